This is an optimization exercise on Yosys and OpenROAD, whose aim is small area and a short achievable clock period, not a production implementation. RTL that was checked went through simulation tests only; none was proved equivalent to the original. The runs stand in the order in which they began. Some may have run side by side, so a run need not build on the results above it, and the first need not be the original design. Not every run is shown, and edits may drop behaviour that the tests do not exercise. Only the layout flow was run in runs 2 and 8; the RTL was not checked for function there.

===== flow/design.v =====
module top_riscv_core 
#(
  parameter ADDR_WIDTH = 8,
  parameter ADDR_NUM = 256
) 
(
    input clk,
    input rst_n,
    input boot_up,
    output valid,
    output [ADDR_WIDTH-1:0] imem_addr,
    input  [32-1 :0] imem_rdata,
    output [ADDR_WIDTH-1:0] dmem_addr,
    output dmem_re,
    output dmem_we,
    output [3:0] dmem_wmask,
    output [32-1 :0] dmem_wdata,
    input  [32-1 :0] dmem_rdata,
    output rf_we,
    output [5-1 :0] rf_waddr,
    output [32-1 :0] rf_wdata
);
    wire [3-1: 0] rs1_ID_fwd;
    wire [3-1: 0] rs2_ID_fwd;
    wire [2-1: 0] rs2_EX_fwd;
    wire [32-1: 0] pc;
    wire [32-1: 0] pc_ID;
    wire [32-1: 0] pc_ID_org;
    wire [32-1 :0] pc_EX;
    wire [32-1: 0] pc_EX_org;
    wire [32-1 :0] pc_M;
    wire [32-1 :0] pc_RB;
    wire [32-1: 0] instr_IF;
    wire [32-1: 0] instr_ID;
    wire [32-1:0] instr_EX;
    wire [32-1:0] instr_M;
    wire [32-1:0] instr_RB;
    wire [32-1: 0] pc_branch_M;
    wire [32-1 :0] alu_result_EX;
    wire [32-1: 0] alu_result_M;
    wire [32-1 :0] alu_result_RB;
    wire [32-1: 0] rd_wdata_RB;
    wire branch_valid;
    wire branch_equal;
    wire jalr_ID;
    wire jalr_EX;
    wire jalr_M;
    wire [32-1: 0] mem_rdata_M;
    wire [32-1: 0] mem_rdata_RB;
    wire [ADDR_WIDTH-1:0] icache_addr;
    wire alu_src_EX;
    wire alu_src_ID;
    wire [4-1: 0] alu_ctrl_ID;
    wire [4-1: 0] alu_ctrl_EX;
    wire [2-1: 0] PMAItoReg_ID;
    wire [2-1: 0] PMAItoReg_EX;
    wire [2-1: 0] PMAItoReg_M;
    wire [2-1: 0] PMAItoReg_RB;
    wire [32-1: 0] imm_ID;
    wire [32-1: 0] imm_EX;
    wire [32-1: 0] imm_M;
    wire [32-1: 0] imm_RB;
    wire [32-1: 0] rs1_rdata_ID;
    wire [32-1: 0] rs1_rdata_EX;
    wire [32-1: 0] rs2_rdata_ID;
    wire [32-1: 0] rs2_rdata_EX;
    wire [32-1: 0] rs2_rdata_M;
    wire [5-1: 0] rd_waddr_ID;
    wire [5-1: 0] rd_waddr_EX;
    wire [5-1: 0] rd_waddr_M;
    wire [5-1: 0] rd_waddr_RB;
    wire rd_wen_ID;
    wire rd_wen_EX;
    wire rd_wen_M;
    wire rd_wen_RB;
    wire branch_ID;
    wire branch_EX;
    wire branch_M;
    wire [32-1 :0] opr1; 
    wire [32-1 :0] opr2;
    wire [3-1: 0] funct3_M;
    wire zero_EX;
    wire zero_M;
    wire mem_write_ID;
    wire mem_write_EX;
    wire mem_write_M;
    wire jal_ID;
    wire jal_EX;
    wire jal_M;
    wire [5-1: 0] rs1_raddr_ID;
    wire [5-1: 0] rs1_raddr_EX;
    wire [5-1: 0] rs1_raddr_M;
    wire [5-1: 0] rs1_raddr_RB;
    wire [5-1: 0] rs2_raddr_ID;
    wire [5-1: 0] rs2_raddr_EX;
    wire [5-1: 0] rs2_raddr_M;
    wire [5-1: 0] rs2_raddr_RB;
    wire [32-1:0] instr_ID_mux;
    wire keep_pc;
    wire keep_instr;
    wire nop_sel;
    wire pc_running;
    wire [31:0] pc_branch_ID;
    wire beq_ID;
    wire bne_ID;
    wire auipc_EX;
    wire [32-1: 0] rs1_rdata_ID_muxed;
    wire [32-1: 0] rs2_rdata_ID_muxed;
    wire [32-1: 0] rs2_rdata_EX_muxed;
    assign rs1_rdata_ID_muxed = (rs1_ID_fwd == 0)? rs1_rdata_ID:
        (rs1_ID_fwd == 1)? alu_result_EX:
        (rs1_ID_fwd == 2)? alu_result_M: 
        (rs1_ID_fwd == 4)? rd_wdata_RB: 
        (rs1_ID_fwd == 5)? pc_M: mem_rdata_M;
    assign rs2_rdata_ID_muxed = (rs2_ID_fwd == 0)? rs2_rdata_ID:
        (rs2_ID_fwd == 1)? alu_result_EX:
        (rs2_ID_fwd == 2)? alu_result_M:
        (rs2_ID_fwd == 4)? rd_wdata_RB: 
        (rs2_ID_fwd == 5)? pc_M: mem_rdata_M;
    assign rs2_rdata_EX_muxed = (rs2_EX_fwd == 0)? rs2_rdata_EX:
        (rs2_EX_fwd == 1)? alu_result_M: mem_rdata_M;
    assign rd_wdata_RB = (PMAItoReg_RB == 2'd3)? pc_RB:
        (PMAItoReg_RB == 2'd2)? mem_rdata_RB:
        (PMAItoReg_RB == 2'd1)? alu_result_RB: imm_RB;
    assign opr1 = (auipc_EX) ? pc_EX_org : rs1_rdata_EX;
    assign opr2 = (alu_src_EX)? rs2_rdata_EX: imm_EX;
    assign beq_ID = (instr_ID_mux[14:12] == 3'b000) && (rs1_rdata_ID_muxed == rs2_rdata_ID_muxed);
    assign bne_ID = (instr_ID_mux[14:12] == 3'b001) && ~(rs1_rdata_ID_muxed == rs2_rdata_ID_muxed);
    assign branch_valid = ((beq_ID || bne_ID) && branch_ID) || jal_ID;
    assign pc_branch_ID = (jal_ID || (branch_ID && ~nop_sel) ) ? pc_ID_org + $signed(imm_ID) : pc_ID_org + $signed(imm_ID) - 4;
    reg [4-1: 0] counter;
    assign valid = (counter == 12);
    always @(posedge clk) begin
        if (~rst_n) counter <= 0;
        else if (boot_up == 0 && instr_IF == 0) counter <= counter + 1;
        else counter <= 0;
    end
    PC PC_U0 (
        .clk(clk),
        .rst_n(rst_n),
        .pc_branch_M(pc_branch_ID),  
        .alu_result_M(alu_result_M),
        .boot_up(boot_up),
        .keep_PC(keep_pc),
        .branch_valid(branch_valid),
        .jalr_M(jalr_M),
        .pc(pc),
        .pc_running(pc_running)
    );
    assign imem_addr = pc[ADDR_WIDTH + 1: 2];
    assign instr_IF = imem_rdata;
    IF_ID IF_ID_U0 (
        .clk(clk),
        .rst_n(rst_n),
        .pc_running(pc_running),
        .pc(pc),
        .instr_IF(instr_IF),
        .keep_instr(keep_instr),
        .jalr_ID(jalr_ID),
        .jalr_EX(jalr_EX),
        .jalr_M(jalr_M),
        .PC_ID(pc_ID),
        .PC_ID_org(pc_ID_org),
        .instr_ID(instr_ID),
        .rs1_raddr(rs1_raddr_ID),
        .rs2_raddr(rs2_raddr_ID),
        .rd_waddr_ID(rd_waddr_ID),
        .branch_valid(branch_valid)
    );
    control_unit control_unit_U0 (
        .instr_ID(instr_ID_mux), .ALU_src(alu_src_ID), .ALU_ctrl(alu_ctrl_ID),
        .branch(branch_ID), .MemWrite(mem_write_ID), .jal(jal_ID),
        .jalr(jalr_ID), .PMAItoReg(PMAItoReg_ID), .rd_wen(rd_wen_ID)
    );
    imm_gen imm_gen_U0 (
        .instr(instr_ID_mux), .imm(imm_ID)
    );
    regfile regfile_U0 (
        .clk(clk), .srst_n(rst_n), .raddr1(rs1_raddr_ID), .raddr2(rs2_raddr_ID),
        .wen(rd_wen_RB), .waddr(rd_waddr_RB), .wdata(rd_wdata_RB),
        .rdata1(rs1_rdata_ID), .rdata2(rs2_rdata_ID)
    );
    ID_EX ID_EX_U0 (
        .clk(clk), 
        .rst_n(rst_n),
        .PC_ID(pc_ID),
        .PC_ID_org(pc_ID_org),
        .imm_ID(imm_ID),
        .rs1_rdata_ID(rs1_rdata_ID_muxed),
        .rs2_rdata_ID(rs2_rdata_ID_muxed),
        .rd_waddr_ID(rd_waddr_ID),
        .ALU_src_ID(alu_src_ID),
        .ALU_ctrl_ID(alu_ctrl_ID),
        .branch_ID(branch_ID),
        .MemWrite_ID(mem_write_ID),
        .jal_ID(jal_ID),
        .jalr_ID(jalr_ID),
        .PMAItoReg_ID(PMAItoReg_ID),
        .rd_wen_ID(rd_wen_ID),
        .PC_EX(pc_EX),
        .PC_EX_org(pc_EX_org),
        .imm_EX(imm_EX),
        .rs1_rdata_EX(rs1_rdata_EX),
        .rs2_rdata_EX(rs2_rdata_EX),
        .rd_waddr_EX(rd_waddr_EX),
        .ALU_src_EX(alu_src_EX),
        .ALU_ctrl_EX(alu_ctrl_EX),
        .branch_EX(branch_EX),
        .MemWrite_EX(mem_write_EX),
        .jal_EX(jal_EX),
        .jalr_EX(jalr_EX),
        .PMAItoReg_EX(PMAItoReg_EX),
        .rd_wen_EX(rd_wen_EX),
        .rs1_raddr_ID(rs1_raddr_ID), .rs2_raddr_ID(rs2_raddr_ID),
        .rs1_raddr_EX(rs1_raddr_EX), .rs2_raddr_EX(rs2_raddr_EX),
        .instr_ID(instr_ID_mux), .instr_EX(instr_EX),
        .auipc_EX(auipc_EX)
    );
    ALU ALU_U0 (
        .opr1(opr1), .opr2(opr2), 
        .alu_ctrl(alu_ctrl_EX), .zero(zero_EX), 
        .alu_out(alu_result_EX)
    );
    EX_M EX_M_U0(
        .clk(clk),
        .rst_n(rst_n),
        .PC_EX(pc_EX),
        .imm_EX(imm_EX),
        .rs2_rdata_EX(rs2_rdata_EX_muxed),
        .rd_waddr_EX(rd_waddr_EX),
        .ALU_ctrl_EX(alu_ctrl_EX),
        .zero_EX(zero_EX),
        .alu_result_EX(alu_result_EX),
        .branch_EX(branch_EX),
        .MemWrite_EX(mem_write_EX),
        .jal_EX(jal_EX),
        .jalr_EX(jalr_EX),
        .PMAItoReg_EX(PMAItoReg_EX),
        .rd_wen_EX(rd_wen_EX),
        .PC_M(pc_M),
        .PC_branch_M(pc_branch_M),
        .imm_M(imm_M),
        .rs2_rdata_M(rs2_rdata_M),
        .rd_waddr_M(rd_waddr_M),
        .funct3_M(funct3_M),
        .alu_result_M(alu_result_M),
        .branch_M(branch_M),
        .MemWrite_M(mem_write_M),
        .jal_M(jal_M),
        .jalr_M(jalr_M),
        .PMAItoReg_M(PMAItoReg_M),
        .rd_wen_M(rd_wen_M),
        .rs1_raddr_EX(rs1_raddr_EX),
        .rs2_raddr_EX(rs2_raddr_EX),
        .rs1_raddr_M(rs1_raddr_M),
        .rs2_raddr_M(rs2_raddr_M),
        .instr_EX(instr_EX),
        .instr_M(instr_M)
    );
    Dcache Dcache_U0(
        .clk(clk),
        .rst_n(rst_n),
        .MemWrite(mem_write_M), 
        .alu_result_M(alu_result_M), 
        .rs2_rdata_M(rs2_rdata_M),
        .funct3(funct3_M),
        .mem_rdata(mem_rdata_M),
        .dmem_rdata(dmem_rdata),
        .dmem_addr(dmem_addr),
        .dmem_we(dmem_we),
        .dmem_wmask(dmem_wmask),
        .dmem_wdata(dmem_wdata)
    );
    assign dmem_re = (instr_M[6:0] == 7'b0000011);
    assign rf_we = rd_wen_RB;
    assign rf_waddr = rd_waddr_RB;
    assign rf_wdata = rd_wdata_RB;
    M_RB M_RB_U0(
        .clk(clk),
        .rst_n(rst_n),
        .PMAItoReg_M(PMAItoReg_M),
        .rd_wen_M(rd_wen_M),
        .imm_M(imm_M),
        .mem_rdata_M(mem_rdata_M),
        .alu_result_M(alu_result_M),
        .PC_M(pc_M),
        .rd_waddr_M(rd_waddr_M),
        .PMAItoReg_RB(PMAItoReg_RB),
        .rd_wen_RB(rd_wen_RB),
        .imm_RB(imm_RB),
        .mem_rdata_RB(mem_rdata_RB),
        .alu_result_RB(alu_result_RB),
        .PC_RB(pc_RB),
        .rd_waddr_RB(rd_waddr_RB),
        .rs1_raddr_RB(rs1_raddr_RB),
        .rs2_raddr_RB(rs2_raddr_RB),
        .rs1_raddr_M(rs1_raddr_M),
        .rs2_raddr_M(rs2_raddr_M),
        .instr_M(instr_M),
        .instr_RB(instr_RB)
    );
    stall_unit stall_unit_U0(
        .instr_ID(instr_ID),
        .instr_EX(instr_EX),
        .instr_M(instr_M),
        .keep_PC(keep_pc),
        .keep_instr(keep_instr),
        .nop_sel(nop_sel)
    );
    nop_mux nop_mux_U0(
        .instr_ID(instr_ID),
        .nop_sel(nop_sel),
        .instr_ID_mux(instr_ID_mux)
    );
    forward_unit forward_unit(
        .instr_IF(instr_IF),
        .instr_ID(instr_ID_mux),
        .instr_EX(instr_EX),
        .instr_M(instr_M),
        .instr_RB(instr_RB),
        .rs1_raddr_ID(rs1_raddr_ID),
        .rs2_raddr_ID(rs2_raddr_ID),
        .rs1_raddr_EX(rs1_raddr_EX),
        .rs2_raddr_EX(rs2_raddr_EX),
        .rd_waddr_EX(rd_waddr_EX),
        .rs1_raddr_M(rs1_raddr_M),
        .rs2_raddr_M(rs2_raddr_M),
        .rd_waddr_M(rd_waddr_M),
        .rs1_raddr_RB(rs1_raddr_RB),
        .rs2_raddr_RB(rs2_raddr_RB),
        .rd_waddr_RB(rd_waddr_RB),
        .rs1_ID_fwd(rs1_ID_fwd),
        .rs2_ID_fwd(rs2_ID_fwd),
        .rs2_EX_fwd(rs2_EX_fwd)
    );
endmodule
module PC(
    input clk,
    input rst_n,
    input [31:0] pc_branch_M,  
    input [31:0] alu_result_M,
    input boot_up,
    input branch_valid,
    input jalr_M,
    input keep_PC,
    output reg [31:0] pc,
    output pc_running
);
localparam  PC_IDLE = 2'b00,
            PC_LOAD = 2'b01,
            PC_RUN  = 2'b10;
wire [32-1: 0] pc_IF;
reg [1:0] state, state_n;
reg [31:0] pc_temp;
assign pc_running = (state == PC_RUN);
assign pc_IF = pc + 4;
always@(posedge clk)
    if(!rst_n)
        state <= PC_IDLE;
    else
        state <= state_n;
always@*
    case(state)
        PC_IDLE: state_n = boot_up ? PC_LOAD : PC_IDLE;
        PC_LOAD: state_n = ~boot_up ? PC_RUN : PC_LOAD;
        default   : state_n = PC_RUN;
    endcase
always@(posedge clk) begin
    if(~rst_n || (state != PC_RUN))
        pc <= 0;
    else
        pc <= pc_temp;
end
always@* begin
    case(1'b1)
        branch_valid: pc_temp = pc_branch_M;  
        jalr_M: pc_temp = alu_result_M;
        keep_PC: pc_temp = pc;
        default: pc_temp = pc_IF;
    endcase
end
endmodule
module IF_ID(
    input clk,
    input rst_n,
    input pc_running,
    input [31:0] pc,
    input [31:0] instr_IF,
    input branch_valid,
    input keep_instr,
    input jalr_ID,
    input jalr_EX,
    input jalr_M,
    output reg [31:0] PC_ID,
    output reg [31:0] PC_ID_org,
    output reg [31:0] instr_ID,
    output [4:0] rs1_raddr,
    output [4:0] rs2_raddr,
    output [4:0] rd_waddr_ID
);
wire [31:0] instr_ID_n;    
wire [31:0] PC_IF;
assign PC_IF = pc + 4;
assign rs1_raddr = instr_ID[19:15];
assign rs2_raddr = instr_ID[24:20];
assign rd_waddr_ID = instr_ID[11:7];
always@(posedge clk) begin
    if(~(rst_n & pc_running))begin
        PC_ID <= 0;
        instr_ID <= 0;
        PC_ID_org <= 0;
    end
    else begin
        PC_ID <= PC_IF;
        instr_ID <= instr_ID_n;
        PC_ID_org <= pc;
    end
end
reg keep_instr_n;
assign instr_ID_n = ((branch_valid) || jalr_EX || jalr_ID || jalr_M)? 0: (keep_instr) ? instr_ID : instr_IF;
always @(posedge clk) begin
    keep_instr_n <= keep_instr;
end
endmodule
module control_unit(
    input [31:0] instr_ID,
    output reg ALU_src,  
    output reg [3:0] ALU_ctrl,
    output reg branch,
    output reg MemWrite,
    output reg jal,
    output reg jalr,
    output reg [1:0] PMAItoReg,  
    output reg rd_wen
);
wire [6:0] opcode;
wire [2:0] funct3;
wire [6:0] funct7;
assign opcode = instr_ID[6:0];
assign funct3 = instr_ID[14:12];
assign funct7 = instr_ID[31:25];
reg state, state_n;
wire r_type;
wire i_type;
wire i_type_load;
wire i_type_jalr;
wire s_type;
wire b_type;
wire u_type_lui;
wire u_type_auipc;
wire j_type;
assign r_type		= (opcode == 7'b0110011);
assign i_type		= (opcode == 7'b0010011);
assign i_type_load	= (opcode == 7'b0000011);
assign i_type_jalr	= (opcode == 7'b1100111);
assign s_type		= (opcode == 7'b0100011);
assign b_type		= (opcode == 7'b1100011);
assign u_type_lui	= (opcode == 7'b0110111);
assign u_type_auipc	= (opcode == 7'b0010111);
assign j_type		= (opcode == 7'b1101111);
always@* begin
    case(1'b1) 
        i_type_jalr: begin
            jal = 0;
            jalr = 1;
        end
        j_type: begin
            jal = 1;
            jalr = 0;
        end
        default: begin
            jal = 0;
            jalr = 0;
        end
    endcase
end
always@* begin
    case(1'b1) 
        r_type: begin 
            ALU_src = 1'b1;
            ALU_ctrl[2:0] = funct3;
            ALU_ctrl[3] = funct7[5];
            branch = 1'b0;
            MemWrite = 1'b0;
            PMAItoReg = 2'b01;
            rd_wen = 1'b1;
        end
        i_type: begin 
            ALU_src = 1'b0;
            ALU_ctrl[2:0] = funct3;
            ALU_ctrl[3] = (funct3 == 3'h1 | funct3 == 3'h5 | funct3 == 3'h5)? funct7[5]:
                          0;
            branch = 1'b0;
            MemWrite = 1'b0;
            PMAItoReg = 2'b01;
            rd_wen = 1'b1;
        end
        i_type_load: begin 
            ALU_src = 1'b0;
            ALU_ctrl[2:0] = 3'h0;
            ALU_ctrl[3] = 0;
            branch = 1'b0;
            MemWrite = 1'b0;
            PMAItoReg = 2'b10;
            rd_wen = 1'b1;
        end
        i_type_jalr: begin 
            ALU_src = 1'b0;
            ALU_ctrl[2:0] = funct3;
            ALU_ctrl[3] = 0;
            branch = 1'b0;
            MemWrite = 1'b0;
            PMAItoReg = 2'b11;
            rd_wen = 1'b1;
        end
        s_type: begin 
            ALU_src = 1'b0;
            ALU_ctrl[2:0] = 3'h0;
            ALU_ctrl[3] = 0;
            branch = 1'b0;
            MemWrite = 1'b1;
            PMAItoReg = 2'b00;
            rd_wen = 1'b0;
        end
        b_type: begin 
            ALU_src = 1'b1;
            ALU_ctrl[2:0] = 3'h0;
            ALU_ctrl[3] = 1;
            branch = 1'b1;
            MemWrite = 1'b0;
            PMAItoReg = 2'b00;
            rd_wen = 1'b0;
        end
        u_type_lui: begin  
            ALU_src = 1'b1;
            ALU_ctrl[2:0] = funct3;
            ALU_ctrl[3] = funct7;
            branch = 1'b0;
            MemWrite = 1'b0;
            PMAItoReg = 2'b00;
            rd_wen = 1'b1;
        end
        u_type_auipc: begin 
            ALU_src = 1'b0;
            ALU_ctrl[2:0] = 3'h0;
            ALU_ctrl[3] = 0;
            branch = 1'b0;
            MemWrite = 1'b0;
            PMAItoReg = 2'b01;
            rd_wen = 1'b1;
        end
        j_type: begin 
            ALU_src = 1'b1;
            ALU_ctrl[2:0] = 3'h0;
            ALU_ctrl[3] = 0;
            branch = 1'b0;
            MemWrite = 1'b0;
            PMAItoReg = 2'b11;
            rd_wen = 1'b1;
        end
        default: begin 
            ALU_src = 1'b0;
            ALU_ctrl[2:0] = funct3;
            ALU_ctrl[3] = funct7;
            branch = 1'b0;
            MemWrite = 1'b0;
            PMAItoReg = 2'b00;
            rd_wen = 1'b0;
        end
    endcase
end
endmodule
module imm_gen
(
    input [31:0] instr,
    output reg [31:0] imm
);
wire [6:0] opcode;
wire [31:0] i, s, b, j, u;
assign opcode = instr[6:0];
assign i = {{20{instr[31]}}, instr[31:20]};
assign s = {{20{instr[31]}}, instr[31:25], instr[11:7]};
assign b = {{20{instr[31]}}, instr[7], instr[30:25], instr[11:8], 1'b0};
assign j = {{12{instr[31]}}, instr[19:12], instr[20], instr[30:21], 1'b0};
assign u = {instr[31:12], 12'd0};
always @(*) begin
    case(opcode)
        7'b0110011:        imm = 0;
        7'b0010011: imm = i;
        7'b0000011:   imm = i;
        7'b0100011:        imm = s;
        7'b1100011:        imm = b;
        7'b1101111:        imm = j;
        7'b1100111:   imm = i;
        7'b0110111:    imm = u;
        7'b0010111:  imm = u;
        default:        imm = 0;
    endcase
end
endmodule
module regfile(
	input clk,
	input srst_n,
	input [4:0] raddr1,
	input [4:0] raddr2,
	input wen,
	input [4:0]  waddr,
	input [31:0] wdata,
	output [31:0] rdata1,
	output [31:0] rdata2
);
reg [31:0] gpr   [31:0];
reg [31:0] gpr_n [31:0];
integer i;
assign rdata1 = gpr[raddr1];
assign rdata2 = gpr[raddr2];
always @(posedge clk) begin
    if (~srst_n) begin
        for(i = 0; i < 32; i = i + 1) begin
		    gpr[i] <= 0;
	    end
    end
    else begin
		gpr [0] <= 0;
	    for(i = 1; i < 32; i = i + 1) begin
	    	gpr[i] <= gpr_n[i];
	    end
    end
end
always @(*) begin
	for(i = 0; i < 32; i = i + 1) begin
		gpr_n[i] = (wen && (i == waddr)) ? wdata : gpr[i];
	end
end
endmodule
module ID_EX(
    input clk,
    input rst_n,
    input [31:0] instr_ID,
    output reg [31:0] instr_EX,
    input [31:0] PC_ID,
    input [31:0] PC_ID_org,
    input [31:0] imm_ID,
    input [31:0] rs1_rdata_ID,
    input [31:0] rs2_rdata_ID,
    input [4:0] rd_waddr_ID,
    input ALU_src_ID,
    input [3:0] ALU_ctrl_ID,
    input branch_ID,
    input MemWrite_ID,
    input jal_ID,
    input jalr_ID,
    input [1:0] PMAItoReg_ID,
    input rd_wen_ID,
    input [5-1: 0] rs1_raddr_ID,
    input [5-1: 0] rs2_raddr_ID,
    output reg auipc_EX,
    output reg [5-1: 0] rs1_raddr_EX,
    output reg [5-1: 0] rs2_raddr_EX,
    output reg [31:0] PC_EX,
    output reg [31:0] PC_EX_org,
    output reg [31:0] imm_EX,
    output reg [31:0] rs1_rdata_EX,
    output reg [31:0] rs2_rdata_EX,
    output reg [4:0] rd_waddr_EX,
    output reg ALU_src_EX,
    output reg [3:0] ALU_ctrl_EX,
    output reg branch_EX,
    output reg MemWrite_EX,
    output reg jal_EX,
    output reg jalr_EX,
    output reg [1:0] PMAItoReg_EX,
    output reg rd_wen_EX
);
wire auipc_ID;
assign auipc_ID = (instr_ID[6:0] == 7'b0010111);
always@(posedge clk) begin
    if(!rst_n) begin
        rd_wen_EX <= 0;
        MemWrite_EX <= 0;
    end
    else begin
        rd_wen_EX <= rd_wen_ID;
        MemWrite_EX <= MemWrite_ID;
    end
end
always@(posedge clk) begin
    PC_EX <= PC_ID;
    PC_EX_org <= PC_ID_org;
    imm_EX <= imm_ID;
    rs1_rdata_EX <= rs1_rdata_ID;
    rs2_rdata_EX <= rs2_rdata_ID;
    rd_waddr_EX <= rd_waddr_ID;
    ALU_src_EX <= ALU_src_ID;
    ALU_ctrl_EX <= ALU_ctrl_ID;
    branch_EX <= branch_ID;
    jal_EX <= jal_ID;
    jalr_EX <= jalr_ID;
    PMAItoReg_EX <= PMAItoReg_ID;
    rs1_raddr_EX <= rs1_raddr_ID;
    rs2_raddr_EX <= rs2_raddr_ID;
    instr_EX <= instr_ID;
    auipc_EX <= auipc_ID;
end
endmodule
module ALU
(
    input [31:0] opr1,
    input [31:0] opr2,
    input [3:0]  alu_ctrl,
    output zero,
    output reg [31:0] alu_out
);
assign zero = (alu_out == 0) ? 1'b1 : 1'b0;
always @(*) begin
    case(1'b1)
        (alu_ctrl == {1'b0, 3'h0}):  alu_out = $signed(opr1) + $signed(opr2);
        (alu_ctrl == {1'b1, 3'h0}):  alu_out = $signed(opr1) - $signed(opr2);
        (alu_ctrl == {1'b0, 3'h4}):  alu_out = opr1 ^ opr2;
        (alu_ctrl == {1'b0, 3'h6}):   alu_out = opr1 | opr2;
        (alu_ctrl == {1'b0, 3'h7}):  alu_out = opr1 & opr2;
        (alu_ctrl == {1'b0, 3'h1}):  alu_out = opr1 << opr2[4:0];
        (alu_ctrl == {1'b0, 3'h5}):  alu_out = opr1 >> opr2;
        (alu_ctrl == {1'b1, 3'h5}):  alu_out = $signed(opr1) >>> opr2;
        (alu_ctrl == {1'b0, 3'h2}):  alu_out = ($signed(opr1) < $signed(opr2)) ? 1 : 0;
        (alu_ctrl == {1'b0, 3'h3}): alu_out = (opr1 < opr2) ? 1 : 0;
        default:                            alu_out = 0;
    endcase
end
endmodule
module EX_M(
    input clk,
    input rst_n,
    input [31:0] PC_EX,
    input [31:0] imm_EX,
    input [31:0] rs2_rdata_EX,
    input [4:0] rd_waddr_EX,
    input [3:0] ALU_ctrl_EX,
    input zero_EX,
    input [31:0] alu_result_EX,
    input branch_EX,
    input MemWrite_EX,
    input jal_EX,
    input jalr_EX,
    input [1:0] PMAItoReg_EX,
    input rd_wen_EX,
    input [5-1: 0] rs1_raddr_EX,
    input [5-1: 0] rs2_raddr_EX,
    input [32-1:0] instr_EX,
    output reg [32-1:0] instr_M,
    output reg [5-1: 0] rs1_raddr_M,
    output reg [5-1: 0] rs2_raddr_M,
    output reg [31:0] PC_M,
    output reg [31:0] PC_branch_M,
    output reg [31:0] imm_M,
    output reg [31:0] rs2_rdata_M,
    output reg [4:0] rd_waddr_M,
    output reg [2:0] funct3_M,
    output reg [31:0] alu_result_M,
    output reg branch_M,
    output reg MemWrite_M,
    output reg jal_M,
    output reg jalr_M,
    output reg [1:0] PMAItoReg_M,
    output reg rd_wen_M
);
wire [2:0] funct3_EX;    
wire [31:0] pc_branch_EX;
assign funct3_EX = instr_EX[14:12];
assign pc_branch_EX = PC_EX + (imm_EX << 2);
always@(posedge clk) begin
    if(!rst_n) begin
        rd_wen_M <= 0;
        MemWrite_M <= 0;
    end
    else begin
        rd_wen_M <= rd_wen_EX;
        MemWrite_M <= MemWrite_EX;
    end
end
always@(posedge clk) begin
    PC_M <= PC_EX;
    PC_branch_M <= pc_branch_EX;
    imm_M <= imm_EX;
    rs2_rdata_M <= rs2_rdata_EX;
    rd_waddr_M <= rd_waddr_EX;
    funct3_M <= funct3_EX;
    alu_result_M <= alu_result_EX;
    branch_M <= branch_EX;
    jal_M <= jal_EX;
    jalr_M <= jalr_EX;
    PMAItoReg_M <= PMAItoReg_EX;
    rs1_raddr_M <= rs1_raddr_EX;
    rs2_raddr_M <= rs2_raddr_EX;
    instr_M <= instr_EX;
end
endmodule
module Dcache 
#(
  parameter ADDR_WIDTH = 8,
  parameter ADDR_NUM = 256
) 
(
    input clk,
    input rst_n,
    input MemWrite,
    input [32-1: 0] alu_result_M,
    input [32-1: 0] rs2_rdata_M,
    input [2:0] funct3,
    output reg [32-1: 0] mem_rdata,
    input  [32-1: 0] dmem_rdata,
    output [ADDR_WIDTH-1: 0] dmem_addr,
    output dmem_we,
    output [3:0] dmem_wmask,
    output [32-1: 0] dmem_wdata
);
wire [ADDR_WIDTH-1: 0] addr;
wire ext;
wire mask_b;
wire mask_h;
assign ext = (funct3 == 0)? dmem_rdata[7]:
             (funct3 == 1)? dmem_rdata[15]:
             1'b0;
assign mask_b = (funct3 == 0)? 1'b1:
                (funct3 == 1)? 1'b0:
                1'b0;
assign mask_h = (funct3 == 0)? 1'b1:
                (funct3 == 1)? 1'b1:
                1'b0;
assign addr = alu_result_M [ADDR_WIDTH + 1: 2];
always @(*) begin
    mem_rdata = 
    (dmem_rdata & {{16{~(mask_b | mask_h)}}, {8{~mask_b}}, {8{1'b1}}}) |
    ({32{ext}} & {{16{(mask_b | mask_h)}}, {8{mask_b}}, {8{1'b0}}});
end
assign dmem_addr  = addr;
assign dmem_we    = MemWrite;
assign dmem_wmask = (funct3 == 0) ? 4'b0001 :
                    (funct3 == 1) ? 4'b0011 : 4'b1111;
assign dmem_wdata = rs2_rdata_M;
endmodule
module M_RB(
    input clk,
    input rst_n,
    input [1:0] PMAItoReg_M,
    input rd_wen_M,
    input [31:0] imm_M,
    input [31:0] mem_rdata_M,
    input [31:0] alu_result_M,
    input [31:0] PC_M,
    input [4:0] rd_waddr_M,
    input [5-1: 0] rs1_raddr_M,
    input [5-1: 0] rs2_raddr_M,
    input [31:0] instr_M,
    output reg [31:0] instr_RB,
    output reg [5-1: 0] rs1_raddr_RB,
    output reg [5-1: 0] rs2_raddr_RB,
    output reg [1:0] PMAItoReg_RB,
    output reg rd_wen_RB,
    output reg [31:0] imm_RB,
    output reg [31:0] mem_rdata_RB,
    output reg [31:0] alu_result_RB,
    output reg [31:0] PC_RB,
    output reg [4:0] rd_waddr_RB
);
always@(posedge clk) begin
    if(!rst_n) begin
        rd_wen_RB <= 0;
    end
    else begin
        rd_wen_RB <= rd_wen_M;
    end
end
always@(posedge clk) begin
    PMAItoReg_RB <= PMAItoReg_M;
    imm_RB <= imm_M;
    mem_rdata_RB <= mem_rdata_M;
    alu_result_RB <= alu_result_M;
    PC_RB <= PC_M;
    rd_waddr_RB <= rd_waddr_M;
    rs1_raddr_RB <= rs1_raddr_M;
    rs2_raddr_RB <= rs2_raddr_M;
    instr_RB <= instr_M;
end
endmodule
module stall_unit
(
    input [31:0] instr_ID,
    input [31:0] instr_EX,
    input [31:0] instr_M,
    output reg keep_PC,
    output reg keep_instr,
    output reg nop_sel
);
wire [6:0] opcode_ID;
wire [6:0] opcode_EX;
wire [6:0] opcode_M;
wire [4:0] rd_ID;
wire [4:0] rd_EX;
wire [4:0] rd_M;
wire [4:0] rs1_ID;
wire [4:0] rs1_EX;
wire [4:0] rs1_M;
wire [4:0] rs2_ID;
wire [4:0] rs2_EX;
wire [4:0] rs2_M;
assign opcode_ID = instr_ID[6:0];
assign opcode_EX = instr_EX[6:0];
assign opcode_M  = instr_M[6:0];
assign rd_ID = instr_ID[11:7];
assign rd_EX = instr_EX[11:7];
assign rd_M  = instr_M[11:7];
assign rs1_ID = instr_ID[19:15];
assign rs1_EX = instr_EX[19:15];
assign rs1_M  = instr_M[19:15];
assign rs2_ID = instr_ID[24:20];
assign rs2_EX = instr_EX[24:20];
assign rs2_M  = instr_M[24:20];
always @(*) begin
    case(1'b1)
        (opcode_EX == 7'b0000011 && opcode_ID == 7'b0110011): begin
            case(1'b1)
                (rd_EX == rs1_ID): {keep_PC, keep_instr, nop_sel} = 3'b111;
                (rd_EX == rs2_ID): {keep_PC, keep_instr, nop_sel} = 3'b111;
                default:           {keep_PC, keep_instr, nop_sel} = 3'b000;
            endcase
        end
        (opcode_EX == 7'b0000011 && opcode_ID == 7'b0010011): begin
            case(1'b1)
                (rd_EX == rs1_ID): {keep_PC, keep_instr, nop_sel} = 3'b111;
                default:           {keep_PC, keep_instr, nop_sel} = 3'b000;
            endcase
        end
        (opcode_EX == 7'b0000011 && opcode_ID == 7'b0100011): begin
            case(1'b1)
                (rd_EX == rs1_ID): {keep_PC, keep_instr, nop_sel} = 3'b111;
                default:           {keep_PC, keep_instr, nop_sel} = 3'b000;
            endcase
        end
        (opcode_EX == 7'b0000011 && opcode_ID == 7'b1100011): begin
            case(1'b1)
                (rd_EX == rs1_ID): {keep_PC, keep_instr, nop_sel} = 3'b111;
                (rd_EX == rs2_ID): {keep_PC, keep_instr, nop_sel} = 3'b111;
                default:           {keep_PC, keep_instr, nop_sel} = 3'b000;
            endcase
        end
        (opcode_M == 7'b0000011 && opcode_ID == 7'b1100011): begin
            case(1'b1)
                (rd_M == rs1_ID): {keep_PC, keep_instr, nop_sel} = 3'b111;
                (rd_M == rs2_ID): {keep_PC, keep_instr, nop_sel} = 3'b111;
                default:          {keep_PC, keep_instr, nop_sel} = 3'b000;
            endcase
        end
        (opcode_EX == 7'b1100011 && ~(opcode_ID == 7'b1101111) ): begin
            {keep_PC, keep_instr, nop_sel} = 3'b111;
        end
        default: {keep_PC, keep_instr, nop_sel} = 3'b000;
    endcase
end
endmodule
module nop_mux
(
    input [31:0] instr_ID,
    input nop_sel,
    output [31:0] instr_ID_mux
);
assign instr_ID_mux = (nop_sel) ? 32'd0 : instr_ID;
endmodule
module forward_unit (
        input [32-1: 0] instr_IF,
        input [32-1: 0] instr_ID,
        input [32-1:0] instr_EX,
        input [32-1:0] instr_M,
        input [32-1:0] instr_RB,
        input [5-1: 0] rs1_raddr_ID,
        input [5-1: 0] rs2_raddr_ID,
        input [5-1: 0] rs1_raddr_EX,
        input [5-1: 0] rs2_raddr_EX,
        input [5-1: 0] rd_waddr_EX,
        input [5-1: 0] rs1_raddr_M,
        input [5-1: 0] rs2_raddr_M,
        input [5-1: 0] rd_waddr_M,
        input [5-1: 0] rs1_raddr_RB,
        input [5-1: 0] rs2_raddr_RB,
        input [5-1: 0] rd_waddr_RB,
        output [3-1: 0] rs1_ID_fwd, 
        output [3-1: 0] rs2_ID_fwd, 
        output [2-1: 0] rs2_EX_fwd 
);
    wire [6:0] op_IF;
    wire [6:0] op_ID;
    wire [6:0] op_EX;
    wire [6:0] op_M;
    wire [6:0] op_RB;
    assign op_IF = instr_IF[6:0];
    assign op_ID = instr_ID[6:0];
    assign op_EX = instr_EX[6:0];
    assign op_M = instr_M[6:0];
    assign op_RB = instr_RB[6:0];
    assign rs1_ID_fwd = (((op_EX==7'b0110011 || op_EX==7'b0010011) && (op_ID==7'b0110011 || op_ID==7'b0000011 || op_ID==7'b0010011 || op_ID==7'b0100011 || op_ID==7'b1100011) && rd_waddr_EX == rs1_raddr_ID && ~(rs1_raddr_ID == 0))==1)? 1:
        (((op_M==7'b1101111) && (op_ID==7'b1100011) && rd_waddr_M == rs1_raddr_ID && ~(rs1_raddr_ID == 0))==1)? 5:
        (((op_M==7'b0110011 || op_M==7'b0010011) && (op_ID==7'b1100011 || op_ID==7'b0100011) && rd_waddr_M == rs1_raddr_ID)==1 && ~(rs1_raddr_ID == 0))? 2:
        (((op_M==7'b0110011 || op_M==7'b0010011) && (op_ID==7'b0110011 || op_ID==7'b0010011) && rd_waddr_M == rs1_raddr_ID)==1 && ~(rs1_raddr_ID == 0))? 2:
        ((op_M==7'b0000011 && (op_ID==7'b0110011 || op_ID==7'b0000011 || op_ID==7'b0010011 || op_ID==7'b0100011 || op_ID==7'b1100111) && rd_waddr_M == rs1_raddr_ID && ~(rs1_raddr_ID == 0))==1)? 3: 
        ((((op_RB==7'b0000011 || op_RB==7'b0110011 || op_RB==7'b0010011 || op_RB == 7'b1101111) && (op_ID==7'b1100011 || op_ID==7'b0100011)) && rd_waddr_RB == rs1_raddr_ID && ~(rs1_raddr_ID == 0))==1) ? 4:
        ((op_RB==7'b0010011 && op_ID==7'b0010011 && rd_waddr_RB == rs1_raddr_ID && ~(rs1_raddr_ID == 0))==1)? 4: 0;
    assign rs2_ID_fwd = ((op_EX==7'b0110011 && (op_ID==7'b0110011 || op_ID==7'b1100011) && rd_waddr_EX == rs2_raddr_ID && ~(rs2_raddr_ID == 0))==1)? 1:
        (((op_M==7'b1101111) && (op_ID==7'b1100011) && rd_waddr_M == rs2_raddr_ID && ~(rs2_raddr_ID == 0))==1)? 5:
        ((((op_RB == 7'b1101111) && (op_ID==7'b0100011)) && rd_waddr_RB == rs2_raddr_ID && ~(rs2_raddr_ID == 0))==1) ? 4:
        ((op_M==7'b0110011 && op_ID==7'b1100011 && rd_waddr_M == rs2_raddr_ID && ~(rs2_raddr_ID == 0))==1)? 2:
        (((op_M==7'b0110011) && (op_ID==7'b0110011) && rd_waddr_M == rs2_raddr_ID)==1 && ~(rs2_raddr_ID == 0))? 2:
        ((op_M==7'b0000011 && (op_ID==7'b0110011 || op_ID==7'b0100011) && rd_waddr_M == rs2_raddr_ID && ~(rs2_raddr_ID == 0))==1)? 3: 
        (((op_RB==7'b0000011 && op_ID==7'b1100011) && rd_waddr_RB == rs2_raddr_ID && ~(rs2_raddr_ID == 0))==1) ? 4: 0;
    assign rs2_EX_fwd = (((op_M==7'b0110011 || op_M==7'b0010011 ) && op_EX==7'b0100011 && rd_waddr_M == rs2_raddr_EX && ~(rs2_raddr_EX == 0))==1)? 1:
        ((op_M==7'b0000011 && op_EX==7'b0100011 && rd_waddr_M == rs2_raddr_EX && ~(rs2_raddr_EX == 0))==1)? 2: 0;
endmodule

===== flow/run.sh =====
#!/bin/bash
# synth_recipe.tcl (not shown) runs the flow's synth.tcl, then flattens the netlist and writes it again
# the make line also repeats each setting of config.mk as NAME=value (left out here)
make -C /OpenROAD-flow-scripts/flow DESIGN_CONFIG=/design/flow/config.mk WORK_HOME=/design/flow/orfs CLKGATE_MAP_FILE= SYNTH_SCRIPT=/design/flow/synth_recipe.tcl finish

===== flow/config.mk =====
export PLATFORM = sky130hd
export DESIGN_NAME = top_riscv_core
export DESIGN_NICKNAME = top_riscv_core
export VERILOG_FILES = /design/flow/design.v
export SDC_FILE = /design/flow/constraint.sdc
export NUM_CORES = 8
export LEC_CHECK = 0
export CAP_MARGIN = 20
export CORE_MARGIN = 2
export CORE_UTILIZATION = 30
export SLEW_MARGIN = 20

===== flow/constraint.sdc =====
create_clock -name core_clock -period 11.0 [get_ports {clk}]
set_input_delay 2.2000 -clock core_clock [delete_from_list [all_inputs] [get_ports {clk}]]
set_output_delay 2.2000 -clock core_clock [all_outputs]
set_load 0.01 [all_outputs]

==> results.toml, run 1 <==
[flow_run]
maxCapViolCount = 0

[sta]
slew_headroom = 0.126
fmax_mhz = 109
drv_slew = 0
worst_pin_slew_ns = 1.30
hold_viol_final = 0
timing.final.crit_share = 0.835
fin_setup_tns_ns = 0
fin_skew_ns = 0.101
setup_violations = 0
rsz0062_at_grt = "false"
post-route-min-period_ns = 9.19

[cells_and_area]
layout_commonest_cell = "nand2_1"
syn_to_final_growth_pct = 14.3
regArea_sq_mm = 0.0323
multi_input_area_sq_mm = 0.0496
fin_cells = 14443
final_nets = 10734
fillers = 29436
largest_reg_flops = 992
drive_above_1_share = 0.0897
regMostFlops = "regfile_U0.gpr"
final_cell_mix = "2688 x nand2_1, 1606 x dfxtp_1, 1004 x a21boi_0, 838 x a22oi_1, 375 x nor2_1"

[global_routing]
grt_usage = 0.355
grt_start_max_net_pins = 223
antenna_found_initial = 56
grt_pass1_vias = 84682
grt_pass1_wl_microns = 717000
grt_overflow = 0

[setup_path]
path_max_fanout = 42
rrSetupSlack_ns = 1.81
crit_top_cell = "a21oi_1"
reg2reg_to = "IF_ID_U0.instr_ID[0]"
cp_cell_sequence = "mux2i_4 > buf_4 > ha_1 > nor2_1 > o311ai_0 > a31oi_1 > a211oi_2 > o21ai_0 > a31oi_1 > o21bai_1 > a21oi_1 > mux2i_1 > o32ai_1 > a21oi_1 > xor2_1 > nor4_1 > nand2_1 > mux2_4 > or2_2 > nand3_1 > buf_4 > a21oi_1"
critPathLaunchType = "flip-flop"
max_stage_delay_ns = 0.97
crit_buf_inv = 2
crit_path_start = "ID_EX_U0.ALU_src_EX"
crit_type = "reg -> reg"
timing.rr.start = "ID_EX_U0.ALU_src_EX"
worst_setup_path_end_kind = "flip-flop"
crit_arrival_ns = 9.90
crit_required_ns = 11.71
crit_family = "compound AO/OA/AOI/OAI gates"
reg2reg_depth = 22
timing.critical_path.slowest_stage_cell = "dfxtp_2"

[synthesis]
ys_types = 122
synth_ff_type = "dfxtp_1"
synthMuxAreaShare = 0.0421
synth_top_area_frac = 0.379
seq_area_frac_synth = 0.379
mappedNetlistArea_sq_mm = 0.0853
synth_seq_cells = 1614
synth_fa_ha_area_frac = 0.0201
synth_cells = 10765
synth_top_family_by_area = "compound AO/OA/AOI/OAI gates"
yosys_warnings = 14
synth.avg_cell_area_sq_um = 7.92
synthXorXnorAreaFrac = 0.0168
synth_enable_flop_cells = 0
yosys.area.top_type = "dfxtp_1"
yosys-top-cells-area = "dfxtp_1 38%, nand2_1 12%, a21boi_0 8.8%"
async_flop_share = 0
synth_compound_area_frac = 0.278
synth-simple-area-share = 0.214

[clocking]
numCtsBuffers = 183
cts_hold_buf = 0
clk_pin_slew_ns = 0.07
root_buffer = "clkbuf_16"
h-tree-depth = 4
cts.sinks = 1614
clk_path_buf_depth = 4
clkLatencyLatePin_ns = 0.93
post_cts_buffers = 0
cts_resized = 0
cts_tree = "built"

[drt]
drtPass1Iterations = 15
ant_nets = 0
wl_per_cell_microns = 37.2
vias = 95102
wirelength_microns = 537000
drc = 0
drt-vias-per-instance = 6.58
drt-initial-drc-count = 20840

[floorplanning]
die_w_microns = 537
die_h_microns = 537
ios = 160
placementRows = 195
start_util = 0.302
floorplan.die_area_sq_mm = 0.289
core-area_sq_mm = 0.283

[place]
gp_congestion = 1.08
post-place-cells = 14088
dp_hpwl_microns = 340000
numPortBuffers = 158

[worst_hold_path]
hold_start = "EX_M_U0.imm_M[8]"
hold_end = "M_RB_U0.imm_RB[8]"
whs_path_depth = 0
hp-class = "reg -> reg"

[status]
status = "timing/DRC/antenna clean"
==> synthesized netlist by cell type (all sizes together) (51+ instances only) <==
cell	instances
o31ai	51
a21oi	321
mux2i	217
nand3	206
a21boi	1007
and3	99
a211oi	66
clkbuf	670
buf	226
nor2	459
and2	80
a221oi	58
nor3	181
xor2	82
a22oi	838
a31oi	54
o211ai	56
xnor2	82
nor4	84
dfxtp	1614
nand4	116
o22ai	64
nand2b	53
a21o	84
ha	132
nand2	2714
inv	161
o21ai	299
==> metrics by stage <==
step	setup slack (ns)	util	hold slack, ns	instance area, sq um
after floorplan	3.96	-	0.310	85300
after global placement	2.40	0.323	0.310	91200
after detailed placement	2.33	0.323	0.312	91200
after CTS	2.25	0.344	0.289	97300
after global routing	1.63	0.345	0.298	97400
final	1.81	0.345	0.291	97500
==> worst reg2reg max path, cell delays in order (launching register included) <==
cell	delay [ns]
dfxtp_2	0.97
mux2i_4	0.61
buf_4	0.46
ha_1	0.25
nor2_1	0.07
o311ai_0	0.70
a31oi_1	0.43
a211oi_2	0.69
o21ai_0	0.36
a31oi_1	0.47
o21bai_1	0.11
a21oi_1	0.19
mux2i_1	0.09
o32ai_1	0.79
a21oi_1	0.22
xor2_1	0.22
nor4_1	0.28
nand2_1	0.27
mux2_4	0.46
or2_2	0.74
nand3_1	0.25
buf_4	0.34
a21oi_1	0.09
==> cell families after synthesis <==
family / Yosys count
flip-flops: 1614
buffers and inverters: 1060
AND/OR/NAND/NOR: 4215
multiplexers: 298
other: 1
XOR/XNOR: 164
AO/OA/AOI/OAI: 3278
adder cells (fa/ha/maj): 135
==> worst max-delay path by stage <==
stage | endpoint | slack, ns | depth (start not counted)
finish | IF_ID_U0.instr_ID[0] | 1.81 | 22
detailed placement | IF_ID_U0.instr_ID[0] | 2.33 | 22
global route | IF_ID_U0.instr_ID[3] | 1.63 | 22
floorplan | PC_U0.pc[28] | 3.96 | 35
global placement | IF_ID_U0.instr_ID[26] | 2.40 | 22
CTS | IF_ID_U0.instr_ID[0] | 2.25 | 22
==> metal layers <==
layer / GRT usage / wire length (microns) / part of all wire
met1: 0.447 / 195000 / 0.36
met2: 0.472 / 202000 / 0.38
met3: 0.158 / 89200 / 0.17
met4: 0.260 / 51000 / 0.095
met5: 0.00247 / 287 / 0.00053
==> area by class of cell <==
class,instances,area share
tap,3743,0.0480
timing repair buffer,478,0.0413
antenna,36,0.000924
clock buffer,249,0.0538
sequential,1614,0.332
inverter,164,0.00634
clock inverter,68,0.00875
multi-input combinational,8091,0.509
Power of run 1 is not shown: the default activity estimate is doubtful for this run.
==> inputs of run 2 (changes only) <==
==> flow/design.v (replaced) <==
module top_riscv_core
#(
  parameter ADDR_WIDTH = 8,
  parameter ADDR_NUM = 256
)
(
    input clk,
    input rst_n,
    input boot_up,
    output valid,
    output [ADDR_WIDTH-1:0] imem_addr,
    input  [32-1 :0] imem_rdata,
    output [ADDR_WIDTH-1:0] dmem_addr,
    output dmem_re,
    output dmem_we,
    output [3:0] dmem_wmask,
    output [32-1 :0] dmem_wdata,
    input  [32-1 :0] dmem_rdata,
    output rf_we,
    output [5-1 :0] rf_waddr,
    output [32-1 :0] rf_wdata
);
    localparam OP_R     = 7'b0110011;
    localparam OP_I     = 7'b0010011;
    localparam OP_L     = 7'b0000011;
    localparam OP_S     = 7'b0100011;
    localparam OP_B     = 7'b1100011;
    localparam OP_J     = 7'b1101111;
    localparam OP_JR    = 7'b1100111;
    localparam OP_LUI   = 7'b0110111;
    localparam OP_AUIPC = 7'b0010111;
    reg        loaded, running;
    reg [31:0] pc;
    reg [3:0]  cnt;
    reg        valid_r;
    reg [31:0] ir;
    reg        iv;
    reg [31:0] pcid;
    reg [31:0] op1_ex, op2_ex, x_ex;
    reg        big_ex;
    reg        a_add, a_sub, a_xor, a_or, a_and, a_sll, a_srl, a_sra, a_slt, a_sltu;
    reg        exR, exI, exL, exS, exB, exJ, exJR, exX, wen_ex;
    reg [4:0]  rd_ex, rs2_ex;
    reg        nb_ex, w_ex;
    reg [31:0] res_m, aux_m;
    reg        mR, mI, mL, mS, mJ, mJR, wen_m;
    reg [4:0]  rd_m;
    reg        nb_m, w_m;
    reg [31:0] res_rb;
    reg        rbL, rbR, rbI, rbJ, wen_rb;
    reg [4:0]  rd_rb;
    reg [31:0] gpr [1:31];
    always @(posedge clk) begin
        running <= rst_n & (running | (loaded & ~boot_up));
        loaded  <= rst_n & ~running & boot_up;
    end
    wire [3:0] cnt_n = (~rst_n) ? 4'd0 : (~boot_up && imem_rdata == 32'd0) ? cnt + 4'd1 : 4'd0;
    always @(posedge clk) begin
        cnt     <= cnt_n;
        valid_r <= (cnt_n == 4'd12);
    end
    assign valid = valid_r;
    assign imem_addr = pc[ADDR_WIDTH+1:2];
    wire [6:0] op = ir[6:0];
    wire [2:0] f3 = ir[14:12];
    wire [4:0] rs1 = ir[19:15];
    wire [4:0] rs2 = ir[24:20];
    wire [4:0] rd  = ir[11:7];
    wire rawR   = iv & (op == OP_R);
    wire rawI   = iv & (op == OP_I);
    wire rawL   = iv & (op == OP_L);
    wire rawS   = iv & (op == OP_S);
    wire rawB   = iv & (op == OP_B);
    wire rawJ   = iv & (op == OP_J);
    wire rawJR  = iv & (op == OP_JR);
    wire rawLUI = iv & (op == OP_LUI);
    wire rawAU  = iv & (op == OP_AUIPC);
    wire e1 = (rd_ex == rs1);
    wire e2 = (rd_ex == rs2);
    wire m1 = (rd_m == rs1);
    wire m2 = (rd_m == rs2);
    wire r1 = (rd_rb == rs1);
    wire r2 = (rd_rb == rs2);
    wire nz1 = |rs1;
    wire nz2 = |rs2;
    wire stall = exL ? (((rawR | rawB) & (e1 | e2)) | ((rawI | rawS) & e1)) :
                 (mL & rawB) ? (m1 | m2) :
                 (exB & ~rawJ);
    wire idB  = rawB & ~stall;
    wire idJ  = rawJ & ~stall;
    wire idJR = rawJR & ~stall;
    wire f1E = (exR | exI) & (rawR | rawL | rawI | rawS | rawB) & e1 & nz1;
    wire f1M = ((mJ & rawB) | ((mR | mI) & (rawB | rawS | rawR | rawI)) |
                (mL & (rawR | rawL | rawI | rawS | rawJR))) & m1 & nz1;
    wire f1R = (((rbL | rbR | rbI | rbJ) & (rawB | rawS)) | (rbI & rawI)) & r1 & nz1;
    wire f2E  = exR & (rawR | rawB) & e2 & nz2;
    wire f2Ra = rbJ & rawS & r2 & nz2;
    wire f2M0 = ((mJ & rawB) | (mR & (rawB | rawR)) | (mL & (rawR | rawS))) & m2 & nz2;
    wire f2Rb = rbL & rawB & r2 & nz2;
    wire f2M  = f2M0 & ~f2Ra;
    wire f2R  = f2Ra | (f2Rb & ~f2M0);
    wire [31:0] rdata1 = (rs1 == 5'd0) ? 32'd0 : gpr[rs1];
    wire [31:0] rdata2 = (rs2 == 5'd0) ? 32'd0 : gpr[rs2];
    wire [31:0] alu_out;
    wire [31:0] mem_data;
    wire [31:0] c1 = f1E ? alu_out : f1M ? res_m : f1R ? res_rb : rdata1;
    wire [31:0] c2 = f2E ? alu_out : f2M ? res_m : f2R ? res_rb : rdata2;
    wire [31:0] v1 = (f1M & ~f1E & mL) ? mem_data : c1;
    wire [31:0] v2 = (f2M & ~f2E & mL) ? mem_data : c2;
    wire eq = (c1 == c2);
    wire taken = (idB & ((f3 == 3'd0 & eq) | (f3 == 3'd1 & ~eq))) | idJ;
    wire [31:0] immI = {{20{ir[31]}}, ir[31:20]};
    wire [31:0] immS = {{20{ir[31]}}, ir[31:25], ir[11:7]};
    wire [31:0] immB = {{20{ir[31]}}, ir[7], ir[30:25], ir[11:8], 1'b0};
    wire [31:0] immJ = {{12{ir[31]}}, ir[19:12], ir[20], ir[30:21], 1'b0};
    wire [31:0] immU = {ir[31:12], 12'd0};
    wire [31:0] immT = ir[2] ? (ir[3] ? immJ : immU) : immB;
    wire [31:0] target = pcid + immT;
    wire [31:0] link = pcid + 32'd4;
    wire [3:0] ctrl = rawR ? {ir[30], f3} :
                      rawI ? {((f3 == 3'd1) | (f3 == 3'd5)) & ir[30], f3} :
                      rawJR ? {1'b0, f3} : 4'b0000;
    wire c_sub  = (ctrl == 4'b1000) | (ctrl == 4'b0010) | (ctrl == 4'b0011);
    wire [31:0] b_val = rawR ? v2 : (rawS ? immS : immI);
    always @(posedge clk) begin
        op1_ex <= v1;
        op2_ex <= c_sub ? ~b_val : b_val;
        big_ex <= |b_val[31:5];
        x_ex   <= rawS ? v2 : rawLUI ? immU : rawAU ? target : link;
        a_add  <= (ctrl == 4'b0000) | (ctrl == 4'b1000);
        a_sub  <= c_sub;
        a_xor  <= (ctrl == 4'b0100);
        a_or   <= (ctrl == 4'b0110);
        a_and  <= (ctrl == 4'b0111);
        a_sll  <= (ctrl == 4'b0001);
        a_srl  <= (ctrl == 4'b0101);
        a_sra  <= (ctrl == 4'b1101);
        a_slt  <= (ctrl == 4'b0010);
        a_sltu <= (ctrl == 4'b0011);
        exR    <= rawR & ~stall;
        exI    <= rawI & ~stall;
        exL    <= rawL & ~stall;
        exS    <= rawS & ~stall;
        exB    <= rawB & ~stall;
        exJ    <= rawJ & ~stall;
        exJR   <= rawJR & ~stall;
        exX    <= (rawJ | rawLUI | rawAU) & ~stall;
        wen_ex <= (rawR | rawI | rawL | rawJR | rawLUI | rawAU | rawJ) & ~stall;
        rd_ex  <= rd;
        rs2_ex <= rs2;
        nb_ex  <= (f3 != 3'd0);
        w_ex   <= (f3[2:1] != 2'd0);
    end
    wire [32:0] sum = {1'b0, op1_ex} + {1'b0, op2_ex} + {32'd0, a_sub};
    wire b31 = ~op2_ex[31];    
    wire lt_s = (op1_ex[31] ^ b31) ? op1_ex[31] : sum[31];
    wire lt_u = ~sum[32];
    wire [31:0] sh_l = op1_ex << op2_ex[4:0];
    wire [31:0] sh_r = $signed({a_sra & op1_ex[31], op1_ex}) >>> op2_ex[4:0];
    wire [31:0] sh_rb = big_ex ? {32{a_sra & op1_ex[31]}} : sh_r;
    assign alu_out = ({32{a_add}} & sum[31:0]) |
                     ({32{a_xor}} & (op1_ex ^ op2_ex)) |
                     ({32{a_or}}  & (op1_ex | op2_ex)) |
                     ({32{a_and}} & (op1_ex & op2_ex)) |
                     ({32{a_sll}} & sh_l) |
                     ({32{a_srl | a_sra}} & sh_rb) |
                     {31'd0, (a_slt & lt_s) | (a_sltu & lt_u)};
    wire sf = (mR | mI | mL) & exS & (rd_m == rs2_ex) & (rs2_ex != 5'd0);
    wire [31:0] mval = mL ? mem_data : res_m;
    always @(posedge clk) begin
        res_m <= exX ? x_ex : alu_out;
        aux_m <= sf ? mval : x_ex;
        mR    <= exR;
        mI    <= exI;
        mL    <= exL;
        mS    <= exS;
        mJ    <= exJ;
        mJR   <= exJR;
        wen_m <= wen_ex;
        rd_m  <= rd_ex;
        nb_m  <= nb_ex;
        w_m   <= w_ex;
    end
    wire byte_m = ~nb_m;
    wire half_m = nb_m & ~w_m;
    wire sx = byte_m ? dmem_rdata[7] : dmem_rdata[15];
    assign mem_data = {w_m ? dmem_rdata[31:16] : {16{sx}},
                       byte_m ? {8{dmem_rdata[7]}} : dmem_rdata[15:8],
                       dmem_rdata[7:0]};
    assign dmem_addr  = res_m[ADDR_WIDTH+1:2];
    assign dmem_re    = mL;
    assign dmem_we    = mS;
    assign dmem_wmask = {w_m, w_m, nb_m, 1'b1};
    assign dmem_wdata = aux_m;
    always @(posedge clk) begin
        res_rb <= mL ? mem_data : mJR ? aux_m : res_m;
        rbL    <= mL;
        rbR    <= mR;
        rbI    <= mI;
        rbJ    <= mJ;
        wen_rb <= wen_m;
        rd_rb  <= rd_m;
    end
    assign rf_we    = wen_rb;
    assign rf_waddr = rd_rb;
    assign rf_wdata = res_rb;
    wire [31:0] wd = rst_n ? res_rb : 32'd0;
    integer i;
    always @(posedge clk) begin
        for (i = 1; i < 32; i = i + 1)
            if (~rst_n | (wen_rb & (rd_rb == i))) gpr[i] <= wd;
    end
    wire flush = taken | idJR | exJR | mJR;
    wire [31:0] pc_n = taken ? target : mJR ? res_m : stall ? pc : pc + 32'd4;
    always @(posedge clk) begin
        pc   <= (rst_n & running) ? pc_n : 32'd0;
        ir   <= stall ? ir : imem_rdata;
        iv   <= rst_n & running & ~flush & (~stall | iv);
        pcid <= pc;
    end
endmodule
==> run 2 against run 1 <==
  * Still clean
  * Global-route usage is 4.1 points lower
  * Design area fell by 17%
  * Final cell count fell by 32%
  * Sequential share of layout area rose by 13 points
  * Via count down 30%
  * Largest cell class is now sequential cells
==> results.toml, run 2 <==
[setup_path]
path_max_fanout = 52
crit_required_ns = 11.70
critPathLaunchType = "flip-flop"
reg2reg_depth = 26
crit_type = "reg -> reg"
worst_setup_path_end_kind = "flip-flop"
crit_arrival_ns = 9.17

[synthesis]
mappedNetlistArea_sq_mm = 0.0704
synth_common_cells = "1024 x edfxtp_1, 547 x a22oi_1, 469 x nand2_1"
synth_ff_type = "edfxtp_1"
yosys.area.top_type = "edfxtp_1"
synth_top_area_frac = 0.437
ys_types = 104
async_flop_share = 0
synth.most_common_cell = "edfxtp_1"
yosys-top-cells-area = "edfxtp_1 44%, dfxtp_1 9.1%, a22oi_1 5.8%"
seq_area_frac_synth = 0.528
synth.avg_cell_area_sq_um = 10.7
yosys_warnings = 34
synth_enable_flop_cells = 1024
synth_cells = 6564
synth_seq_cells = 1344

[drt]
wirelength_microns = 390000
drt-initial-drc-count = 12903
drtPass1Iterations = 10
drc = 0
drt-vias-per-instance = 6.73
vias = 66397
ant_nets = 0
wl_per_cell_microns = 39.5

[clocking]
clk_pin_slew_ns = 0.06
h-tree-depth = 4
cts.sinks = 1344
clk_path_buf_depth = 3
post_cts_buffers = 0
cts_tree = "built"
numCtsBuffers = 148
clkLatencyLatePin_ns = 0.85
cts_hold_buf = 0
cts_resized = 0
root_buffer = "clkbuf_16"

[sta]
setup_ws_ns = 2.53
fin_skew_ns = 0.0643
drv_slew = 0
timing.final.crit_share = 0.770
worst_pin_slew_ns = 1.32
slew_headroom = 0.120
setup_violations = 0
fmax_mhz = 118
hold_viol_final = 0
rsz0062_at_grt = "false"
fin_setup_tns_ns = 0
hold_ws_ns = 0.327
post-route-min-period_ns = 8.47

[floorplanning]
die_h_microns = 488
ios = 160
floorplan.die_area_sq_mm = 0.238
placementRows = 177
start_util = 0.302
die_w_microns = 488
core-area_sq_mm = 0.233

[cells_and_area]
layout_commonest_cell = "edfxtp_1"
final_nets = 6750
fillers = 23197
syn_to_final_growth_pct = 15.4
largest_reg_flops = 992
fin_cells = 9862
regMostFlops = "gpr"
drive_above_1_share = 0.115
final_cell_mix = "1024 x edfxtp_1, 547 x a22oi_1, 469 x nand2_1, 421 x and3_1, 323 x a21oi_1"

[global_routing]
grt_start_max_net_pins = 77
grt_pass1_wl_microns = 522000
grt_overflow = 0
grt_usage = 0.314
grt_pass1_vias = 61350
antenna_found_initial = 37

[worst_hold_path]
whs_path_depth = 0
hp-class = "reg -> reg"

[status]
status = "timing/DRC/antenna clean"

[place]
numPortBuffers = 158
pre_cts_slack_ns = 2.57
post-place-cells = 9562
dp_hpwl_microns = 247000
gp_congestion = 1.01

[flow_run]
maxCapViolCount = 0
[run 2: cell count changes after synthesis, moves of 46 or more]
cell and change:
nand2_1 -2244, dfxtp_1 -1294, edfxtp_1 +1024, a21boi_0 -1000
clkbuf_1 -347, and3_1 +322, a22oi_1 -291, a2111oi_0 +90
nor2_1 -82, nor3_1 -68, buf_1 -60, xnor2_1 +49
a21o_1 -46
[run 2: path summary, 6_finish.rpt]
path	start	to	slack, ns
hold reg to reg	wen_m	wen_rb	0.33
setup / recovery	op2_ex[2]	pc[9]	2.53
hold / removal	wen_m	wen_rb	0.33
setup reg to reg	op2_ex[2]	pc[9]	2.53
[run 2: layout make-up]
| type | instances | area, sq um | area share |
|---|---|---|---|
| Antenna cell | 33 | 82.6 | 0.00102 |
| Clock buffer | 201 | 4130 | 0.0508 |
| Clock inverter | 65 | 706 | 0.00869 |
| Inverter | 144 | 541 | 0.00666 |
| Multi-Input combinational cell | 4550 | 31300 | 0.386 |
| Sequential cell | 1344 | 37200 | 0.458 |
| Tap cell | 3132 | 3920 | 0.0483 |
| Timing Repair Buffer | 393 | 3340 | 0.0412 |
[run 2: cell families after synthesis]
family	share of synthesized area
xor gates and xnor gates	0.0238
DFF	0.528
adders and majority gates	0.0186
muxes	0.0492
other	0.0000533
and+or+nand+nor	0.155
AOI/OAI and AO/OA	0.184
buffers and inverters	0.0409
[run 2: stage by stage]
step | util | cell area, sq um
final | 0.349 | 81200
after global placement | 0.327 | 76200
after floorplan | - | 70400
after CTS | 0.348 | 81100
after detailed placement | 0.327 | 76200
after global routing | 0.348 | 81100
[run 2: layer usage]
metal / global-route usage / vias up / routed length, microns
met2: 0.445 / 6842 / 157000
met4: 0.236 / 31 / 37800
met3: 0.134 / 1894 / 62100
met5: 0 / - / 336
met1: 0.377 / 32057 / 133000
li1: - / 25573 / -
[run 2: worst max-delay path: stages (launching register included)]
cell	delay [ns]
dfxtp_4	0.34
buf_4	0.55
ha_1	0.42
o211ai_1	0.14
o211a_1	0.31
nor4_1	0.45
o21ai_0	0.33
o31a_1	0.41
o21ai_0	0.24
o41ai_1	0.14
o21bai_1	0.15
a21oi_1	0.11
fa_1	0.50
o22ai_1	0.07
nor3_1	0.26
o311ai_1	0.32
mux2_2	0.38
xnor2_1	0.15
a2111oi_2	0.25
nand4bb_1	0.21
nor4_1	0.69
nand4b_1	0.21
nor3_2	0.23
mux2i_2	0.21
nor2_8	0.61
mux2_2	0.42
a211oi_1	0.21
Power of run 2 is not shown: the default activity estimate is doubtful for this run.
==> inputs of run 3 (changes only) <==
--- a/flow/design.v
+++ b/flow/design.v
@@ -38,4 +38,5 @@
     reg [31:0] pcid;
+    reg [31:0] rd1_q, rd2_q;    
     reg [31:0] op1_ex, op2_ex, x_ex;
-    reg        big_ex;
+    reg [4:0]  shl_ex, shr_ex;  
     reg        a_add, a_sub, a_xor, a_or, a_and, a_sll, a_srl, a_sra, a_slt, a_sltu;
@@ -91,22 +92,47 @@
     wire idJR = rawJR & ~stall;
-    wire f1E = (exR | exI) & (rawR | rawL | rawI | rawS | rawB) & e1 & nz1;
-    wire f1M = ((mJ & rawB) | ((mR | mI) & (rawB | rawS | rawR | rawI)) |
-                (mL & (rawR | rawL | rawI | rawS | rawJR))) & m1 & nz1;
-    wire f1R = (((rbL | rbR | rbI | rbJ) & (rawB | rawS)) | (rbI & rawI)) & r1 & nz1;
-    wire f2E  = exR & (rawR | rawB) & e2 & nz2;
-    wire f2Ra = rbJ & rawS & r2 & nz2;
-    wire f2M0 = ((mJ & rawB) | (mR & (rawB | rawR)) | (mL & (rawR | rawS))) & m2 & nz2;
-    wire f2Rb = rbL & rawB & r2 & nz2;
-    wire f2M  = f2M0 & ~f2Ra;
-    wire f2R  = f2Ra | (f2Rb & ~f2M0);
-    wire [31:0] rdata1 = (rs1 == 5'd0) ? 32'd0 : gpr[rs1];
-    wire [31:0] rdata2 = (rs2 == 5'd0) ? 32'd0 : gpr[rs2];
-    wire [31:0] alu_out;
+    reg f1E, f1M, u1, f1ML, f2E, f2M, u2, f2ML;
+    reg s_all, s_add, s_na, s_12;
+    wire [31:0] alu_out, alu_na, alu_lg, sh;
+    wire        alu_lt;
     wire [31:0] mem_data;
-    wire [31:0] c1 = f1E ? alu_out : f1M ? res_m : f1R ? res_rb : rdata1;
-    wire [31:0] c2 = f2E ? alu_out : f2M ? res_m : f2R ? res_rb : rdata2;
-    wire [31:0] v1 = (f1M & ~f1E & mL) ? mem_data : c1;
-    wire [31:0] v2 = (f2M & ~f2E & mL) ? mem_data : c2;
-    wire eq = (c1 == c2);
-    wire taken = (idB & ((f3 == 3'd0 & eq) | (f3 == 3'd1 & ~eq))) | idJ;
+    wire [31:0] e1v = f1M ? res_m : res_rb;
+    wire [31:0] e2v = f2M ? res_m : res_rb;
+    wire [31:0] c1n = u1 ? e1v : rd1_q;
+    wire [31:0] c2n = u2 ? e2v : rd2_q;
+    wire [31:0] v1m = f1ML ? mem_data : c1n;
+    wire [31:0] v1 = f1E ? alu_out : v1m;
+    wire [31:0] v2s = f2ML ? mem_data : c2n;      
+    wire [31:0] oth = f1E ? c2n : c1n;
+    wire [31:0] eqb_add;
+    eq_sum u_eqs (.x(op1_ex ^ op2_ex), .n(op1_ex & op2_ex), .o(op1_ex | op2_ex),
+                  .k(oth), .cin(a_sub), .e(eqb_add));
+    wire [31:0] eqp1, eqp0, eqb;
+    genvar ge;
+    generate
+        for (ge = 0; ge < 32; ge = ge + 1) begin : g_eqb
+            eq_pre u_pre (.s_all(s_all), .s_add(s_add), .s_na(s_na), .s_12(s_12),
+                          .ea(eqb_add[ge]), .lg(alu_lg[ge]), .k(oth[ge]),
+                          .c1(c1n[ge]), .c2(c2n[ge]), .p1(eqp1[ge]), .p0(eqp0[ge]));
+            if (ge > 0) begin : g_m
+                mux2_m u_mx (.s(sh[ge]), .a(eqp1[ge]), .b(eqp0[ge]), .y(eqb[ge]));
+            end
+        end
+    endgenerate
+    wire ne0;
+    muxn2_m u_mx0 (.s(sh[0] | alu_lt), .a(eqp1[0]), .b(eqp0[0]), .y(ne0));
+    assign eqb[0] = ~ne0;
+    wire [7:0] eqn;
+    nand3_m u_eqn0 (.a(eqb[3:1]), .y(eqn[0]));
+    generate
+        for (ge = 1; ge < 8; ge = ge + 1) begin : g_eqn
+            nand4_m u_eqn (.a(eqb[4*ge+3:4*ge]), .y(eqn[ge]));
+        end
+    endgenerate
+    wire [3:0] eqq;
+    nor3_m u_eqq0 (.a({ne0, eqn[1:0]}), .y(eqq[0]));
+    nor2_m u_eqq1 (.a(eqn[3:2]), .y(eqq[1]));
+    nor2_m u_eqq2 (.a(eqn[5:4]), .y(eqq[2]));
+    nor2_m u_eqq3 (.a(eqn[7:6]), .y(eqq[3]));
+    wire tEq = idJ | (idB & (f3 == 3'd0));
+    wire tNe = idJ | (idB & (f3 == 3'd1));
     wire [31:0] immI = {{20{ir[31]}}, ir[31:20]};
@@ -117,3 +143,5 @@
     wire [31:0] immT = ir[2] ? (ir[3] ? immJ : immU) : immB;
-    wire [31:0] target = pcid + immT;
+    wire [32:0] target_s;
+    ks_add u_tgt (.a(pcid), .b(immT), .cin(1'b0), .s(target_s));
+    wire [31:0] target = target_s[31:0];
     wire [31:0] link = pcid + 32'd4;
@@ -123,9 +151,15 @@
     wire c_sub  = (ctrl == 4'b1000) | (ctrl == 4'b0010) | (ctrl == 4'b0011);
-    wire [31:0] b_val = rawR ? v2 : (rawS ? immS : immI);
+    wire c_add  = (ctrl == 4'b0000) | (ctrl == 4'b1000);
+    wire [31:0] imm_b = rawS ? immS : immI;
+    wire [31:0] b_r  = (f2ML ? mem_data : c2n);
+    wire [31:0] b_nx = (rawR ? b_r : imm_b);
+    wire [31:0] b_x  = (rawR & f2E) ? alu_out : b_nx;
+    wire [4:0]  sh_n = b_x[4:0];
     always @(posedge clk) begin
         op1_ex <= v1;
-        op2_ex <= c_sub ? ~b_val : b_val;
-        big_ex <= |b_val[31:5];
-        x_ex   <= rawS ? v2 : rawLUI ? immU : rawAU ? target : link;
-        a_add  <= (ctrl == 4'b0000) | (ctrl == 4'b1000);
+        op2_ex <= b_x ^ {32{c_sub}};
+        shl_ex <= sh_n;
+        shr_ex <= sh_n;
+        x_ex   <= rawS ? v2s : rawLUI ? immU : rawAU ? target : link;
+        a_add  <= c_add;
         a_sub  <= c_sub;
@@ -153,16 +187,12 @@
     end
-    wire [32:0] sum = {1'b0, op1_ex} + {1'b0, op2_ex} + {32'd0, a_sub};
-    wire b31 = ~op2_ex[31];    
-    wire lt_s = (op1_ex[31] ^ b31) ? op1_ex[31] : sum[31];
-    wire lt_u = ~sum[32];
-    wire [31:0] sh_l = op1_ex << op2_ex[4:0];
-    wire [31:0] sh_r = $signed({a_sra & op1_ex[31], op1_ex}) >>> op2_ex[4:0];
-    wire [31:0] sh_rb = big_ex ? {32{a_sra & op1_ex[31]}} : sh_r;
-    assign alu_out = ({32{a_add}} & sum[31:0]) |
-                     ({32{a_xor}} & (op1_ex ^ op2_ex)) |
-                     ({32{a_or}}  & (op1_ex | op2_ex)) |
-                     ({32{a_and}} & (op1_ex & op2_ex)) |
-                     ({32{a_sll}} & sh_l) |
-                     ({32{a_srl | a_sra}} & sh_rb) |
-                     {31'd0, (a_slt & lt_s) | (a_sltu & lt_u)};
+    wire [32:0] sum;
+    ks_add u_add (.a(op1_ex), .b(op2_ex), .cin(a_sub), .s(sum));
+    assign alu_lt = (a_slt & (op1_ex[31] ^ op2_ex[31] ^ sum[32])) | (a_sltu & ~sum[32]);
+    shifter u_sh (.a(op1_ex), .sl(shl_ex), .sr(shr_ex), .hi(op2_ex[31:5]), .sll(a_sll),
+                  .srl(a_srl), .sra(a_sra), .y(sh));
+    assign alu_lg = ({32{a_xor}} & (op1_ex ^ op2_ex)) |
+                         ({32{a_or}}  & (op1_ex | op2_ex)) |
+                         ({32{a_and}} & (op1_ex & op2_ex));
+    assign alu_na = alu_lg | sh;
+    assign alu_out = a_add ? sum[31:0] : {alu_na[31:1], alu_na[0] | alu_lt};
     wire sf = (mR | mI | mL) & exS & (rd_m == rs2_ex) & (rs2_ex != 5'd0);
@@ -184,3 +214,2 @@
     wire byte_m = ~nb_m;
-    wire half_m = nb_m & ~w_m;
     wire sx = byte_m ? dmem_rdata[7] : dmem_rdata[15];
@@ -206,3 +235,5 @@
     assign rf_wdata = res_rb;
-    wire [31:0] wd = rst_n ? res_rb : 32'd0;
+    reg rst_q;
+    always @(posedge clk) rst_q <= rst_n;
+    wire [31:0] wd = rst_q ? res_rb : 32'd0;
     integer i;
@@ -210,12 +241,226 @@
         for (i = 1; i < 32; i = i + 1)
-            if (~rst_n | (wen_rb & (rd_rb == i))) gpr[i] <= wd;
+            if (~rst_q | (wen_rb & (rd_rb == i))) gpr[i] <= wd;
     end
-    wire flush = taken | idJR | exJR | mJR;
-    wire [31:0] pc_n = taken ? target : mJR ? res_m : stall ? pc : pc + 32'd4;
+    wire [31:0] ir_n = stall ? ir : imem_rdata;
+    wire [31:1] fs1, fs2;
+    wire [31:0] frd1, frd2;
+    genvar gi, gb;
+    generate
+        for (gi = 1; gi < 32; gi = gi + 1) begin : g_dec
+            assign fs1[gi] = (imem_rdata[19:15] == gi);
+            assign fs2[gi] = (imem_rdata[24:20] == gi);
+        end
+        for (gb = 0; gb < 32; gb = gb + 1) begin : g_col
+            wire [31:1] col;
+            for (gi = 1; gi < 32; gi = gi + 1) begin : g_bit
+                assign col[gi] = gpr[gi][gb];
+            end
+            rf_rd u_rd1 (.s(fs1), .d(col), .o(frd1[gb]));
+            rf_rd u_rd2 (.s(fs2), .d(col), .o(frd2[gb]));
+        end
+    endgenerate
+    wire [4:0] rs1N = ir_n[19:15];
+    wire [4:0] rs2N = ir_n[24:20];
+    wire nz1N = |rs1N;
+    wire nz2N = |rs2N;
+    wire wb1 = wen_rb & (stall ? ((rd_rb == ir[19:15]) & nz1) :
+                                 ((rd_rb == imem_rdata[19:15]) & (|imem_rdata[19:15])));
+    wire wb2 = wen_rb & (stall ? ((rd_rb == ir[24:20]) & nz2) :
+                                 ((rd_rb == imem_rdata[24:20]) & (|imem_rdata[24:20])));
+    wire [6:0] opN = ir_n[6:0];
+    wire nR  = (opN == OP_R);
+    wire nI  = (opN == OP_I);
+    wire nL  = (opN == OP_L);
+    wire nS  = (opN == OP_S);
+    wire nB  = (opN == OP_B);
+    wire nJR = (opN == OP_JR);
+    wire xR  = rawR & ~stall;
+    wire xI  = rawI & ~stall;
+    wire e1N = (rd == rs1N);
+    wire e2N = (rd == rs2N);
+    wire m1N = (rd_ex == rs1N);
+    wire m2N = (rd_ex == rs2N);
+    wire r1N = (rd_m == rs1N);
+    wire r2N = (rd_m == rs2N);
+    wire g1E  = (xR | xI) & (nR | nL | nI | nS | nB) & e1N & nz1N;
+    wire g1M  = ((exJ & nB) | ((exR | exI) & (nB | nS | nR | nI)) |
+                 (exL & (nR | nL | nI | nS | nJR))) & m1N & nz1N;
+    wire g1R  = (((mL | mR | mI | mJ) & (nB | nS)) | (mI & nI)) & r1N & nz1N;
+    wire g2E  = xR & (nR | nB) & e2N & nz2N;
+    wire g2Ra = mJ & nS & r2N & nz2N;
+    wire g2M0 = ((exJ & nB) | (exR & (nB | nR)) | (exL & (nR | nS))) & m2N & nz2N;
+    wire g2Rb = mL & nB & r2N & nz2N;
+    wire g2M  = g2M0 & ~g2Ra;
+    wire g2R  = g2Ra | (g2Rb & ~g2M0);
     always @(posedge clk) begin
-        pc   <= (rst_n & running) ? pc_n : 32'd0;
-        ir   <= stall ? ir : imem_rdata;
-        iv   <= rst_n & running & ~flush & (~stall | iv);
-        pcid <= pc;
+        f1E   <= g1E;
+        f1M   <= g1M;
+        u1    <= g1M | g1R;
+        f1ML  <= g1M & exL & ~g1E;
+        f2E   <= g2E;
+        f2M   <= g2M;
+        u2    <= g2M | g2R;
+        f2ML  <= g2M & exL & ~g2E;
+        s_all <= g1E & g2E;
+        s_add <= (g1E ^ g2E) & c_add;
+        s_na  <= (g1E ^ g2E) & ~c_add;
+        s_12  <= ~(g1E | g2E);
     end
+    wire go = running;    
+    wire [31:0] pc_rest = mJR ? res_m : stall ? pc : pc + 32'd4;
+    wire [31:0] pc_eq = ~go ? 32'd0 : tEq ? target : pc_rest;
+    wire [31:0] pc_ne = ~go ? 32'd0 : tNe ? target : pc_rest;
+    wire iv_keep = go & ~(idJR | exJR | mJR) & (~stall | iv);
+    wire iv_eq = iv_keep & ~tEq;
+    wire iv_ne = iv_keep & ~tNe;
+    wire [32:0] pcv_n;
+    generate
+        for (ge = 0; ge < 4; ge = ge + 1) begin : g_pcsel
+            if (ge < 3) begin : g_q
+                pc_sel #(.W(8)) u_sel (.q(eqq),
+                    .a(pc_eq[8*ge+7:8*ge]), .b(pc_ne[8*ge+7:8*ge]), .y(pcv_n[8*ge+7:8*ge]));
+            end else begin : g_l
+                pc_sel #(.W(9)) u_sel (.q(eqq),
+                    .a({iv_eq, pc_eq[31:24]}), .b({iv_ne, pc_ne[31:24]}), .y(pcv_n[32:24]));
+            end
+        end
+    endgenerate
+    always @(posedge clk) begin
+        pc    <= pcv_n[31:0];
+        iv    <= pcv_n[32];
+        ir    <= ir_n;
+        pcid  <= pc;
+        rd1_q <= wb1 ? res_rb : stall ? rd1_q : frd1;
+        rd2_q <= wb2 ? res_rb : stall ? rd2_q : frd2;
+    end
+endmodule
+module rf_rd (
+    input  [31:1] s,
+    input  [31:1] d,
+    output        o
+);
+    assign o = |(s & d);
+endmodule
+module eq_sum (
+    input  [31:0] x,
+    input  [31:0] n,
+    input  [31:0] o,
+    input  [31:0] k,
+    input         cin,
+    output [31:0] e
+);
+    wire [31:0] g = (n | (o & ~k));
+    assign e = ~(x ^ k ^ {g[30:0], cin});
+endmodule
+module ks_add (
+    input  [31:0] a,
+    input  [31:0] b,
+    input         cin,
+    output [32:0] s
+);
+    wire [32:0] G [0:5];
+    wire [32:0] P [0:5];
+    assign G[0] = {a & b, cin};
+    assign P[0] = {a ^ b, 1'b0};
+    genvar l, i;
+    generate
+        for (l = 0; l < 5; l = l + 1) begin : g_lv
+            for (i = 0; i < 33; i = i + 1) begin : g_b
+                if (i >= (1 << l)) begin : g_op
+                    assign G[l+1][i] = G[l][i] | (P[l][i] & G[l][i-(1<<l)]);
+                    assign P[l+1][i] = P[l][i] & P[l][i-(1<<l)];
+                end else begin : g_pass
+                    assign G[l+1][i] = G[l][i];
+                    assign P[l+1][i] = P[l][i];
+                end
+            end
+        end
+    endgenerate
+    assign s = {G[5][32] | (P[5][32] & cin), (a ^ b) ^ G[5][31:0]};
+endmodule
+module shifter (
+    input  [31:0] a,
+    input  [4:0]  sl,
+    input  [4:0]  sr,
+    input  [26:0] hi,
+    input         sll,
+    input         srl,
+    input         sra,
+    output [31:0] y
+);
+    wire fill = sra & a[31];
+    wire big = |hi;
+    wire [31:0] l = a << sl;
+    wire [31:0] r = $signed({fill, a}) >>> sr;
+    wire use_r = (srl | sra) & ~big;
+    wire use_f = (srl | sra) & big & fill;
+    assign y = ({32{sll}} & l) | ({32{use_r}} & r) | {32{use_f}};
+endmodule
+module eq_pre (
+    input  s_all,
+    input  s_add,
+    input  s_na,
+    input  s_12,
+    input  ea,
+    input  lg,
+    input  k,
+    input  c1,
+    input  c2,
+    output p1,
+    output p0
+);
+    wire early = s_all | (s_add & ea) | (s_12 & ~(c1 ^ c2));
+    assign p1 = early | (s_na & k);
+    assign p0 = early | (s_na & ~(lg ^ k));
+endmodule
+module mux2_m (
+    input  s,
+    input  a,
+    input  b,
+    output y
+);
+    assign y = s ? a : b;
+endmodule
+module muxn2_m (
+    input  s,
+    input  a,
+    input  b,
+    output y
+);
+    assign y = ~(s ? a : b);
+endmodule
+module nor2_m (
+    input  [1:0] a,
+    output       y
+);
+    assign y = ~|a;
+endmodule
+module nor3_m (
+    input  [2:0] a,
+    output       y
+);
+    assign y = ~|a;
+endmodule
+module nand3_m (
+    input  [2:0] a,
+    output       y
+);
+    assign y = ~&a;
+endmodule
+module nand4_m (
+    input  [3:0] a,
+    output       y
+);
+    assign y = ~&a;
+endmodule
+module pc_sel #(
+    parameter W = 8
+) (
+    input  [3:0]   q,
+    input  [W-1:0] a,
+    input  [W-1:0] b,
+    output [W-1:0] y
+);
+    wire ne = ~&q;
+    assign y = ne ? b : a;
 endmodule
==> flow/flow/run.sh (new file) <==
#!/bin/bash
set -euo pipefail
export SETUP_SLACK_MARGIN=7.0
export CTS_ARGS="-sink_clustering_enable -repair_clock_nets -buf_list sky130_fd_sc_hd__clkbuf_8 -root_buf sky130_fd_sc_hd__clkbuf_16 -dont_use_dummy_load"
bash standard.sh > orfs_make.log 2>&1
==> flow/standard.sh (new file) <==
#!/bin/bash
# synth_recipe.tcl (not shown) runs the flow's synth.tcl, then flattens the netlist and writes it again
# the make line also repeats each setting of config.mk as NAME=value (left out here)
make -C /OpenROAD-flow-scripts/flow DESIGN_CONFIG=/design/flow/config.mk WORK_HOME=/design/flow/orfs CLKGATE_MAP_FILE= SYNTH_SCRIPT=/design/flow/synth_recipe.tcl "${@:-finish}"
--- a/flow/config.mk
+++ b/flow/config.mk
@@ -9,3 +9,5 @@
 export CORE_MARGIN = 2
-export CORE_UTILIZATION = 30
+export CORE_UTILIZATION = 60
 export SLEW_MARGIN = 20
+export SYNTH_HIERARCHICAL = 1
+export SYNTH_MINIMUM_KEEP_SIZE = 0
removed: flow/run.sh
==> run 3 against run 2 <==
  * Core utilization up 34 points
  * Wire length down 20%
  * Clock skew up 0.10 ns
  * Final cell count down 11%
  * Design area up 6.6%
  * Count of clock-buffer cells in the layout up 26
  * Flip-flop and latch count up 77
  * Critical endpoint is now x_ex[23]
  * Largest cell class unchanged
  * Highest routed layer unchanged
==> results.toml, run 3 <==
[status]
status = "timing/DRC/antenna clean"

[cells_and_area]
final_cell_mix = "1071 x edfxtp_1, 777 x a22oi_1, 479 x nand2_1, 307 x inv_1, 268 x o21ai_0"
largest_reg_flops = 992
regMostFlops = "gpr"
layout_commonest_cell = "edfxtp_1"
syn_to_final_growth_pct = 14.0
regArea_sq_mm = 0.0394
drive_above_1_share = 0.189
multi_input_area_sq_mm = 0.0359
fillers = 9263
final_nets = 7325

[setup_path]
crit_top_cell = "a21oi_2"
path_max_fanout = 11
critPathLaunchType = "flip-flop"
cp_cell_sequence = "and2_4 > nand2_1 > o21ai_0 > ha_2 > a21oi_2 > a2bb2oi_1 > a21oi_1 > a21oi_2 > o221ai_1 > a21oi_2 > xnor2_1 > mux2i_1 > nand2_1 > o211ai_1 > o21ai_0"
crit_path_start = "ir[2]"
crit_arrival_ns = 4.72
crit_buf_inv = 0
worst_setup_path_end_kind = "flip-flop"
timing.rr.start = "ir[2]"
crit_required_ns = 11.57
crit_type = "reg -> reg"
max_stage_delay_ns = 0.44
timing.critical_path.slowest_stage_cell = "dfxtp_4"
crit_family = "compound AO/OA/AOI/OAI gates"

[sta]
setup_violations = 0
fin_skew_ns = 0.164
post-route-min-period_ns = 4.15
drv_slew = 0
timing.final.crit_share = 0.378
fmax_mhz = 241
slew_headroom = 0.154
hold_viol_final = 0
worst_pin_slew_ns = 1.26
rsz0062_at_grt = "true"
fin_setup_tns_ns = 0

[clocking]
clk_path_buf_depth = 3
cts.sinks = 1421
clk_pin_slew_ns = 0.06
clkLatencyLatePin_ns = 0.84
root_buffer = "clkbuf_16"
numCtsBuffers = 227
cts_tree = "built"
h-tree-depth = 4

[global_routing]
antenna_found_initial = 16
grt_pass1_vias = 62234
grt_start_max_net_pins = 93
grt_overflow = 0
grt_usage = 0.465
grt_pass1_wl_microns = 435000

[drt]
drc = 0
drt-vias-per-instance = 7.53
drt-initial-drc-count = 11034
vias = 66163
wirelength_microns = 312000
wl_per_cell_microns = 35.6
drtPass1Iterations = 9
ant_nets = 0

[place]
gp_congestion = 1.05
dp_hpwl_microns = 197000
numPortBuffers = 158

[floorplanning]
placementRows = 130
die_h_microns = 360
core-area_sq_mm = 0.126
ios = 160
floorplan.die_area_sq_mm = 0.129
die_w_microns = 360
start_util = 0.605

[synthesis]
yosys_warnings = 9
mappedNetlistArea_sq_mm = 0.0759
synth_cells = 6750
synth.avg_cell_area_sq_um = 11.3

[worst_hold_path]
hold_start = "wen_m"
hp-class = "reg -> reg"

[flow_run]
maxCapViolCount = 0
==> run 3: cell types whose count changed in the layout (fill, tap and decap cells not counted), moves of 71 or more <==
| cell | change |
|---|---|
| clkbuf_8 | +219 |
| a2111oi_0 | -118 |
| inv_1 | +170 |
| clkbuf_16 | -148 |
| nor2_1 | -89 |
| a22oi_1 | +230 |
| and3_1 | -391 |
| xor2_1 | +71 |
==> run 3: worst register-to-register path, cell delays in order, from the launching register on <==
cell,delay [ns]
dfxtp_4,0.44
and2_4,0.27
nand2_1,0.07
o21ai_0,0.22
ha_2,0.43
a21oi_2,0.19
a2bb2oi_1,0.25
a21oi_1,0.16
a21oi_2,0.29
o221ai_1,0.34
a21oi_2,0.29
xnor2_1,0.13
mux2i_1,0.15
nand2_1,0.07
o211ai_1,0.39
o21ai_0,0.27
==> run 3: per-layer routing <==
metal / GRT usage / part of all wire / vias up
met1: 0.573 / 0.34 / 31888
met5: 0 / 0.00061 / -
li1: - / - / 27113
met2: 0.693 / 0.43 / 5734
met4: 0.304 / 0.081 / 16
met3: 0.163 / 0.15 / 1412
==> run 3: path summary, 6_finish.rpt <==
check                           endpoint  slack (ns)  cells past startpoint
worst min register to register    wen_rb        0.32                      0
worst max register to register  x_ex[23]        6.85                     15
worst max-delay path            x_ex[23]        6.85                     15
worst min-delay path              wen_rb        0.32                      0
==> run 3: layout make-up <==
class,instances,area share
tap,1650,0.0238
sequential,1421,0.455
clock buffer,227,0.0362
multi-input combinational,4689,0.414
timing repair buffer,468,0.0558
inverter,315,0.0140
timing repair inverter,1,0.0000578
antenna,10,0.000289
==> run 3: stage by stage <==
stage	std cells	setup WS [ns]	instance area [sq um]	utilization	hold WS, ns
6_report	8781	6.85	86600	0.690	0.325
5_1_grt	8772	6.84	86600	0.689	0.329
4_1_cts	8717	6.92	85500	0.681	0.324
3_5_place_dp	8391	5.16	80400	0.640	0.312
3_3_place_gp	8391	5.21	80400	0.640	0.310
2_1_floorplan	6753	6.79	76700	-	0.310
==> run 3: what timing repair did <==
| item | in CTS | in global routing |
|---|---|---|
| hold endpoints to repair | 0 | 0 |
| resized for setup | 378 | 123 |
| gates cloned | 9 | 5 |
| setup buffers | 90 | 47 |
| hold buffers | 0 | 0 |
| setup endpoints to repair | 291 | 138 |
| pin swaps | 57 | 64 |
Power of run 3 is not shown: the default activity estimate is doubtful for this run.
==> inputs of run 4 (changes only) <==
--- a/flow/design.v
+++ b/flow/design.v
@@ -40,3 +40,4 @@
     reg [31:0] op1_ex, op2_ex, x_ex;
-    reg [4:0]  shl_ex, shr_ex;  
+    reg [3:0]  sha_ex, shb_ex;  
+    reg [1:0]  shc_ex;          
     reg        a_add, a_sub, a_xor, a_or, a_and, a_sll, a_srl, a_sra, a_slt, a_sltu;
@@ -109,2 +110,3 @@
     wire [31:0] eqp1, eqp0, eqb;
+    wire [31:0] eqp1z, eqp0z;    
     genvar ge;
@@ -113,6 +115,7 @@
             eq_pre u_pre (.s_all(s_all), .s_add(s_add), .s_na(s_na), .s_12(s_12),
-                          .ea(eqb_add[ge]), .lg(alu_lg[ge]), .k(oth[ge]),
-                          .c1(c1n[ge]), .c2(c2n[ge]), .p1(eqp1[ge]), .p0(eqp0[ge]));
+                          .ea(eqb_add[ge]), .lg(alu_lg[ge]), .k(oth_s[ge]),
+                          .c1(c1n[ge]), .c2(c2n[ge]), .use_r(sh_use_r), .use_f(sh_use_f),
+                          .p1(eqp1[ge]), .p0(eqp0[ge]), .p1z(eqp1z[ge]), .p0z(eqp0z[ge]));
             if (ge > 0) begin : g_m
-                mux2_m u_mx (.s(sh[ge]), .a(eqp1[ge]), .b(eqp0[ge]), .y(eqb[ge]));
+                mux2_m u_mx (.s(shr[ge]), .a(eqp1[ge]), .b(eqp0[ge]), .y(eqb[ge]));
             end
@@ -121,3 +124,3 @@
     wire ne0;
-    muxn2_m u_mx0 (.s(sh[0] | alu_lt), .a(eqp1[0]), .b(eqp0[0]), .y(ne0));
+    muxn2_m u_mx0 (.s(alu_lt | (shr[0] & sh_use_r) | sh_use_f), .a(eqp1z[0]), .b(eqp0z[0]), .y(ne0));
     assign eqb[0] = ~ne0;
@@ -143,5 +146,4 @@
     wire [31:0] immT = ir[2] ? (ir[3] ? immJ : immU) : immB;
-    wire [32:0] target_s;
-    ks_add u_tgt (.a(pcid), .b(immT), .cin(1'b0), .s(target_s));
-    wire [31:0] target = target_s[31:0];
+    wire [31:0] target;
+    bk_add u_tgt (.a(pcid), .b(immT), .s(target));
     wire [31:0] link = pcid + 32'd4;
@@ -160,4 +162,5 @@
         op2_ex <= b_x ^ {32{c_sub}};
-        shl_ex <= sh_n;
-        shr_ex <= sh_n;
+        sha_ex <= {sh_n[1:0] == 2'd3, sh_n[1:0] == 2'd2, sh_n[1:0] == 2'd1, sh_n[1:0] == 2'd0};
+        shb_ex <= {sh_n[3:2] == 2'd3, sh_n[3:2] == 2'd2, sh_n[3:2] == 2'd1, sh_n[3:2] == 2'd0};
+        shc_ex <= {sh_n[4], ~sh_n[4]};
         x_ex   <= rawS ? v2s : rawLUI ? immU : rawAU ? target : link;
@@ -190,4 +193,20 @@
     assign alu_lt = (a_slt & (op1_ex[31] ^ op2_ex[31] ^ sum[32])) | (a_sltu & ~sum[32]);
-    shifter u_sh (.a(op1_ex), .sl(shl_ex), .sr(shr_ex), .hi(op2_ex[31:5]), .sll(a_sll),
-                  .srl(a_srl), .sra(a_sra), .y(sh));
+    wire [31:0] shr;
+    wire sh_fill = a_sra & op1_ex[31];
+    shifter u_sh (.a(op1_ex), .sll(a_sll), .fill(sh_fill), .da(sha_ex), .db(shb_ex),
+                  .dc(shc_ex), .y(shr));
+    wire sh_big = |op2_ex[31:5];    
+    wire sh_use_r = a_sll | ((a_srl | a_sra) & ~sh_big);
+    wire sh_use_f = (a_srl | a_sra) & sh_big & sh_fill;
+    wire [31:0] shr_rev, oth_rev;
+    genvar gr;
+    generate
+        for (gr = 0; gr < 32; gr = gr + 1) begin : g_rev
+            assign shr_rev[gr] = shr[31-gr];
+            assign oth_rev[gr] = oth[31-gr];
+        end
+    endgenerate
+    assign sh = ({32{sh_use_r & a_sll}} & shr_rev) | ({32{sh_use_r & ~a_sll}} & shr) |
+                {32{sh_use_f}};
+    wire [31:0] oth_s = a_sll ? oth_rev : oth;
     assign alu_lg = ({32{a_xor}} & (op1_ex ^ op2_ex)) |
@@ -265,6 +284,8 @@
     wire nz2N = |rs2N;
-    wire wb1 = wen_rb & (stall ? ((rd_rb == ir[19:15]) & nz1) :
-                                 ((rd_rb == imem_rdata[19:15]) & (|imem_rdata[19:15])));
-    wire wb2 = wen_rb & (stall ? ((rd_rb == ir[24:20]) & nz2) :
-                                 ((rd_rb == imem_rdata[24:20]) & (|imem_rdata[24:20])));
+    wire wv = wen_rb & (rd_rb != 5'd0);
+    wire wbf1, wbf2;
+    eq5_m u_wbf1 (.a(rd_rb), .b(imem_rdata[19:15]), .y(wbf1));
+    eq5_m u_wbf2 (.a(rd_rb), .b(imem_rdata[24:20]), .y(wbf2));
+    wire wb1 = wv & (stall ? (rd_rb == ir[19:15]) : wbf1);
+    wire wb2 = wv & (stall ? (rd_rb == ir[24:20]) : wbf2);
     wire [6:0] opN = ir_n[6:0];
@@ -382,17 +403,37 @@
     input  [31:0] a,
-    input  [4:0]  sl,
-    input  [4:0]  sr,
-    input  [26:0] hi,
     input         sll,
-    input         srl,
-    input         sra,
+    input         fill,
+    input  [3:0]  da,
+    input  [3:0]  db,
+    input  [1:0]  dc,
     output [31:0] y
 );
-    wire fill = sra & a[31];
-    wire big = |hi;
-    wire [31:0] l = a << sl;
-    wire [31:0] r = $signed({fill, a}) >>> sr;
-    wire use_r = (srl | sra) & ~big;
-    wire use_f = (srl | sra) & big & fill;
-    assign y = ({32{sll}} & l) | ({32{use_r}} & r) | {32{use_f}};
+    wire [31:0] a_rev;
+    genvar i;
+    generate
+        for (i = 0; i < 32; i = i + 1) begin : g_rev
+            assign a_rev[i] = a[31-i];
+        end
+    endgenerate
+    wire [31:0] ai = sll ? a_rev : a;
+    wire [34:0] x0 = {{3{fill}}, ai};
+    wire [31:0] t1;
+    generate
+        for (i = 0; i < 32; i = i + 1) begin : g_a
+            assign t1[i] = (da[0] & x0[i]) | (da[1] & x0[i+1]) | (da[2] & x0[i+2]) | (da[3] & x0[i+3]);
+        end
+    endgenerate
+    wire [43:0] x1 = {{12{fill}}, t1};
+    wire [31:0] t2;
+    generate
+        for (i = 0; i < 32; i = i + 1) begin : g_b
+            assign t2[i] = (db[0] & x1[i]) | (db[1] & x1[i+4]) | (db[2] & x1[i+8]) | (db[3] & x1[i+12]);
+        end
+    endgenerate
+    wire [47:0] x2 = {{16{fill}}, t2};
+    generate
+        for (i = 0; i < 32; i = i + 1) begin : g_c
+            assign y[i] = (dc[0] & x2[i]) | (dc[1] & x2[i+16]);
+        end
+    endgenerate
 endmodule
@@ -408,8 +449,14 @@
     input  c2,
+    input  use_r,
+    input  use_f,
     output p1,
-    output p0
+    output p0,
+    output p1z,
+    output p0z
 );
     wire early = s_all | (s_add & ea) | (s_12 & ~(c1 ^ c2));
-    assign p1 = early | (s_na & k);
-    assign p0 = early | (s_na & ~(lg ^ k));
+    assign p1z = early | (s_na & k);
+    assign p0z = early | (s_na & ~(lg ^ k));
+    assign p1 = (use_r | use_f) ? p1z : p0z;
+    assign p0 = use_f ? p1z : p0z;
 endmodule
@@ -466 +513,82 @@
 endmodule
+module bk_add (
+    input  [31:0] a,
+    input  [31:0] b,
+    output [31:0] s
+);
+    wire [31:0] p = a ^ b;
+    wire [31:0] g0 = a & b;
+    wire [31:0] G1, P1, G2, P2, G3, P3, G4, P4, G5, P5;
+    genvar i;
+    generate
+        for (i = 0; i < 32; i = i + 1) begin : u1
+            if (i % 2 == 1) begin : o
+                assign G1[i] = g0[i] | (p[i] & g0[i-1]);
+                assign P1[i] = p[i] & p[i-1];
+            end else begin : e
+                assign G1[i] = g0[i]; assign P1[i] = p[i];
+            end
+        end
+        for (i = 0; i < 32; i = i + 1) begin : u2
+            if (i % 4 == 3) begin : o
+                assign G2[i] = G1[i] | (P1[i] & G1[i-2]);
+                assign P2[i] = P1[i] & P1[i-2];
+            end else begin : e
+                assign G2[i] = G1[i]; assign P2[i] = P1[i];
+            end
+        end
+        for (i = 0; i < 32; i = i + 1) begin : u3
+            if (i % 8 == 7) begin : o
+                assign G3[i] = G2[i] | (P2[i] & G2[i-4]);
+                assign P3[i] = P2[i] & P2[i-4];
+            end else begin : e
+                assign G3[i] = G2[i]; assign P3[i] = P2[i];
+            end
+        end
+        for (i = 0; i < 32; i = i + 1) begin : u4
+            if (i % 16 == 15) begin : o
+                assign G4[i] = G3[i] | (P3[i] & G3[i-8]);
+                assign P4[i] = P3[i] & P3[i-8];
+            end else begin : e
+                assign G4[i] = G3[i]; assign P4[i] = P3[i];
+            end
+        end
+        for (i = 0; i < 32; i = i + 1) begin : u5
+            if (i == 31) begin : o
+                assign G5[i] = G4[i] | (P4[i] & G4[i-16]);
+                assign P5[i] = P4[i] & P4[i-16];
+            end else begin : e
+                assign G5[i] = G4[i]; assign P5[i] = P4[i];
+            end
+        end
+    endgenerate
+    wire [31:0] C;
+    generate
+        for (i = 0; i < 32; i = i + 1) begin : d
+            if (i == 0 || i == 1 || i == 3 || i == 7 || i == 15 || i == 31) begin : k
+                assign C[i] = G5[i];
+            end else begin : c
+                localparam integer LOW = (i % 16 == 15) ? 16 : (i % 8 == 7) ? 8 : (i % 4 == 3) ? 4 : (i % 2 == 1) ? 2 : 1;
+                if (LOW == 1) begin : l1
+                    assign C[i] = g0[i] | (p[i] & C[i-1]);
+                end else if (LOW == 2) begin : l2
+                    assign C[i] = G1[i] | (P1[i] & C[i-2]);
+                end else if (LOW == 4) begin : l4
+                    assign C[i] = G2[i] | (P2[i] & C[i-4]);
+                end else if (LOW == 8) begin : l8
+                    assign C[i] = G3[i] | (P3[i] & C[i-8]);
+                end else begin : l16
+                    assign C[i] = G4[i] | (P4[i] & C[i-16]);
+                end
+            end
+        end
+    endgenerate
+    assign s = p ^ {C[30:0], 1'b0};
+endmodule
+module eq5_m (
+    input  [4:0] a,
+    input  [4:0] b,
+    output       y
+);
+    assign y = (a == b);
+endmodule
==> flow/flow/run.sh (replaced) <==
#!/bin/bash
set -euo pipefail
export SETUP_SLACK_MARGIN=7.0
export CTS_ARGS="-sink_clustering_enable -repair_clock_nets -buf_list sky130_fd_sc_hd__clkbuf_8 -root_buf sky130_fd_sc_hd__clkbuf_16 -dont_use_dummy_load"
export BUFFER_PORTS_ARGS="-buffer_cell sky130_fd_sc_hd__buf_4"
bash standard.sh > orfs_make.log 2>&1
==> run 4 against run 3 <==
  * Wire length increased by 2.7%
  * Design area is 2.3% lower
  * Final cell count shrank 0.83%
  * Count of clock-buffer cells in the layout rose by 1
  * Sequential share of layout area up 1.0 points
  * Worst hold slack worse by 0.084 ns
  * Critical endpoint is now rd2_q[5]
==> results.toml, run 4 <==
[status]
status = "timing/DRC/antenna clean"

[global_routing]
grt_overflow = 0
antenna_found_initial = 17
grt_pass1_wl_microns = 445000
grt_pass1_vias = 62638
grt_start_max_net_pins = 65
grt_usage = 0.491

[setup_path]
timing.critical_path.slowest_stage_cell = "nor2_4"
critPathLaunchType = "primary input"
crit_buf_inv = 3
path_max_fanout = 20
cp_cell_sequence = "buf_4 > inv_4 > or3_4 > nor2_4 > buf_4 > a22oi_1 > nand4_1 > or4_1 > mux2_4"
max_stage_delay_ns = 0.57
crit_top_cell = "buf_4"
crit_type = "in -> reg"
crit_family = "simple AND/OR/NAND/NOR gates"
crit_arrival_ns = 4.75
crit_required_ns = 11.66
worst_setup_path_end_kind = "flip-flop"

[sta]
fmax_mhz = 245
setup_violations = 0
fin_skew_ns = 0.139
slew_headroom = 0.224
post-route-min-period_ns = 4.09
drv_slew = 0
hold_viol_final = 0
timing.final.crit_share = 0.372
worst_pin_slew_ns = 1.16
rsz0062_at_grt = "true"
fin_setup_tns_ns = 0

[floorplanning]
start_util = 0.605
ios = 160
floorplan.die_area_sq_mm = 0.128
die_h_microns = 357
core-area_sq_mm = 0.124
die_w_microns = 357
placementRows = 129

[cells_and_area]
final_cell_mix = "1071 x edfxtp_1, 844 x a22oi_1, 439 x nand2_1, 379 x o21ai_0, 329 x buf_4"
drive_above_1_share = 0.194
largest_reg_flops = 992
syn_to_final_growth_pct = 13.0
regArea_sq_mm = 0.0394
fillers = 9215
layout_commonest_cell = "edfxtp_1"
final_nets = 7276
regMostFlops = "gpr"
multi_input_area_sq_mm = 0.0352

[clocking]
root_buffer = "clkbuf_16"
clkLatencyLatePin_ns = 0.87
h-tree-depth = 4
cts_tree = "built"
cts.sinks = 1426
clk_path_buf_depth = 3
clk_pin_slew_ns = 0.07
numCtsBuffers = 228

[drt]
drt-initial-drc-count = 11248
ant_nets = 0
highest_layer = "met5"
wirelength_microns = 321000
drc = 0
wl_met2_microns = 136000
drtPass1Iterations = 28
dr_wl_met3_microns = 47500
wl_per_cell_microns = 36.8
vias = 65821
drt-vias-per-instance = 7.56
wl_met1_microns = 105000

[synthesis]
yosys_warnings = 9
synth_cells = 6735
mappedNetlistArea_sq_mm = 0.0749
synth.avg_cell_area_sq_um = 11.1

[flow_run]
maxCapViolCount = 0

[worst_hold_path]
hp-class = "reg -> reg"

[place]
dp_hpwl_microns = 197000
numPortBuffers = 158
gp_congestion = 1.04
-- run 4: changes by cell type in the layout (fill, tap and decap cells not counted), sizes merged, moves of 36 or more --
cell           delta
a22oi            +55
buf              +98
clkdlybuf4s50   -124
mux2i            -51
mux4             -61
nand2            -41
nor2            +105
o211ai           -62
o21ai            +74
o221ai           -39
o31ai            -36
xnor2            +82
xor2             -55
-- run 4: worst register-to-register path, delay by kind of cell, from the launching register on --
family | cells | cell delay [ns]
AOI/OAI and AO/OA | 3 | 1.25
muxes | 2 | 0.68
and+or+nand+nor | 3 | 0.52
DFF | 1 | 0.75
buffers and inverters | 2 | 0.72
-- run 4: final cells by class --
class / count / area share
Antenna cell: 11 / 0.000325
Clock buffer: 228 / 0.0372
Inverter: 301 / 0.0135
Multi-Input combinational cell: 4697 / 0.416
Sequential cell: 1426 / 0.465
Tap cell: 1637 / 0.0242
Timing Repair Buffer: 408 / 0.0434
-- run 4: metal layers --
| layer | vias to the layer above | global-route usage |
|---|---|---|
| li1 | 26735 | - |
| met1 | 31384 | 0.582 |
| met2 | 5970 | 0.723 |
| met3 | 1720 | 0.173 |
| met4 | 12 | 0.397 |
| met5 | - | 0.0104 |
-- run 4: worst paths after layout --
path                            endpoint  cells past startpoint  slack (ns)      startpoint
worst max-delay path            rd2_q[5]                      9        6.91  imem_rdata[21]
worst min-delay path               wen_m                      0        0.24          wen_ex
worst max register to register    pc[16]                     10        6.91       shb_ex[2]
worst min register to register     wen_m                      0        0.24          wen_ex
-- run 4: what timing repair did --
| item | CTS | global route |
|---|---|---|
| resized for setup | 129 | 228 |
| endpoints found under the setup margin | 154 | 151 |
| setup buffers | 22 | 54 |
| pin swaps | 12 | 43 |
| gates cloned | 1 | 2 |
| hold buffers | 0 | 0 |
-- run 4: stage by stage --
stage          cells   util  cell area, sq um  hold slack, ns  worst slack, ns
6_report        8708  0.683             84600           0.240             6.91
5_1_grt         8699  0.683             84600           0.280             6.95
4_1_cts         8641  0.672             83200           0.272             6.94
3_5_place_dp    8390  0.641             79300           0.313             5.95
3_3_place_gp    8388  0.640             79200           0.311             5.98
2_1_floorplan   6735      -             75600           0.310             6.81
Power of run 4 is not shown: the default activity estimate is doubtful for this run.
==> inputs of run 5 (changes only) <==
--- a/flow/design.v
+++ b/flow/design.v
@@ -39,2 +39,3 @@
     reg [31:0] rd1_q, rd2_q;    
+    reg        tsel_j, tsel_u, tsel_b;    
     reg [31:0] op1_ex, op2_ex, x_ex;
@@ -97,2 +98,3 @@
     wire        alu_lt;
+    wire [32:0] sum;
     wire [31:0] mem_data;
@@ -124,3 +126,8 @@
     wire ne0;
-    muxn2_m u_mx0 (.s(alu_lt | (shr[0] & sh_use_r) | sh_use_f), .a(eqp1z[0]), .b(eqp0z[0]), .y(ne0));
+    wire lt1 = a_slt & ~(op1_ex[31] ^ op2_ex[31]);
+    wire lt0 = (a_slt & (op1_ex[31] ^ op2_ex[31])) | a_sltu;
+    wire q1 = lt1 ? eqp1z[0] : eqp0z[0];
+    wire q0 = lt0 ? eqp1z[0] : eqp0z[0];
+    bit0_m u_mx0 (.x((shr[0] & sh_use_r) | sh_use_f), .c(sum[32]), .p1(eqp1z[0]),
+                  .q1(q1), .q0(q0), .y(ne0));
     assign eqb[0] = ~ne0;
@@ -145,5 +152,6 @@
     wire [31:0] immU = {ir[31:12], 12'd0};
-    wire [31:0] immT = ir[2] ? (ir[3] ? immJ : immU) : immB;
-    wire [31:0] target;
-    bk_add u_tgt (.a(pcid), .b(immT), .s(target));
+    wire [31:0] immT = ({32{tsel_j}} & immJ) | ({32{tsel_u}} & immU) | ({32{tsel_b}} & immB);
+    wire [32:0] target_s;
+    ks_add u_tgt (.a(pcid), .b(immT), .cin(1'b0), .s(target_s));
+    wire [31:0] target = target_s[31:0];
     wire [31:0] link = pcid + 32'd4;
@@ -165,3 +173,3 @@
         shc_ex <= {sh_n[4], ~sh_n[4]};
-        x_ex   <= rawS ? v2s : rawLUI ? immU : rawAU ? target : link;
+        x_ex   <= rawAU ? target : rawS ? v2s : rawLUI ? immU : link;
         a_add  <= c_add;
@@ -190,3 +198,2 @@
     end
-    wire [32:0] sum;
     ks_add u_add (.a(op1_ex), .b(op2_ex), .cin(a_sub), .s(sum));
@@ -242,4 +249,5 @@
     assign dmem_wdata = aux_m;
+    wire [31:0] res_rb_n = mL ? mem_data : mJR ? aux_m : res_m;
     always @(posedge clk) begin
-        res_rb <= mL ? mem_data : mJR ? aux_m : res_m;
+        res_rb <= res_rb_n;
         rbL    <= mL;
@@ -256,3 +264,3 @@
     always @(posedge clk) rst_q <= rst_n;
-    wire [31:0] wd = rst_q ? res_rb : 32'd0;
+    wire [31:0] wd = rst_q ? res_rb_n : 32'd0;
     integer i;
@@ -260,3 +268,3 @@
         for (i = 1; i < 32; i = i + 1)
-            if (~rst_q | (wen_rb & (rd_rb == i))) gpr[i] <= wd;
+            if (~rst_q | (wen_m & (rd_m == i))) gpr[i] <= wd;
     end
@@ -276,4 +284,13 @@
             end
-            rf_rd u_rd1 (.s(fs1), .d(col), .o(frd1[gb]));
-            rf_rd u_rd2 (.s(fs2), .d(col), .o(frd2[gb]));
+            wire [3:0] p1, p2;
+            rd8_m u_r1a (.s({fs1[7:1], 1'b0}), .d({col[7:1], 1'b0}), .o(p1[0]));
+            rd8_m u_r1b (.s(fs1[15:8]), .d(col[15:8]), .o(p1[1]));
+            rd8_m u_r1c (.s(fs1[23:16]), .d(col[23:16]), .o(p1[2]));
+            rd8_m u_r1d (.s(fs1[31:24]), .d(col[31:24]), .o(p1[3]));
+            rd8_m u_r2a (.s({fs2[7:1], 1'b0}), .d({col[7:1], 1'b0}), .o(p2[0]));
+            rd8_m u_r2b (.s(fs2[15:8]), .d(col[15:8]), .o(p2[1]));
+            rd8_m u_r2c (.s(fs2[23:16]), .d(col[23:16]), .o(p2[2]));
+            rd8_m u_r2d (.s(fs2[31:24]), .d(col[31:24]), .o(p2[3]));
+            assign frd1[gb] = |p1;
+            assign frd2[gb] = |p2;
         end
@@ -285,7 +302,4 @@
     wire wv = wen_rb & (rd_rb != 5'd0);
-    wire wbf1, wbf2;
-    eq5_m u_wbf1 (.a(rd_rb), .b(imem_rdata[19:15]), .y(wbf1));
-    eq5_m u_wbf2 (.a(rd_rb), .b(imem_rdata[24:20]), .y(wbf2));
-    wire wb1 = wv & (stall ? (rd_rb == ir[19:15]) : wbf1);
-    wire wb2 = wv & (stall ? (rd_rb == ir[24:20]) : wbf2);
+    wire wbs1 = wv & (rd_rb == ir[19:15]);
+    wire wbs2 = wv & (rd_rb == ir[24:20]);
     wire [6:0] opN = ir_n[6:0];
@@ -352,11 +366,14 @@
         ir    <= ir_n;
+        tsel_j <= ir_n[2] & ir_n[3];
+        tsel_u <= ir_n[2] & ~ir_n[3];
+        tsel_b <= ~ir_n[2];
         pcid  <= pc;
-        rd1_q <= wb1 ? res_rb : stall ? rd1_q : frd1;
-        rd2_q <= wb2 ? res_rb : stall ? rd2_q : frd2;
+        rd1_q <= ~stall ? frd1 : wbs1 ? res_rb : rd1_q;
+        rd2_q <= ~stall ? frd2 : wbs2 ? res_rb : rd2_q;
     end
 endmodule
-module rf_rd (
-    input  [31:1] s,
-    input  [31:1] d,
-    output        o
+module rd8_m (
+    input  [7:0] s,
+    input  [7:0] d,
+    output       o
 );
@@ -513,82 +530,11 @@
 endmodule
-module bk_add (
-    input  [31:0] a,
-    input  [31:0] b,
-    output [31:0] s
-);
-    wire [31:0] p = a ^ b;
-    wire [31:0] g0 = a & b;
-    wire [31:0] G1, P1, G2, P2, G3, P3, G4, P4, G5, P5;
-    genvar i;
-    generate
-        for (i = 0; i < 32; i = i + 1) begin : u1
-            if (i % 2 == 1) begin : o
-                assign G1[i] = g0[i] | (p[i] & g0[i-1]);
-                assign P1[i] = p[i] & p[i-1];
-            end else begin : e
-                assign G1[i] = g0[i]; assign P1[i] = p[i];
-            end
-        end
-        for (i = 0; i < 32; i = i + 1) begin : u2
-            if (i % 4 == 3) begin : o
-                assign G2[i] = G1[i] | (P1[i] & G1[i-2]);
-                assign P2[i] = P1[i] & P1[i-2];
-            end else begin : e
-                assign G2[i] = G1[i]; assign P2[i] = P1[i];
-            end
-        end
-        for (i = 0; i < 32; i = i + 1) begin : u3
-            if (i % 8 == 7) begin : o
-                assign G3[i] = G2[i] | (P2[i] & G2[i-4]);
-                assign P3[i] = P2[i] & P2[i-4];
-            end else begin : e
-                assign G3[i] = G2[i]; assign P3[i] = P2[i];
-            end
-        end
-        for (i = 0; i < 32; i = i + 1) begin : u4
-            if (i % 16 == 15) begin : o
-                assign G4[i] = G3[i] | (P3[i] & G3[i-8]);
-                assign P4[i] = P3[i] & P3[i-8];
-            end else begin : e
-                assign G4[i] = G3[i]; assign P4[i] = P3[i];
-            end
-        end
-        for (i = 0; i < 32; i = i + 1) begin : u5
-            if (i == 31) begin : o
-                assign G5[i] = G4[i] | (P4[i] & G4[i-16]);
-                assign P5[i] = P4[i] & P4[i-16];
-            end else begin : e
-                assign G5[i] = G4[i]; assign P5[i] = P4[i];
-            end
-        end
-    endgenerate
-    wire [31:0] C;
-    generate
-        for (i = 0; i < 32; i = i + 1) begin : d
-            if (i == 0 || i == 1 || i == 3 || i == 7 || i == 15 || i == 31) begin : k
-                assign C[i] = G5[i];
-            end else begin : c
-                localparam integer LOW = (i % 16 == 15) ? 16 : (i % 8 == 7) ? 8 : (i % 4 == 3) ? 4 : (i % 2 == 1) ? 2 : 1;
-                if (LOW == 1) begin : l1
-                    assign C[i] = g0[i] | (p[i] & C[i-1]);
-                end else if (LOW == 2) begin : l2
-                    assign C[i] = G1[i] | (P1[i] & C[i-2]);
-                end else if (LOW == 4) begin : l4
-                    assign C[i] = G2[i] | (P2[i] & C[i-4]);
-                end else if (LOW == 8) begin : l8
-                    assign C[i] = G3[i] | (P3[i] & C[i-8]);
-                end else begin : l16
-                    assign C[i] = G4[i] | (P4[i] & C[i-16]);
-                end
-            end
-        end
-    endgenerate
-    assign s = p ^ {C[30:0], 1'b0};
-endmodule
-module eq5_m (
-    input  [4:0] a,
-    input  [4:0] b,
-    output       y
+module bit0_m (
+    input  x,
+    input  c,
+    input  p1,
+    input  q1,
+    input  q0,
+    output y
 );
-    assign y = (a == b);
+    assign y = ~(x ? p1 : (c ? q1 : q0));
 endmodule
==> flow/flow/run.sh (replaced) <==
#!/bin/bash
set -euo pipefail
export SETUP_SLACK_MARGIN=7.25
export CTS_ARGS="-sink_clustering_enable -repair_clock_nets -buf_list sky130_fd_sc_hd__clkbuf_8 -root_buf sky130_fd_sc_hd__clkbuf_16 -dont_use_dummy_load -sink_clustering_size 12 -sink_clustering_max_diameter 50"
export BUFFER_PORTS_ARGS="-buffer_cell sky130_fd_sc_hd__buf_4"
bash standard.sh > orfs_make.log 2>&1
==> run 5 against run 4 <==
  * Final cell count increased by 2.7%
  * Maximum frequency is 5.0% higher
  * Design area rose by 2.7%
  * Die area barely moved
  * Global-route usage decreased by 1.6 points
  * Largest cell class unchanged
  * Still clean on timing, DRC and antenna
  * Area after synthesis barely moved
  * Count of clock-buffer cells in the layout decreased by 68
  * Critical path type unchanged
  * First-iteration DRC count is 0.25% higher
==> results.toml, run 5 <==
[sta]
timing.final.crit_share = 0.354
post-route-min-period_ns = 3.90
slew_headroom = 0.0874
worst_pin_slew_ns = 1.37
fin_skew_ns = 0.141
hold_viol_final = 0
drv_slew = 0
fmax_mhz = 257
setup_violations = 0
rsz0062_at_grt = "true"
fin_setup_tns_ns = 0

[cells_and_area]
largest_reg_flops = 992
layout_commonest_cell = "edfxtp_1"
multi_input_area_sq_mm = 0.0369
regArea_sq_mm = 0.0395
drive_above_1_share = 0.209
final_nets = 7501
syn_to_final_growth_pct = 15.9
final_cell_mix = "1071 x edfxtp_1, 1060 x a22oi_1, 386 x buf_4, 353 x nand2_1, 345 x nor2_1"
regMostFlops = "gpr"
fillers = 8965

[setup_path]
crit_required_ns = 11.71
reg2reg_depth = 13
reg2reg_to = "pc[21]"
worst_setup_path_end_kind = "flip-flop"
critPathLaunchType = "primary input"
timing.rr.start = "op2_ex[31]"
path_max_fanout = 3
crit_type = "in -> reg"
rrSetupSlack_ns = 7.11
crit_arrival_ns = 4.61
crit_path_start = "imem_rdata[3]"

[synthesis]
yosys_warnings = 9
synth_cells = 6804
mappedNetlistArea_sq_mm = 0.0749
synth.avg_cell_area_sq_um = 11.0

[clocking]
h-tree-depth = 4
cts_tree = "built"
clk_path_buf_depth = 3
root_buffer = "clkbuf_16"
cts.sinks = 1429
clk_pin_slew_ns = 0.09
clkLatencyLatePin_ns = 0.81
numCtsBuffers = 160

[global_routing]
grt_pass1_wl_microns = 435000
grt_overflow = 0
grt_pass1_vias = 61110
antenna_found_initial = 20
grt_start_max_net_pins = 65
grt_usage = 0.475

[worst_hold_path]
hold_end = "mI"
whs_path_depth = 0
hold_start = "exI"
hp-class = "reg -> reg"

[place]
dp_hpwl_microns = 203000
numPortBuffers = 158
gp_congestion = 1.05

[floorplanning]
core-area_sq_mm = 0.124
ios = 160
die_w_microns = 357
start_util = 0.605
floorplan.die_area_sq_mm = 0.128
placementRows = 129
die_h_microns = 357

[drt]
drtPass1Iterations = 7
wirelength_microns = 320000
vias = 66762
drc = 0
wl_per_cell_microns = 35.8
ant_nets = 0
drt-initial-drc-count = 11276
drt-vias-per-instance = 7.46

[flow_run]
maxCapViolCount = 0

[status]
status = "timing/DRC/antenna clean"
## run 5: changes by cell type in the layout (fill, tap and decap cells not counted), sizes merged, moves of 51 or more
cell / previous run / this run
or4: 69 / 10
a221oi: 104 / 38
a21oi: 289 / 361
mux2: 187 / 136
conb: 2 / 134
nand3: 275 / 128
nand2: 447 / 366
a22o: 65 / 6
nor4: 30 / 98
clkbuf: 231 / 174
a22oi: 855 / 1117
a222oi: 64 / 1
buf: 405 / 494
nand4: 168 / 307
## run 5: layout make-up
class                           count  area share
Sequential cell                  1429       0.455
Multi-Input combinational cell   4923       0.424
Timing Repair Buffer              511      0.0594
Clock buffer                      160      0.0255
Tap cell                         1637      0.0236
Inverter                          274      0.0121
Antenna cell                       11    0.000317
## run 5: worst max path at each step
stage	slack [ns]	depth (start not counted)	to
6_report	7.10	12	s_na
2_1_floorplan	6.80	10	s_na
5_1_grt	7.06	12	s_na
4_1_cts	7.17	12	s_na
3_5_place_dp	5.61	11	pc[3]
3_3_place_gp	5.57	11	pc[3]
## run 5: layer usage
layer | track usage | wire length (microns) | vias up
met2 | 0.696 | 136000 | 5792
met1 | 0.594 | 108000 | 31981
met5 | 0 | 240 | -
met4 | 0.329 | 28300 | 18
li1 | - | - | 27499
met3 | 0.160 | 47600 | 1472
## run 5: what timing repair did
item,CTS,global route
buffers inserted,57,87
gates resized for setup,310,414
setup endpoints to repair,778,755
hold buffers,0,0
pin swaps,45,97
gates cloned,7,25
## run 5: critical path: stages
cell and delay (ns):
buf_8 0.09, nand3b_1 0.20, or4b_4 0.56, nor4_4 0.24, nand2_1 0.10, a21oi_2 0.12
o2111ai_2 0.11, a221oi_2 0.28, buf_4 0.21, inv_2 0.05, ha_4 0.29, and3_1 0.14
## run 5: through the flow
step / instance area [sq um] / util / hold slack (ns) / setup WS (ns) / instances
after floorplan: 76000 / - / 0.310 / 6.80 / 6936
after global placement: 79700 / 0.643 / 0.311 / 5.57 / 8594
after detailed placement: 79700 / 0.644 / 0.314 / 5.61 / 8597
after CTS: 84000 / 0.679 / 0.304 / 7.17 / 8821
after global routing: 86800 / 0.701 / 0.318 / 7.06 / 8936
final: 86900 / 0.702 / 0.307 / 7.10 / 8945
Power of run 5 is not shown: the default activity estimate is doubtful for this run.
==> inputs of run 6 (changes only) <==
--- a/flow/design.v
+++ b/flow/design.v
@@ -153,5 +153,4 @@
     wire [31:0] immT = ({32{tsel_j}} & immJ) | ({32{tsel_u}} & immU) | ({32{tsel_b}} & immB);
-    wire [32:0] target_s;
-    ks_add u_tgt (.a(pcid), .b(immT), .cin(1'b0), .s(target_s));
-    wire [31:0] target = target_s[31:0];
+    wire [31:0] target;
+    bk_add u_tgt (.a(pcid), .b(immT), .s(target));
     wire [31:0] link = pcid + 32'd4;
@@ -540 +539,75 @@
 endmodule
+module bk_add (
+    input  [31:0] a,
+    input  [31:0] b,
+    output [31:0] s
+);
+    wire [31:0] p = a ^ b;
+    wire [31:0] g0 = a & b;
+    wire [31:0] G1, P1, G2, P2, G3, P3, G4, P4, G5, P5;
+    genvar i;
+    generate
+        for (i = 0; i < 32; i = i + 1) begin : u1
+            if (i % 2 == 1) begin : o
+                assign G1[i] = g0[i] | (p[i] & g0[i-1]);
+                assign P1[i] = p[i] & p[i-1];
+            end else begin : e
+                assign G1[i] = g0[i]; assign P1[i] = p[i];
+            end
+        end
+        for (i = 0; i < 32; i = i + 1) begin : u2
+            if (i % 4 == 3) begin : o
+                assign G2[i] = G1[i] | (P1[i] & G1[i-2]);
+                assign P2[i] = P1[i] & P1[i-2];
+            end else begin : e
+                assign G2[i] = G1[i]; assign P2[i] = P1[i];
+            end
+        end
+        for (i = 0; i < 32; i = i + 1) begin : u3
+            if (i % 8 == 7) begin : o
+                assign G3[i] = G2[i] | (P2[i] & G2[i-4]);
+                assign P3[i] = P2[i] & P2[i-4];
+            end else begin : e
+                assign G3[i] = G2[i]; assign P3[i] = P2[i];
+            end
+        end
+        for (i = 0; i < 32; i = i + 1) begin : u4
+            if (i % 16 == 15) begin : o
+                assign G4[i] = G3[i] | (P3[i] & G3[i-8]);
+                assign P4[i] = P3[i] & P3[i-8];
+            end else begin : e
+                assign G4[i] = G3[i]; assign P4[i] = P3[i];
+            end
+        end
+        for (i = 0; i < 32; i = i + 1) begin : u5
+            if (i == 31) begin : o
+                assign G5[i] = G4[i] | (P4[i] & G4[i-16]);
+                assign P5[i] = P4[i] & P4[i-16];
+            end else begin : e
+                assign G5[i] = G4[i]; assign P5[i] = P4[i];
+            end
+        end
+    endgenerate
+    wire [31:0] C;
+    generate
+        for (i = 0; i < 32; i = i + 1) begin : d
+            if (i == 0 || i == 1 || i == 3 || i == 7 || i == 15 || i == 31) begin : k
+                assign C[i] = G5[i];
+            end else begin : c
+                localparam integer LOW = (i % 16 == 15) ? 16 : (i % 8 == 7) ? 8 : (i % 4 == 3) ? 4 : (i % 2 == 1) ? 2 : 1;
+                if (LOW == 1) begin : l1
+                    assign C[i] = g0[i] | (p[i] & C[i-1]);
+                end else if (LOW == 2) begin : l2
+                    assign C[i] = G1[i] | (P1[i] & C[i-2]);
+                end else if (LOW == 4) begin : l4
+                    assign C[i] = G2[i] | (P2[i] & C[i-4]);
+                end else if (LOW == 8) begin : l8
+                    assign C[i] = G3[i] | (P3[i] & C[i-8]);
+                end else begin : l16
+                    assign C[i] = G4[i] | (P4[i] & C[i-16]);
+                end
+            end
+        end
+    endgenerate
+    assign s = p ^ {C[30:0], 1'b0};
+endmodule
==> run 6 against run 5 <==
  * Still clean
  * Critical endpoint is now pc[8]
  * Via count shrank 2.5%
  * Critical path type is now reg -> reg
  * Setup slack gained 0.057 ns
  * Register-to-register slack gained 0.05 ns
==> results.toml, run 6 <==
[drt]
wirelength_microns = 306000
drt-vias-per-instance = 7.39
drc = 0
ant_nets = 0
vias = 65105
drtPass1Iterations = 7
wl_per_cell_microns = 34.7
drt-initial-drc-count = 10440

[setup_path]
max_stage_delay_ns = 0.46
cp_cell_sequence = "ha_1 > nand2_1 > o21ai_1 > a31oi_4 > nand4_4 > a31oi_4 > o21ai_2 > a221o_2 > mux2_4 > mux2i_4 > nor3_4 > buf_12 > nand4_4 > mux2_4"
crit_arrival_ns = 4.46
crit_family = "compound AO/OA/AOI/OAI gates"
timing.critical_path.slowest_stage_cell = "dfxtp_2"
path_max_fanout = 8
crit_buf_inv = 1
worst_setup_path_end_kind = "flip-flop"
crit_required_ns = 11.62
crit_type = "reg -> reg"
critPathLaunchType = "flip-flop"

[worst_hold_path]
hp-class = "reg -> reg"

[cells_and_area]
fillers = 9149
regArea_sq_mm = 0.0395
final_nets = 7384
multi_input_area_sq_mm = 0.0361
largest_reg_flops = 992
syn_to_final_growth_pct = 14.8
final_cell_mix = "1071 x edfxtp_1, 1062 x a22oi_1, 402 x nor2_1, 376 x nand2_1, 366 x buf_4"
regMostFlops = "gpr"
drive_above_1_share = 0.201
layout_commonest_cell = "edfxtp_1"

[place]
dp_hpwl_microns = 198000
gp_congestion = 1.01
numPortBuffers = 158

[sta]
worst_pin_slew_ns = 1.20
fin_skew_ns = 0.106
drv_slew = 0
post-route-min-period_ns = 3.84
fmax_mhz = 260
hold_viol_final = 0
timing.final.crit_share = 0.349
fin_setup_tns_ns = 0
setup_violations = 0
slew_headroom = 0.192
rsz0062_at_grt = "true"

[floorplanning]
die_w_microns = 356
ios = 160
start_util = 0.602
floorplan.die_area_sq_mm = 0.127
die_h_microns = 356
core-area_sq_mm = 0.123
placementRows = 129

[synthesis]
synth_cells = 6718
mappedNetlistArea_sq_mm = 0.0742
synth.avg_cell_area_sq_um = 11.1
yosys_warnings = 9

[clocking]
h-tree-depth = 4
cts_hold_buf = 0
clkLatencyLatePin_ns = 0.80
cts_tree = "built"
clk_pin_slew_ns = 0.09
root_buffer = "clkbuf_16"
cts.sinks = 1429
numCtsBuffers = 157
clk_path_buf_depth = 3

[global_routing]
grt_pass1_wl_microns = 422000
grt_overflow = 0
grt_usage = 0.461
grt_start_max_net_pins = 96
antenna_found_initial = 11
grt_pass1_vias = 59640

[status]
status = "timing/DRC/antenna clean"

[flow_run]
maxCapViolCount = 0
-- run 6: path summary, 6_finish.rpt --
kind,from,endpoint,slack (ns),cells after the start
setup / recovery,op2_ex[8],pc[8],7.16,14
hold / removal,w_ex,w_m,0.33,0
setup reg to reg,op2_ex[8],pc[8],7.16,14
hold reg to reg,w_ex,w_m,0.33,0
-- run 6: area by class of cell --
cell class	instances	share of cell area
Multi-Input combinational cell	4827	0.423
Tap cell	1637	0.0240
Antenna cell	6	0.000176
Sequential cell	1429	0.463
Inverter	294	0.0133
Timing Repair inverter	1	0.000132
Timing Repair Buffer	460	0.0507
Clock buffer	157	0.0255
-- run 6: routing by layer --
layer	part of all wire	vias up	track usage
met4	0.077	14	0.268
met2	0.43	5457	0.698
met5	0.00032	-	0
li1	-	26845	-
met1	0.34	31462	0.587
met3	0.15	1327	0.140
-- run 6: timing repair --
action / in CTS / in global routing
gates cloned: 5 / 18
buffers inserted: 61 / 59
endpoints found under the hold margin: 0 / 0
pin swaps: 60 / 77
setup endpoints to repair: 667 / 715
gates resized for setup: 322 / 327
-- run 6: per-stage QoR --
stage / cell area (sq um) / util / worst slack, ns / hold slack, ns / std cells
3_3_place_gp: 79000 / 0.640 / 5.71 / 0.314 / 8504
6_report: 85200 / 0.691 / 7.16 / 0.335 / 8811
3_5_place_dp: 79000 / 0.640 / 5.66 / 0.314 / 8504
5_1_grt: 85200 / 0.691 / 7.13 / 0.338 / 8806
2_1_floorplan: 75600 / - / 7.19 / 0.310 / 6846
4_1_cts: 83200 / 0.674 / 7.19 / 0.334 / 8727
Power of run 6 is not shown: the default activity estimate is doubtful for this run.
==> inputs of run 7 (changes only) <==
--- a/flow/design.v
+++ b/flow/design.v
@@ -284,3 +284,3 @@
             wire [3:0] p1, p2;
-            rd8_m u_r1a (.s({fs1[7:1], 1'b0}), .d({col[7:1], 1'b0}), .o(p1[0]));
+            rd7_m u_r1a (.s(fs1[7:1]), .d(col[7:1]), .o(p1[0]));
             rd8_m u_r1b (.s(fs1[15:8]), .d(col[15:8]), .o(p1[1]));
@@ -288,3 +288,3 @@
             rd8_m u_r1d (.s(fs1[31:24]), .d(col[31:24]), .o(p1[3]));
-            rd8_m u_r2a (.s({fs2[7:1], 1'b0}), .d({col[7:1], 1'b0}), .o(p2[0]));
+            rd7_m u_r2a (.s(fs2[7:1]), .d(col[7:1]), .o(p2[0]));
             rd8_m u_r2b (.s(fs2[15:8]), .d(col[15:8]), .o(p2[1]));
@@ -373,2 +373,9 @@
 endmodule
+module rd7_m (
+    input  [6:0] s,
+    input  [6:0] d,
+    output       o
+);
+    assign o = |(s & d);
+endmodule
 module rd8_m (
==> run 7 against run 6 <==
  * Critical path type unchanged
  * Still clean on timing, DRC and antenna
  * Design area fell by 0.71%
  * Via count increased by 0.80%
  * Highest routed layer unchanged
  * Area after synthesis is 0.54% lower
  * Core utilization grew 0.32 points
  * Worst hold slack lost 0.039 ns
==> results.toml, run 7 <==
[setup_path]
rrSetupSlack_ns = 7.14
worst_setup_path_end_kind = "flip-flop"
crit_type = "reg -> reg"
crit_arrival_ns = 4.47
crit_required_ns = 11.61
reg2reg_to = "pc[15]"
reg2reg_depth = 16
timing.rr.start = "op1_ex[14]"
critPathLaunchType = "flip-flop"
path_max_fanout = 8

[sta]
slew_headroom = 0.0843
hold_viol_final = 0
timing.final.crit_share = 0.350
fin_setup_tns_ns = 0
fin_skew_ns = 0.117
setup_violations = 0
post-route-min-period_ns = 3.86
rsz0062_at_grt = "true"
fmax_mhz = 259
drv_slew = 0
worst_pin_slew_ns = 1.37

[synthesis]
mappedNetlistArea_sq_mm = 0.0738
yosys_warnings = 9
synth.avg_cell_area_sq_um = 11.1
synth_cells = 6654

[drt]
drc = 0
highest_layer = "met5"
wl_per_cell_microns = 36.4
drt-initial-drc-count = 11989
vias = 65626
wl_met2_microns = 134000
wirelength_microns = 315000
ant_nets = 0
wl_met1_microns = 105000
drt-vias-per-instance = 7.57
dr_wl_met3_microns = 49100
drtPass1Iterations = 9

[worst_hold_path]
hold_end = "nb_m"
hp-class = "reg -> reg"
hold_start = "nb_ex"
whs_path_depth = 0

[cells_and_area]
fillers = 8960
drive_above_1_share = 0.209
fin_cells = 8666
largest_reg_flops = 992
regMostFlops = "gpr"
final_nets = 7240
layout_commonest_cell = "edfxtp_1"
syn_to_final_growth_pct = 14.6
final_cell_mix = "1071 x edfxtp_1, 962 x a22oi_1, 407 x buf_4, 403 x nor2_1, 380 x nand2_1"

[floorplanning]
die_h_microns = 355
placementRows = 128
floorplan.die_area_sq_mm = 0.126
ios = 160
start_util = 0.606
core-area_sq_mm = 0.122
die_w_microns = 355

[global_routing]
grt_start_max_net_pins = 84
grt_usage = 0.476
grt_pass1_vias = 59495
antenna_found_initial = 29
grt_pass1_wl_microns = 431000
grt_overflow = 0

[place]
numPortBuffers = 158
dp_hpwl_microns = 203000
post-place-cells = 8294
gp_congestion = 1.06

[clocking]
clkLatencyLatePin_ns = 0.80
clk_path_buf_depth = 3
cts_tree = "built"
cts.sinks = 1429
numCtsBuffers = 157
h-tree-depth = 4
clk_pin_slew_ns = 0.08
root_buffer = "clkbuf_16"

[flow_run]
maxCapViolCount = 0

[status]
status = "timing/DRC/antenna clean"
run 7: area by class of cell:
| type | instances | area (sq um) | share of cell area |
|---|---|---|---|
| tap | 1625 | 2030 | 0.0240 |
| inverter | 294 | 1130 | 0.0134 |
| timing repair buffer | 490 | 4480 | 0.0529 |
| timing repair inverter | 2 | 17.5 | 0.000207 |
| clock buffer | 157 | 2170 | 0.0257 |
| sequential | 1429 | 39500 | 0.467 |
| multi-input combinational | 4652 | 35200 | 0.416 |
| antenna | 17 | 42.5 | 0.000503 |
run 7: metal layers:
layer	vias to the layer above	global-route usage
li1	26618	-
met5	-	0
met3	1535	0.154
met4	24	0.296
met1	31290	0.602
met2	6159	0.711
run 7: worst max-delay path by stage:
stage | cells after the start | start | slack (ns) | to
final | 16 | op1_ex[14] | 7.14 | pc[15]
after global routing | 11 | dmem_rdata[7] | 7.12 | op2_ex[19]
after CTS | 9 | dmem_rdata[7] | 7.14 | gpr[13][31]
after detailed placement | 7 | imem_rdata[22] | 5.75 | rd2_q[2]
after global placement | 5 | dmem_rdata[7] | 5.84 | gpr[21][8]
after floorplan | 7 | imem_rdata[21] | 7.20 | rd2_q[23]
run 7: timing repair:
action | CTS | global route
pin swaps | 52 | 95
setup endpoints to repair | 984 | 670
hold buffers | 0 | 0
cloned | 25 | 13
setup buffers | 65 | 93
gates resized for setup | 326 | 274
run 7: critical path, stage by stage, from the launching register on:
cell	delay (ns)
dfxtp_2	0.47
ha_2	0.38
and3_1	0.19
and2_4	0.17
nand3_2	0.10
a41oi_4	0.13
a31oi_4	0.28
o21ai_2	0.10
a221o_2	0.43
buf_4	0.17
mux2_4	0.30
mux2i_4	0.19
nor3_4	0.06
buf_12	0.15
nand4_4	0.09
buf_12	0.15
mux2_2	0.33
run 7: per-stage QoR:
step | cell area, sq um | hold WS, ns | setup WS, ns | utilization
CTS | 82300 | 0.300 | 7.14 | 0.675
floorplan | 74700 | 0.310 | 7.20 | -
detailed placement | 78000 | 0.314 | 5.75 | 0.640
finish | 84600 | 0.295 | 7.14 | 0.694
global placement | 78000 | 0.311 | 5.84 | 0.640
global route | 84600 | 0.316 | 7.12 | 0.694
Power of run 7 is not shown: the default activity estimate is doubtful for this run.
==> inputs of run 8 (changes only) <==
--- a/flow/design.v
+++ b/flow/design.v
@@ -51,2 +51,3 @@
     reg        nb_m, w_m;
+    reg        mb_m, mh_m, mw_m;    
     reg [31:0] res_rb;
@@ -237,7 +238,9 @@
         w_m   <= w_ex;
+        mb_m  <= ~nb_ex;
+        mh_m  <= nb_ex & ~w_ex;
+        mw_m  <= w_ex;
     end
-    wire byte_m = ~nb_m;
-    wire sx = byte_m ? dmem_rdata[7] : dmem_rdata[15];
-    assign mem_data = {w_m ? dmem_rdata[31:16] : {16{sx}},
-                       byte_m ? {8{dmem_rdata[7]}} : dmem_rdata[15:8],
+    assign mem_data = {({16{mw_m}} & dmem_rdata[31:16]) | {16{mb_m & dmem_rdata[7]}} |
+                       {16{mh_m & dmem_rdata[15]}},
+                       ({8{~mb_m}} & dmem_rdata[15:8]) | {8{mb_m & dmem_rdata[7]}},
                        dmem_rdata[7:0]};
@@ -248,3 +251,9 @@
     assign dmem_wdata = aux_m;
-    wire [31:0] res_rb_n = mL ? mem_data : mJR ? aux_m : res_m;
+    reg rst_q;
+    always @(posedge clk) rst_q <= rst_n;
+    wire wsel_m = rst_q & mL;
+    wire wsel_j = rst_q & ~mL & mJR;
+    wire wsel_r = rst_q & ~mL & ~mJR;
+    wire [31:0] res_rb_n = ({32{wsel_m}} & mem_data) | ({32{wsel_j}} & aux_m) |
+                           ({32{wsel_r}} & res_m);
     always @(posedge clk) begin
@@ -261,5 +270,3 @@
     assign rf_wdata = res_rb;
-    reg rst_q;
-    always @(posedge clk) rst_q <= rst_n;
-    wire [31:0] wd = rst_q ? res_rb_n : 32'd0;
+    wire [31:0] wd = res_rb_n;
     integer i;
==> run 8 against run 7 <==
  * Largest cell class unchanged
  * Area after synthesis fell by 0.32%
  * Flip-flop and latch count rose by 2
  * Final cell count is 1.1% lower
  * Register-to-register slack worse by 0.08 ns
  * Setup slack worse by 0.080 ns
  * Worst hold slack improved by 0.020 ns
  * First-iteration DRC count down 5.5%
  * Die area shrank 0.32%
  * Sequential share of layout area rose by 0.18 points
  * Critical path depth decreased by 3
  * Via count fell by 1.5%
  * Still clean
==> results.toml, run 8 <==
[clocking]
root_buffer = "clkbuf_16"
clk_pin_slew_ns = 0.09
clkLatencyLatePin_ns = 0.82
cts.sinks = 1431
cts_tree = "built"
numCtsBuffers = 160
clk_path_buf_depth = 3
h-tree-depth = 4

[global_routing]
grt_start_max_net_pins = 96
antenna_found_initial = 6
grt_pass1_wl_microns = 426000
grt_overflow = 0
grt_pass1_vias = 59116
grt_usage = 0.470

[floorplanning]
start_util = 0.605
ios = 160
die_w_microns = 354
floorplan.die_area_sq_mm = 0.125
placementRows = 128
die_h_microns = 354
core-area_sq_mm = 0.122

[place]
pre_cts_slack_ns = 5.70
dp_hpwl_microns = 202000
gp_congestion = 1.04
numPortBuffers = 158

[drt]
vias = 64638
drc = 0
drt-initial-drc-count = 11335
wl_per_cell_microns = 36.3
drtPass1Iterations = 9
wirelength_microns = 311000
ant_nets = 0
drt-vias-per-instance = 7.54

[synthesis]
synth_cells = 6616
synth.avg_cell_area_sq_um = 11.1
mappedNetlistArea_sq_mm = 0.0736
yosys_warnings = 9

[cells_and_area]
final_cell_mix = "1071 x edfxtp_1, 930 x a22oi_1, 385 x o21ai_0, 377 x buf_4, 363 x nand2_1"
fin_util = 0.692
drive_above_1_share = 0.207
final_nets = 7158
fillers = 8953
largest_reg_flops = 992
syn_to_final_growth_pct = 14.5
layout_commonest_cell = "edfxtp_1"
regMostFlops = "gpr"

[setup_path]
crit_required_ns = 11.67
crit_type = "reg -> reg"
max_stage_delay_ns = 0.57
cp_cell_sequence = "fa_1 > a211oi_1 > o21ai_1 > a211oi_2 > and4bb_2 > o21ai_2 > nand4b_1 > o311ai_1 > nor2_1 > a31oi_2 > mux2i_1 > o21ai_0 > xor2_1"
path_max_fanout = 6
critPathLaunchType = "flip-flop"
timing.critical_path.slowest_stage_cell = "fa_1"
crit_arrival_ns = 4.60
worst_setup_path_end_kind = "flip-flop"
reg2reg_depth = 13

[sta]
fin_setup_tns_ns = 0
rsz0062_at_grt = "true"
fmax_mhz = 254
fin_skew_ns = 0.135
setup_violations = 0
drv_slew = 0
hold_ws_ns = 0.316
slew_headroom = 0.0387
worst_pin_slew_ns = 1.43
hold_viol_final = 0
setup_ws_ns = 7.06
timing.final.crit_share = 0.358
post-route-min-period_ns = 3.94

[worst_hold_path]
whs_path_depth = 0
hp-class = "reg -> reg"

[flow_run]
maxCapViolCount = 0

[status]
status = "timing/DRC/antenna clean"
## run 8: cell count changes in the layout (fill, tap and decap cells not counted), moves of 31 or more
cell and delta:
o31ai_1 -43, nor2_1 -60, a22oi_1 -32, a31oi_1 -39, nand3_1 +31, o21ai_0 +101
## run 8: worst paths after layout
path	end	startpoint	slack (ns)
hold / removal	pcid[20]	pc[20]	0.32
hold reg to reg	pcid[20]	pc[20]	0.32
setup reg to reg	op2_ex[29]	op1_ex[0]	7.06
setup / recovery	op2_ex[29]	op1_ex[0]	7.06
## run 8: routing by layer
layer  GRT usage  wire length (microns)  up-vias
met3       0.149                  47700     1339
met4       0.287                  25700        4
met2       0.697                 131000     5788
met1       0.604                 106000    31092
li1            -                      -    26415
met5           0                    214        -
## run 8: per-stage QoR
step | std cells | instance area (sq um)
finish | 8572 | 84300
detailed placement | 8272 | 78000
global route | 8568 | 84200
global placement | 8271 | 78000
floorplan | 6616 | 74500
CTS | 8471 | 81700
## run 8: area by class of cell
class / instances / area [sq um] / share of cell area
Sequential cell: 1431 / 39500 / 0.469
Multi-Input combinational cell: 4599 / 35100 / 0.417
Timing Repair Buffer: 463 / 4240 / 0.0504
Clock buffer: 160 / 2210 / 0.0263
Tap cell: 1625 / 2030 / 0.0241
Inverter: 289 / 1100 / 0.0130
Antenna cell: 5 / 12.5 / 0.000149
## run 8: critical path: cells and delay by family, from the launching register on
kind | cells | cell delay [ns]
AOI/OAI and AO/OA | 7 | 2.00
xor gates and xnor gates | 1 | 0.17
adders and majority gates | 1 | 0.57
DFF | 1 | 0.39
muxes | 1 | 0.18
and+or+nand+nor | 3 | 0.57
## run 8: timing repair
item / in CTS / in global routing
gates resized for setup: 247 / 368
gates cloned: 3 / 8
hold buffers: 0 / 0
pin swaps: 20 / 122
buffers inserted: 36 / 86
endpoints found under the hold margin: 0 / 0
endpoints found under the setup margin: 682 / 355
Power of run 8 is not shown: the default activity estimate is doubtful for this run.
==> inputs of run 9 (changes only) <==
--- a/flow/design.v
+++ b/flow/design.v
@@ -51,3 +51,2 @@
     reg        nb_m, w_m;
-    reg        mb_m, mh_m, mw_m;    
     reg [31:0] res_rb;
@@ -238,9 +237,7 @@
         w_m   <= w_ex;
-        mb_m  <= ~nb_ex;
-        mh_m  <= nb_ex & ~w_ex;
-        mw_m  <= w_ex;
     end
-    assign mem_data = {({16{mw_m}} & dmem_rdata[31:16]) | {16{mb_m & dmem_rdata[7]}} |
-                       {16{mh_m & dmem_rdata[15]}},
-                       ({8{~mb_m}} & dmem_rdata[15:8]) | {8{mb_m & dmem_rdata[7]}},
+    wire byte_m = ~nb_m;
+    wire sx = byte_m ? dmem_rdata[7] : dmem_rdata[15];
+    assign mem_data = {w_m ? dmem_rdata[31:16] : {16{sx}},
+                       byte_m ? {8{dmem_rdata[7]}} : dmem_rdata[15:8],
                        dmem_rdata[7:0]};
@@ -251,9 +248,3 @@
     assign dmem_wdata = aux_m;
-    reg rst_q;
-    always @(posedge clk) rst_q <= rst_n;
-    wire wsel_m = rst_q & mL;
-    wire wsel_j = rst_q & ~mL & mJR;
-    wire wsel_r = rst_q & ~mL & ~mJR;
-    wire [31:0] res_rb_n = ({32{wsel_m}} & mem_data) | ({32{wsel_j}} & aux_m) |
-                           ({32{wsel_r}} & res_m);
+    wire [31:0] res_rb_n = mL ? mem_data : mJR ? aux_m : res_m;
     always @(posedge clk) begin
@@ -270,3 +261,5 @@
     assign rf_wdata = res_rb;
-    wire [31:0] wd = res_rb_n;
+    reg rst_q;
+    always @(posedge clk) rst_q <= rst_n;
+    wire [31:0] wd = rst_q ? res_rb_n : 32'd0;
     integer i;
--- a/flow/flow/run.sh
+++ b/flow/flow/run.sh
@@ -5,2 +5,3 @@
 export BUFFER_PORTS_ARGS="-buffer_cell sky130_fd_sc_hd__buf_4"
+export GLOBAL_PLACEMENT_ARGS="-timing_driven_nets_percentage 25"
 bash standard.sh > orfs_make.log 2>&1
==> run 9 against run 8 <==
  * Die area up 0.32%
  * Worst hold slack better by 0.014 ns
  * Design area down 0.61%
  * Count of clock-buffer cells in the layout down 1
  * Critical path depth unchanged
  * Setup slack worse by 0.15 ns
  * First-iteration DRC count up 5.1%
  * Wire length up 5.5%
  * Core utilization down 0.51 points
  * Flip-flop and latch count down 2
  * Largest cell class unchanged
==> results.toml, run 9 <==
[status]
status = "timing/DRC/antenna clean"

[synthesis]
synth.avg_cell_area_sq_um = 11.1
yosys_warnings = 9
synth_cells = 6654
mappedNetlistArea_sq_mm = 0.0738

[sta]
setup_ws_ns = 6.92
post-route-min-period_ns = 4.08
timing.final.crit_share = 0.371
fin_setup_tns_ns = 0
hold_viol_final = 0
rsz0062_at_grt = "true"
drv_slew = 0
setup_violations = 0
worst_pin_slew_ns = 1.27
slew_headroom = 0.151
fmax_mhz = 245
fin_skew_ns = 0.102

[floorplanning]
placementRows = 128
ios = 160
floorplan.die_area_sq_mm = 0.126
die_h_microns = 355
core-area_sq_mm = 0.122
die_w_microns = 355
start_util = 0.606

[global_routing]
met3_usage = 0.210
grt_pass1_wl_microns = 448000
grt.busiest_layer = "met2"
grt_pass1_vias = 61588
grt_use_met2 = 0.725
grt_overflow = 0
use_met1 = 0.594
grt_start_max_net_pins = 94
antenna_found_initial = 27
grt_usage = 0.502

[cells_and_area]
layout_commonest_cell = "edfxtp_1"
fillers = 9054
regMostFlops = "gpr"
largest_reg_flops = 992
syn_to_final_growth_pct = 13.4
drive_above_1_share = 0.202
final_nets = 7201
final_cell_mix = "1071 x edfxtp_1, 968 x a22oi_1, 406 x buf_4, 400 x nor2_1, 381 x nand2_1"
stdcell_area_sq_mm = 0.0837

[setup_path]
crit_arrival_ns = 4.76
reg2reg_to = "op2_ex[16]"
reg2reg_depth = 13
crit_required_ns = 11.67
crit_end = "op2_ex[16]"
timing.rr.start = "op1_ex[2]"
critPathLaunchType = "flip-flop"
crit_type = "reg -> reg"
worst_setup_path_end_kind = "flip-flop"
rrSetupSlack_ns = 6.92
crit_path_start = "op1_ex[2]"
path_max_fanout = 5

[drt]
wirelength_microns = 328000
vias = 66374
drtPass1Iterations = 15
drc = 0
wl_per_cell_microns = 38.0
drt-vias-per-instance = 7.69
drt-initial-drc-count = 11909
ant_nets = 0

[worst_hold_path]
hp-class = "reg -> reg"

[clocking]
clkLatencyLatePin_ns = 0.80
clk_pin_slew_ns = 0.09
numCtsBuffers = 159
h-tree-depth = 4
cts.sinks = 1429
root_buffer = "clkbuf_16"
cts_hold_buf = 0
cts_tree = "built"
clk_path_buf_depth = 3

[place]
pre_cts_slack_ns = 5.83
placed_area_sq_mm = 0.0780
gp_congestion = 1.06
dp_hpwl_microns = 203000
numPortBuffers = 158

[flow_run]
maxCapViolCount = 0
==> run 9: what timing repair did <==
| item | CTS | global route |
|---|---|---|
| setup endpoints to repair | 928 | 670 |
| resized for setup | 293 | 241 |
| cloned | 23 | 8 |
| pin swaps | 38 | 79 |
| setup buffers | 59 | 75 |
| hold endpoints to repair | 0 | 0 |
==> run 9: worst min path at each step <==
| stage | cells past startpoint | slack, ns | start | endpoint |
|---|---|---|---|---|
| after floorplan | 0 | 0.31 | nb_ex | nb_m |
| after global placement | 0 | 0.31 | w_ex | w_m |
| after detailed placement | 0 | 0.31 | nb_ex | nb_m |
| after CTS | 0 | 0.33 | nb_ex | nb_m |
| after global routing | 0 | 0.34 | nb_ex | nb_m |
| final | 0 | 0.33 | nb_ex | nb_m |
==> run 9: layer usage <==
layer  vias up  wire [microns]
li1      26506               -
met1     31469          106000
met2      6377          135000
met3      1992           53700
met4        30           33100
met5         -             357
==> run 9: critical path, stage by stage, from the launching register on <==
cell and delay, ns:
dfxtp_4 0.41, ha_2 0.39, o211ai_4 0.11, o211ai_1 0.37, a41oi_2 0.26, o21ai_1 0.38, nand3_1 0.13, nand3b_1 0.11
xor2_1 0.15, nor2_1 0.08, a31oi_2 0.88, mux2i_1 0.14, o21ai_0 0.24, xor2_1 0.31
==> run 9: metrics by stage <==
| stage | hold slack, ns | cells | utilization |
|---|---|---|---|
| 2_1_floorplan | 0.310 | 6654 | - |
| 3_3_place_gp | 0.311 | 8286 | 0.640 |
| 3_5_place_dp | 0.314 | 8286 | 0.640 |
| 4_1_cts | 0.330 | 8527 | 0.673 |
| 5_1_grt | 0.341 | 8610 | 0.687 |
| 6_report | 0.330 | 8631 | 0.687 |
==> run 9: final cells by class <==
type                    instances  area (sq um)  share of cell area
repair inverters                2          17.5            0.000209
multi-input cells            4647         34800               0.415
diodes                         21          52.6            0.000628
clock buffers                 159          2200              0.0263
well taps                    1625          2030              0.0243
repair buffers                454          3990              0.0477
inverters                     294          1130              0.0136
flip-flops and latches       1429         39500               0.472
Power of run 9 is not shown: the default activity estimate is doubtful for this run.

## re-timing with driven ports
The results above use ideal ports. As a check the final layouts listed here were re-extracted and re-timed, cells and wires unchanged. Step 1, drivers: a clkbuf_16 drives clk and a buf_2 each remaining input, both assumed. Step 2 times the ports against the registers' clock, not the clock port: input delays grow and output delays shrink by t, the midpoint of the rising clock arrivals with the driver on. Slacks: no drivers / after step 1 / after step 2; pairs: no drivers / after step 1.
run	t (ns)	slack for setup (ns)	worst hold slack (ns)	worst setup path after step 2	worst register clock-pin slew, ns
run 1	0.973	1.813 / 1.813 / 1.813	0.291 / 0.291 / 0.291	register to register	0.07 / 0.07
run 2	0.902	2.529 / 2.529 / 2.529	0.327 / 0.327 / 0.327	register to register	0.07 / 0.07
run 3	0.834	6.847 / 6.847 / 6.100	0.325 / 0.325 / 0.325	input to register	0.07 / 0.07
run 4	0.884	6.910 / 6.906 / 6.085	0.240 / 0.240 / 0.240	input to register	0.07 / 0.07
run 5	0.829	7.103 / 7.113 / 6.288	0.307 / 0.307 / 0.307	input to register	0.09 / 0.09
run 6	0.829	7.161 / 7.143 / 6.388	0.335 / 0.335 / 0.335	input to register	0.09 / 0.09
run 7	0.807	7.145 / 7.113 / 6.377	0.295 / 0.295 / 0.295	input to register	0.09 / 0.09
run 8	0.836	7.065 / 7.065 / 6.362	0.316 / 0.316 / 0.316	input to register	0.09 / 0.09
run 9	0.833	6.916 / 6.916 / 6.410	0.330 / 0.330 / 0.330	input to register	0.09 / 0.09
After both steps every run listed still meets setup and hold. The setup slack of run 4, which loses most, moves by -0.004 ns with the drivers and by -0.825 ns with both steps.
